From an optimization exercise on the open Yosys and OpenROAD flow, aimed at small area; shortcuts taken in it are not production practice. Where RTL was checked, it was by simulation tests only, not by an equivalence proof against the original. Runs are listed by start time; runs that overlapped did not see each other's results, and the first one shown may already differ from the original design. The series may have gaps, and a smaller design here may also do less where the tests do not look. Only the layout flow was run in runs 5 and 6; the RTL was not checked for function there. No driver is modelled on the clock port, so clocking that relies on it looks cheaper here than on a real chip.

## design/flow/run.sh

```bash
#!/bin/bash
# synth_recipe.tcl (not shown) runs the flow's synth.tcl, then flattens the netlist and writes it again
# the make line also repeats each setting of config.mk as NAME=value (left out here)
make -C /OpenROAD-flow-scripts/flow DESIGN_CONFIG=/design/flow/config.mk WORK_HOME=/design/flow/orfs CLKGATE_MAP_FILE= SYNTH_SCRIPT=/design/flow/synth_recipe.tcl finish
```

## design/flow/config.mk

```make
export PLATFORM = sky130hd
export DESIGN_NAME = Decoder
export DESIGN_NICKNAME = Decoder
export VERILOG_FILES = /design/flow/design.v
export SDC_FILE = /design/flow/constraint.sdc
export NUM_CORES = 8
export LEC_CHECK = 0
export CAP_MARGIN = 20
export CORE_MARGIN = 2
export CORE_UTILIZATION = 30
export PLACE_DENSITY = 0.4
export SLEW_MARGIN = 20
```

## design/flow/constraint.sdc

```tcl
create_clock -name core_clock -period 8.5 [get_ports {clk_390p625M}]
set_input_delay 1.7000 -clock core_clock [delete_from_list [all_inputs] [get_ports {clk_390p625M}]]
set_output_delay 1.7000 -clock core_clock [all_outputs]
set_load 0.01 [all_outputs]
```

## design/flow/design.v

```verilog
package definitions;
    parameter POLY   = 10'b1000110011   ;
    typedef enum logic [1:0]{
        RECEIVE_PRBS_0  =   2'b00,
        RECEIVE_PRBS_1  =   2'b01,
        RECEIVE_PRBS_2  =   2'b11,
        RECEIVE_PRBS_3  =   2'b10
    } prbs_state_t;
    typedef enum logic [2:0] {
        ALIGNING        =   3'b000,
        IDLE_B_CHECKING =   3'b001,
        SYNC            =   3'b011,
        UNSTABLE_SYNC   =   3'b010,
        OUT_OF_STEP     =   3'b110
    } sync_state_t;
    typedef enum logic [4:0] {
        IDLEB           =   5'b00000,
        DATA1           =   5'b00001,
        DATA2           =   5'b00011,
        DATA3           =   5'b00010,
        DATA4           =   5'b00110,
        DATA5           =   5'b00111,
        DATA6           =   5'b00101,
        DATA7           =   5'b00100,
        DATA8           =   5'b01100,
        DATA9           =   5'b01101,
        DATA10          =   5'b01111,
        DATA11          =   5'b01110,
        DATA12          =   5'b01010,
        DATA13          =   5'b01011,
        DATA14          =   5'b01001,
        DATA15          =   5'b01000,
        DATA16          =   5'b11000,
        DATA17          =   5'b11001,
        DATA18          =   5'b11011,
        DATA19          =   5'b11010,
        DATA20          =   5'b11110,
        DATA21          =   5'b11111,
        DATA22          =   5'b11101,
        DATA23          =   5'b11100,
        DATA24          =   5'b10100,
        DATA25          =   5'b10101,
        DATA_TAIL       =   5'b10111
    } frame_state_t;
    typedef struct packed {
        logic [1:0] sync_head   ;
        logic [61:0]information ;
    } frame_t;
    typedef struct packed {
        logic [7:0][195:0]   word;
    } valid_data_t;
    typedef struct packed {
        logic [26:1][61:0]   information ;
    } information_t;
    typedef struct packed {
        frame_t  [26:1]      frame       ;
    } packet_t;
endpackage
module block_sync(
    input wire          clk_390p625M        ,
    input wire          rst_n               ,
    input wire   [63:0] data_from_CDR       ,
    input wire   [ 1:0] sync_warning_ctrl   ,
    input wire   [ 7:0] resync_ctrl         ,
    input wire          idle_b_check_result ,
    output logic        block_sync_rdy      ,
    output logic [63:0] data_aligned        ,
    output logic        idle_b_check_en     ,
    output logic        decoder_sync_rdy    ,
    output logic        decoder_sync_warning
);
    definitions::sync_state_t            curr_state              ;
    definitions::sync_state_t            next_state              ;
    logic           [63:0]  dly_data_from_CDR       ;
    wire            [126:0] data_two_cycle          ;
    logic           [63:0]  sync_head_ptr           ;
    logic           [10:0]  sync_head_cnt           ;
    logic                   sync_head_cnt_overflow  ;
    logic           [5:0]   sum_sync_head_ptr       ;
    logic                   alignment               ;
    logic           [63:0]  data_aligned_tmp        ;
    always_ff @( posedge clk_390p625M or negedge rst_n ) begin : delay_input_data
        if(!rst_n)begin
            dly_data_from_CDR <= '0;
        end
        else begin
            dly_data_from_CDR <= data_from_CDR;
        end
    end
    assign data_two_cycle = {data_from_CDR,dly_data_from_CDR[62:0]};
    always_ff @( posedge clk_390p625M or negedge rst_n ) begin : set_ready
        if(!rst_n)begin
            decoder_sync_rdy <= 0;
        end
        else if(curr_state == definitions::SYNC)begin
            decoder_sync_rdy <= 1;
        end
        else begin
            decoder_sync_rdy <= decoder_sync_rdy;
        end
    end
    always_ff @( posedge clk_390p625M or negedge rst_n ) begin : set_warning
        if(!rst_n)begin
            decoder_sync_warning <= 0;
        end
        else if(curr_state == definitions::OUT_OF_STEP)begin
            decoder_sync_warning <= 1;
        end
        else begin
            decoder_sync_warning <= decoder_sync_warning;
        end
    end
    always_ff @( posedge clk_390p625M or negedge rst_n ) begin : set_curr_state
        if(!rst_n)begin
            curr_state <= definitions::ALIGNING;
        end
        else begin
            curr_state <= next_state;
        end
    end
    always_comb begin : set_next_state
        unique case(curr_state)
            definitions::ALIGNING:begin
                block_sync_rdy  = 0;
                idle_b_check_en = 1;
                if(alignment)begin
                    next_state = definitions::IDLE_B_CHECKING;
                end
                else begin
                    next_state = definitions::ALIGNING;
                end
            end
            definitions::IDLE_B_CHECKING:begin
                block_sync_rdy  = 0;
                idle_b_check_en = 1;
                if(idle_b_check_result)begin
                    next_state = definitions::SYNC;
                end
                else begin
                    next_state = definitions::ALIGNING;
                end
            end
            definitions::SYNC:begin
                block_sync_rdy  = 1;
                idle_b_check_en = 0;
                if(data_aligned_tmp[63] ^ data_aligned_tmp[62] == 0)begin
                    next_state = definitions::UNSTABLE_SYNC;
                end
                else begin
                    next_state = definitions::SYNC;
                end
            end
            definitions::UNSTABLE_SYNC:begin
                block_sync_rdy  = 1;
                idle_b_check_en = 0;
                if(sync_head_cnt_overflow)begin
                    next_state = definitions::OUT_OF_STEP;
                end
                else if(data_aligned_tmp[63] ^ data_aligned_tmp[62] == 0)begin
                    next_state = definitions::UNSTABLE_SYNC;
                end
                else begin
                    next_state = definitions::SYNC;
                end
            end
            definitions::OUT_OF_STEP:begin
                block_sync_rdy  = 0;
                idle_b_check_en = 0;
                if(sync_head_cnt_overflow)begin
                    next_state = definitions::SYNC;
                end
                else begin
                    next_state = definitions::OUT_OF_STEP;
                end
            end
            default:begin
                block_sync_rdy  = 0;
                idle_b_check_en = 0;
                next_state = definitions::OUT_OF_STEP;
            end
        endcase
    end
    always_comb begin : detect_1
        integer i;
        for(i = 0;i < 64; i= i + 1)begin:loop
            if(i == 0)      sum_sync_head_ptr = sync_head_ptr[i];
            else            sum_sync_head_ptr = sync_head_ptr[i] + sum_sync_head_ptr;
        end:loop
    end
    always_ff @( posedge clk_390p625M or negedge rst_n ) begin : detect_sync_head
        integer i;
        if(!rst_n)begin
            sync_head_ptr                          <= '1;
            {sync_head_cnt_overflow,sync_head_cnt} <= 1;
            alignment                              <= 0;
        end
        else begin
            unique case(curr_state)
                definitions::ALIGNING:begin
                    if(sync_head_ptr == '0)begin
                        sync_head_ptr                           <= '1   ;
                        {sync_head_cnt_overflow,sync_head_cnt}  <= 1    ;
                        alignment                               <= 0    ;
                    end
                    else if(sync_head_cnt_overflow)begin
                        if(sum_sync_head_ptr != 1)begin
                            sync_head_ptr                           <= '1   ;
                            {sync_head_cnt_overflow,sync_head_cnt}  <= 1    ;
                            alignment                               <= 0    ;
                        end
                        else begin
                            sync_head_ptr                           <= sync_head_ptr    ;
                            sync_head_cnt                           <= 1                ;
                            sync_head_cnt_overflow                  <= 1                ;
                            alignment                               <= 1                ;
                        end
                    end
                    else begin
                        integer i;
                        for(i = 62; i < 126; i = i + 1)begin
                            sync_head_ptr[i-62] <= data_two_cycle[i+1] & (!data_two_cycle[i]) & sync_head_ptr[i-62];
                        end
                        sync_head_cnt[10:6]                         <= 0                                                ;
                        {sync_head_cnt_overflow,sync_head_cnt[5:0]} <= {sync_head_cnt_overflow,sync_head_cnt[5:0]} + 1  ;
                        alignment                                   <= 0                                                ;
                    end
                end
                definitions::IDLE_B_CHECKING:begin
                    if(!idle_b_check_result)begin
                        sync_head_ptr                           <= '1   ;
                        {sync_head_cnt_overflow,sync_head_cnt}  <= 1    ;
                        alignment                               <= 0    ;
                    end
                    else begin
                        sync_head_ptr                           <= sync_head_ptr                            ;
                        {sync_head_cnt_overflow,sync_head_cnt}  <= 1                                        ;
                        alignment                               <= alignment                                ;
                    end
                end
                definitions::SYNC:begin
                    sync_head_ptr                               <= sync_head_ptr                            ;
                    {sync_head_cnt_overflow,sync_head_cnt}      <= 1                                        ;
                    alignment                                   <= alignment                                ;
                end
                definitions::UNSTABLE_SYNC:begin
                    sync_head_ptr                               <= sync_head_ptr                            ;
                    alignment                                   <= 1                                        ;
                    if(sync_head_cnt == {sync_warning_ctrl,1'b0})begin
                        sync_head_cnt_overflow                  <= 1                                        ;
                        sync_head_cnt                           <= 1                                        ;
                    end
                    else begin
                        sync_head_cnt_overflow                  <= 0                                        ;
                        sync_head_cnt                           <= sync_head_cnt + 1                        ;
                    end
                end
                definitions::OUT_OF_STEP:begin
                    if(sync_head_ptr == '0)begin
                        sync_head_ptr                           <= '1   ;
                        {sync_head_cnt_overflow,sync_head_cnt}  <= 1    ;
                        alignment                               <= 0    ;
                    end
                    else if(sync_head_cnt_overflow)begin
                        if(sum_sync_head_ptr != 1)begin
                            sync_head_ptr                           <= '1   ;
                            {sync_head_cnt_overflow,sync_head_cnt}  <= 1    ;
                            alignment                               <= 0    ;
                        end
                        else begin
                            sync_head_ptr                           <= sync_head_ptr    ;
                            sync_head_cnt                           <= 1                ;
                            sync_head_cnt_overflow                  <= 1                ;
                            alignment                               <= 1                ;
                        end
                    end
                    else begin
                        integer i;
                        for(i = 62; i < 126; i = i + 1)begin
                            sync_head_ptr[i-62] <= (data_two_cycle[i+1] ^ data_two_cycle[i]) & sync_head_ptr[i-62];
                        end
                        if(sync_head_cnt == {resync_ctrl,3'b0})begin
                            sync_head_cnt           <= '1   ;
                            sync_head_cnt_overflow  <= 1    ;
                        end
                        else begin
                            sync_head_cnt           <= sync_head_cnt + 1;
                            sync_head_cnt_overflow  <= 0                ;
                        end
                        alignment                   <= 0                ;
                    end
                end
                default:begin
                    if(sync_head_ptr == '0)begin
                        sync_head_ptr                           <= '1   ;
                        {sync_head_cnt_overflow,sync_head_cnt}  <= 1    ;
                        alignment                               <= 0    ;
                    end
                    else if(sync_head_cnt_overflow)begin
                        if(sum_sync_head_ptr != 1)begin
                            sync_head_ptr                           <= '1   ;
                            {sync_head_cnt_overflow,sync_head_cnt}  <= 1    ;
                            alignment                               <= 0    ;
                        end
                        else begin
                            sync_head_ptr                           <= sync_head_ptr    ;
                            sync_head_cnt                           <= 1                ;
                            sync_head_cnt_overflow                  <= 1                ;
                            alignment                               <= 1                ;
                        end
                    end
                    else begin
                        integer i;
                        for(i = 62; i < 126; i = i + 1)begin
                            sync_head_ptr[i-62] <= (data_two_cycle[i+1] ^ data_two_cycle[i]) && sync_head_ptr[i-62];
                        end
                        if(sync_head_cnt == {resync_ctrl,3'b0})begin
                            sync_head_cnt           <= '1   ;
                            sync_head_cnt_overflow  <= 1    ;
                        end
                        else begin
                            sync_head_cnt           <= sync_head_cnt + 1;
                            sync_head_cnt_overflow  <= 0                ;
                        end
                        alignment                   <= 0                ;
                    end
                end
            endcase
        end
    end:detect_sync_head
    always_comb begin : output_aligned_data_tmp
        priority case(1'b1)
            sync_head_ptr[0 ]:data_aligned_tmp = data_two_cycle[63 :0 ];
            sync_head_ptr[1 ]:data_aligned_tmp = data_two_cycle[64 :1 ];
            sync_head_ptr[2 ]:data_aligned_tmp = data_two_cycle[65 :2 ];
            sync_head_ptr[3 ]:data_aligned_tmp = data_two_cycle[66 :3 ];
            sync_head_ptr[4 ]:data_aligned_tmp = data_two_cycle[67 :4 ];
            sync_head_ptr[5 ]:data_aligned_tmp = data_two_cycle[68 :5 ];
            sync_head_ptr[6 ]:data_aligned_tmp = data_two_cycle[69 :6 ];
            sync_head_ptr[7 ]:data_aligned_tmp = data_two_cycle[70 :7 ];
            sync_head_ptr[8 ]:data_aligned_tmp = data_two_cycle[71 :8 ];
            sync_head_ptr[9 ]:data_aligned_tmp = data_two_cycle[72 :9 ];
            sync_head_ptr[10]:data_aligned_tmp = data_two_cycle[73 :10];
            sync_head_ptr[11]:data_aligned_tmp = data_two_cycle[74 :11];
            sync_head_ptr[12]:data_aligned_tmp = data_two_cycle[75 :12];
            sync_head_ptr[13]:data_aligned_tmp = data_two_cycle[76 :13];
            sync_head_ptr[14]:data_aligned_tmp = data_two_cycle[77 :14];
            sync_head_ptr[15]:data_aligned_tmp = data_two_cycle[78 :15];
            sync_head_ptr[16]:data_aligned_tmp = data_two_cycle[79 :16];
            sync_head_ptr[17]:data_aligned_tmp = data_two_cycle[80 :17];
            sync_head_ptr[18]:data_aligned_tmp = data_two_cycle[81 :18];
            sync_head_ptr[19]:data_aligned_tmp = data_two_cycle[82 :19];
            sync_head_ptr[20]:data_aligned_tmp = data_two_cycle[83 :20];
            sync_head_ptr[21]:data_aligned_tmp = data_two_cycle[84 :21];
            sync_head_ptr[22]:data_aligned_tmp = data_two_cycle[85 :22];
            sync_head_ptr[23]:data_aligned_tmp = data_two_cycle[86 :23];
            sync_head_ptr[24]:data_aligned_tmp = data_two_cycle[87 :24];
            sync_head_ptr[25]:data_aligned_tmp = data_two_cycle[88 :25];
            sync_head_ptr[26]:data_aligned_tmp = data_two_cycle[89 :26];
            sync_head_ptr[27]:data_aligned_tmp = data_two_cycle[90 :27];
            sync_head_ptr[28]:data_aligned_tmp = data_two_cycle[91 :28];
            sync_head_ptr[29]:data_aligned_tmp = data_two_cycle[92 :29];
            sync_head_ptr[30]:data_aligned_tmp = data_two_cycle[93 :30];
            sync_head_ptr[31]:data_aligned_tmp = data_two_cycle[94 :31];
            sync_head_ptr[32]:data_aligned_tmp = data_two_cycle[95 :32];
            sync_head_ptr[33]:data_aligned_tmp = data_two_cycle[96 :33];
            sync_head_ptr[34]:data_aligned_tmp = data_two_cycle[97 :34];
            sync_head_ptr[35]:data_aligned_tmp = data_two_cycle[98 :35];
            sync_head_ptr[36]:data_aligned_tmp = data_two_cycle[99 :36];
            sync_head_ptr[37]:data_aligned_tmp = data_two_cycle[100:37];
            sync_head_ptr[38]:data_aligned_tmp = data_two_cycle[101:38];
            sync_head_ptr[39]:data_aligned_tmp = data_two_cycle[102:39];
            sync_head_ptr[40]:data_aligned_tmp = data_two_cycle[103:40];
            sync_head_ptr[41]:data_aligned_tmp = data_two_cycle[104:41];
            sync_head_ptr[42]:data_aligned_tmp = data_two_cycle[105:42];
            sync_head_ptr[43]:data_aligned_tmp = data_two_cycle[106:43];
            sync_head_ptr[44]:data_aligned_tmp = data_two_cycle[107:44];
            sync_head_ptr[45]:data_aligned_tmp = data_two_cycle[108:45];
            sync_head_ptr[46]:data_aligned_tmp = data_two_cycle[109:46];
            sync_head_ptr[47]:data_aligned_tmp = data_two_cycle[110:47];
            sync_head_ptr[48]:data_aligned_tmp = data_two_cycle[111:48];
            sync_head_ptr[49]:data_aligned_tmp = data_two_cycle[112:49];
            sync_head_ptr[50]:data_aligned_tmp = data_two_cycle[113:50];
            sync_head_ptr[51]:data_aligned_tmp = data_two_cycle[114:51];
            sync_head_ptr[52]:data_aligned_tmp = data_two_cycle[115:52];
            sync_head_ptr[53]:data_aligned_tmp = data_two_cycle[116:53];
            sync_head_ptr[54]:data_aligned_tmp = data_two_cycle[117:54];
            sync_head_ptr[55]:data_aligned_tmp = data_two_cycle[118:55];
            sync_head_ptr[56]:data_aligned_tmp = data_two_cycle[119:56];
            sync_head_ptr[57]:data_aligned_tmp = data_two_cycle[120:57];
            sync_head_ptr[58]:data_aligned_tmp = data_two_cycle[121:58];
            sync_head_ptr[59]:data_aligned_tmp = data_two_cycle[122:59];
            sync_head_ptr[60]:data_aligned_tmp = data_two_cycle[123:60];
            sync_head_ptr[61]:data_aligned_tmp = data_two_cycle[124:61];
            sync_head_ptr[62]:data_aligned_tmp = data_two_cycle[125:62];
            sync_head_ptr[63]:data_aligned_tmp = data_two_cycle[126:63];
            default          :data_aligned_tmp = data_two_cycle[126:63];
        endcase
    end
    always_ff @( posedge clk_390p625M or negedge rst_n ) begin : output_data_aligned
        if(!rst_n)begin
            data_aligned <= '0;
        end
        else begin
            data_aligned <= data_aligned_tmp;
        end
    end
endmodule
module descrambler#(
    parameter DATA_WIDTH = 62
)(
    input wire                      clk_390p625M        ,
    input wire                      rst_n               ,
    input wire [0:DATA_WIDTH - 1]   scrambled_data_in   ,
    input wire                      idle_b_check_en     ,
    output logic [DATA_WIDTH - 1:0] unscrambled_data_out,
    output logic                    idle_b_check_result
);
    parameter POLY_WIDTH = 58;
    integer                 i           ;
    logic [POLY_WIDTH-1:0]  poly        ;
    logic [POLY_WIDTH-1:0]  poly_temp   ;
    logic [0:DATA_WIDTH-1]  data_temp   ;
    logic                   xor_bit     ;
    always_comb begin:Descrambling
        poly_temp = poly;
        for(i = 0;i < DATA_WIDTH; i += 1)begin
            xor_bit = scrambled_data_in[i] ^ poly_temp[38] ^ poly_temp[57];
            poly_temp = {poly_temp[POLY_WIDTH-2:0],scrambled_data_in[i]};
            data_temp[i] = xor_bit;
        end
    end:Descrambling
    always_ff @(posedge clk_390p625M or negedge rst_n)begin
        if(!rst_n)begin
            unscrambled_data_out    <= {DATA_WIDTH{1'b0}};
            poly                    <= {POLY_WIDTH{1'b1}};
        end
        else begin
            unscrambled_data_out    <= data_temp    ;
            poly                    <= poly_temp    ;
        end
    end
    always_ff @( posedge clk_390p625M or negedge rst_n ) begin : Check_idle_b
        if(!rst_n)begin
           idle_b_check_result <= 0;
        end
        else if(idle_b_check_en)begin
            if(unscrambled_data_out == {{6'h2C},{7{8'hBC}}})begin
                idle_b_check_result <= 1;
            end
            else begin
                idle_b_check_result <= 0;
            end
        end
        else begin
            idle_b_check_result <= idle_b_check_result;
        end
    end
endmodule
module frame_check(
    input wire              clk_390p625M            ,
    input wire              rst_n                   ,
    input wire [1:0]        sync_head               ,
    input wire [3:0]        packet_tail             ,
	input wire  			block_sync_rdy			,
    output definitions::frame_state_t    curr_state              ,
    output logic [29:0]     packet_count            ,
    output logic            packet_count_overflow   ,
    output logic            packet_wrong			,
	output logic 			dly_data_tail_flag
);
    definitions::frame_state_t           next_state          ;
	logic 					data_tail_flag 		;
	always_ff @( posedge clk_390p625M or negedge rst_n ) begin : delay_tail_flag
		if(!rst_n)begin
			dly_data_tail_flag <= 0;
		end
		else begin
			dly_data_tail_flag <= data_tail_flag;
		end
	end
    always_ff @( posedge clk_390p625M or negedge rst_n ) begin : set_curr_state
        if(!rst_n)begin
            curr_state <= definitions::IDLEB;
        end
        else begin
            curr_state <= next_state;
        end
    end
    always_comb begin : set_next_state
		if(!block_sync_rdy)begin
			next_state 		= definitions::IDLEB	;
			packet_wrong 	= 0		;
			data_tail_flag 	= 0		;
		end
		else begin
			data_tail_flag = 0;
        	unique case(curr_state)
        	    definitions::IDLEB:begin
        	        if(sync_head == 2'b01)begin
						next_state 		= definitions::DATA1	;
						packet_wrong 	= 0		;
					end
        	        else begin
						next_state		= definitions::IDLEB	;
						packet_wrong	= 0		;
					end
        	    end
        	    definitions::DATA1:begin
	    	        if(sync_head == 2'b10 && packet_tail == 4'b0011)begin
        	    		next_state      =   definitions::DATA_TAIL   ;
        	    		packet_wrong    =   1           ;
        	    	end
        	    	else begin
        	    		next_state      =   definitions::DATA2		;
        	    		packet_wrong    =   0           ;
        	    	end
        	    end
        	    definitions::DATA2:begin
        	    	if(sync_head == 2'b10 && packet_tail == 4'b0011)begin
        	    		next_state      =   definitions::DATA_TAIL   ;
        	    		packet_wrong    =   1           ;
        	    	end
        	    	else begin
        	    		next_state      =   definitions::DATA3		;
        	    		packet_wrong    =   0           ;
        	    	end
        	    end
        	    definitions::DATA3:begin
        	    	if(sync_head == 2'b10 && packet_tail == 4'b0011)begin
        	    		next_state      =   definitions::DATA_TAIL   ;
        	    		packet_wrong    =   1           ;
        	    	end
        	    	else begin
        	    		next_state      =   definitions::DATA4		;
        	    		packet_wrong    =   0           ;
        	    	end
        	    end
        	    definitions::DATA4:begin
        	    	if(sync_head == 2'b10 && packet_tail == 4'b0011)begin
        	    		next_state      =   definitions::DATA_TAIL   ;
        	    		packet_wrong    =   1           ;
        	    	end
        	    	else begin
        	    		next_state      =   definitions::DATA5		;
        	    		packet_wrong    =   0           ;
        	    	end
        	    end
        	    definitions::DATA5:begin
        	    	if(sync_head == 2'b10 && packet_tail == 4'b0011)begin
        	    		next_state      =   definitions::DATA_TAIL   ;
        	    		packet_wrong    =   1           ;
        	    	end
        	    	else begin
        	    		next_state      =   definitions::DATA6		;
        	    		packet_wrong    =   0           ;
        	    	end
        	    end
        	    definitions::DATA6:begin
        	    	if(sync_head == 2'b10 && packet_tail == 4'b0011)begin
        	    		next_state      =   definitions::DATA_TAIL   ;
        	    		packet_wrong    =   1           ;
        	    	end
        	    	else begin
        	    		next_state      =   definitions::DATA7		;
        	    		packet_wrong    =   0           ;
        	    	end
        	    end
        	    definitions::DATA7:begin
        	    	if(sync_head == 2'b10 && packet_tail == 4'b0011)begin
        	    		next_state      =   definitions::DATA_TAIL   ;
        	    		packet_wrong    =   1           ;
        	    	end
        	    	else begin
        	    		next_state      =   definitions::DATA8		;
        	    		packet_wrong    =   0           ;
        	    	end
        	    end
        	    definitions::DATA8:begin
        	    	if(sync_head == 2'b10 && packet_tail == 4'b0011)begin
        	    		next_state      =   definitions::DATA_TAIL   ;
        	    		packet_wrong    =   1           ;
        	    	end
        	    	else begin
        	    		next_state      =   definitions::DATA9		;
        	    		packet_wrong    =   0           ;
        	    	end
        	    end
        	    definitions::DATA9:begin
        	    	if(sync_head == 2'b10 && packet_tail == 4'b0011)begin
        	    		next_state      =   definitions::DATA_TAIL   ;
        	    		packet_wrong    =   1           ;
        	    	end
        	    	else begin
        	    		next_state      =   definitions::DATA10		;
        	    		packet_wrong    =   0           ;
        	    	end
        	    end
        	    definitions::DATA10:begin
        	    	if(sync_head == 2'b10 && packet_tail == 4'b0011)begin
        	    		next_state      =   definitions::DATA_TAIL   ;
        	    		packet_wrong    =   1           ;
        	    	end
        	    	else begin
        	    		next_state      =   definitions::DATA11		;
        	    		packet_wrong    =   0           ;
        	    	end
        	    end
        	    definitions::DATA11:begin
        	    	if(sync_head == 2'b10 && packet_tail == 4'b0011)begin
        	    		next_state      =   definitions::DATA_TAIL   ;
        	    		packet_wrong    =   1           ;
        	    	end
        	    	else begin
        	    		next_state      =   definitions::DATA12		;
        	    		packet_wrong    =   0           ;
        	    	end
        	    end
        	    definitions::DATA12:begin
        	    	if(sync_head == 2'b10 && packet_tail == 4'b0011)begin
        	    		next_state      =   definitions::DATA_TAIL   ;
        	    		packet_wrong    =   1           ;
        	    	end
        	    	else begin
        	    		next_state      =   definitions::DATA13		;
        	    		packet_wrong    =   0           ;
        	    	end
        	    end
        	    definitions::DATA13:begin
        	    	if(sync_head == 2'b10 && packet_tail == 4'b0011)begin
        	    		next_state      =   definitions::DATA_TAIL   ;
        	    		packet_wrong    =   1           ;
        	    	end
        	    	else begin
        	    		next_state      =   definitions::DATA14		;
        	    		packet_wrong    =   0           ;
        	    	end
        	    end
        	    definitions::DATA14:begin
        	    	if(sync_head == 2'b10 && packet_tail == 4'b0011)begin
        	    		next_state      =   definitions::DATA_TAIL   ;
        	    		packet_wrong    =   1           ;
        	    	end
        	    	else begin
        	    		next_state      =   definitions::DATA15		;
        	    		packet_wrong    =   0           ;
        	    	end
        	    end
        	    definitions::DATA15:begin
        	    	if(sync_head == 2'b10 && packet_tail == 4'b0011)begin
        	    		next_state      =   definitions::DATA_TAIL   ;
        	    		packet_wrong    =   1           ;
        	    	end
        	    	else begin
        	    		next_state      =   definitions::DATA16		;
        	    		packet_wrong    =   0           ;
        	    	end
        	    end
        	    definitions::DATA16:begin
        	    	if(sync_head == 2'b10 && packet_tail == 4'b0011)begin
        	    		next_state      =   definitions::DATA_TAIL   ;
        	    		packet_wrong    =   1           ;
        	    	end
        	    	else begin
        	    		next_state      =   definitions::DATA17		;
        	    		packet_wrong    =   0           ;
        	    	end
        	    end
        	    definitions::DATA17:begin
        	    	if(sync_head == 2'b10 && packet_tail == 4'b0011)begin
        	    		next_state      =   definitions::DATA_TAIL   ;
        	    		packet_wrong    =   1           ;
        	    	end
        	    	else begin
        	    		next_state      =   definitions::DATA18		;
        	    		packet_wrong    =   0           ;
        	    	end
        	    end
        	    definitions::DATA18:begin
        	    	if(sync_head == 2'b10 && packet_tail == 4'b0011)begin
        	    		next_state      =   definitions::DATA_TAIL   ;
        	    		packet_wrong    =   1           ;
        	    	end
        	    	else begin
        	    		next_state      =   definitions::DATA19		;
        	    		packet_wrong    =   0           ;
        	    	end
        	    end
        	    definitions::DATA19:begin
        	    	if(sync_head == 2'b10 && packet_tail == 4'b0011)begin
        	    		next_state      =   definitions::DATA_TAIL   ;
        	    		packet_wrong    =   1           ;
        	    	end
        	    	else begin
        	    		next_state      =   definitions::DATA20		;
        	    		packet_wrong    =   0           ;
        	    	end
        	    end
        	    definitions::DATA20:begin
        	    	if(sync_head == 2'b10 && packet_tail == 4'b0011)begin
        	    		next_state      =   definitions::DATA_TAIL   ;
        	    		packet_wrong    =   1           ;
        	    	end
        	    	else begin
        	    		next_state      =   definitions::DATA21		;
        	    		packet_wrong    =   0           ;
        	    	end
        	    end
        	    definitions::DATA21:begin
        	    	if(sync_head == 2'b10 && packet_tail == 4'b0011)begin
        	    		next_state      =   definitions::DATA_TAIL   ;
        	    		packet_wrong    =   1           ;
        	    	end
        	    	else begin
        	    		next_state      =   definitions::DATA22		;
        	    		packet_wrong    =   0           ;
        	    	end
        	    end
        	    definitions::DATA22:begin
        	    	if(sync_head == 2'b10 && packet_tail == 4'b0011)begin
        	    		next_state      =   definitions::DATA_TAIL   ;
        	    		packet_wrong    =   1           ;
        	    	end
        	    	else begin
        	    		next_state      =   definitions::DATA23		;
        	    		packet_wrong    =   0           ;
        	    	end
        	    end
        	    definitions::DATA23:begin
        	    	if(sync_head == 2'b10 && packet_tail == 4'b0011)begin
        	    		next_state      =   definitions::DATA_TAIL   ;
        	    		packet_wrong    =   1           ;
        	    	end
        	    	else begin
        	    		next_state      =   definitions::DATA24		;
        	    		packet_wrong    =   0           ;
        	    	end
        	    end
        	    definitions::DATA24:begin
        	    	if(sync_head == 2'b10 && packet_tail == 4'b0011)begin
        	    		next_state      =   definitions::DATA_TAIL   ;
        	    		packet_wrong    =   1           ;
        	    	end
        	    	else begin
        	    		next_state      =   definitions::DATA25		;
        	    		packet_wrong    =   0           ;
        	    	end
        	    end
        	    definitions::DATA25:begin
        	    	if(sync_head == 2'b10 && packet_tail == 4'b0011)begin
        	    		next_state      =   definitions::DATA_TAIL   ;
        	    		packet_wrong    =   0           ;
        	    	end
        	    	else begin
        	    		next_state      =   definitions::DATA_TAIL   ;
        	    		packet_wrong    =   1           ;
        	    	end
        	    end
        	    definitions::DATA_TAIL:begin
					data_tail_flag = 1;
        	        if(sync_head == 2'b10)begin
        	            if(packet_tail == 4'b0011)begin
        	                next_state  =   definitions::DATA_TAIL   ;
        	                packet_wrong=   1           ;
        	            end
        	            else begin
        	                next_state  =   definitions::IDLEB       ;
        	                packet_wrong=   0           ;
        	            end
        	        end
        	        else if(sync_head == 2'b01)begin
        	            next_state      = definitions::DATA1         ;
        	            packet_wrong    = 0             ;
        	        end
        	        else begin
        	            next_state      = definitions::IDLEB         ;
        	            packet_wrong    = 1             ;
        	        end
        	    end
        	    default:begin
        	        next_state      = definitions::IDLEB         ;
        	        packet_wrong    = 0             ;
        	    end
        	endcase
		end
    end
    always_ff @( posedge clk_390p625M or negedge rst_n ) begin : count_error_frame
        if(!rst_n)begin
            {packet_count_overflow,packet_count} <= 1;
        end
        else if(curr_state == definitions::DATA1)begin
            if(packet_count_overflow)begin
                {packet_count_overflow,packet_count} <= 1;
            end
            else begin
                {packet_count_overflow,packet_count} <= {packet_count_overflow,packet_count} + 1;
            end
        end
        else begin
            {packet_count_overflow,packet_count} <= {packet_count_overflow,packet_count};
        end
    end
endmodule
module crc10_15bit (
    input wire [14:0]   data_in ,
    input wire [9:0]    lfsr_q  ,
    output wire [9:0]   crc_out
);
    logic [9:0]   lfsr_c;
    assign crc_out = lfsr_c;
    always_comb begin
        lfsr_c[0] = lfsr_q[4] ^ data_in[0] ^ data_in[1] ^ data_in[2] ^ data_in[3] ^ data_in[4]  ^ data_in[9] ;
        lfsr_c[1] = lfsr_q[0] ^ lfsr_q[4]  ^ lfsr_q[5]  ^ data_in[0] ^ data_in[5] ^ data_in[9]  ^ data_in[10];
        lfsr_c[2] = lfsr_q[1] ^ lfsr_q[5]  ^ lfsr_q[6]  ^ data_in[1] ^ data_in[6] ^ data_in[10] ^ data_in[11];
        lfsr_c[3] = lfsr_q[2] ^ lfsr_q[6]  ^ lfsr_q[7]  ^ data_in[2] ^ data_in[7] ^ data_in[11] ^ data_in[12];
        lfsr_c[4] = lfsr_q[3] ^ lfsr_q[4]  ^ lfsr_q[7]  ^ lfsr_q[8]  ^ data_in[0] ^ data_in[1]  ^ data_in[2] ^ data_in[4]  ^ data_in[8]  ^ data_in[9] ^ data_in[12] ^ data_in[13];
        lfsr_c[5] = lfsr_q[0] ^ lfsr_q[5]  ^ lfsr_q[8]  ^ lfsr_q[9]  ^ data_in[0] ^ data_in[4]  ^ data_in[5] ^ data_in[10] ^ data_in[13] ^ data_in[14];
        lfsr_c[6] = lfsr_q[0] ^ lfsr_q[1]  ^ lfsr_q[6]  ^ lfsr_q[9]  ^ data_in[1] ^ data_in[5]  ^ data_in[6] ^ data_in[11] ^ data_in[14] ;
        lfsr_c[7] = lfsr_q[1] ^ lfsr_q[2]  ^ lfsr_q[7]  ^ data_in[2] ^ data_in[6] ^ data_in[7]  ^ data_in[12];
        lfsr_c[8] = lfsr_q[2] ^ lfsr_q[3]  ^ lfsr_q[8]  ^ data_in[3] ^ data_in[7] ^ data_in[8]  ^ data_in[13];
        lfsr_c[9] = lfsr_q[3] ^ lfsr_q[9]  ^ data_in[0] ^ data_in[1] ^ data_in[2] ^ data_in[3]  ^ data_in[8] ^ data_in[14] ;
    end
endmodule
module crc10_16bit (
    input wire [15:0]   data_in ,
    input wire [9:0]    lfsr_q  ,
    output wire [9:0]    crc_out
);
    logic [9:0]   lfsr_c  ;
    assign crc_out = lfsr_c;
    always_comb begin
        lfsr_c[0] = lfsr_q[3] ^ lfsr_q[9] ^ data_in[0] ^ data_in[1] ^ data_in[2] ^ data_in[3]  ^ data_in[4]  ^ data_in[9]  ^ data_in[15] ;
        lfsr_c[1] = lfsr_q[3] ^ lfsr_q[4] ^ lfsr_q[9]  ^ data_in[0] ^ data_in[5] ^ data_in[9]  ^ data_in[10] ^ data_in[15] ;
        lfsr_c[2] = lfsr_q[0] ^ lfsr_q[4] ^ lfsr_q[5]  ^ data_in[1] ^ data_in[6] ^ data_in[10] ^ data_in[11] ;
        lfsr_c[3] = lfsr_q[1] ^ lfsr_q[5] ^ lfsr_q[6]  ^ data_in[2] ^ data_in[7] ^ data_in[11] ^ data_in[12] ;
        lfsr_c[4] = lfsr_q[2] ^ lfsr_q[3] ^ lfsr_q[6]  ^ lfsr_q[7]  ^ lfsr_q[9]  ^ data_in[0]  ^ data_in[1]  ^ data_in[2]  ^ data_in[4]  ^ data_in[8]  ^ data_in[9] ^ data_in[12] ^ data_in[13] ^ data_in[15];
        lfsr_c[5] = lfsr_q[4] ^ lfsr_q[7] ^ lfsr_q[8]  ^ lfsr_q[9]  ^ data_in[0] ^ data_in[4]  ^ data_in[5]  ^ data_in[10] ^ data_in[13] ^ data_in[14] ^ data_in[15];
        lfsr_c[6] = lfsr_q[0] ^ lfsr_q[5] ^ lfsr_q[8]  ^ lfsr_q[9]  ^ data_in[1] ^ data_in[5]  ^ data_in[6]  ^ data_in[11] ^ data_in[14] ^ data_in[15] ;
        lfsr_c[7] = lfsr_q[0] ^ lfsr_q[1] ^ lfsr_q[6]  ^ lfsr_q[9]  ^ data_in[2] ^ data_in[6]  ^ data_in[7]  ^ data_in[12] ^ data_in[15] ;
        lfsr_c[8] = lfsr_q[1] ^ lfsr_q[2] ^ lfsr_q[7]  ^ data_in[3] ^ data_in[7] ^ data_in[8]  ^ data_in[13] ;
        lfsr_c[9] = lfsr_q[2] ^ lfsr_q[8] ^ lfsr_q[9]  ^ data_in[0] ^ data_in[1] ^ data_in[2]  ^ data_in[3]  ^ data_in[8]  ^ data_in[14] ^ data_in[15] ;
    end
endmodule
module crc10(
    input wire          clk_390p625M            ,
    input wire          rst_n                   ,
    input wire [61:0]   crc10_data_in           ,
    input definitions::frame_state_t frame_state             ,
    input wire          packet_count_overflow   ,
    output reg [21:0]   error_packet_cnt        ,
    output reg          check_result
);
    logic [9:0]         group1_lfsr_q ;
    logic [9:0]         group2_lfsr_q ;
    logic [9:0]         group3_lfsr_q ;
    logic [9:0]         group4_lfsr_q ;
    wire  [9:0]         group1_crc_out;
    wire  [9:0]         group2_crc_out;
    wire  [9:0]         group3_crc_out;
    wire  [9:0]         group4_crc_out;
    wire  [14:0]        group1_data_in;
    wire  [15:0]        group2_data_in;
    wire  [14:0]        group3_data_in;
    wire  [15:0]        group4_data_in;
    logic               delay_frame_tail_flag   ;
    wire                crc10_en                ;
    wire                frame_tail_flag         ;
    assign crc10_en       = (frame_state == definitions::IDLEB)?     (1'b0):(1'b1);
    assign frame_tail_flag= (frame_state == definitions::DATA_TAIL)? (1'b1):(1'b0);
    assign group1_data_in = {frame_tail_flag}?          (crc10_data_in[61:47]                            ):(crc10_data_in[61:47]);
    assign group2_data_in = {frame_tail_flag}?          ({crc10_data_in[46:44],crc10_data_in[33:24],3'b0}):(crc10_data_in[46:31]);
    assign group3_data_in = {frame_tail_flag}?          ({crc10_data_in[23:14],5'b0}                     ):(crc10_data_in[30:16]);
    assign group4_data_in = {frame_tail_flag}?          ({crc10_data_in[13: 4],6'b0}                     ):(crc10_data_in[15: 0]);
    always_ff @( posedge clk_390p625M or negedge rst_n ) begin
        if(!rst_n)begin
            delay_frame_tail_flag <= 1'b0;
        end
        else begin
            delay_frame_tail_flag <= frame_tail_flag;
        end
    end
    always_ff @( posedge clk_390p625M or negedge rst_n ) begin
        if(!rst_n)begin
            group1_lfsr_q <= '0;
            group2_lfsr_q <= '0;
            group3_lfsr_q <= '0;
            group4_lfsr_q <= '0;
        end
        else if(frame_tail_flag)begin
            group1_lfsr_q <= '0  ;
            group2_lfsr_q <= '0  ;
            group3_lfsr_q <= '0  ;
            group4_lfsr_q <= '0  ;
        end
        else if(crc10_en)begin
            group1_lfsr_q <= group1_crc_out ;
            group2_lfsr_q <= group2_crc_out ;
            group3_lfsr_q <= group3_crc_out ;
            group4_lfsr_q <= group4_crc_out ;
        end
        else begin
            group1_lfsr_q <= '0  ;
            group2_lfsr_q <= '0  ;
            group3_lfsr_q <= '0  ;
            group4_lfsr_q <= '0  ;
        end
    end
    crc10_15bit group1_crc10_15bit(
        .data_in  ( group1_data_in  ),
        .lfsr_q   ( group1_lfsr_q   ),
        .crc_out  ( group1_crc_out  )
    );
    crc10_16bit group2_crc10_16bit(
        .data_in  ( group2_data_in  ),
        .lfsr_q   ( group2_lfsr_q   ),
        .crc_out  ( group2_crc_out  )
    );
    crc10_15bit group3_crc10_15bit(
        .data_in  ( group3_data_in  ),
        .lfsr_q   ( group3_lfsr_q   ),
        .crc_out  ( group3_crc_out  )
    );
    crc10_16bit group4_crc10_16bit(
        .data_in  ( group4_data_in  ),
        .lfsr_q   ( group4_lfsr_q   ),
        .crc_out  ( group4_crc_out  )
    );
    always_ff @( posedge clk_390p625M or negedge rst_n ) begin
        if(!rst_n)begin
            check_result        <= '1   ;
        end
        else if(frame_tail_flag)begin
            if(group1_crc_out != crc10_data_in[43:34])begin
                check_result        <= '0   ;
            end
            else if(group2_crc_out != '0)begin
                check_result        <= '0   ;
            end
            else if(group3_crc_out != '0)begin
                check_result        <= '0   ;
            end
            else if(group4_crc_out != '0)begin
                check_result        <= '0   ;
            end
            else begin
                check_result        <= 1    ;
            end
        end
        else begin
            check_result        <= check_result     ;
        end
    end
    always_ff @( posedge clk_390p625M or negedge rst_n ) begin
        if(!rst_n)begin
            error_packet_cnt    <= '0   ;
        end
        else if(packet_count_overflow)begin
            error_packet_cnt <= '0;
        end
        else if(frame_tail_flag)begin
            if(group1_crc_out != crc10_data_in[43:34])begin
                if(error_packet_cnt == '1)begin
                    error_packet_cnt <= '1;
                end
                else begin
                    error_packet_cnt <= error_packet_cnt + 1;
                end
            end
            else if(group2_crc_out != '0)begin
                if(error_packet_cnt == '1)begin
                    error_packet_cnt <= '1;
                end
                else begin
                    error_packet_cnt <= error_packet_cnt + 1;
                end
            end
            else if(group3_crc_out != '0)begin
                if(error_packet_cnt == '1)begin
                    error_packet_cnt <= '1;
                end
                else begin
                    error_packet_cnt <= error_packet_cnt + 1;
                end
            end
            else if(group4_crc_out != '0)begin
                if(error_packet_cnt == '1)begin
                    error_packet_cnt <= '1;
                end
                else begin
                    error_packet_cnt <= error_packet_cnt + 1;
                end
            end
            else begin
                error_packet_cnt    <= error_packet_cnt;
            end
        end
        else begin
            error_packet_cnt    <= error_packet_cnt ;
        end
    end
endmodule
module deserializer(
    input wire                  clk_390p625M        ,
    input wire                  rst_n               ,
    input wire [61:0]           unscrambled_data    ,
    input definitions::frame_state_t         frame_state         ,
    input wire                  dly_data_tail_flag  ,
    output logic [8:1][195:0]   data_1568bit
);
    logic [1567:0]      data_1568bit_temp       ;
    always_ff @( posedge clk_390p625M or negedge rst_n ) begin : stitch_data
        if(!rst_n)begin
            data_1568bit_temp <= '1;
        end
        else begin
            case(frame_state)
                definitions::IDLEB  :    data_1568bit_temp <= data_1568bit_temp;
                definitions::DATA1  :    data_1568bit_temp <= {unscrambled_data,data_1568bit_temp[1505:0]};
                definitions::DATA2  :    data_1568bit_temp <= {data_1568bit_temp[1567:1506],unscrambled_data,data_1568bit_temp[1443:0]};
                definitions::DATA3  :    data_1568bit_temp <= {data_1568bit_temp[1567:1444],unscrambled_data,data_1568bit_temp[1381:0]};
                definitions::DATA4  :    data_1568bit_temp <= {data_1568bit_temp[1567:1372],unscrambled_data,data_1568bit_temp[1309:0]};
                definitions::DATA5  :    data_1568bit_temp <= {data_1568bit_temp[1567:1310],unscrambled_data,data_1568bit_temp[1247:0]};
                definitions::DATA6  :    data_1568bit_temp <= {data_1568bit_temp[1567:1248],unscrambled_data,data_1568bit_temp[1185:0]};
                definitions::DATA7  :    data_1568bit_temp <= {data_1568bit_temp[1567:1176],unscrambled_data,data_1568bit_temp[1113:0]};
                definitions::DATA8  :    data_1568bit_temp <= {data_1568bit_temp[1567:1114],unscrambled_data,data_1568bit_temp[1051:0]};
                definitions::DATA9  :    data_1568bit_temp <= {data_1568bit_temp[1567:1052],unscrambled_data,data_1568bit_temp[989 :0]};
                definitions::DATA10 :    data_1568bit_temp <= {data_1568bit_temp[1567:980 ],unscrambled_data,data_1568bit_temp[917 :0]};
                definitions::DATA11 :    data_1568bit_temp <= {data_1568bit_temp[1567:918 ],unscrambled_data,data_1568bit_temp[855 :0]};
                definitions::DATA12 :    data_1568bit_temp <= {data_1568bit_temp[1567:856 ],unscrambled_data,data_1568bit_temp[793 :0]};
                definitions::DATA13 :    data_1568bit_temp <= {data_1568bit_temp[1567:784 ],unscrambled_data,data_1568bit_temp[721 :0]};
                definitions::DATA14 :    data_1568bit_temp <= {data_1568bit_temp[1567:722 ],unscrambled_data,data_1568bit_temp[659 :0]};
                definitions::DATA15 :    data_1568bit_temp <= {data_1568bit_temp[1567:660 ],unscrambled_data,data_1568bit_temp[597 :0]};
                definitions::DATA16 :    data_1568bit_temp <= {data_1568bit_temp[1567:588 ],unscrambled_data,data_1568bit_temp[525 :0]};
                definitions::DATA17 :    data_1568bit_temp <= {data_1568bit_temp[1567:526 ],unscrambled_data,data_1568bit_temp[463 :0]};
                definitions::DATA18 :    data_1568bit_temp <= {data_1568bit_temp[1567:464 ],unscrambled_data,data_1568bit_temp[401 :0]};
                definitions::DATA19 :    data_1568bit_temp <= {data_1568bit_temp[1567:392 ],unscrambled_data,data_1568bit_temp[329 :0]};
                definitions::DATA20 :    data_1568bit_temp <= {data_1568bit_temp[1567:330 ],unscrambled_data,data_1568bit_temp[267 :0]};
                definitions::DATA21 :    data_1568bit_temp <= {data_1568bit_temp[1567:268 ],unscrambled_data,data_1568bit_temp[205 :0]};
                definitions::DATA22 :    data_1568bit_temp <= {data_1568bit_temp[1567:196 ],unscrambled_data,data_1568bit_temp[133 :0]};
                definitions::DATA23 :    data_1568bit_temp <= {data_1568bit_temp[1567:134 ],unscrambled_data,data_1568bit_temp[71  :0]};
                definitions::DATA24 :    data_1568bit_temp <= {data_1568bit_temp[1567:72  ],unscrambled_data,data_1568bit_temp[9   :0]};
                definitions::DATA25 :begin
                    data_1568bit_temp[1381:1372]    <= unscrambled_data[61:52];
                    data_1568bit_temp[1185:1176]    <= unscrambled_data[51:42];
                    data_1568bit_temp[989 :980 ]    <= unscrambled_data[41:32];
                    data_1568bit_temp[793 :784 ]    <= unscrambled_data[31:22];
                    data_1568bit_temp[597 :588 ]    <= unscrambled_data[21:12];
                    data_1568bit_temp[401 :392 ]    <= unscrambled_data[11:2 ];
                    data_1568bit_temp[205 :204 ]    <= unscrambled_data[1 :0 ];
                end
                definitions::DATA_TAIL:begin
                    data_1568bit_temp[203 :196 ]    <= unscrambled_data[61:54];
                    data_1568bit_temp[9   :0   ]    <= unscrambled_data[53:44];
                end
                default:data_1568bit_temp = data_1568bit_temp;
            endcase
        end
    end : stitch_data
    always_ff @( posedge clk_390p625M or negedge rst_n ) begin : output_stitched_data
        if(!rst_n)begin
            data_1568bit <= '1;
        end
        else if(dly_data_tail_flag)begin
            data_1568bit[8] <= data_1568bit_temp[1567:1372];
            data_1568bit[7] <= data_1568bit_temp[1371:1176];
            data_1568bit[6] <= data_1568bit_temp[1175:980 ];
            data_1568bit[5] <= data_1568bit_temp[979 :784 ];
            data_1568bit[4] <= data_1568bit_temp[783 :588 ];
            data_1568bit[3] <= data_1568bit_temp[587 :392 ];
            data_1568bit[2] <= data_1568bit_temp[391 :196 ];
            data_1568bit[1] <= data_1568bit_temp[195 :0   ];
        end
    end
endmodule
module Decoder(
    input wire              clk_390p625M        ,
    input wire              rst_n               ,
    input wire [63:0]       data_from_CDR       ,
    input wire [ 1:0]       sync_warning_ctrl   ,
    input wire [ 7:0]       resync_ctrl         ,
    input wire              monitor_EN          ,
    output logic            prbs31_sync_ready   ,
    output logic [9:0]      error_bit_count     ,
    output logic            decoder_sync_ready  ,
    output logic            decoder_sync_warning,
    output logic [1567:0]   data_1568bit        ,
    output logic [29:0]     packet_count        ,
    output logic [21:0]     error_packet_count  ,
    output logic            crc10_check_result
);
    wire            idle_b_check_result     ;
    wire            block_sync_rdy          ;
    wire [63:0]     data_aligned            ;
    wire            idle_b_check_en         ;
    wire [61:0]     unscrambled_data        ;
    wire            packet_count_overflow   ;
    wire            packet_wrong            ;
    wire            dly_data_tail_flag      ;
    logic [1:0]     sync_head               ;
    definitions::frame_state_t   frame_state             ;
    logic [61:0]    delay_unscrambled_data  ;
    assign prbs31_sync_ready = 1'b0;
    assign error_bit_count   = '0;
    always_ff @( posedge clk_390p625M or negedge rst_n ) begin
        if(!rst_n)begin
            sync_head <= '0;
            delay_unscrambled_data <= '0;
        end
        else begin
            sync_head <= data_aligned[63:62];
            delay_unscrambled_data <= unscrambled_data;
        end
    end
block_sync u_block_sync(
    .clk_390p625M            ( clk_390p625M            ),
    .rst_n                   ( rst_n                   ),
    .data_from_CDR           ( data_from_CDR           ),
    .sync_warning_ctrl       ( sync_warning_ctrl       ),
    .resync_ctrl             ( resync_ctrl             ),
    .idle_b_check_result     ( idle_b_check_result     ),
    .block_sync_rdy          ( block_sync_rdy          ),
    .data_aligned            ( data_aligned            ),
    .idle_b_check_en         ( idle_b_check_en         ),
    .decoder_sync_rdy        ( decoder_sync_ready      ),
    .decoder_sync_warning    ( decoder_sync_warning    )
);
descrambler#(
    .DATA_WIDTH                  ( 62 )
)u_descrambler(
    .clk_390p625M                ( clk_390p625M                ),
    .rst_n                       ( rst_n                       ),
    .scrambled_data_in           ( data_aligned[61:0]          ),
    .idle_b_check_en             ( idle_b_check_en             ),
    .unscrambled_data_out        ( unscrambled_data            ),
    .idle_b_check_result         ( idle_b_check_result         )
);
frame_check u_frame_check(
    .clk_390p625M                 ( clk_390p625M                 ),
    .rst_n                        ( rst_n                        ),
    .sync_head                    ( sync_head                    ),
    .packet_tail                  ( unscrambled_data[3:0]        ),
    .block_sync_rdy               ( block_sync_rdy               ),
    .curr_state                   ( frame_state                  ),
    .packet_count                 ( packet_count                 ),
    .packet_count_overflow        ( packet_count_overflow        ),
    .packet_wrong                 ( packet_wrong                 ),
    .dly_data_tail_flag           ( dly_data_tail_flag           )
);
crc10 u_crc10(
    .clk_390p625M               ( clk_390p625M               ),
    .rst_n                      ( rst_n                      ),
    .crc10_data_in              ( delay_unscrambled_data     ),
    .frame_state                ( frame_state                ),
    .packet_count_overflow      ( packet_count_overflow      ),
    .error_packet_cnt           ( error_packet_count         ),
    .check_result               ( crc10_check_result         )
);
deserializer u_deserializer(
    .clk_390p625M               ( clk_390p625M               ),
    .rst_n                      ( rst_n                      ),
    .unscrambled_data           ( delay_unscrambled_data     ),
    .frame_state                ( frame_state                ),
    .dly_data_tail_flag         ( dly_data_tail_flag         ),
    .data_1568bit               ( data_1568bit               )
);
endmodule
```

==> summary.md, run 1 <==
| Metric | Value |
|---|---|
| Hold Buf Count CTS | `0` |
| CTS clk-pin slew, worst paths | `0.06 ns` |
| Setup Skew | `roughly 0.076 ns` |
| Initial Utilization | `between 30% and 40%` |
| Area post-placement | `just over 0.2 mm²` |
| Overall Global Routing Usage | `a little under a third` |
| CTS Buffer Depth | `4` |
| Synth Area per Inst | `12.13 µm²` |
| Most frequent cell after synthesis | `dfstp_2` |
| Final WL | `between 900 and 1000 mm` |
| # fillers | `57730` |
| Min-Delay Path Class | `flip-flop to flip-flop` |
| Max Slew Vio Count | `0` |
| Highest clock rate | `around 120 MHz` |
| Io pins | `~1700` |
| Final setup TNS | `0 ns` |
| Fin util | `between 30 and 40%` |
| RePlAce Congestion | `~1` |
| Clock sinks | `approximately 3600` |
| Min Tclk post-route | `around 8 ns` |
| Yosys warnings | `8` |
| Critical Path AT | `8.96 ns` |
| CP Class | `flip-flop to flip-flop` |
| Post-synth cell types | `90` |
| Area contributors post-synth | `dfstp_2 (48%), mux2_2 (20%), dfrtp_1 (5.2%), clkbuf_1 (2.9%), a221oi_1 (2.5%)` |
| FP Rows | `about 280` |
| Nets | `15910` |
| Die area | `0.5973 mm²` |
| Post-synth top area cell | `dfstp_2` |
| Fin. Hold Viols | `0` |
| Hpwl dp | `about 650 mm` |
| Cell area after synthesis | `0.1773 mm²` |
| Reg-to-reg endpoint | `u_block_sync.sync_head_ptr[57]` |
| Reg-to-Reg Start | `u_block_sync.sync_head_ptr[0]` |
| Clock latency on the worst-skew pair | `a little over 1 ns` |
| Ys async rst share | `between 90% and 100%` |
| Register area share after synthesis | `a little over half` |
| Rel. slew slack | `10.64%` |
| Final period util | `95.43%` |
| Post-synth top area share | `between 40% and 50%` |
| Residual DRC | `0` |
| Vias | `approximately 140k` |
| Most instantiated cells after synthesis | `dfstp_2 (3261), mux2_2 (3133), clkbuf_1 (1386)` |
| Post-synth EDFFs | `0` |
| TritonRoute pass-1 iters | `12` |
| Worst setup EP type | `flip-flop` |
| WL per Instance | `40.31 µm` |
| CTS tree | `built` |
| Syn Inst Count | `about 15000` |
| Initial antenna violation count | `101` |
| Main synth FF type | `dfstp_2` |
| I/O Buffers | `approximately 1700` |
| Setup crit start kind | `flip-flop` |
| Post-Layout Inst Area | `between 0.2 and 0.25 mm²` |
| Worst R2R Setup Slack | `a little under 0.4 ns` |
| Detail Route Antenna Nets | `0` |
| H-tree Lvls | `5` |
| Synth-to-Final Area Change | `22.59%` |
| Total CTS buffers | `~420` |
| Slew @ Worst Pin | `approximately 1.3 ns` |
| Ratio of cells with drive above 1 in the final layout | `between 40% and 50%` |
| Chip width | `a little under 800 µm` |
| Global-route wire length before repair | `~1300 mm` |
| Hold Crit Start | `u_descrambler.unscrambled_data_out[38]` |
| RSZ-0062 raised after global routing | `false` |
| Hold Crit Depth | `0` |
| Max Cap Violations | `0` |
| CP required | `around 9.4 ns` |
| Worst R2R Path Depth | `24` |
| Worst Hold Path EP | `delay_unscrambled_data[38]` |
| Vias in the first global route | `between 100k and 150k` |
| Vias/cell | `roughly 6` |
| Clk root buf | `clkbuf_16` |
| GRT Residual Overflow | `0` |
| #FFs+latches synth | `between 3000 and 4000` |
| Final Setup Violations | `0` |
| Largest net degree at the start of global routing | `roughly 160` |
| Core area | `0.5892 mm²` |
| Die height | `between 700 and 800 µm` |
| Initial drt markers | `~19000` |
| Crit-path max FO | `8` |
| Status | `finished clean` |
[metal layers]
layer	share of wire (%)	track usage [%]
met1	38	37.46
met2	46	50.23
met3	9.5	9.526
met4	6.3	14.34
met5	0.033	0.2232
[registers in the layout, summed over array words and instances, names as in the netlist, 2 cells and up]
register                            count
u_block_sync.curr_state                 3
u_crc10.group4_lfsr_q                  10
u_crc10.group3_lfsr_q                  10
u_crc10.group2_lfsr_q                  10
u_frame_check.packet_count             30
u_crc10.error_packet_cnt               22
u_block_sync.sync_head_ptr             64
u_descrambler.unscrambled_data_out     62
delay_unscrambled_data                 62
sync_head                               2
u_deserializer.data_1568bit          1568
u_frame_check.curr_state                5
u_deserializer.data_1568bit_temp     1568
u_block_sync.data_aligned              64
u_crc10.group1_lfsr_q                  10
u_block_sync.dly_data_from_CDR         63
u_descrambler.poly                     58
u_block_sync.sync_head_cnt             11
[through the flow]
stage | setup slack [ns] | hold slack (ns) | instances
after CTS | 0.03250 | 0.3707 | 23840
after global routing | 0.02464 | 0.3774 | 23850
final | 0.3885 | 0.3712 | 23900
after floorplan | 0.2062 | 0.3312 | 14630
after global placement | 0.04103 | 0.3551 | 23080
after detailed placement | 0.08363 | 0.3568 | 23080
[placed cells by master (no fill, tap or decap), drive strengths merged, types with 82 or more instances in the layout]
cell type and n:
o221ai 314, ha 82, o211ai 177, nand2 649, xnor2 248, dfstp 3261, inv 211, clkinv 103
clkbuf 662, o21ai 601, nor2 485, a221oi 513, buf 659, nand3 123, a21oi 705, dfrtp 369
mux2 3133, o22ai 238, clkdlybuf4s50 1665, a211oi 200, a22oi 206, a221o 157, nor3 117
[cell families (layout without fill, tap and decap cells)]
family	count (synthesis)	count (layout)	share of synthesized area, %
adders and majority gates	136	136	1.188
muxes	3198	3198	20.26
and+or+nand+nor	1773	1774	4.580
other	1	66	0.002115
AOI/OAI and AO/OA	3626	3626	14.48
buffers and inverters	1905	3311	4.100
xor gates and xnor gates	347	347	1.870
DFF	3630	3630	53.52
[worst max-delay path by stage]
| stage | startpoint | end | slack, ns | depth (start not counted) |
|---|---|---|---|---|
| 6_report | u_block_sync.sync_head_ptr[0] | u_block_sync.sync_head_ptr[57] | 0.39 | 24 |
| 5_1_grt | u_block_sync.sync_head_ptr[0] | u_block_sync.sync_head_ptr[5] | 0.02 | 24 |
| 4_1_cts | u_block_sync.sync_head_ptr[0] | u_block_sync.sync_head_ptr[57] | 0.03 | 25 |
| 3_5_place_dp | u_block_sync.sync_head_ptr[0] | u_block_sync.sync_head_ptr[57] | 0.08 | 25 |
| 3_3_place_gp | u_block_sync.sync_head_ptr[1] | u_block_sync.sync_head_ptr[57] | 0.04 | 25 |
| 2_1_floorplan | u_block_sync.sync_head_ptr[0] | u_block_sync.sync_head_ptr[10] | 0.21 | 31 |
[layout make-up]
cell class	count	area [µm²]	share of cell area [%]
Clock buffer	660	12530	5.763
Tap cell	7810	9772	4.495
Sequential cell	3630	95060	43.73
Inverter	229	859.6	0.3954
Timing Repair Buffer	2326	22200	10.21
Clock inverter	96	1160	0.5335
Multi-Input combinational cell	9092	75670	34.81
Antenna cell	55	137.6	0.06331
[worst max-delay path, stage by stage, from the launching register on]
cell and delay (ns):
dfstp_2 0.55, inv_1 0.06, ha_1 0.27, inv_1 0.05
fa_1 0.58, inv_1 0.07, fa_1 0.55, fa_1 0.53
fa_1 0.52, fa_1 0.53, fa_1 0.54, inv_1 0.05
fa_1 0.50, fa_1 0.52, fa_1 0.46, buf_4 0.14
inv_1 0.05, fa_1 0.40, nor3_1 0.31, o2111ai_1 0.25
o32a_2 0.50, nor2b_4 0.18, buf_4 0.22, nor2_1 0.10
a21oi_1 0.05
[timing repair]
item	4_1_cts	5_1_grt
hold endpoints to repair	0	0
setup buffers	0	1
setup endpoints to repair	0	63
gates resized for setup	0	2
Power of run 1 is not shown: the default activity estimate is doubtful for this run.
==> run 2: changes to the inputs <==
==> design/flow/design.v (replaced) <==
module crc10_15bit (
    input wire [14:0]   data_in ,
    input wire [9:0]    lfsr_q  ,
    output wire [9:0]   crc_out
);
    logic [9:0]   lfsr_c;
    assign crc_out = lfsr_c;
    always_comb begin
        lfsr_c[0] = lfsr_q[4] ^ data_in[0] ^ data_in[1] ^ data_in[2] ^ data_in[3] ^ data_in[4]  ^ data_in[9] ;
        lfsr_c[1] = lfsr_q[0] ^ lfsr_q[4]  ^ lfsr_q[5]  ^ data_in[0] ^ data_in[5] ^ data_in[9]  ^ data_in[10];
        lfsr_c[2] = lfsr_q[1] ^ lfsr_q[5]  ^ lfsr_q[6]  ^ data_in[1] ^ data_in[6] ^ data_in[10] ^ data_in[11];
        lfsr_c[3] = lfsr_q[2] ^ lfsr_q[6]  ^ lfsr_q[7]  ^ data_in[2] ^ data_in[7] ^ data_in[11] ^ data_in[12];
        lfsr_c[4] = lfsr_q[3] ^ lfsr_q[4]  ^ lfsr_q[7]  ^ lfsr_q[8]  ^ data_in[0] ^ data_in[1]  ^ data_in[2] ^ data_in[4]  ^ data_in[8]  ^ data_in[9] ^ data_in[12] ^ data_in[13];
        lfsr_c[5] = lfsr_q[0] ^ lfsr_q[5]  ^ lfsr_q[8]  ^ lfsr_q[9]  ^ data_in[0] ^ data_in[4]  ^ data_in[5] ^ data_in[10] ^ data_in[13] ^ data_in[14];
        lfsr_c[6] = lfsr_q[0] ^ lfsr_q[1]  ^ lfsr_q[6]  ^ lfsr_q[9]  ^ data_in[1] ^ data_in[5]  ^ data_in[6] ^ data_in[11] ^ data_in[14] ;
        lfsr_c[7] = lfsr_q[1] ^ lfsr_q[2]  ^ lfsr_q[7]  ^ data_in[2] ^ data_in[6] ^ data_in[7]  ^ data_in[12];
        lfsr_c[8] = lfsr_q[2] ^ lfsr_q[3]  ^ lfsr_q[8]  ^ data_in[3] ^ data_in[7] ^ data_in[8]  ^ data_in[13];
        lfsr_c[9] = lfsr_q[3] ^ lfsr_q[9]  ^ data_in[0] ^ data_in[1] ^ data_in[2] ^ data_in[3]  ^ data_in[8] ^ data_in[14] ;
    end
endmodule
module crc10_16bit (
    input wire [15:0]   data_in ,
    input wire [9:0]    lfsr_q  ,
    output wire [9:0]    crc_out
);
    logic [9:0]   lfsr_c  ;
    assign crc_out = lfsr_c;
    always_comb begin
        lfsr_c[0] = lfsr_q[3] ^ lfsr_q[9] ^ data_in[0] ^ data_in[1] ^ data_in[2] ^ data_in[3]  ^ data_in[4]  ^ data_in[9]  ^ data_in[15] ;
        lfsr_c[1] = lfsr_q[3] ^ lfsr_q[4] ^ lfsr_q[9]  ^ data_in[0] ^ data_in[5] ^ data_in[9]  ^ data_in[10] ^ data_in[15] ;
        lfsr_c[2] = lfsr_q[0] ^ lfsr_q[4] ^ lfsr_q[5]  ^ data_in[1] ^ data_in[6] ^ data_in[10] ^ data_in[11] ;
        lfsr_c[3] = lfsr_q[1] ^ lfsr_q[5] ^ lfsr_q[6]  ^ data_in[2] ^ data_in[7] ^ data_in[11] ^ data_in[12] ;
        lfsr_c[4] = lfsr_q[2] ^ lfsr_q[3] ^ lfsr_q[6]  ^ lfsr_q[7]  ^ lfsr_q[9]  ^ data_in[0]  ^ data_in[1]  ^ data_in[2]  ^ data_in[4]  ^ data_in[8]  ^ data_in[9] ^ data_in[12] ^ data_in[13] ^ data_in[15];
        lfsr_c[5] = lfsr_q[4] ^ lfsr_q[7] ^ lfsr_q[8]  ^ lfsr_q[9]  ^ data_in[0] ^ data_in[4]  ^ data_in[5]  ^ data_in[10] ^ data_in[13] ^ data_in[14] ^ data_in[15];
        lfsr_c[6] = lfsr_q[0] ^ lfsr_q[5] ^ lfsr_q[8]  ^ lfsr_q[9]  ^ data_in[1] ^ data_in[5]  ^ data_in[6]  ^ data_in[11] ^ data_in[14] ^ data_in[15] ;
        lfsr_c[7] = lfsr_q[0] ^ lfsr_q[1] ^ lfsr_q[6]  ^ lfsr_q[9]  ^ data_in[2] ^ data_in[6]  ^ data_in[7]  ^ data_in[12] ^ data_in[15] ;
        lfsr_c[8] = lfsr_q[1] ^ lfsr_q[2] ^ lfsr_q[7]  ^ data_in[3] ^ data_in[7] ^ data_in[8]  ^ data_in[13] ;
        lfsr_c[9] = lfsr_q[2] ^ lfsr_q[8] ^ lfsr_q[9]  ^ data_in[0] ^ data_in[1] ^ data_in[2]  ^ data_in[3]  ^ data_in[8]  ^ data_in[14] ^ data_in[15] ;
    end
endmodule
module Decoder(
    input wire              clk_390p625M        ,
    input wire              rst_n               ,
    input wire [63:0]       data_from_CDR       ,
    input wire [ 1:0]       sync_warning_ctrl   ,
    input wire [ 7:0]       resync_ctrl         ,
    input wire              monitor_EN          ,
    output logic            prbs31_sync_ready   ,
    output logic [9:0]      error_bit_count     ,
    output logic            decoder_sync_ready  ,
    output logic            decoder_sync_warning,
    output logic [1567:0]   data_1568bit        ,
    output logic [29:0]     packet_count        ,
    output logic [21:0]     error_packet_count  ,
    output logic            crc10_check_result
);
    assign prbs31_sync_ready = 1'b0;
    assign error_bit_count   = '0;
    localparam logic [2:0] S_ALIGN = 3'b000;
    localparam logic [2:0] S_IDLEB = 3'b001;
    localparam logic [2:0] S_SYNC  = 3'b011;
    localparam logic [2:0] S_UNST  = 3'b010;
    localparam logic [2:0] S_OOS   = 3'b110;
    logic [62:0]    dly_data;
    wire  [126:0]   dtc = {data_from_CDR, dly_data};
    logic [2:0]     bs_state;
    logic [2:0]     bs_next;
    logic [63:0]    ptr;
    logic [10:0]    cnt;
    logic           ovf;
    logic           align;
    logic           idle_res;
    logic           bs_rdy;
    logic           idle_en;
    logic [63:0]    dal;
    logic [63:0]    dal_tmp;
    always_ff @(posedge clk_390p625M or negedge rst_n) begin
        if (!rst_n) dly_data[62] <= 1'b0;
        else        dly_data[62] <= data_from_CDR[62];
    end
    always_ff @(posedge clk_390p625M) begin
        dly_data[61:0] <= data_from_CDR[61:0];
        dal            <= dal_tmp;
    end
    logic [5:0]     pidx;
    logic           pany;
    logic           pmany;
    always_comb begin
        logic [63:0] a;
        logic [63:0] m;
        logic [5:0]  ix [64];
        a = ptr;
        m = '0;
        for (int n = 0; n < 64; n++) ix[n] = '0;
        for (int l = 0; l < 6; l++) begin
            for (int n = 0; n < (32 >> l); n++) begin
                ix[n] = a[2*n] ? ix[2*n] : (ix[2*n+1] | (6'd1 << l));
                m[n]  = m[2*n] | m[2*n+1] | (a[2*n] & a[2*n+1]);
                a[n]  = a[2*n] | a[2*n+1];
            end
        end
        pidx  = ix[0];
        pany  = a[0];
        pmany = m[0];
    end
    wire [94:0] sh1 = pidx[5] ? dtc[126:32] : dtc[94:0];
    wire [78:0] sh2 = pidx[4] ? sh1[94:16]  : sh1[78:0];
    wire [70:0] sh3 = pidx[3] ? sh2[78:8]   : sh2[70:0];
    wire [66:0] sh4 = pidx[2] ? sh3[70:4]   : sh3[66:0];
    wire [64:0] sh5 = pidx[1] ? sh4[66:2]   : sh4[64:0];
    assign dal_tmp  = pidx[0] ? sh5[64:1]   : sh5[63:0];
    wire head_bad = dal_tmp[63] ~^ dal_tmp[62];
    always_comb begin
        case (bs_state)
            S_ALIGN: begin bs_rdy = 0; idle_en = 1; bs_next = align    ? S_IDLEB : S_ALIGN; end
            S_IDLEB: begin bs_rdy = 0; idle_en = 1; bs_next = idle_res ? S_SYNC  : S_ALIGN; end
            S_SYNC : begin bs_rdy = 1; idle_en = 0; bs_next = head_bad ? S_UNST  : S_SYNC;  end
            S_UNST : begin bs_rdy = 1; idle_en = 0; bs_next = ovf ? S_OOS : (head_bad ? S_UNST : S_SYNC); end
            S_OOS  : begin bs_rdy = 0; idle_en = 0; bs_next = ovf      ? S_SYNC  : S_OOS;   end
            default: begin bs_rdy = 0; idle_en = 0; bs_next = S_OOS; end
        endcase
    end
    always_ff @(posedge clk_390p625M or negedge rst_n) begin
        if (!rst_n) begin
            bs_state             <= S_ALIGN;
            decoder_sync_ready   <= 1'b0;
            decoder_sync_warning <= 1'b0;
        end
        else begin
            bs_state             <= bs_next;
            decoder_sync_ready   <= decoder_sync_ready   | (bs_state == S_SYNC);
            decoder_sync_warning <= decoder_sync_warning | (bs_state == S_OOS);
        end
    end
    wire [63:0] h10;
    wire [63:0] hok;
    genvar gj;
    generate
        for (gj = 0; gj < 64; gj++) begin : g_head
            assign h10[gj] = dtc[gj+63] & ~dtc[gj+62];
            assign hok[gj] = dtc[gj+63] ^  dtc[gj+62];
        end
    endgenerate
    always_ff @(posedge clk_390p625M or negedge rst_n) begin
        if (!rst_n) begin
            ptr         <= '1;
            {ovf, cnt}  <= 12'd1;
            align       <= 1'b0;
        end
        else begin
            case (bs_state)
                S_IDLEB: begin
                    {ovf, cnt} <= 12'd1;
                    if (!idle_res) begin
                        ptr   <= '1;
                        align <= 1'b0;
                    end
                end
                S_SYNC: begin
                    {ovf, cnt} <= 12'd1;
                end
                S_UNST: begin
                    align <= 1'b1;
                    if (cnt == {8'd0, sync_warning_ctrl, 1'b0}) begin
                        ovf <= 1'b1;
                        cnt <= 11'd1;
                    end
                    else begin
                        ovf <= 1'b0;
                        cnt <= cnt + 11'd1;
                    end
                end
                default: begin
                    if (!pany || (ovf && pmany)) begin
                        ptr        <= '1;
                        {ovf, cnt} <= 12'd1;
                        align      <= 1'b0;
                    end
                    else if (ovf) begin
                        cnt   <= 11'd1;
                        align <= 1'b1;
                    end
                    else if (bs_state == S_ALIGN) begin
                        ptr                <= ptr & h10;
                        cnt[10:6]          <= '0;
                        {ovf, cnt[5:0]}    <= {1'b0, cnt[5:0]} + 7'd1;
                        align              <= 1'b0;
                    end
                    else begin
                        ptr   <= ptr & hok;
                        align <= 1'b0;
                        if (cnt == {resync_ctrl, 3'b0}) begin
                            cnt <= '1;
                            ovf <= 1'b1;
                        end
                        else begin
                            cnt <= cnt + 11'd1;
                            ovf <= 1'b0;
                        end
                    end
                end
            endcase
        end
    end
    logic [57:0]    poly;
    logic [57:0]    poly_next;
    logic [61:0]    ud;
    logic [61:0]    ud_next;
    always_comb begin
        logic [57:0] p;
        logic        s;
        p = poly;
        for (int i = 61; i >= 0; i--) begin
            s          = dal[i];
            ud_next[i] = s ^ p[38] ^ p[57];
            p          = {p[56:0], s};
        end
        poly_next = p;
    end
    always_ff @(posedge clk_390p625M) begin
        ud   <= ud_next;
        poly <= poly_next;
    end
    always_ff @(posedge clk_390p625M or negedge rst_n) begin
        if (!rst_n)       idle_res <= 1'b0;
        else if (idle_en) idle_res <= (ud == {6'h2C, {7{8'hBC}}});
    end
    logic [1:0]     sh;
    logic [61:0]    dud;
    logic [4:0]     fs;
    logic [4:0]     fs_next;
    logic           tail_flag;
    logic           dly_tail;
    logic           ndly_tail;   
    logic [4:0]     fs_n;        
    logic           pc_ovf;
    always_ff @(posedge clk_390p625M) begin
        sh  <= dal[63:62];
        dud <= ud;
    end
    wire sh10    = (sh == 2'b10);
    wire sh01    = (sh == 2'b01);
    wire pt_ok   = (ud[3:0] == 4'b0011);
    always_comb begin
        tail_flag = 1'b0;
        if (!bs_rdy)           fs_next = 5'd0;
        else if (fs == 5'd0)   fs_next = sh01 ? 5'd1 : 5'd0;
        else if (fs == 5'd26) begin
            tail_flag = 1'b1;
            fs_next   = sh10 ? (pt_ok ? 5'd26 : 5'd0) : (sh01 ? 5'd1 : 5'd0);
        end
        else if (fs == 5'd25)  fs_next = 5'd26;
        else                   fs_next = (sh10 && pt_ok) ? 5'd26 : fs + 5'd1;
    end
    always_ff @(posedge clk_390p625M or negedge rst_n) begin
        if (!rst_n) begin
            fs        <= 5'd0;
            fs_n      <= 5'h1f;
            dly_tail  <= 1'b0;
            ndly_tail <= 1'b1;
        end
        else begin
            fs        <= fs_next;
            fs_n      <= ~fs_next;
            dly_tail  <= tail_flag;
            ndly_tail <= ~tail_flag;
        end
    end
    always_ff @(posedge clk_390p625M or negedge rst_n) begin
        if (!rst_n)
            {pc_ovf, packet_count} <= 31'd1;
        else if (fs == 5'd1)
            {pc_ovf, packet_count} <= pc_ovf ? 31'd1 : {pc_ovf, packet_count} + 31'd1;
    end
    wire        crc_en = (fs != 5'd0);
    wire        ftail  = (fs == 5'd26);
    logic [9:0] q1, q2, q3, q4;
    wire  [9:0] c1, c2, c3, c4;
    wire [14:0] g1_in = dud[61:47];
    wire [15:0] g2_in = ftail ? {dud[46:44], dud[33:24], 3'b0} : dud[46:31];
    wire [14:0] g3_in = ftail ? {dud[23:14], 5'b0}             : dud[30:16];
    wire [15:0] g4_in = ftail ? {dud[13:4], 6'b0}              : dud[15:0];
    crc10_15bit u_g1 (.data_in(g1_in), .lfsr_q(q1), .crc_out(c1));
    crc10_16bit u_g2 (.data_in(g2_in), .lfsr_q(q2), .crc_out(c2));
    crc10_15bit u_g3 (.data_in(g3_in), .lfsr_q(q3), .crc_out(c3));
    crc10_16bit u_g4 (.data_in(g4_in), .lfsr_q(q4), .crc_out(c4));
    wire crc_run = crc_en & ~ftail;
    wire crc_ok  = (c1 == dud[43:34]) & ~|c2 & ~|c3 & ~|c4;
    always_ff @(posedge clk_390p625M or negedge rst_n) begin
        if (!rst_n) begin
            q1 <= '0; q2 <= '0; q3 <= '0; q4 <= '0;
        end
        else begin
            q1 <= crc_run ? c1 : 10'd0;
            q2 <= crc_run ? c2 : 10'd0;
            q3 <= crc_run ? c3 : 10'd0;
            q4 <= crc_run ? c4 : 10'd0;
        end
    end
    always_ff @(posedge clk_390p625M or negedge rst_n) begin
        if (!rst_n)     crc10_check_result <= 1'b1;
        else if (ftail) crc10_check_result <= crc_ok;
    end
    always_ff @(posedge clk_390p625M or negedge rst_n) begin
        if (!rst_n)
            error_packet_count <= '0;
        else if (pc_ovf)
            error_packet_count <= '0;
        else if (ftail && !crc_ok && error_packet_count != '1)
            error_packet_count <= error_packet_count + 22'd1;
    end
    logic [26:1]    wr;
    logic           oflag;
    logic [26:1]    we;
    logic [26:1]    nwe;
    logic [26:1]    g;
    logic [1567:0]  tmp_n;
    logic [1567:0]  out_n;
    logic [1567:0]  wdat_n;      
    logic [1567:0]  webit;
    logic [1567:0]  nwebit;
    logic [1567:0]  gbit;
    genvar gk;
    generate
        for (gk = 1; gk <= 26; gk++) begin : g_slot
            localparam logic [4:0] K  = gk;
            localparam logic [4:0] KN = ~K;
            assign we[gk]  = (fs == K);
            assign nwe[gk] = (fs_n != KN);
            assign g[gk]   = dly_tail & wr[gk];
        end
    endgenerate
    always_comb begin
        wdat_n = '0;
        webit  = '0;
        nwebit = '0;
        gbit   = '0;
        for (int k = 1; k <= 24; k++) begin
            wdat_n[1567 - 196*((k-1)/3) - 62*((k-1)%3) -: 62] = ~dud;
            webit [1567 - 196*((k-1)/3) - 62*((k-1)%3) -: 62] = {62{we[k]}};
            nwebit[1567 - 196*((k-1)/3) - 62*((k-1)%3) -: 62] = {62{nwe[k]}};
            gbit  [1567 - 196*((k-1)/3) - 62*((k-1)%3) -: 62] = {62{g[k]}};
        end
        for (int w = 0; w < 6; w++) begin
            wdat_n[1381 - 196*w -: 10] = ~dud[61 - 10*w -: 10];
            webit [1381 - 196*w -: 10] = {10{we[25]}};
            nwebit[1381 - 196*w -: 10] = {10{nwe[25]}};
            gbit  [1381 - 196*w -: 10] = {10{g[25]}};
        end
        wdat_n[205:204] = ~dud[1:0];
        webit [205:204] = {2{we[25]}};
        nwebit[205:204] = {2{nwe[25]}};
        gbit  [205:204] = {2{g[25]}};
        wdat_n[203:196] = ~dud[61:54];
        webit [203:196] = {8{we[26]}};
        nwebit[203:196] = {8{nwe[26]}};
        gbit  [203:196] = {8{g[26]}};
        wdat_n[9:0]     = ~dud[53:44];
        webit [9:0]     = {10{we[26]}};
        nwebit[9:0]     = {10{nwe[26]}};
        gbit  [9:0]     = {10{g[26]}};
    end
    always_ff @(posedge clk_390p625M or negedge rst_n) begin
        if (!rst_n) begin
            wr    <= '0;
            oflag <= 1'b0;
        end
        else begin
            wr    <= wr | we;
            oflag <= oflag | dly_tail;
        end
    end
    always_ff @(posedge clk_390p625M) begin
        tmp_n <= (webit & wdat_n) | (nwebit & tmp_n);
        out_n <= (gbit & tmp_n) | ({1568{ndly_tail}} & out_n);
    end
    assign data_1568bit = ~(out_n & {1568{oflag}});
endmodule
==> summary.md, run 2 <==
| Metric | Value |
|---|---|
| Initial drt markers | `8655 (was 19220)` |
| Cell area after synthesis | `0.1281 mm² (was 0.1773 mm²)` |
| FP Rows | `239 (was 282)` |
| Vias in the first global route | `103300 (was 136400)` |
| Ratio of cells with drive above 1 in the final layout | `7.654% (was 49.30%)` |
| Synth Area per Inst | `9.612 µm² (was 12.13 µm²)` |
| Highest clock rate | `171.2 MHz (was 123.3 MHz)` |
| Die height | `657.4 µm (was 772.9 µm)` |
| Post-synth top area cell | `dfxtp_1 (was dfstp_2)` |
| Critical Path AT | `4.14 ns (was 8.96 ns)` |
| Main synth FF type | `dfxtp_1 (was dfstp_2)` |
| Max Cap Violations | `0 (unchanged)` |
| Slew @ Worst Pin | `1.216 ns (was 1.307 ns)` |
| Global-route wire length before repair | `895.4 mm (was 1300 mm)` |
| Min Tclk post-route | `5.840 ns (was 8.112 ns)` |
| CTS Buffer Depth | `4 (unchanged)` |
| Total CTS buffers | `415 (was 421)` |
| Yosys warnings | `4 (was 8)` |
| Most instantiated cells after synthesis | `dfxtp_1 (3446), nand2_1 (3409), o21ai_0 (1686) (was dfstp_2 (3261), mux2_2 (3133), clkbuf_1 (1386))` |
| Most frequent cells in the layout | `dfxtp_1 (3384), nand2_1 (3372), clkdlybuf4s50_1 (1697), o21ai_0 (1686), a22o_1 (1573) (was dfstp_2 (3258), mux2_2 (3133), clkdlybuf4s50_1 (1665), a21oi_1 (703), nand2_1 (629))` |
| Setup crit start kind | `flip-flop (unchanged)` |
| Final WL | `661.6 mm (was 963.4 mm)` |
| Min-Delay Path Class | `flip-flop to flip-flop (unchanged)` |
| Initial antenna violation count | `66 (was 101)` |
| Setup Skew | `0.03152 ns (was 0.07649 ns)` |
| Fin util | `38.59% (was 36.89%)` |
| Ys async rst share | `5.924% (was 100.0%)` |
| Fin. Hold Viols | `0 (unchanged)` |
| Max Slew Vio Count | `0 (unchanged)` |
| Overall Global Routing Usage | `29.40% (was 30.92%)` |
| Worst setup EP type | `output port (was flip-flop)` |
| Register area share after synthesis | `58.17% (was 53.52%)` |
| Post-synth top area share | `53.86% (was 48.32%)` |
| Die area | `0.4322 mm² (was 0.5973 mm²)` |
| Vias | `106300 (was 143100)` |
| Clock latency on the worst-skew pair | `0.97 ns (was 1.03 ns)` |
| Clock sinks | `3663 (was 3630)` |
| I/O Buffers | `1698 (unchanged)` |
| TritonRoute pass-1 iters | `6 (was 12)` |
| Most frequent cell after synthesis | `dfxtp_1 (was dfstp_2)` |
| Syn Inst Count | `13330 (was 14620)` |
| CP Class | `flip-flop to output port (was flip-flop to flip-flop)` |
| Area contributors post-synth | `dfxtp_1 (54%), a22o_1 (11%), nand2_1 (10%), o21ai_0 (6.6%), clkbuf_1 (3.1%) (was dfstp_2 (48%), mux2_2 (20%), dfrtp_1 (5.2%), clkbuf_1 (2.9%), a221oi_1 (2.5%))` |
| Chip width | `657.4 µm (was 772.9 µm)` |
| Hold Crit Depth | `0 (unchanged)` |
| Crit-path max FO | `76 (was 8)` |
| Final Setup Violations | `0 (unchanged)` |
| Post-Layout Inst Area | `0.1637 mm² (was 0.2174 mm²)` |
| Placed Instances | `19710 (was 23080)` |
| CP required | `6.80 ns (was 9.35 ns)` |
| RSZ-0062 raised after global routing | `false (unchanged)` |
| Final setup TNS | `0 ns (unchanged)` |
| Biggest regs | `out_n: 1568 flops, tmp_n: 1568 flops (was u_deserializer.data_1568bit: 1568 flops, u_deserializer.data_1568bit_temp: 1568 flops)` |
| Hpwl dp | `435.8 mm (was 648.9 mm)` |
| Post-CTS Resized | `0 (unchanged)` |
| Detail Route Antenna Nets | `0 (unchanged)` |
| Status | `finished clean (unchanged)` |
| #FFs+latches synth | `3663 (was 3630)` |
| Post-synth EDFFs | `0 (unchanged)` |
| Residual DRC | `0 (unchanged)` |
| H-tree Lvls | `5 (unchanged)` |
| GRT Residual Overflow | `0 (unchanged)` |
| Synth-to-Final Area Change | `27.83% (was 22.59%)` |
| CTS clk-pin slew, worst paths | `0.06 ns (about the same)` |
| Most common cell after layout, fill and taps aside | `dfxtp_1 (was dfstp_2)` |
| Vias/cell | `5.190 (was 5.987)` |
| Final period util | `68.70% (was 95.43%)` |
| Post-CTS Setup Inserts | `0 (unchanged)` |
| Nets | `14610 (was 15910)` |
| Io pins | `1711 (unchanged)` |
| Core area | `0.4243 mm² (was 0.5892 mm²)` |
| Worst R2R Path Depth | `12 (was 24)` |
| Final std cells w/o fill | `20490 (was 23900)` |
| Rel. slew slack | `18.95% (was 10.64%)` |
| Hold Buf Count CTS | `0 (unchanged)` |
| Initial Utilization | `30.18% (was 30.10%)` |
| Area post-placement | `0.1499 mm² (was 0.2034 mm²)` |
| Largest net degree at the start of global routing | `203 (was 161)` |
| Post-synth cell types | `83 (was 90)` |
| WL per Instance | `32.29 µm (was 40.31 µm)` |
| CTS tree | `built (unchanged)` |
| Clk root buf | `clkbuf_16 (unchanged)` |
| RePlAce Congestion | `0.8796 (was 1.007)` |
-- run 2: cell types whose count changed in the layout (fill, tap and decap cells not counted), sizes merged, moves of 1087 or more --
cell / delta
a22o: +1557
dfstp: -3188
dfxtp: +3446
mux2: -3083
nand2: +2760
o21ai: +1087
-- run 2: stage by stage --
stage / hold slack [ns] / setup slack, ns
after CTS: 0.3317 / 2.458
after floorplan: 0.3096 / 4.759
final: 0.3409 / 2.660
after detailed placement: 0.3274 / 2.906
after global routing: 0.3395 / 2.532
after global placement: 0.3284 / 2.976
-- run 2: final timing paths --
kind / startpoint / to / slack (ns)
setup / recovery: oflag / data_1568bit[951] / 2.66
hold / removal: ud[61] / dud[61] / 0.34
setup reg to reg: fs[0] / error_packet_count[8] / 2.88
hold reg to reg: ud[61] / dud[61] / 0.34
max in group asynchronous: rst_n / oflag / 6.45
min in group asynchronous: rst_n / cnt[10] / 0.73
-- run 2: layout make-up --
cell class	instances	area, µm²
sequential	3663	74730
clock buffer	624	12450
timing repair buffer	1877	18570
inverter	95	356.6
fill	41830	260600
multi-input combinational	8412	49180
tap	5663	7086
clock inverter	118	1267
antenna	35	87.58
-- run 2: kinds of logic after synthesis --
kind of cell	count (synthesis)	synth area share [%]
other cells	1	0.002928
xor+xnor	376	2.818
simple gates	3977	12.35
compound gates	3581	18.94
fa+ha+maj	73	0.7131
mux	394	3.160
buf+inv	1260	3.847
flops	3663	58.17
-- run 2: worst max-delay path, stage by stage, from the launching register on --
cell             delay [ns]
dfrtp_4                0.87
buf_4                  0.44
buf_4                  0.66
nand2_1                0.36
clkdlybuf4s50_1        0.58
-- run 2: layer usage --
layer	track usage, %	vias up	part of all wire (%)	wire length [µm]
met3	5.444	956	6.3	41460
met5	0	-	0.0041	27
met2	48.61	3896	47	309100
met1	36.18	53450	41	270400
li1	-	48010	-	-
met4	15.99	4	6.1	40690
Power of run 2 is not shown: the default activity estimate is doubtful for this run.
==> run 3: changes to the inputs <==
==> design/flow/flow/run.sh (new file) <==
#!/bin/bash
# Own layout flow: the standard layout (standard.sh), with buf_1 port
# buffers and a clock tree of clkbuf_8 without dummy loads.
export BUFFER_PORTS_ARGS="-buffer_cell sky130_fd_sc_hd__buf_1"
export CTS_ARGS="-sink_clustering_enable -repair_clock_nets -dont_use_dummy_load -buf_list sky130_fd_sc_hd__clkbuf_8 -sink_clustering_size 16 -sink_clustering_max_diameter 50"
bash standard.sh > standard.log 2>&1
==> design/flow/standard.sh (new file) <==
#!/bin/bash
# synth_recipe.tcl (not shown) runs the flow's synth.tcl, then flattens the netlist and writes it again
# the make line also repeats each setting of config.mk as NAME=value (left out here)
make -C /OpenROAD-flow-scripts/flow DESIGN_CONFIG=/design/flow/config.mk WORK_HOME=/design/flow/orfs CLKGATE_MAP_FILE= SYNTH_SCRIPT=/design/flow/synth_recipe.tcl "${@:-finish}"
--- a/design/flow/config.mk
+++ b/design/flow/config.mk
@@ -8,5 +8,5 @@
 export CAP_MARGIN = 20
 export CORE_MARGIN = 2
-export CORE_UTILIZATION = 30
-export PLACE_DENSITY = 0.4
+export CORE_UTILIZATION = 50
+export PLACE_DENSITY = 0.6
 export SLEW_MARGIN = 20
removed: design/flow/run.sh
==> summary.md, run 3 <==
| Metric | Value |
|---|---|
| Clk root buf | `clkbuf_8 (was clkbuf_16)` |
| Vias/cell | `6.159 (was 5.190)` |
| I/O Buffers | `1698 (unchanged)` |
| Rel. slew slack | `14.05% (was 18.95%)` |
| PnR worst setup slack | `2.623 ns (was 2.660 ns)` |
| Die height | `510.1 µm (was 657.4 µm)` |
| Final setup TNS | `0 ns (unchanged)` |
| Initial antenna violation count | `83 (was 66)` |
| Worst setup EP type | `output port (unchanged)` |
| Initial Utilization | `50.35% (was 30.18%)` |
| Post-CTS Setup Inserts | `0 (unchanged)` |
| Crit-path max FO | `98 (was 76)` |
| Residual DRC | `0 (unchanged)` |
| Mux contribution to synthesized area | `3.160% (unchanged)` |
| TritonRoute pass-1 iters | `8 (was 6)` |
| Syn Inst Count | `13330 (unchanged)` |
| Post-synth top area share | `53.86% (unchanged)` |
| Hpwl dp | `374.7 mm (was 435.8 mm)` |
| Clock latency on the worst-skew pair | `1.21 ns (was 0.97 ns)` |
| FP Rows | `185 (was 239)` |
| WL per Instance | `32.46 µm (was 32.29 µm)` |
| Biggest regs | `out_n: 1568 flops, tmp_n: 1568 flops (unchanged)` |
| Reg-to-Reg Start | `fs[0] (unchanged)` |
| CP Launch Point | `oflag (unchanged)` |
| Critical Path AT | `4.18 ns (was 4.14 ns)` |
| Slew @ Worst Pin | `1.289 ns (was 1.216 ns)` |
| Register area share after synthesis | `58.17% (unchanged)` |
| Max Cap Violations | `0 (unchanged)` |
| Yosys warnings | `4 (unchanged)` |
| CP required | `6.80 ns (about the same)` |
| Ratio of cells with drive above 1 in the final layout | `5.900% (was 7.654%)` |
| Vias | `109700 (was 106300)` |
| Synth Area in XOR/XNOR | `2.818% (unchanged)` |
| Main combinational cell family by area after synthesis | `compound AO/OA/AOI/OAI gates (unchanged)` |
| Overall Global Routing Usage | `42.47% (was 29.40%)` |
| Nets | `14560 (was 14610)` |
| Post-synth top area cell | `dfxtp_1 (unchanged)` |
| Setup crit start kind | `flip-flop (unchanged)` |
| Largest net degree at the start of global routing | `209 (was 203)` |
| Die area | `0.2602 mm² (was 0.4322 mm²)` |
| RePlAce Congestion | `0.9830 (was 0.8796)` |
| Most instantiated cells after synthesis | `dfxtp_1 (3446), nand2_1 (3409), o21ai_0 (1686) (unchanged)` |
| Core area | `0.2544 mm² (was 0.4243 mm²)` |
| Clock sinks | `3663 (unchanged)` |
| Fin util | `55.56% (was 38.59%)` |
| Synth Area per Inst | `9.612 µm² (unchanged)` |
| Most frequent cell after synthesis | `dfxtp_1 (unchanged)` |
| Hold Crit Start | `ud[40] (was ud[61])` |
| CTS Buffer Depth | `4 (unchanged)` |
| Most common cell after layout, fill and taps aside | `dfxtp_1 (unchanged)` |
| Highest clock rate | `170.2 MHz (was 171.2 MHz)` |
| #FFs+latches synth | `3663 (unchanged)` |
| Main synth FF type | `dfxtp_1 (unchanged)` |
| Detail Route Antenna Nets | `0 (unchanged)` |
| Ys async rst share | `5.924% (unchanged)` |
| Chip width | `510.1 µm (was 657.4 µm)` |
| Compound-cell area share of the yosys netlist | `18.94% (unchanged)` |
| Post-synth EDFFs | `0 (unchanged)` |
| Total CTS buffers | `367 (was 415)` |
| H-tree Lvls | `5 (unchanged)` |
| Max Slew Vio Count | `0 (unchanged)` |
| CTS tree | `built (unchanged)` |
| Post-CTS Resized | `0 (unchanged)` |
| Final Setup Violations | `0 (unchanged)` |
| Hold_ws | `0.3053 ns (was 0.3409 ns)` |
| Post-synthesis simple-gate area fraction | `12.35% (unchanged)` |
| Final WL | `578.5 mm (was 661.6 mm)` |
| Cell area after synthesis | `0.1281 mm² (unchanged)` |
| Fin. Hold Viols | `0 (unchanged)` |
| CP Class | `flip-flop to output port (unchanged)` |
| Hold Buf Count CTS | `0 (unchanged)` |
| Io pins | `1711 (unchanged)` |
| Most frequent cells in the layout | `dfxtp_1 (3384), nand2_1 (3372), buf_1 (1697), o21ai_0 (1686), a22o_1 (1573) (was dfxtp_1 (3384), nand2_1 (3372), clkdlybuf4s50_1 (1697), o21ai_0 (1686), a22o_1 (1573))` |
| CTS clk-pin slew, worst paths | `0.09 ns (was 0.06 ns)` |
| Final period util | `69.14% (was 68.70%)` |
| Min Tclk post-route | `5.877 ns (was 5.840 ns)` |
| Vias in the first global route | `101600 (was 103300)` |
| Post-synth cell types | `83 (unchanged)` |
| Synth-to-Final Area Change | `10.35% (was 27.83%)` |
| Setup Skew | `0.1597 ns (was 0.03152 ns)` |
| Initial drt markers | `13280 (was 8655)` |
| Min-Delay Path Class | `flip-flop to flip-flop (unchanged)` |
| Area contributors post-synth | `dfxtp_1 (54%), a22o_1 (11%), nand2_1 (10%), o21ai_0 (6.6%), clkbuf_1 (3.1%) (unchanged)` |
| Post-Place Worst Slack | `3.113 ns (was 2.906 ns)` |
| Status | `finished clean (unchanged)` |
| RSZ-0062 raised after global routing | `false (unchanged)` |
| GRT Residual Overflow | `0 (unchanged)` |
| Global-route wire length before repair | `789.1 mm (was 895.4 mm)` |
| Adder-Cell Fraction of Synth Area | `0.7131% (unchanged)` |
run 3: critical path, stage by stage (launching register included):
cell and delay (ns):
dfrtp_4 0.92, buf_4 0.72, buf_4 0.91, nand2_1 0.27, buf_1 0.20
run 3: final timing paths:
check,to,slack (ns),cells past startpoint
hold / removal,dud[40],0.31,0
setup / recovery,data_1568bit[207],2.62,4
setup reg to reg,error_packet_count[8],3.04,13
max in group asynchronous,packet_count[17],6.41,2
min in group asynchronous,cnt[5],0.59,1
hold reg to reg,dud[40],0.31,0
run 3: cell type report:
cell class	count	area [µm²]
Inverter	95	356.6
Timing Repair Buffer	1871	7854
Sequential cell	3663	74660
Antenna cell	46	115.1
Fill cell	23330	113000
Multi-Input combinational cell	8412	49090
Tap cell	3366	4212
Clock buffer	367	5051
run 3: stage by stage:
stage                     cell area (µm²)  cells
after floorplan                    128100  13340
after global placement             136100  17410
after detailed placement           136100  17410
after CTS                          141200  17770
after global routing               141200  17780
final                              141300  17820
run 3: kinds of logic (layout without fill, tap and decap cells):
| kind of cell | Yosys count | after routing |
|---|---|---|
| AOI/OAI and AO/OA | 3581 | 3581 |
| xor gates and xnor gates | 376 | 376 |
| adders and majority gates | 73 | 73 |
| buffers and inverters | 1260 | 2333 |
| DFF | 3663 | 3663 |
| muxes | 394 | 394 |
| other | 1 | 57 |
| and+or+nand+nor | 3977 | 3977 |
run 3: layer usage:
| layer | track usage (%) | up-vias | share of wire, % |
|---|---|---|---|
| met5 | 0 | - | 0.038 |
| met2 | 63.87 | 6068 | 44 |
| met3 | 12.16 | 1429 | 10 |
| li1 | - | 47400 | - |
| met1 | 51.84 | 54810 | 38 |
| met4 | 31.40 | 34 | 8.3 |
Power of run 3 is not shown: the default activity estimate is doubtful for this run.
==> run 4: changes to the inputs <==
--- a/design/flow/config.mk
+++ b/design/flow/config.mk
@@ -8,5 +8,5 @@
 export CAP_MARGIN = 20
 export CORE_MARGIN = 2
-export CORE_UTILIZATION = 50
-export PLACE_DENSITY = 0.6
+export CORE_UTILIZATION = 65
+export PLACE_DENSITY = 0.75
 export SLEW_MARGIN = 20
==> summary.md, run 4 <==
| Metric | Value |
|---|---|
| Status | `stopped before the end (was finished clean)` |
| Last flow stage reached | `I/O pin placement (3_2_place_iop)` |
| First Err | `[ERROR PPL-0024] Number of IO pins (1711) exceeds maximum number of available positions (1620). Increase the die perimeter from 1791.62um to 2326.96um.` |
| Most frequent cell after synthesis | `dfxtp_1 (unchanged)` |
| Initial Utilization | `65.55% (was 50.35%)` |
| Post-synth EDFFs | `0 (unchanged)` |
| FP Rows | `162 (was 185)` |
| Cell area after synthesis | `0.1281 mm² (unchanged)` |
| Synth Area per Inst | `9.612 µm² (unchanged)` |
| Chip width | `447.9 µm (was 510.1 µm)` |
| Main synth FF type | `dfxtp_1 (unchanged)` |
| Post-synth cell types | `83 (unchanged)` |
| Syn Inst Count | `13330 (unchanged)` |
| Most instantiated cells after synthesis | `dfxtp_1 (3446), nand2_1 (3409), o21ai_0 (1686) (unchanged)` |
| Post-synth top area share | `53.86% (unchanged)` |
| Register area share after synthesis | `58.17% (unchanged)` |
| #FFs+latches synth | `3663 (unchanged)` |
| Die height | `447.9 µm (was 510.1 µm)` |
| Post-synth top area cell | `dfxtp_1 (unchanged)` |
| Area contributors post-synth | `dfxtp_1 (54%), a22o_1 (11%), nand2_1 (10%), o21ai_0 (6.6%), clkbuf_1 (3.1%) (unchanged)` |
| Yosys warnings | `4 (unchanged)` |
| Ys async rst share | `5.924% (unchanged)` |
==> run 4: cell counts after synthesis <==
Identical to the previous run, type by type.
==> run 4: cells by family after synthesis <==
| family | after synthesis | share of synthesized area (%) |
|---|---|---|
| other cells | 1 | 0.002928 |
| fa+ha+maj | 73 | 0.7131 |
| flops | 3663 | 58.17 |
| compound gates | 3581 | 18.94 |
| xor+xnor | 376 | 2.818 |
| mux | 394 | 3.160 |
| simple gates | 3977 | 12.35 |
| buf+inv | 1260 | 3.847 |
==> run 5: changes to the inputs <==
--- a/design/flow/design.v
+++ b/design/flow/design.v
@@ -353,11 +353,11 @@
         gbit  [205:204] = {2{g[25]}};
         wdat_n[203:196] = ~dud[61:54];
-        webit [203:196] = {8{we[26]}};
-        nwebit[203:196] = {8{nwe[26]}};
-        gbit  [203:196] = {8{g[26]}};
+        webit [203:196] = '1;
+        nwebit[203:196] = '0;
+        gbit  [203:196] = {8{dly_tail}};
         wdat_n[9:0]     = ~dud[53:44];
-        webit [9:0]     = {10{we[26]}};
-        nwebit[9:0]     = {10{nwe[26]}};
-        gbit  [9:0]     = {10{g[26]}};
+        webit [9:0]     = '1;
+        nwebit[9:0]     = '0;
+        gbit  [9:0]     = {10{dly_tail}};
     end
     always_ff @(posedge clk_390p625M or negedge rst_n) begin
==> design/flow/flow/run.sh (replaced) <==
#!/bin/bash
# Own layout flow: the standard layout (standard.sh), with buf_1 port
# buffers, pins one track apart and a clock tree of clkbuf_8 without dummy loads.
export BUFFER_PORTS_ARGS="-buffer_cell sky130_fd_sc_hd__buf_1"
export PLACE_PINS_ARGS="-min_distance 1 -min_distance_in_tracks"
export CTS_ARGS="-sink_clustering_enable -repair_clock_nets -dont_use_dummy_load -buf_list sky130_fd_sc_hd__clkbuf_8 -sink_clustering_size 16 -sink_clustering_max_diameter 50"
bash standard.sh > standard.log 2>&1
==> summary.md, run 5 <==
| Metric | Value |
|---|---|
| First Err | `[ERROR GRT-0116] Global routing finished with congestion. Check the congestion regions in the DRC Viewer. (was [ERROR PPL-0024] Number of IO pins (1711) exceeds maximum number of available positions (1620). Increase the die perimeter from 1791.62um to 2326.96um.)` |
| I/O Buffers | `1698` |
| Global-route wire length before repair | `706.0 mm` |
| Last flow stage reached | `global routing (5_1_grt) (was I/O pin placement (3_2_place_iop))` |
| Hpwl dp | `around 310 mm` |
| Post-Place Worst Slack | `roughly 3.3 ns` |
| Post-CTS Setup Inserts | `0` |
| Clock sinks | `approximately 3700` |
| Chip width | `446.6 µm (was 447.9 µm)` |
| Largest net degree at the start of global routing | `about 250` |
| Cell area after synthesis | `0.1273 mm² (was 0.1281 mm²)` |
| Post-synth EDFFs | `0 (unchanged)` |
| Most frequent cell after synthesis | `dfxtp_1 (unchanged)` |
| GRT Residual Overflow | `12` |
| H-tree Lvls | `5` |
| Synth Area per Inst | `9.645 µm² (was 9.612 µm²)` |
| Main synth FF type | `dfxtp_1 (unchanged)` |
| Post-CTS Resized | `0` |
| Total CTS buffers | `305` |
| Status | `stopped before the end (unchanged)` |
| Hold Buf Count CTS | `0` |
| Post-synth top area cell | `dfxtp_1 (unchanged)` |
| Overall Global Routing Usage | `between 40% and 50%` |
| Die height | `446.6 µm (was 447.9 µm)` |
| FP Rows | `162 (unchanged)` |
| Register area share after synthesis | `58.49% (was 58.17%)` |
| Clk root buf | `clkbuf_8` |
| Post-synth top area share | `54.18% (was 53.86%)` |
| Post-synth cell types | `87 (was 83)` |
| Placed Instances | `16570` |
| Ys async rst share | `5.898% (was 5.924%)` |
| Initial Utilization | `65.37% (was 65.55%)` |
| Area contributors post-synth | `dfxtp_1 (54%), a22o_1 (11%), nand2_1 (9.8%), o21ai_0 (6.5%), clkbuf_1 (3.2%) (was dfxtp_1 (54%), a22o_1 (11%), nand2_1 (10%), o21ai_0 (6.6%), clkbuf_1 (3.1%))` |
| Vias in the first global route | `roughly 100k` |
| Io pins | `1711` |
| #FFs+latches synth | `3662 (was 3663)` |
| CTS Buffer Depth | `4` |
| RePlAce Congestion | `about 1` |
| Most instantiated cells after synthesis | `dfxtp_1 (3446), nand2_1 (3330), o21ai_0 (1651) (was dfxtp_1 (3446), nand2_1 (3409), o21ai_0 (1686))` |
| Syn Inst Count | `13200 (was 13330)` |
| Yosys warnings | `4 (unchanged)` |
[run 5: cell types whose count changed after synthesis, sizes merged, moves of 10 or more]
cell and delta:
a21oi -33, nor2 +15, and3 -10, a211oi +20
mux2i -60, a2bb2oi +38, buf -21, clkbuf +17
inv +23, o22ai -10, o21ai -34, nand3 +14
o22a +25, nand2 -79
[run 5: worst max path at each step]
stage	startpoint	endpoint	slack, ns	cells past startpoint
floorplan	fs[0]	error_packet_count[5]	4.80	14
global placement	fs[2]	error_packet_count[13]	3.40	11
detailed placement	fs[0]	error_packet_count[13]	3.32	13
CTS	oflag	data_1568bit[1471]	2.97	4
[run 5: cell families after synthesis]
group,count (synthesis),share of synthesized area (%)
AND/OR/NAND/NOR,3885,12.08
flip-flops,3662,58.49
AO/OA/AOI/OAI,3591,19.32
buffers and inverters,1278,3.865
XOR/XNOR,372,2.766
multiplexers,339,2.745
adder cells (fa/ha/maj),75,0.7330
other,1,0.002945
[run 5: routing by layer]
metal | global-route usage [%] | GRT overflow
met2 | 69.76 | 10
met3 | 19.97 | 0
met5 | 3.639 | 0
met4 | 32.24 | 2
met1 | 58.89 | 0
[run 5: through the flow]
step,area (µm²),hold slack [ns]
detailed placement,134600,0.3334
CTS,138800,0.3338
floorplan,127400,0.3096
global placement,134600,0.3271
==> run 6: changes to the inputs <==
--- a/design/flow/config.mk
+++ b/design/flow/config.mk
@@ -8,5 +8,5 @@
 export CAP_MARGIN = 20
 export CORE_MARGIN = 2
-export CORE_UTILIZATION = 65
-export PLACE_DENSITY = 0.75
+export CORE_UTILIZATION = 55
+export PLACE_DENSITY = 0.65
 export SLEW_MARGIN = 20
==> summary.md, run 6 <==
| Metric | Value |
|---|---|
| Status | `finished clean (was stopped before the end)` |
| Io pins | `1711 (unchanged)` |
| Post-CTS Setup Inserts | `0 (unchanged)` |
| CTS tree | `built` |
| Die area | `around 0.24 mm²` |
| Synth Area per Inst | `9.645 µm² (unchanged)` |
| Register area share after synthesis | `58.49% (unchanged)` |
| GRT Residual Overflow | `0` |
| Min-Delay Path Class | `flip-flop to flip-flop` |
| RePlAce Congestion | `0.9786 (was 1.005)` |
| Setup crit start kind | `flip-flop` |
| Overall Global Routing Usage | `between 40% and 50%` |
| Hpwl dp | `329.2 mm (was 314.3 mm)` |
| Clock sinks | `3662 (unchanged)` |
| Largest net degree at the start of global routing | `228` |
| Synth-to-Final Area Change | `9.753%` |
| Final period util | `between 60 and 70%` |
| Initial antenna violation count | `53` |
| Cell area after synthesis | `0.1273 mm² (unchanged)` |
| Core area | `~0.23 mm²` |
| Most instantiated cells after synthesis | `dfxtp_1 (3446), nand2_1 (3330), o21ai_0 (1651) (unchanged)` |
| Clk root buf | `clkbuf_8 (unchanged)` |
| Worst setup EP type | `flip-flop` |
| CP required | `9.48 ns` |
| #FFs+latches synth | `3662 (unchanged)` |
| Die height | `485.2 µm (was 446.6 µm)` |
| Highest clock rate | `175.0 MHz` |
| H-tree Lvls | `5 (unchanged)` |
| Vias | `107600` |
| CTS clk-pin slew, worst paths | `around 0.1 ns` |
| Critical path buffers and inverters | `1` |
| Max Slew Vio Count | `0` |
| Post-Place Worst Slack | `2.890 ns (was 3.315 ns)` |
| Hold Buf Count CTS | `0 (unchanged)` |
| Final setup TNS | `0 ns` |
| Critical Path, Cell by Cell | `inv_1 > ha_1 > nand4b_4 > mux2i_1 > xnor2_4 > xor2_2 > mux2i_1 > or4_1 > or4_4 > nor2_4 > and3b_1 > mux2_1` |
| Post-synth cell types | `87 (unchanged)` |
| Residual DRC | `0` |
| Vias/cell | `just over 6` |
| Area of the multi-input gates | `about 0.048 mm²` |
| Fin util | `between 60 and 70%` |
| Area contributors post-synth | `dfxtp_1 (54%), a22o_1 (11%), nand2_1 (9.8%), o21ai_0 (6.5%), clkbuf_1 (3.2%) (unchanged)` |
| Final Setup Violations | `0` |
| # fillers | `slightly above 20000` |
| WL per Instance | `29.82 µm` |
| Rel. slew slack | `under 10%` |
| Hold_ws | `between 0.3 and 0.4 ns` |
| Vias in the first global route | `slightly below 100k` |
| Detail Route Antenna Nets | `0` |
| FF+latch area | `around 0.075 mm²` |
| Worst stage delay on the critical path | `~0.86 ns` |
| Ys async rst share | `5.898% (unchanged)` |
| Ratio of cells with drive above 1 in the final layout | `approximately 5.7%` |
| CP most frequent cell | `mux2i_1` |
| Slew @ Worst Pin | `1.366 ns` |
| Min Tclk post-route | `between 5 and 6 ns` |
| TritonRoute pass-1 iters | `8` |
| CTS Buffer Depth | `4 (unchanged)` |
| Nets | `roughly 14000` |
| RSZ-0062 raised after global routing | `false` |
| Most frequent cells in the layout | `dfxtp_1 (3384), nand2_1 (3298), buf_1 (1697), o21ai_0 (1651), a22o_1 (1574)` |
| Chip width | `485.2 µm (was 446.6 µm)` |
| Total CTS buffers | `335 (was 305)` |
| Crit-path leading delay family | `simple AND/OR/NAND/NOR gates` |
| Post-synth EDFFs | `0 (unchanged)` |
| Post-synth top area cell | `dfxtp_1 (unchanged)` |
| Max Cap Violations | `0` |
| CP Class | `flip-flop to flip-flop` |
| Critical Path AT | `between 6 and 7 ns` |
| Biggest regs | `out_n: 1568 flops, tmp_n: 1568 flops` |
| Fin. Hold Viols | `0` |
| Slowest CP cell | `nand4b_4` |
| Main synth FF type | `dfxtp_1 (unchanged)` |
| FP Rows | `176 (was 162)` |
| Initial drt markers | `between 10000 and 15000` |
| Global-route wire length before repair | `between 700 and 800 mm` |
| Post-CTS Resized | `0 (unchanged)` |
| Yosys warnings | `4 (unchanged)` |
| Clock latency on the worst-skew pair | `~1.1 ns` |
| Initial Utilization | `55.34% (was 65.37%)` |
| Most common cell after layout, fill and taps aside | `dfxtp_1` |
| Most frequent cell after synthesis | `dfxtp_1 (unchanged)` |
| Final WL | `516.9 mm` |
| PnR worst setup slack | `between 2 and 3 ns` |
| Crit-path max FO | `39` |
| I/O Buffers | `1698 (unchanged)` |
| Setup Skew | `around 0.1 ns` |
| Syn Inst Count | `13200 (unchanged)` |
| Post-synth top area share | `54.18% (unchanged)` |
[run 6: metal layers]
metal | track usage, % | vias up | share of wire, %
met4 | 26.30 | 18 | 7.0
met3 | 15.71 | 1244 | 13
met1 | 54.26 | 52910 | 39
met2 | 58.93 | 6458 | 41
met5 | 1.674 | - | 0.091
li1 | - | 46970 | -
[run 6: final cells by class]
type | instances | area share [%]
flip-flops and latches | 3662 | 53.36
multi-input cells | 8273 | 34.60
repair buffers | 1886 | 5.663
clock buffers | 335 | 3.299
well taps | 3026 | 2.709
inverters | 117 | 0.3160
diodes | 32 | 0.05730
[run 6: worst paths after layout]
| check | from | to | slack (ns) | cells after the start |
|---|---|---|---|---|
| worst max-delay path | fs[0] | error_packet_count[15] | 2.79 | 12 |
| worst min-delay path | dal[16] | poly[16] | 0.31 | 0 |
| worst max register to register | fs[0] | error_packet_count[15] | 2.79 | 12 |
| worst min register to register | dal[16] | poly[16] | 0.31 | 0 |
| max in group asynchronous | rst_n | ptr[36] | 5.68 | 3 |
| min in group asynchronous | rst_n | error_packet_count[5] | 0.70 | 1 |
[run 6: cells by family (layout without fill, tap and decap cells)]
logic type	count (synthesis)	in the layout	synth area share, %
xor gates and xnor gates	372	372	2.766
DFF	3662	3662	58.49
other	1	43	0.002945
buffers and inverters	1278	2338	3.865
and+or+nand+nor	3885	3885	12.08
adders and majority gates	75	75	0.7330
muxes	339	339	2.745
AOI/OAI and AO/OA	3591	3591	19.32
[run 6: through the flow]
step	cell area [µm²]	instances
after floorplan	127400	13210
after global placement	135100	16960
after detailed placement	135100	16960
after CTS	139700	17300
after global routing	139700	17300
final	139800	17330
Power of run 6 is not shown: the default activity estimate is doubtful for this run.
==> run 7: changes to the inputs <==
--- a/design/flow/design.v
+++ b/design/flow/design.v
@@ -222,7 +222,6 @@
         poly <= poly_next;
     end
-    always_ff @(posedge clk_390p625M or negedge rst_n) begin
-        if (!rst_n)       idle_res <= 1'b0;
-        else if (idle_en) idle_res <= (ud == {6'h2C, {7{8'hBC}}});
+    always_ff @(posedge clk_390p625M) begin
+        if (idle_en) idle_res <= (ud == {6'h2C, {7{8'hBC}}});
     end
     logic [1:0]     sh;
@@ -287,14 +286,9 @@
     wire crc_run = crc_en & ~ftail;
     wire crc_ok  = (c1 == dud[43:34]) & ~|c2 & ~|c3 & ~|c4;
-    always_ff @(posedge clk_390p625M or negedge rst_n) begin
-        if (!rst_n) begin
-            q1 <= '0; q2 <= '0; q3 <= '0; q4 <= '0;
-        end
-        else begin
-            q1 <= crc_run ? c1 : 10'd0;
-            q2 <= crc_run ? c2 : 10'd0;
-            q3 <= crc_run ? c3 : 10'd0;
-            q4 <= crc_run ? c4 : 10'd0;
-        end
+    always_ff @(posedge clk_390p625M) begin
+        q1 <= crc_run ? c1 : 10'd0;
+        q2 <= crc_run ? c2 : 10'd0;
+        q3 <= crc_run ? c3 : 10'd0;
+        q4 <= crc_run ? c4 : 10'd0;
     end
     always_ff @(posedge clk_390p625M or negedge rst_n) begin
==> summary.md, run 7 <==
| Metric | Value |
|---|---|
| GRT Residual Overflow | `0 (unchanged)` |
| Biggest regs | `out_n: 1568 flops, tmp_n: 1568 flops (unchanged)` |
| Worst setup EP type | `output port (was flip-flop)` |
| Post-synth cell types | `99 (was 87)` |
| Status | `finished clean (unchanged)` |
| Final period util | `65.69% (was 67.23%)` |
| Final Setup Violations | `0 (unchanged)` |
| Crit-path max FO | `230 (was 39)` |
| Chip width | `485.6 µm (was 485.2 µm)` |
| Highest clock rate | `179.1 MHz (was 175.0 MHz)` |
| Vias in the first global route | `99160 (was 98710)` |
| CP Capture Point | `data_1568bit[99] (was error_packet_count[15])` |
| Io pins | `1711 (unchanged)` |
| FP Rows | `176 (unchanged)` |
| Final setup TNS | `0 ns (unchanged)` |
| CTS clk-pin slew, worst paths | `0.10 ns (about the same)` |
| Initial Utilization | `55.38% (was 55.34%)` |
| Most frequent cells in the layout | `dfxtp_1 (3424), nand2_1 (3323), buf_1 (1696), o21ai_0 (1670), a22o_1 (1572) (was dfxtp_1 (3384), nand2_1 (3298), buf_1 (1697), o21ai_0 (1651), a22o_1 (1574))` |
| I/O Buffers | `1698 (unchanged)` |
| CP required | `6.80 ns (was 9.48 ns)` |
| Residual DRC | `0 (unchanged)` |
| TritonRoute pass-1 iters | `6 (was 8)` |
| Overall Global Routing Usage | `42.02% (was 42.00%)` |
| Cell area after synthesis | `0.1276 mm² (was 0.1273 mm²)` |
| Min-Delay Path Class | `flip-flop to flip-flop (unchanged)` |
| CP Class | `flip-flop to output port (was flip-flop to flip-flop)` |
| Area contributors post-synth | `dfxtp_1 (55%), a22o_1 (11%), nand2_1 (9.9%), o21ai_0 (6.6%), clkbuf_1 (3.1%) (was dfxtp_1 (54%), a22o_1 (11%), nand2_1 (9.8%), o21ai_0 (6.5%), clkbuf_1 (3.2%))` |
| CTS Buffer Depth | `4 (unchanged)` |
| Final WL | `517.5 mm (was 516.9 mm)` |
| # fillers | `20330 (was 20180)` |
| Nets | `14510 (was 14430)` |
| Setup Skew | `0.1402 ns (was 0.09994 ns)` |
| RSZ-0062 raised after global routing | `false (unchanged)` |
| Initial antenna violation count | `54 (was 53)` |
| Max Slew Vio Count | `0 (unchanged)` |
| Clock latency on the worst-skew pair | `1.15 ns (was 1.12 ns)` |
| CP Launch Point | `oflag (was fs[0])` |
| Min Tclk post-route | `5.584 ns (was 5.715 ns)` |
| Post-CTS Resized | `0 (unchanged)` |
| Most frequent cell after synthesis | `dfxtp_1 (unchanged)` |
| Ys async rst share | `4.779% (was 5.898%)` |
| Post-synth top area cell | `dfxtp_1 (unchanged)` |
| CTS tree | `built (unchanged)` |
| Hpwl dp | `330.2 mm (was 329.2 mm)` |
| Max Cap Violations | `0 (unchanged)` |
| Clk root buf | `clkbuf_8 (unchanged)` |
| Die area | `0.2358 mm² (was 0.2354 mm²)` |
| RePlAce Congestion | `0.9548 (was 0.9786)` |
| Die height | `485.6 µm (was 485.2 µm)` |
| Critical Path AT | `3.88 ns (was 6.69 ns)` |
| Fin. Hold Viols | `0 (unchanged)` |
| Initial drt markers | `13270 (was 13670)` |
| Yosys warnings | `4 (unchanged)` |
| Main synth FF type | `dfxtp_1 (unchanged)` |
| Reg-to-Reg Start | `fs[2] (was fs[0])` |
| Syn Inst Count | `13290 (was 13200)` |
| Hold Buf Count CTS | `0 (unchanged)` |
| Total CTS buffers | `341 (was 335)` |
| Reg-to-reg endpoint | `error_packet_count[21] (was error_packet_count[15])` |
| Worst R2R Path Depth | `11 (was 12)` |
| Clock sinks | `3662 (unchanged)` |
| #FFs+latches synth | `3662 (unchanged)` |
| Post-synth top area share | `54.71% (was 54.18%)` |
| Synth-to-Final Area Change | `9.641% (was 9.753%)` |
| Vias/cell | `6.192 (was 6.209)` |
| Detail Route Antenna Nets | `0 (unchanged)` |
| Post-synth EDFFs | `1 (was 0)` |
| Ratio of cells with drive above 1 in the final layout | `5.747% (was 5.696%)` |
| Largest net degree at the start of global routing | `237 (was 228)` |
| Core area | `0.2303 mm² (was 0.2301 mm²)` |
| Register area share after synthesis | `58.24% (was 58.49%)` |
| H-tree Lvls | `5 (unchanged)` |
| Slew @ Worst Pin | `1.348 ns (was 1.366 ns)` |
| Post-CTS Setup Inserts | `0 (unchanged)` |
| Worst R2R Setup Slack | `2.98 ns (was 2.79 ns)` |
| WL per Instance | `29.73 µm (was 29.82 µm)` |
| Synth Area per Inst | `9.602 µm² (was 9.645 µm²)` |
| Global-route wire length before repair | `724.0 mm (was 722.6 mm)` |
| Setup crit start kind | `flip-flop (unchanged)` |
| Most common cell after layout, fill and taps aside | `dfxtp_1 (unchanged)` |
| Vias | `107800 (was 107600)` |
| Rel. slew slack | `10.16% (was 8.954%)` |
| Most instantiated cells after synthesis | `dfxtp_1 (3486), nand2_1 (3356), o21ai_0 (1670) (was dfxtp_1 (3446), nand2_1 (3330), o21ai_0 (1651))` |
run 7: cell count changes after synthesis, sizes merged, moves of 14 or more:
cell     delta
dfxtp      +40
o21ai      +19
a21oi      +60
mux2i      -21
clkbuf     -17
buf        +19
nand2      +27
dfrtp      -41
o22a       -25
a2bb2oi    -38
xnor3      +14
run 7: layout make-up:
| cell class | instances | area (µm²) | share of cell area (%) |
|---|---|---|---|
| antenna | 23 | 57.56 | 0.04115 |
| clock buffer | 341 | 4693 | 3.356 |
| inverter | 118 | 442.9 | 0.3167 |
| multi-input combinational | 8352 | 48570 | 34.73 |
| sequential | 3662 | 74370 | 53.18 |
| tap | 3026 | 3786 | 2.707 |
| timing repair buffer | 1883 | 7938 | 5.675 |
run 7: stage by stage:
step           cells  cell area, µm²  utilization, %  hold WS (ns)  setup WS, ns
6_report       17410          139900           60.72        0.3095         2.916
5_1_grt        17390          139800           60.70        0.3224         2.695
4_1_cts        17380          139800           60.68        0.3071         2.883
3_5_place_dp   17040          135100           58.64        0.3314         3.044
3_3_place_gp   17040          135100           58.64        0.3190         3.132
2_1_floorplan  13300          127600               -        0.3096         5.267
run 7: worst min path at each step:
stage / end / cells after the start / start / slack (ns)
after global placement: sh[0] / 0 / dal[62] / 0.32
after detailed placement: dud[6] / 0 / ud[6] / 0.33
final: poly[15] / 0 / dal[15] / 0.31
after global routing: poly[16] / 0 / dal[16] / 0.32
after floorplan: sh[0] / 0 / dal[62] / 0.31
after CTS: poly[15] / 0 / dal[15] / 0.31
run 7: cells by family after synthesis:
| group | count (synthesis) | share of synthesized area, % |
|---|---|---|
| adders and majority gates | 73 | 0.7160 |
| muxes | 303 | 2.420 |
| and+or+nand+nor | 3941 | 12.31 |
| other | 1 | 0.002940 |
| buffers and inverters | 1281 | 3.943 |
| DFF | 3662 | 58.24 |
| xor gates and xnor gates | 376 | 2.919 |
| AOI/OAI and AO/OA | 3648 | 19.45 |
run 7: per-layer routing:
metal	share of wire (%)	track usage, %	vias up
li1	-	-	47240
met1	39	53.77	53070
met2	41	58.95	6083
met3	13	16.71	1335
met4	7.2	25.84	34
met5	0.19	2.449	-
run 7: critical path: stages, from the launching register on:
cell and delay, ns:
dfrtp_4 1.01, buf_12 0.67, nand2_1 0.42, buf_1 0.25
Power of run 7 is not shown: the default activity estimate is doubtful for this run.
==> run 8: changes to the inputs <==
--- a/design/flow/config.mk
+++ b/design/flow/config.mk
@@ -6,7 +6,7 @@
 export NUM_CORES = 8
 export LEC_CHECK = 0
-export CAP_MARGIN = 20
+export CAP_MARGIN = 5
 export CORE_MARGIN = 2
 export CORE_UTILIZATION = 55
 export PLACE_DENSITY = 0.65
-export SLEW_MARGIN = 20
+export SLEW_MARGIN = 5
==> summary.md, run 8 <==
| Metric | Value |
|---|---|
| Largest net degree at the start of global routing | `237 (unchanged)` |
| Chip width | `485.6 µm (unchanged)` |
| Most frequent cells in the layout | `dfxtp_1 (3424), nand2_1 (3323), buf_1 (1697), o21ai_0 (1670), a22o_1 (1572) (was dfxtp_1 (3424), nand2_1 (3323), buf_1 (1696), o21ai_0 (1670), a22o_1 (1572))` |
| Synth-to-Final Area Change | `9.616% (was 9.641%)` |
| Global-route wire length before repair | `724.0 mm (unchanged)` |
| Vias/cell | `6.201 (was 6.192)` |
| Die height | `485.6 µm (unchanged)` |
| Final WL | `517.4 mm (was 517.5 mm)` |
| H-tree Lvls | `5 (unchanged)` |
| Worst Hold Path EP | `poly[15] (unchanged)` |
| Ys async rst share | `4.779% (unchanged)` |
| Highest clock rate | `176.3 MHz (was 179.1 MHz)` |
| Ratio of cells with drive above 1 in the final layout | `5.733% (was 5.747%)` |
| I/O Buffers | `1698 (unchanged)` |
| Crit-path max FO | `230 (unchanged)` |
| Total CTS buffers | `341 (unchanged)` |
| Nets | `14510 (about the same)` |
| Max Cap Violations | `0 (unchanged)` |
| Fin. Hold Viols | `0 (unchanged)` |
| Io pins | `1711 (unchanged)` |
| Initial Utilization | `55.38% (unchanged)` |
| Hold Crit Start | `dal[15] (unchanged)` |
| Hold Crit Depth | `0 (unchanged)` |
| FP Rows | `176 (unchanged)` |
| Overall Global Routing Usage | `42.02% (unchanged)` |
| PnR worst setup slack | `2.829 ns (was 2.916 ns)` |
| Post-synth cell types | `99 (unchanged)` |
| Critical Path AT | `3.97 ns (was 3.88 ns)` |
| Clk root buf | `clkbuf_8 (unchanged)` |
| CTS Buffer Depth | `4 (unchanged)` |
| Reg-to-Reg Start | `fs[2] (unchanged)` |
| Clock latency on the worst-skew pair | `1.14 ns (was 1.15 ns)` |
| Most frequent cell after synthesis | `dfxtp_1 (unchanged)` |
| Post-Place Worst Slack | `3.044 ns (unchanged)` |
| GRT Residual Overflow | `0 (unchanged)` |
| FF+latch area | `0.07437 mm² (unchanged)` |
| Initial antenna violation count | `54 (unchanged)` |
| Hold Buf Count CTS | `0 (unchanged)` |
| #FFs+latches synth | `3662 (unchanged)` |
| Worst setup EP type | `output port (unchanged)` |
| Core area | `0.2303 mm² (unchanged)` |
| Most instantiated cells after synthesis | `dfxtp_1 (3486), nand2_1 (3356), o21ai_0 (1670) (unchanged)` |
| Final period util | `66.71% (was 65.69%)` |
| Die area | `0.2358 mm² (unchanged)` |
| Final setup TNS | `0 ns (unchanged)` |
| Vias | `107900 (was 107800)` |
| WL per Instance | `29.73 µm (about the same)` |
| Hpwl dp | `330.2 mm (unchanged)` |
| Syn Inst Count | `13290 (unchanged)` |
| Worst R2R Path Depth | `11 (unchanged)` |
| CTS tree | `built (unchanged)` |
| CP required | `6.80 ns (about the same)` |
| Register area share after synthesis | `58.24% (unchanged)` |
| Area of the multi-input gates | `0.04857 mm² (unchanged)` |
| Initial drt markers | `13180 (was 13270)` |
| Min-Delay Path Class | `flip-flop to flip-flop (unchanged)` |
| TritonRoute pass-1 iters | `8 (was 6)` |
| Rel. slew slack | `14.71% (was 10.16%)` |
| Setup Skew | `0.1400 ns (was 0.1402 ns)` |
| Synth Area per Inst | `9.602 µm² (unchanged)` |
| Residual DRC | `0 (unchanged)` |
| Status | `finished clean (unchanged)` |
| Worst R2R Setup Slack | `2.97 ns (was 2.98 ns)` |
| Max Slew Vio Count | `0 (unchanged)` |
| CTS clk-pin slew, worst paths | `0.10 ns (about the same)` |
| Post-synth top area share | `54.71% (unchanged)` |
| # fillers | `20340 (was 20330)` |
| Post-CTS Setup Inserts | `0 (unchanged)` |
| Main synth FF type | `dfxtp_1 (unchanged)` |
| Post-CTS Resized | `0 (unchanged)` |
| Cell area after synthesis | `0.1276 mm² (unchanged)` |
| CP Class | `flip-flop to output port (unchanged)` |
| Reg-to-reg endpoint | `error_packet_count[21] (unchanged)` |
| Biggest regs | `out_n: 1568 flops, tmp_n: 1568 flops (unchanged)` |
| Most common cell after layout, fill and taps aside | `dfxtp_1 (unchanged)` |
| Final Setup Violations | `0 (unchanged)` |
| Slew @ Worst Pin | `1.285 ns (was 1.348 ns)` |
| Area contributors post-synth | `dfxtp_1 (55%), a22o_1 (11%), nand2_1 (9.9%), o21ai_0 (6.6%), clkbuf_1 (3.1%) (unchanged)` |
| Yosys warnings | `4 (unchanged)` |
| Clock sinks | `3662 (unchanged)` |
| Min Tclk post-route | `5.671 ns (was 5.584 ns)` |
| Post-synth top area cell | `dfxtp_1 (unchanged)` |
| Vias in the first global route | `99160 (unchanged)` |
| RePlAce Congestion | `0.9548 (unchanged)` |
| Detail Route Antenna Nets | `0 (unchanged)` |
| Setup crit start kind | `flip-flop (unchanged)` |
| Post-synth EDFFs | `1 (unchanged)` |
| RSZ-0062 raised after global routing | `false (unchanged)` |
==> run 8: cells by family (layout without fill, tap and decap cells) <==
logic type,after synthesis,after routing,synth area share (%)
AO/OA/AOI/OAI,3648,3648,19.45
XOR/XNOR,376,376,2.919
adder cells (fa/ha/maj),73,73,0.7160
buffers and inverters,1281,2341,3.943
flip-flops,3662,3662,58.24
multiplexers,303,303,2.420
other,1,33,0.002940
AND/OR/NAND/NOR,3941,3941,12.31
==> run 8: metrics by stage <==
step | area [µm²] | utilization [%] | hold WS, ns | cells
floorplan | 127600 | - | 0.3096 | 13300
global placement | 135100 | 58.64 | 0.3190 | 17040
detailed placement | 135100 | 58.64 | 0.3314 | 17040
CTS | 139800 | 60.68 | 0.3071 | 17380
global route | 139800 | 60.69 | 0.3224 | 17390
finish | 139800 | 60.70 | 0.3103 | 17400
==> run 8: worst max-delay path by stage <==
| stage | from | to | slack, ns | cells past startpoint |
|---|---|---|---|---|
| 2_1_floorplan | fs[0] | error_packet_count[8] | 5.27 | 13 |
| 3_3_place_gp | fs[2] | error_packet_count[21] | 3.13 | 11 |
| 3_5_place_dp | fs[2] | error_packet_count[21] | 3.04 | 11 |
| 4_1_cts | oflag | data_1568bit[1463] | 2.88 | 4 |
| 5_1_grt | oflag | data_1568bit[979] | 2.71 | 3 |
| 6_report | oflag | data_1568bit[494] | 2.83 | 3 |
==> run 8: routing by layer <==
| metal | vias to the layer above | GRT usage [%] | part of all wire, % |
|---|---|---|---|
| met2 | 6046 | 58.95 | 41 |
| met1 | 53260 | 53.77 | 39 |
| met4 | 34 | 25.84 | 7.2 |
| met3 | 1323 | 16.71 | 13 |
| li1 | 47250 | - | - |
| met5 | - | 2.449 | 0.18 |
==> run 8: worst max-delay path, cell delays in order, from the launching register on <==
cell and delay (ns):
dfrtp_4 1.00, buf_12 0.63, nand2_1 0.55, buf_1 0.27
==> run 8: cell type report <==
| type | count | share of cell area, % |
|---|---|---|
| Antenna cell | 22 | 0.03937 |
| Clock buffer | 341 | 3.356 |
| Inverter | 118 | 0.3168 |
| Multi-Input combinational cell | 8352 | 34.73 |
| Sequential cell | 3662 | 53.19 |
| Tap cell | 3026 | 2.708 |
| Timing Repair Buffer | 1882 | 5.656 |
Power of run 8 is not shown: the default activity estimate is doubtful for this run.
==> run 9: changes to the inputs <==
--- a/design/flow/config.mk
+++ b/design/flow/config.mk
@@ -9,4 +9,5 @@
 export CORE_MARGIN = 2
 export CORE_UTILIZATION = 55
+export GPL_TIMING_DRIVEN = 0
 export PLACE_DENSITY = 0.65
 export SLEW_MARGIN = 5
==> summary.md, run 9 <==
| Metric | Value |
|---|---|
| Final Setup Violations | `0 (unchanged)` |
| Worst stage delay on the critical path | `0.92 ns (was 1.00 ns)` |
| Worst setup EP type | `output port (unchanged)` |
| Setup crit start kind | `flip-flop (unchanged)` |
| RSZ-0062 raised after global routing | `false (unchanged)` |
| Largest net degree at the start of global routing | `37 (was 237)` |
| CTS Buffer Depth | `4 (unchanged)` |
| Critical Path AT | `4.66 ns (was 3.97 ns)` |
| CP required | `6.80 ns (about the same)` |
| Io pins | `1711 (unchanged)` |
| Min Tclk post-route | `6.359 ns (was 5.671 ns)` |
| Reg-to-reg endpoint | `dal[28] (was error_packet_count[21])` |
| Critical Path, Cell by Cell | `clkbuf_1 > clkbuf_1 > clkbuf_1 > nand2_1 > buf_1 (was buf_12 > nand2_1 > buf_1)` |
| Hold Crit Start | `dal[12] (was dal[15])` |
| FP Rows | `176 (unchanged)` |
| H-tree Lvls | `5 (unchanged)` |
| Cell area after synthesis | `0.1276 mm² (unchanged)` |
| Nets | `15500 (was 14510)` |
| Ratio of cells with drive above 1 in the final layout | `4.084% (was 5.733%)` |
| Post-Route M1 WL | `204.8 mm (was 200.6 mm)` |
| Detail Route Antenna Nets | `0 (unchanged)` |
| Area contributors post-synth | `dfxtp_1 (55%), a22o_1 (11%), nand2_1 (9.9%), o21ai_0 (6.6%), clkbuf_1 (3.1%) (unchanged)` |
| Min-Delay Path Class | `flip-flop to flip-flop (unchanged)` |
| Worst R2R Setup Slack | `3.25 ns (was 2.97 ns)` |
| Register area share after synthesis | `58.24% (unchanged)` |
| Most instantiated cells after synthesis | `dfxtp_1 (3486), nand2_1 (3356), o21ai_0 (1670) (unchanged)` |
| Initial Utilization | `55.38% (unchanged)` |
| Setup Skew | `0.1349 ns (was 0.1400 ns)` |
| Hold Crit Depth | `0 (unchanged)` |
| Overall Global Routing Usage | `45.44% (was 42.02%)` |
| Worst Hold Path EP | `poly[12] (was poly[15])` |
| Cell depth of the worst setup path | `5 (was 3)` |
| Vias | `114500 (was 107900)` |
| DR top layer | `met5 (unchanged)` |
| Met3 Wirelength | `72.45 mm (was 67.19 mm)` |
| Highest clock rate | `157.2 MHz (was 176.3 MHz)` |
| Most frequent cells in the layout | `dfxtp_1 (3486), nand2_1 (3356), buf_1 (1716), o21ai_0 (1670), a22o_1 (1572) (was dfxtp_1 (3424), nand2_1 (3323), buf_1 (1697), o21ai_0 (1670), a22o_1 (1572))` |
| CP Class | `flip-flop to output port (unchanged)` |
| Chip width | `485.6 µm (unchanged)` |
| Mux contribution to synthesized area | `2.420% (unchanged)` |
| #FFs+latches synth | `3662 (unchanged)` |
| CTS clk-pin slew, worst paths | `0.10 ns (about the same)` |
| Core area | `0.2303 mm² (unchanged)` |
| WL per Instance | `30.38 µm (was 29.73 µm)` |
| Clock sinks | `3662 (unchanged)` |
| GRT Residual Overflow | `0 (unchanged)` |
| Reg-to-Reg Start | `ptr[40] (was fs[2])` |
| Worst R2R Path Depth | `11 (unchanged)` |
| Adder-Cell Fraction of Synth Area | `0.7160% (unchanged)` |
| TritonRoute pass-1 iters | `8 (unchanged)` |
| Post-synth top area share | `54.71% (unchanged)` |
| Vias/cell | `6.216 (was 6.201)` |
| Max Cap Violations | `4 (was 0)` |
| CP most frequent cell | `clkbuf_1` |
| Syn Inst Count | `13290 (unchanged)` |
| Main combinational cell family by area after synthesis | `compound AO/OA/AOI/OAI gates (unchanged)` |
| Hold Buf Count CTS | `0 (unchanged)` |
| Crit-path leading delay family | `buffers and inverters (was flip-flops)` |
| Post-synth cell types | `99 (unchanged)` |
| Initial antenna violation count | `52 (was 54)` |
| Hpwl dp | `414.7 mm (was 330.2 mm)` |
| Global-route wire length before repair | `769.9 mm (was 724.0 mm)` |
| Synth-to-Final Area Change | `12.11% (was 9.616%)` |
| Status | `finished with violations (was finished clean)` |
| Slew @ Worst Pin | `1.573 ns (was 1.285 ns)` |
| Fin util | `62.09% (was 60.70%)` |
| Post-synth top area cell | `dfxtp_1 (unchanged)` |
| Biggest regs | `out_n: 1568 flops, tmp_n: 1568 flops (unchanged)` |
| Ys async rst share | `4.779% (unchanged)` |
| Most frequent cell after synthesis | `dfxtp_1 (unchanged)` |
| Post-synthesis simple-gate area fraction | `12.31% (unchanged)` |
| Main synth FF type | `dfxtp_1 (unchanged)` |
| Post-synth EDFFs | `1 (unchanged)` |
| Crit-path max FO | `10 (was 230)` |
| Final period util | `74.82% (was 66.71%)` |
| Synth Area in XOR/XNOR | `2.919% (unchanged)` |
| Total CTS buffers | `338 (was 341)` |
| Hold_ws | `0.2864 ns (was 0.3103 ns)` |
| Die area | `0.2358 mm² (unchanged)` |
| Post-CTS Setup Inserts | `0 (unchanged)` |
| Clock latency on the worst-skew pair | `1.11 ns (was 1.14 ns)` |
| Max Slew Vio Count | `28 (was 0)` |
| Compound-cell area share of the yosys netlist | `19.45% (unchanged)` |
| RePlAce Congestion | `1.025 (was 0.9548)` |
| Layout violations | `max-capacitance violations, max-slew violations` |
| Post-CTS Resized | `0 (unchanged)` |
| Final WL | `559.4 mm (was 517.4 mm)` |
| Rel. slew slack | `-4.891% (was 14.71%)` |
| Slowest CP cell | `clkbuf_1 (was dfrtp_4)` |
| Final std cells w/o fill | `18420 (was 17400)` |
| Die height | `485.6 µm (unchanged)` |
| I/O Buffers | `1698 (unchanged)` |
| Residual DRC | `0 (unchanged)` |
| Critical path buffers and inverters | `4 (was 2)` |
| Final setup TNS | `0 ns (unchanged)` |
| Yosys warnings | `4 (unchanged)` |
| Placed Instances | `18040 (was 17040)` |
| Vias in the first global route | `105400 (was 99160)` |
| Initial drt markers | `14280 (was 13180)` |
| WL met2 | `232.4 mm (was 211.6 mm)` |
| CTS tree | `built (unchanged)` |
| Synth Area per Inst | `9.602 µm² (unchanged)` |
| Most common cell after layout, fill and taps aside | `dfxtp_1 (unchanged)` |
| Fin. Hold Viols | `0 (unchanged)` |
| Clk root buf | `clkbuf_8 (unchanged)` |
-- run 9: cell counts after synthesis --
Identical to the previous run, type by type.
-- run 9: logic make-up (layout without fill, tap and decap cells) --
kind of cell | after synthesis | after routing
multiplexers | 303 | 303
flip-flops | 3662 | 3662
buffers and inverters | 1281 | 3337
AO/OA/AOI/OAI | 3648 | 3648
adder cells (fa/ha/maj) | 73 | 73
AND/OR/NAND/NOR | 3941 | 3941
XOR/XNOR | 376 | 376
other | 1 | 50
-- run 9: area by class of cell --
| type | instances | area, µm² |
|---|---|---|
| timing repair buffer | 1718 | 6828 |
| clock buffer | 338 | 4652 |
| sequential | 3662 | 74290 |
| antenna | 39 | 97.59 |
| buffer | 1163 | 4632 |
| multi-input combinational | 8352 | 48290 |
| inverter | 118 | 442.9 |
| fill | 19940 | 87330 |
| tap | 3026 | 3786 |
-- run 9: metal layers --
metal  vias up  global-route usage, %
met5         -                  2.082
met2      7618                  66.18
met3      1842                  15.85
met1     55610                  55.42
met4        32                  33.41
li1      49370                      -
-- run 9: how the worst max path moves through the flow --
stage / from / end / slack, ns
2_1_floorplan: fs[0] / error_packet_count[8] / 5.27
3_3_place_gp: rst_n / error_packet_count[20] / -4.15
3_5_place_dp: fs[0] / error_packet_count[8] / 3.52
4_1_cts: oflag / data_1568bit[660] / 2.37
5_1_grt: oflag / data_1568bit[721] / 2.20
6_report: oflag / data_1568bit[719] / 2.14
-- run 9: stage by stage --
stage | cell area (µm²) | setup WS, ns
after floorplan | 127600 | 5.267
after global placement | 137800 | -4.148
after detailed placement | 138300 | 3.524
after CTS | 142900 | 2.375
after global routing | 142900 | 2.199
final | 143000 | 2.141
Power of run 9 is not shown: the default activity estimate is doubtful for this run.
==> run 10: changes to the inputs <==
--- a/design/flow/design.v
+++ b/design/flow/design.v
@@ -1,41 +1,82 @@
-module crc10_15bit (
-    input wire [14:0]   data_in ,
-    input wire [9:0]    lfsr_q  ,
-    output wire [9:0]   crc_out
+module crc10_g1 (
+    input  wire [14:0] data_in,
+    input  wire [9:0]  lfsr_q,
+    output wire [9:0]  crc_out
 );
-    logic [9:0]   lfsr_c;
-    assign crc_out = lfsr_c;
-    always_comb begin
-        lfsr_c[0] = lfsr_q[4] ^ data_in[0] ^ data_in[1] ^ data_in[2] ^ data_in[3] ^ data_in[4]  ^ data_in[9] ;
-        lfsr_c[1] = lfsr_q[0] ^ lfsr_q[4]  ^ lfsr_q[5]  ^ data_in[0] ^ data_in[5] ^ data_in[9]  ^ data_in[10];
-        lfsr_c[2] = lfsr_q[1] ^ lfsr_q[5]  ^ lfsr_q[6]  ^ data_in[1] ^ data_in[6] ^ data_in[10] ^ data_in[11];
-        lfsr_c[3] = lfsr_q[2] ^ lfsr_q[6]  ^ lfsr_q[7]  ^ data_in[2] ^ data_in[7] ^ data_in[11] ^ data_in[12];
-        lfsr_c[4] = lfsr_q[3] ^ lfsr_q[4]  ^ lfsr_q[7]  ^ lfsr_q[8]  ^ data_in[0] ^ data_in[1]  ^ data_in[2] ^ data_in[4]  ^ data_in[8]  ^ data_in[9] ^ data_in[12] ^ data_in[13];
-        lfsr_c[5] = lfsr_q[0] ^ lfsr_q[5]  ^ lfsr_q[8]  ^ lfsr_q[9]  ^ data_in[0] ^ data_in[4]  ^ data_in[5] ^ data_in[10] ^ data_in[13] ^ data_in[14];
-        lfsr_c[6] = lfsr_q[0] ^ lfsr_q[1]  ^ lfsr_q[6]  ^ lfsr_q[9]  ^ data_in[1] ^ data_in[5]  ^ data_in[6] ^ data_in[11] ^ data_in[14] ;
-        lfsr_c[7] = lfsr_q[1] ^ lfsr_q[2]  ^ lfsr_q[7]  ^ data_in[2] ^ data_in[6] ^ data_in[7]  ^ data_in[12];
-        lfsr_c[8] = lfsr_q[2] ^ lfsr_q[3]  ^ lfsr_q[8]  ^ data_in[3] ^ data_in[7] ^ data_in[8]  ^ data_in[13];
-        lfsr_c[9] = lfsr_q[3] ^ lfsr_q[9]  ^ data_in[0] ^ data_in[1] ^ data_in[2] ^ data_in[3]  ^ data_in[8] ^ data_in[14] ;
-    end
+    assign crc_out[0] = lfsr_q[3] ^ data_in[3] ^ data_in[12];
+    assign crc_out[1] = lfsr_q[4] ^ lfsr_q[8] ^ data_in[5] ^ data_in[10] ^ data_in[14];
+    assign crc_out[2] = lfsr_q[1] ^ lfsr_q[3] ^ data_in[2] ^ data_in[7] ^ data_in[11] ^ data_in[12];
+    assign crc_out[3] = lfsr_q[3] ^ lfsr_q[4] ^ lfsr_q[7] ^ data_in[2] ^ data_in[6] ^ data_in[7] ^ data_in[12];
+    assign crc_out[4] = lfsr_q[0] ^ lfsr_q[1] ^ lfsr_q[9] ^ data_in[0] ^ data_in[5] ^ data_in[9] ^ data_in[10];
+    assign crc_out[5] = lfsr_q[5] ^ lfsr_q[9] ^ data_in[1] ^ data_in[2] ^ data_in[3] ^ data_in[4] ^ data_in[14];
+    assign crc_out[6] = lfsr_q[7] ^ data_in[3] ^ data_in[7];
+    assign crc_out[7] = lfsr_q[4] ^ lfsr_q[7] ^ lfsr_q[8] ^ lfsr_q[9] ^ data_in[1] ^ data_in[6] ^ data_in[10] ^ data_in[11];
+    assign crc_out[8] = lfsr_q[2] ^ lfsr_q[6] ^ lfsr_q[8] ^ data_in[8] ^ data_in[13];
+    assign crc_out[9] = lfsr_q[2] ^ data_in[0] ^ data_in[4] ^ data_in[8];
 endmodule
-module crc10_16bit (
-    input wire [15:0]   data_in ,
-    input wire [9:0]    lfsr_q  ,
-    output wire [9:0]    crc_out
+module crc10_g2 (
+    input  wire [15:0] data_in,
+    input  wire [9:0]  lfsr_q,
+    output wire [9:0]  crc_out
 );
-    logic [9:0]   lfsr_c  ;
-    assign crc_out = lfsr_c;
-    always_comb begin
-        lfsr_c[0] = lfsr_q[3] ^ lfsr_q[9] ^ data_in[0] ^ data_in[1] ^ data_in[2] ^ data_in[3]  ^ data_in[4]  ^ data_in[9]  ^ data_in[15] ;
-        lfsr_c[1] = lfsr_q[3] ^ lfsr_q[4] ^ lfsr_q[9]  ^ data_in[0] ^ data_in[5] ^ data_in[9]  ^ data_in[10] ^ data_in[15] ;
-        lfsr_c[2] = lfsr_q[0] ^ lfsr_q[4] ^ lfsr_q[5]  ^ data_in[1] ^ data_in[6] ^ data_in[10] ^ data_in[11] ;
-        lfsr_c[3] = lfsr_q[1] ^ lfsr_q[5] ^ lfsr_q[6]  ^ data_in[2] ^ data_in[7] ^ data_in[11] ^ data_in[12] ;
-        lfsr_c[4] = lfsr_q[2] ^ lfsr_q[3] ^ lfsr_q[6]  ^ lfsr_q[7]  ^ lfsr_q[9]  ^ data_in[0]  ^ data_in[1]  ^ data_in[2]  ^ data_in[4]  ^ data_in[8]  ^ data_in[9] ^ data_in[12] ^ data_in[13] ^ data_in[15];
-        lfsr_c[5] = lfsr_q[4] ^ lfsr_q[7] ^ lfsr_q[8]  ^ lfsr_q[9]  ^ data_in[0] ^ data_in[4]  ^ data_in[5]  ^ data_in[10] ^ data_in[13] ^ data_in[14] ^ data_in[15];
-        lfsr_c[6] = lfsr_q[0] ^ lfsr_q[5] ^ lfsr_q[8]  ^ lfsr_q[9]  ^ data_in[1] ^ data_in[5]  ^ data_in[6]  ^ data_in[11] ^ data_in[14] ^ data_in[15] ;
-        lfsr_c[7] = lfsr_q[0] ^ lfsr_q[1] ^ lfsr_q[6]  ^ lfsr_q[9]  ^ data_in[2] ^ data_in[6]  ^ data_in[7]  ^ data_in[12] ^ data_in[15] ;
-        lfsr_c[8] = lfsr_q[1] ^ lfsr_q[2] ^ lfsr_q[7]  ^ data_in[3] ^ data_in[7] ^ data_in[8]  ^ data_in[13] ;
-        lfsr_c[9] = lfsr_q[2] ^ lfsr_q[8] ^ lfsr_q[9]  ^ data_in[0] ^ data_in[1] ^ data_in[2]  ^ data_in[3]  ^ data_in[8]  ^ data_in[14] ^ data_in[15] ;
-    end
+    assign crc_out[0] = lfsr_q[2] ^ lfsr_q[4] ^ lfsr_q[7] ^ data_in[4] ^ data_in[9] ^ data_in[13] ^ data_in[14];
+    assign crc_out[1] = lfsr_q[6] ^ lfsr_q[7] ^ data_in[3] ^ data_in[12];
+    assign crc_out[2] = lfsr_q[1] ^ lfsr_q[8] ^ lfsr_q[9] ^ data_in[8] ^ data_in[13];
+    assign crc_out[3] = lfsr_q[3] ^ lfsr_q[7] ^ lfsr_q[8] ^ lfsr_q[9] ^ data_in[4] ^ data_in[5] ^ data_in[6] ^ data_in[7];
+    assign crc_out[4] = lfsr_q[5] ^ data_in[3] ^ data_in[7];
+    assign crc_out[5] = lfsr_q[0] ^ lfsr_q[8] ^ data_in[0] ^ data_in[5] ^ data_in[9] ^ data_in[10] ^ data_in[15];
+    assign crc_out[6] = lfsr_q[2] ^ lfsr_q[4] ^ data_in[1] ^ data_in[5] ^ data_in[14];
+    assign crc_out[7] = lfsr_q[2] ^ lfsr_q[5] ^ data_in[6] ^ data_in[11] ^ data_in[15];
+    assign crc_out[8] = lfsr_q[0] ^ data_in[2] ^ data_in[3] ^ data_in[7] ^ data_in[11];
+    assign crc_out[9] = lfsr_q[0] ^ lfsr_q[1] ^ data_in[1] ^ data_in[10] ^ data_in[15];
+endmodule
+module crc10_g3 (
+    input  wire [14:0] data_in,
+    input  wire [9:0]  lfsr_q,
+    output wire [9:0]  crc_out
+);
+    assign crc_out[0] = lfsr_q[1] ^ lfsr_q[7] ^ data_in[5] ^ data_in[10] ^ data_in[14];
+    assign crc_out[1] = lfsr_q[0] ^ lfsr_q[3] ^ lfsr_q[4] ^ data_in[0] ^ data_in[5] ^ data_in[9] ^ data_in[10];
+    assign crc_out[2] = lfsr_q[3] ^ lfsr_q[6] ^ lfsr_q[9] ^ data_in[7] ^ data_in[12];
+    assign crc_out[3] = lfsr_q[2] ^ lfsr_q[8] ^ data_in[3] ^ data_in[12];
+    assign crc_out[4] = lfsr_q[3] ^ lfsr_q[9] ^ data_in[0] ^ data_in[4] ^ data_in[8];
+    assign crc_out[5] = lfsr_q[5] ^ lfsr_q[9] ^ data_in[4] ^ data_in[5] ^ data_in[6] ^ data_in[7];
+    assign crc_out[6] = lfsr_q[0] ^ lfsr_q[4] ^ lfsr_q[7] ^ data_in[1] ^ data_in[10];
+    assign crc_out[7] = lfsr_q[2] ^ lfsr_q[7] ^ lfsr_q[9] ^ data_in[8] ^ data_in[13];
+    assign crc_out[8] = lfsr_q[1] ^ data_in[2] ^ data_in[6];
+    assign crc_out[9] = lfsr_q[0] ^ data_in[2] ^ data_in[3] ^ data_in[7] ^ data_in[11];
+endmodule
+module crc10_g4 (
+    input  wire [15:0] data_in,
+    input  wire [9:0]  lfsr_q,
+    output wire [9:0]  crc_out
+);
+    assign crc_out[0] = lfsr_q[2] ^ lfsr_q[4] ^ lfsr_q[7] ^ data_in[4] ^ data_in[9] ^ data_in[13] ^ data_in[14];
+    assign crc_out[1] = lfsr_q[6] ^ lfsr_q[7] ^ data_in[3] ^ data_in[12];
+    assign crc_out[2] = lfsr_q[1] ^ lfsr_q[8] ^ lfsr_q[9] ^ data_in[8] ^ data_in[13];
+    assign crc_out[3] = lfsr_q[3] ^ lfsr_q[7] ^ lfsr_q[8] ^ lfsr_q[9] ^ data_in[4] ^ data_in[5] ^ data_in[6] ^ data_in[7];
+    assign crc_out[4] = lfsr_q[5] ^ data_in[3] ^ data_in[7];
+    assign crc_out[5] = lfsr_q[0] ^ lfsr_q[8] ^ data_in[0] ^ data_in[5] ^ data_in[9] ^ data_in[10] ^ data_in[15];
+    assign crc_out[6] = lfsr_q[2] ^ lfsr_q[4] ^ data_in[1] ^ data_in[5] ^ data_in[14];
+    assign crc_out[7] = lfsr_q[2] ^ lfsr_q[5] ^ data_in[6] ^ data_in[11] ^ data_in[15];
+    assign crc_out[8] = lfsr_q[0] ^ data_in[2] ^ data_in[3] ^ data_in[7] ^ data_in[11];
+    assign crc_out[9] = lfsr_q[0] ^ lfsr_q[1] ^ data_in[1] ^ data_in[10] ^ data_in[15];
+endmodule
+module crc10_g1_check (
+    input  wire [9:0] u,
+    input  wire [9:0] x,
+    output wire       ok
+);
+    wire t0 = u[1] ^ u[4] ^ u[5];
+    wire t1 = u[4];
+    wire t2 = u[7];
+    wire t3 = u[2];
+    wire t4 = u[0] ^ u[1] ^ u[4] ^ u[5] ^ u[8];
+    wire t5 = u[1] ^ u[8] ^ u[9];
+    wire t6 = u[1] ^ u[7];
+    wire t7 = u[3];
+    wire t8 = u[6] ^ u[8];
+    wire t9 = u[5] ^ u[9];
+    assign ok = ({t9,t8,t7,t6,t5,t4,t3,t2,t1,t0} == x);
 endmodule
 module Decoder(
@@ -280,10 +321,12 @@
     wire [14:0] g3_in = ftail ? {dud[23:14], 5'b0}             : dud[30:16];
     wire [15:0] g4_in = ftail ? {dud[13:4], 6'b0}              : dud[15:0];
-    crc10_15bit u_g1 (.data_in(g1_in), .lfsr_q(q1), .crc_out(c1));
-    crc10_16bit u_g2 (.data_in(g2_in), .lfsr_q(q2), .crc_out(c2));
-    crc10_15bit u_g3 (.data_in(g3_in), .lfsr_q(q3), .crc_out(c3));
-    crc10_16bit u_g4 (.data_in(g4_in), .lfsr_q(q4), .crc_out(c4));
+    crc10_g1 u_g1 (.data_in(g1_in), .lfsr_q(q1), .crc_out(c1));
+    crc10_g2 u_g2 (.data_in(g2_in), .lfsr_q(q2), .crc_out(c2));
+    crc10_g3 u_g3 (.data_in(g3_in), .lfsr_q(q3), .crc_out(c3));
+    crc10_g4 u_g4 (.data_in(g4_in), .lfsr_q(q4), .crc_out(c4));
+    wire crc1_ok;
+    crc10_g1_check u_g1_check (.u(c1), .x(dud[43:34]), .ok(crc1_ok));
     wire crc_run = crc_en & ~ftail;
-    wire crc_ok  = (c1 == dud[43:34]) & ~|c2 & ~|c3 & ~|c4;
+    wire crc_ok  = crc1_ok & ~|c2 & ~|c3 & ~|c4;
     always_ff @(posedge clk_390p625M) begin
         q1 <= crc_run ? c1 : 10'd0;
--- a/design/flow/config.mk
+++ b/design/flow/config.mk
@@ -6,8 +6,7 @@
 export NUM_CORES = 8
 export LEC_CHECK = 0
-export CAP_MARGIN = 5
+export CAP_MARGIN = 20
 export CORE_MARGIN = 2
 export CORE_UTILIZATION = 55
-export GPL_TIMING_DRIVEN = 0
 export PLACE_DENSITY = 0.65
-export SLEW_MARGIN = 5
+export SLEW_MARGIN = 20
==> summary.md, run 10 <==
| Metric | Value |
|---|---|
| Max Cap Violations | `0 (was 4)` |
| Yosys warnings | `2 (was 4)` |
| Biggest regs | `out_n: 1568 flops, tmp_n: 1568 flops (unchanged)` |
| Status | `finished clean (was finished with violations)` |
| Synth-to-Final Area Change | `9.789% (was 12.11%)` |
| Total CTS buffers | `329 (was 338)` |
| Global-route wire length before repair | `718.2 mm (was 769.9 mm)` |
| I/O Buffers | `1698 (unchanged)` |
| Most common cell after layout, fill and taps aside | `dfxtp_1 (unchanged)` |
| Final Setup Violations | `0 (unchanged)` |
| Synth Area per Inst | `9.664 µm² (was 9.602 µm²)` |
| Worst stage delay on the critical path | `0.85 ns (was 0.92 ns)` |
| Critical Path, Cell by Cell | `buf_4 > buf_4 > nand2_1 > buf_1 (was clkbuf_1 > clkbuf_1 > clkbuf_1 > nand2_1 > buf_1)` |
| Main synth FF type | `dfxtp_1 (unchanged)` |
| Final period util | `64.86% (was 74.82%)` |
| Post-CTS Setup Inserts | `0 (unchanged)` |
| Clock latency on the worst-skew pair | `1.16 ns (was 1.11 ns)` |
| Hold Buf Count CTS | `0 (unchanged)` |
| FP Rows | `176 (unchanged)` |
| Final setup TNS | `0 ns (unchanged)` |
| Min-Delay Path Class | `flip-flop to flip-flop (unchanged)` |
| Ys async rst share | `4.779% (unchanged)` |
| Largest net degree at the start of global routing | `271 (was 37)` |
| Final WL | `512.2 mm (was 559.4 mm)` |
| Chip width | `484.0 µm (was 485.6 µm)` |
| Min Tclk post-route | `5.513 ns (was 6.359 ns)` |
| Fin. Hold Viols | `0 (unchanged)` |
| Critical Path AT | `3.81 ns (was 4.66 ns)` |
| Initial antenna violation count | `54 (was 52)` |
| Core area | `0.2295 mm² (was 0.2303 mm²)` |
| CTS Buffer Depth | `4 (unchanged)` |
| Max Slew Vio Count | `0 (was 28)` |
| # fillers | `20120 (was 19940)` |
| Reg-to-Reg Start | `ptr[4] (was ptr[40])` |
| TritonRoute pass-1 iters | `10 (was 8)` |
| Setup Skew | `0.1312 ns (was 0.1349 ns)` |
| Vias/cell | `6.203 (was 6.216)` |
| Highest clock rate | `181.4 MHz (was 157.2 MHz)` |
| CTS tree | `built (unchanged)` |
| Most instantiated cells after synthesis | `dfxtp_1 (3486), nand2_1 (3311), o21ai_0 (1665) (was dfxtp_1 (3486), nand2_1 (3356), o21ai_0 (1670))` |
| Hold_ws | `0.3178 ns (was 0.2864 ns)` |
| Crit-path max FO | `76 (was 10)` |
| RSZ-0062 raised after global routing | `false (unchanged)` |
| Hold Crit Start | `ud[36] (was dal[12])` |
| Die area | `0.2343 mm² (was 0.2358 mm²)` |
| Register area share after synthesis | `58.62% (was 58.24%)` |
| WL per Instance | `29.72 µm (was 30.38 µm)` |
| Ratio of cells with drive above 1 in the final layout | `5.774% (was 4.084%)` |
| Worst setup EP type | `output port (unchanged)` |
| Cell area after synthesis | `0.1267 mm² (was 0.1276 mm²)` |
| Vias in the first global route | `97730 (was 105400)` |
| CTS clk-pin slew, worst paths | `0.08 ns (was 0.10 ns)` |
| Most frequent cells in the layout | `dfxtp_1 (3424), nand2_1 (3282), buf_1 (1697), o21ai_0 (1665), a22o_1 (1569) (was dfxtp_1 (3486), nand2_1 (3356), buf_1 (1716), o21ai_0 (1670), a22o_1 (1572))` |
| Most frequent cell after synthesis | `dfxtp_1 (unchanged)` |
| Placed Instances | `16880 (was 18040)` |
| CP Class | `flip-flop to output port (unchanged)` |
| CP most frequent cell | `buf_4 (was clkbuf_1)` |
| Slew @ Worst Pin | `1.395 ns (was 1.573 ns)` |
| Detail Route Antenna Nets | `0 (unchanged)` |
| Clk root buf | `clkbuf_8 (unchanged)` |
| Area contributors post-synth | `dfxtp_1 (55%), a22o_1 (11%), nand2_1 (9.8%), o21ai_0 (6.6%), clkbuf_1 (3.2%) (was dfxtp_1 (55%), a22o_1 (11%), nand2_1 (9.9%), o21ai_0 (6.6%), clkbuf_1 (3.1%))` |
| Initial Utilization | `55.23% (was 55.38%)` |
| H-tree Lvls | `5 (unchanged)` |
| RePlAce Congestion | `0.9768 (was 1.025)` |
| CP Launch Point | `oflag (unchanged)` |
| Hpwl dp | `326.6 mm (was 414.7 mm)` |
| Overall Global Routing Usage | `41.86% (was 45.44%)` |
| Post-synth top area share | `55.06% (was 54.71%)` |
| Io pins | `1711 (unchanged)` |
| CP required | `6.80 ns (about the same)` |
| Slowest CP cell | `dfrtp_4 (was clkbuf_1)` |
| #FFs+latches synth | `3662 (unchanged)` |
| Post-synth cell types | `85 (was 99)` |
| Rel. slew slack | `7.027% (was -4.891%)` |
| Clock sinks | `3662 (unchanged)` |
| Residual DRC | `0 (unchanged)` |
| Initial drt markers | `13410 (was 14280)` |
| Nets | `14340 (was 15500)` |
| Vias | `106900 (was 114500)` |
| GRT Residual Overflow | `0 (unchanged)` |
| Die height | `484.0 µm (was 485.6 µm)` |
| Post-synth top area cell | `dfxtp_1 (unchanged)` |
| Post-CTS Resized | `0 (unchanged)` |
| Final std cells w/o fill | `17240 (was 18420)` |
| Post-synth EDFFs | `1 (unchanged)` |
| Syn Inst Count | `13110 (was 13290)` |
| Setup crit start kind | `flip-flop (unchanged)` |
[run 10: changes by cell type in the layout (fill, tap and decap cells not counted), moves of 35 or more]
cell	previous run	this run
a21oi_1	185	141
and2_1	40	5
buf_2	46	0
buf_4	24	177
clkbuf_1	1030	0
clkbuf_2	36	0
dfxtp_1	3486	3424
dfxtp_2	0	61
mux2i_1	260	348
nand2_1	3356	3282
nor2_1	259	190
[run 10: worst max-delay path, delay by kind of cell, from the launching register on]
family | cells | cell delay [ns]
simple gates | 1 | 0.27
flops | 1 | 0.85
buf+inv | 3 | 1.56
[run 10: area by class of cell]
class	instances	area, µm²	share of cell area (%)
inverter	113	424.2	0.3048
timing repair buffer	1891	8025	5.768
antenna	25	62.56	0.04496
sequential	3662	74380	53.45
multi-input combinational	8189	47940	34.45
clock buffer	329	4528	3.254
tap	3026	3786	2.721
[run 10: worst paths after layout]
path                                      end  slack (ns)  cells after the start
setup / recovery           data_1568bit[1036]        2.99                      4
hold / removal                        dud[36]        0.32                      0
setup reg to reg                      dal[10]        3.61                      8
hold reg to reg                       dud[36]        0.32                      0
max in group asynchronous              pc_ovf        6.01                      3
min in group asynchronous              cnt[3]        0.54                      1
[run 10: layer usage]
metal	vias up	GRT usage [%]	part of all wire [%]
met5	-	2.858	0.19
met4	44	25.39	6.9
met3	1271	16.84	13
met2	6193	58.10	41
met1	52670	54.08	39
li1	46730	-	-
[run 10: kinds of logic after synthesis]
family,count (synthesis),synth area share [%]
AOI/OAI and AO/OA,3545,19.06
xor gates and xnor gates,341,2.467
adders and majority gates,73,0.7207
buffers and inverters,1273,3.866
DFF,3662,58.62
muxes,407,3.308
other,1,0.002959
and+or+nand+nor,3812,11.95
[run 10: stage by stage]
| stage | worst slack, ns | cell area (µm²) | utilization (%) |
|---|---|---|---|
| after floorplan | 5.134 | 126800 | - |
| after global placement | 3.627 | 134500 | 58.60 |
| after detailed placement | 3.612 | 134500 | 58.60 |
| after CTS | 3.012 | 139000 | 60.58 |
| after global routing | 2.841 | 139100 | 60.62 |
| final | 2.987 | 139100 | 60.64 |
Power of run 10 is not shown: the default activity estimate is doubtful for this run.
==> run 11: changes to the inputs <==
--- a/design/flow/config.mk
+++ b/design/flow/config.mk
@@ -9,4 +9,4 @@
 export CORE_MARGIN = 2
 export CORE_UTILIZATION = 55
-export PLACE_DENSITY = 0.65
+export PLACE_DENSITY = 0.72
 export SLEW_MARGIN = 20
==> summary.md, run 11 <==
| Metric | Value |
|---|---|
| Status | `finished clean (unchanged)` |
| GRT Max-Usage Layer | `met2 (unchanged)` |
| Slew @ Worst Pin | `1.259 ns (was 1.395 ns)` |
| Syn Inst Count | `13110 (unchanged)` |
| Critical Path AT | `3.83 ns (was 3.81 ns)` |
| Min-Delay Path Class | `flip-flop to flip-flop (unchanged)` |
| CP required | `6.80 ns (about the same)` |
| TritonRoute pass-1 iters | `9 (was 10)` |
| Clock sinks | `3662 (unchanged)` |
| Ys async rst share | `4.779% (unchanged)` |
| Nets | `14350 (was 14340)` |
| Fin. Hold Viols | `0 (unchanged)` |
| Vias | `108300 (was 106900)` |
| Setup crit start kind | `flip-flop (unchanged)` |
| Largest net degree at the start of global routing | `253 (was 271)` |
| Final WL | `515.1 mm (was 512.2 mm)` |
| Most frequent cells in the layout | `dfxtp_1 (3424), nand2_1 (3283), buf_1 (1697), o21ai_0 (1665), a22o_1 (1569) (was dfxtp_1 (3424), nand2_1 (3282), buf_1 (1697), o21ai_0 (1665), a22o_1 (1569))` |
| Vias in the first global route | `99540 (was 97730)` |
| Register area share after synthesis | `58.62% (unchanged)` |
| Global-route wire length before repair | `719.9 mm (was 718.2 mm)` |
| CP most frequent cell | `buf_4 (unchanged)` |
| Rel. slew slack | `16.06% (was 7.027%)` |
| RSZ-0062 raised after global routing | `false (unchanged)` |
| Worst setup EP type | `output port (unchanged)` |
| Max Slew Vio Count | `0 (unchanged)` |
| Chip width | `484.0 µm (unchanged)` |
| Final period util | `65.05% (was 64.86%)` |
| Initial Utilization | `55.23% (unchanged)` |
| Slowest CP cell | `dfrtp_4 (unchanged)` |
| Cell area after synthesis | `0.1267 mm² (unchanged)` |
| Most frequent cell after synthesis | `dfxtp_1 (unchanged)` |
| H-tree Lvls | `5 (unchanged)` |
| Critical Path, Cell by Cell | `buf_4 > buf_4 > nand2_1 > buf_1 (unchanged)` |
| Clock latency on the worst-skew pair | `1.19 ns (was 1.16 ns)` |
| Io pins | `1711 (unchanged)` |
| Post-synth top area cell | `dfxtp_1 (unchanged)` |
| Crit-path max FO | `69 (was 76)` |
| GRT Residual Overflow | `0 (unchanged)` |
| Main synth FF type | `dfxtp_1 (unchanged)` |
| Synth-to-Final Area Change | `9.941% (was 9.789%)` |
| Most instantiated cells after synthesis | `dfxtp_1 (3486), nand2_1 (3311), o21ai_0 (1665) (unchanged)` |
| CTS clk-pin slew, worst paths | `0.09 ns (was 0.08 ns)` |
| Post-synth top area share | `55.06% (unchanged)` |
| Vias/cell | `6.274 (was 6.203)` |
| Setup Skew | `0.1433 ns (was 0.1312 ns)` |
| Final setup TNS | `0 ns (unchanged)` |
| CTS Buffer Depth | `4 (unchanged)` |
| Synth Area per Inst | `9.664 µm² (unchanged)` |
| Hold Buf Count CTS | `0 (unchanged)` |
| CTS tree | `built (unchanged)` |
| Die height | `484.0 µm (unchanged)` |
| Max Cap Violations | `0 (unchanged)` |
| Biggest regs | `out_n: 1568 flops, tmp_n: 1568 flops (unchanged)` |
| Grt met1 use | `53.71% (was 54.08%)` |
| Detail Route Antenna Nets | `0 (unchanged)` |
| Initial antenna violation count | `42 (was 54)` |
| RePlAce Congestion | `1.042 (was 0.9768)` |
| Met3 Track Usage GR | `17.00% (was 16.84%)` |
| Post-synth EDFFs | `1 (unchanged)` |
| Area contributors post-synth | `dfxtp_1 (55%), a22o_1 (11%), nand2_1 (9.8%), o21ai_0 (6.6%), clkbuf_1 (3.2%) (unchanged)` |
| Highest clock rate | `180.8 MHz (was 181.4 MHz)` |
| Overall Global Routing Usage | `41.87% (was 41.86%)` |
| Ratio of cells with drive above 1 in the final layout | `5.853% (was 5.774%)` |
| Most common cell after layout, fill and taps aside | `dfxtp_1 (unchanged)` |
| Worst stage delay on the critical path | `0.73 ns (was 0.85 ns)` |
| Core area | `0.2295 mm² (unchanged)` |
| I/O Buffers | `1698 (unchanged)` |
| Final Setup Violations | `0 (unchanged)` |
| Total CTS buffers | `338 (was 329)` |
| Initial drt markers | `14810 (was 13410)` |
| Min Tclk post-route | `5.530 ns (was 5.513 ns)` |
| WL per Instance | `29.85 µm (was 29.72 µm)` |
| M2 GR Usage | `57.99% (was 58.10%)` |
| #FFs+latches synth | `3662 (unchanged)` |
| Clk root buf | `clkbuf_8 (unchanged)` |
| Die area | `0.2343 mm² (unchanged)` |
| CP Class | `flip-flop to output port (unchanged)` |
| FP Rows | `176 (unchanged)` |
| Hpwl dp | `325.7 mm (was 326.6 mm)` |
| Post-CTS Setup Inserts | `0 (unchanged)` |
| Post-CTS Resized | `0 (unchanged)` |
| Residual DRC | `0 (unchanged)` |
| Yosys warnings | `2 (unchanged)` |
| Post-synth cell types | `85 (unchanged)` |
run 11: cell count changes in the layout (fill, tap and decap cells not counted), moves of 2 or more:
cell,before,now
buf_4,177,182
clkbuf_8,329,338
diode_2,25,31
nand2_2,25,21
nand2_4,5,8
nand3_2,10,8
nand3_4,5,7
run 11: through the flow:
step	hold WS (ns)	std cells	cell area [µm²]	setup WS, ns	utilization [%]
after floorplan	0.3096	13120	126800	5.134	-
after global placement	0.3262	16880	134600	3.356	58.64
after detailed placement	0.3314	16880	134600	3.280	58.64
after CTS	0.2909	17220	139200	3.060	60.67
after global routing	0.2922	17230	139300	2.868	60.69
final	0.2956	17250	139300	2.970	60.72
run 11: cell families (layout without fill, tap and decap cells):
logic type | after synthesis | count (layout) | synth area share [%]
AND/OR/NAND/NOR | 3812 | 3812 | 11.95
flip-flops | 3662 | 3662 | 58.62
AO/OA/AOI/OAI | 3545 | 3545 | 19.06
buffers and inverters | 1273 | 2346 | 3.866
multiplexers | 407 | 407 | 3.308
XOR/XNOR | 341 | 341 | 2.467
adder cells (fa/ha/maj) | 73 | 73 | 0.7207
other | 1 | 42 | 0.002959
run 11: metal layers:
| metal | vias up | wire, µm |
|---|---|---|
| met5 | - | 923 |
| met4 | 22 | 37810 |
| met3 | 1481 | 71870 |
| met2 | 7057 | 207400 |
| met1 | 52960 | 197100 |
| li1 | 46740 | - |
run 11: final cells by class:
type	instances	area, µm²
multi-input cells	8189	47970
clock buffers	338	4652
fillers	19740	90130
diodes	31	77.57
flip-flops and latches	3662	74380
repair buffers	1895	8051
inverters	113	424.2
well taps	3026	3786
run 11: worst paths after layout:
path	start	to	slack (ns)	cells after the start
setup / recovery	oflag	data_1568bit[1207]	2.97	4
hold / removal	ud[43]	dud[43]	0.30	0
setup reg to reg	ptr[20]	dal[1]	3.16	9
hold reg to reg	ud[43]	dud[43]	0.30	0
max in group asynchronous	rst_n	packet_count[19]	6.32	2
min in group asynchronous	rst_n	cnt[2]	0.65	1
run 11: worst max-delay path: cells and delay by family (launching register included):
family / cells / cell delay [ns]
buf+inv: 3 / 1.65
flops: 1 / 0.73
simple gates: 1 / 0.27
Power of run 11 is not shown: the default activity estimate is doubtful for this run.
==> run 12: changes to the inputs <==
==> design/flow/flow/run.sh (replaced) <==
#!/bin/bash
# Own layout flow: the standard layout (standard.sh), with buf_1 port
# buffers, pins one track apart, a clock tree of clkbuf_8 without dummy loads,
# and a power-recovery resizing pass after clock tree synthesis.
export BUFFER_PORTS_ARGS="-buffer_cell sky130_fd_sc_hd__buf_1"
export PLACE_PINS_ARGS="-min_distance 1 -min_distance_in_tracks"
export CTS_ARGS="-sink_clustering_enable -repair_clock_nets -dont_use_dummy_load -buf_list sky130_fd_sc_hd__clkbuf_8 -sink_clustering_size 16 -sink_clustering_max_diameter 60"
export POST_CTS_TCL="$(pwd)/flow/recover.tcl"
bash standard.sh > standard.log 2>&1
==> design/flow/flow/recover.tcl (new file) <==
# After clock tree synthesis: downsize cells that have timing slack to spare
# (OpenRoad's power recovery), then legalize the placement again.
estimate_parasitics -placement
repair_timing -recover_power 100 -setup_margin 0.5
detailed_placement
check_placement -verbose
--- a/design/flow/config.mk
+++ b/design/flow/config.mk
@@ -9,4 +9,4 @@
 export CORE_MARGIN = 2
 export CORE_UTILIZATION = 55
-export PLACE_DENSITY = 0.72
+export PLACE_DENSITY = 0.65
 export SLEW_MARGIN = 20
==> summary.md, run 12 <==
| Metric | Value |
|---|---|
| CP required | `6.80 ns (about the same)` |
| Clock latency on the worst-skew pair | `1.13 ns (was 1.19 ns)` |
| Nets | `14360 (was 14350)` |
| Max Cap Violations | `0 (unchanged)` |
| #FFs+latches synth | `3662 (unchanged)` |
| Die height | `484.0 µm (unchanged)` |
| Highest clock rate | `185.4 MHz (was 180.8 MHz)` |
| Most frequent cell after synthesis | `dfxtp_1 (unchanged)` |
| Vias in the first global route | `97420 (was 99540)` |
| Met3 Track Usage GR | `16.83% (was 17.00%)` |
| Io pins | `1711 (unchanged)` |
| Worst setup EP type | `output port (unchanged)` |
| Area contributors post-synth | `dfxtp_1 (55%), a22o_1 (11%), nand2_1 (9.8%), o21ai_0 (6.6%), clkbuf_1 (3.2%) (unchanged)` |
| Clock sinks | `3662 (unchanged)` |
| Cell area after synthesis | `0.1267 mm² (unchanged)` |
| Min-Delay Path Class | `flip-flop to flip-flop (unchanged)` |
| GRT Residual Overflow | `0 (unchanged)` |
| Post-Place Worst Slack | `3.612 ns (was 3.280 ns)` |
| Initial antenna violation count | `50 (was 42)` |
| Critical Path AT | `3.69 ns (was 3.83 ns)` |
| FP Rows | `176 (unchanged)` |
| Initial Utilization | `55.23% (unchanged)` |
| TritonRoute pass-1 iters | `8 (was 9)` |
| Vias | `106700 (was 108300)` |
| I/O Buffers | `1698 (unchanged)` |
| Hpwl dp | `326.6 mm (was 325.7 mm)` |
| Ratio of cells with drive above 1 in the final layout | `5.694% (was 5.853%)` |
| CP Launch Point | `oflag (unchanged)` |
| Fin. Hold Viols | `0 (unchanged)` |
| Post-synth top area cell | `dfxtp_1 (unchanged)` |
| CTS tree | `built (unchanged)` |
| Residual DRC | `0 (unchanged)` |
| Chip width | `484.0 µm (unchanged)` |
| Most frequent cells in the layout | `dfxtp_1 (3433), nand2_1 (3283), o21ai_0 (1665), a22o_1 (1569), buf_1 (1242) (was dfxtp_1 (3424), nand2_1 (3283), buf_1 (1697), o21ai_0 (1665), a22o_1 (1569))` |
| Min Tclk post-route | `5.393 ns (was 5.530 ns)` |
| Register area share after synthesis | `58.62% (unchanged)` |
| Grt met1 use | `53.95% (was 53.71%)` |
| Final WL | `513.4 mm (was 515.1 mm)` |
| Vias/cell | `6.183 (was 6.274)` |
| Biggest regs | `out_n: 1568 flops, tmp_n: 1568 flops (unchanged)` |
| CP Class | `flip-flop to output port (unchanged)` |
| Post-synth EDFFs | `1 (unchanged)` |
| CTS clk-pin slew, worst paths | `0.10 ns (was 0.09 ns)` |
| Final period util | `63.45% (was 65.05%)` |
| Largest net degree at the start of global routing | `271 (was 253)` |
| M2 GR Usage | `58.70% (was 57.99%)` |
| Ys async rst share | `4.779% (unchanged)` |
| Core area | `0.2295 mm² (unchanged)` |
| Crit-path max FO | `76 (was 69)` |
| RePlAce Congestion | `0.9768 (was 1.042)` |
| Synth-to-Final Area Change | `10.44% (was 9.941%)` |
| Worst stage delay on the critical path | `0.71 ns (was 0.73 ns)` |
| Synth Area per Inst | `9.664 µm² (unchanged)` |
| Die area | `0.2343 mm² (unchanged)` |
| Hold Crit Start | `ud[61] (was ud[43])` |
| Overall Global Routing Usage | `41.88% (was 41.87%)` |
| Reg-to-Reg Start | `ptr[29] (was ptr[20])` |
| GRT Max-Usage Layer | `met2 (unchanged)` |
| Setup Skew | `0.1321 ns (was 0.1433 ns)` |
| Post-synth top area share | `55.06% (unchanged)` |
| Post-synth cell types | `85 (unchanged)` |
| Area of the multi-input gates | `0.04792 mm² (was 0.04797 mm²)` |
| Final Setup Violations | `0 (unchanged)` |
| Most instantiated cells after synthesis | `dfxtp_1 (3486), nand2_1 (3311), o21ai_0 (1665) (unchanged)` |
| CP most frequent cell | `buf_4 (unchanged)` |
| Initial drt markers | `12880 (was 14810)` |
| Most common cell after layout, fill and taps aside | `dfxtp_1 (unchanged)` |
| FF+latch area | `0.07436 mm² (was 0.07438 mm²)` |
| # fillers | `20120 (was 19740)` |
| Setup crit start kind | `flip-flop (unchanged)` |
| Status | `finished clean (unchanged)` |
| Slew @ Worst Pin | `1.190 ns (was 1.259 ns)` |
| Yosys warnings | `2 (unchanged)` |
| Max Slew Vio Count | `0 (unchanged)` |
| Final setup TNS | `0 ns (unchanged)` |
| RSZ-0062 raised after global routing | `false (unchanged)` |
| PnR worst setup slack | `3.107 ns (was 2.970 ns)` |
| Syn Inst Count | `13110 (unchanged)` |
| Critical Path, Cell by Cell | `buf_12 > buf_4 > buf_4 > nand2_1 > buf_1 (was buf_4 > buf_4 > nand2_1 > buf_1)` |
| Main synth FF type | `dfxtp_1 (unchanged)` |
| WL per Instance | `29.75 µm (was 29.85 µm)` |
| Rel. slew slack | `20.66% (was 16.06%)` |
| Detail Route Antenna Nets | `0 (unchanged)` |
| Global-route wire length before repair | `718.2 mm (was 719.9 mm)` |
| Slowest CP cell | `buf_4 (was dfrtp_4)` |
==> run 12: cell counts after synthesis <==
Identical to the previous run, type by type.
==> run 12: layout make-up <==
class	instances	area share (%)
clock buffer	287	2.822
antenna	25	0.04470
tap	3026	2.705
timing repair buffer	1956	6.763
sequential	3662	53.13
inverter	113	0.3030
multi-input combinational	8189	34.23
==> run 12: layer usage <==
metal	vias up	wire length (µm)
met5	-	598
met3	1258	67200
met2	6080	209600
met4	34	35440
li1	46740	-
met1	52590	200500
==> run 12: cells by family after synthesis <==
kind of cell	after synthesis	synth area share, %
compound gates	3545	19.06
flops	3662	58.62
fa+ha+maj	73	0.7207
simple gates	3812	11.95
other cells	1	0.002959
mux	407	3.308
xor+xnor	341	2.467
buf+inv	1273	3.866
==> run 12: worst paths after layout <==
| kind | to | slack [ns] | depth (start not counted) |
|---|---|---|---|
| setup / recovery | data_1568bit[1036] | 3.11 | 5 |
| min in group asynchronous | cnt[2] | 0.74 | 2 |
| setup reg to reg | dal[10] | 3.60 | 9 |
| max in group asynchronous | packet_count[25] | 5.99 | 4 |
| hold / removal | dud[61] | 0.32 | 0 |
| hold reg to reg | dud[61] | 0.32 | 0 |
==> run 12: metrics by stage <==
step	instance area (µm²)	cells	hold slack, ns	utilization (%)
global placement	134500	16880	0.3290	58.60
floorplan	126800	13120	0.3096	-
detailed placement	134500	16880	0.3336	58.60
global route	139900	17240	0.3303	60.97
finish	140000	17260	0.3241	61.00
==> run 12: critical path: cells and delay by family, from the launching register on <==
kind | cells | cell delay (ns)
AND/OR/NAND/NOR | 1 | 0.27
buffers and inverters | 4 | 1.74
flip-flops | 1 | 0.59
Power of run 12 is not shown: the default activity estimate is doubtful for this run.
==> run 13: changes to the inputs <==
==> design/flow/flow/run.sh (replaced) <==
#!/bin/bash
# Own layout flow: the standard layout (standard.sh), with buf_1 port
# buffers, pins one track apart and a clock tree of clkbuf_8 without dummy loads.
export BUFFER_PORTS_ARGS="-buffer_cell sky130_fd_sc_hd__buf_1"
export PLACE_PINS_ARGS="-min_distance 1 -min_distance_in_tracks"
export CTS_ARGS="-sink_clustering_enable -repair_clock_nets -dont_use_dummy_load -buf_list sky130_fd_sc_hd__clkbuf_8 -sink_clustering_size 16 -sink_clustering_max_diameter 60"
bash standard.sh > standard.log 2>&1
removed: design/flow/flow/recover.tcl
==> summary.md, run 13 <==
| Metric | Value |
|---|---|
| Critical path buffers and inverters | `3 (was 4)` |
| WL per Instance | `29.83 µm (was 29.75 µm)` |
| Post-Layout Inst Area | `0.1386 mm² (was 0.1400 mm²)` |
| Clk root buf | `clkbuf_8` |
| Rel. slew slack | `16.55% (was 20.66%)` |
| Initial drt markers | `12970 (was 12880)` |
| Worst R2R Setup Slack | `3.55 ns (was 3.60 ns)` |
| Cell area after synthesis | `0.1267 mm² (unchanged)` |
| Area post-placement | `0.1345 mm² (unchanged)` |
| Met3 Track Usage GR | `16.84% (was 16.83%)` |
| #FFs+latches synth | `3662 (unchanged)` |
| Io pins | `1711 (unchanged)` |
| Critical Path AT | `3.79 ns (was 3.69 ns)` |
| Vias | `106400 (was 106700)` |
| Biggest regs | `out_n: 1568 flops, tmp_n: 1568 flops (unchanged)` |
| CTS tree | `built (unchanged)` |
| Worst R2R Path Depth | `8 (was 9)` |
| Final WL | `512.9 mm (was 513.4 mm)` |
| Final Setup Violations | `0 (unchanged)` |
| Max Slew Vio Count | `0 (unchanged)` |
| Global-route wire length before repair | `717.8 mm (was 718.2 mm)` |
| Hold Crit Start | `ud[61] (unchanged)` |
| RePlAce Congestion | `0.9768 (unchanged)` |
| Post-synth top area share | `55.06% (unchanged)` |
| Register area share after synthesis | `58.62% (unchanged)` |
| M2 GR Usage | `58.39% (was 58.70%)` |
| Synth-to-Final Area Change | `9.333% (was 10.44%)` |
| Core area | `0.2295 mm² (unchanged)` |
| Yosys warnings | `2 (unchanged)` |
| Vias in the first global route | `97500 (was 97420)` |
| Setup crit start kind | `flip-flop (unchanged)` |
| Highest clock rate | `182.1 MHz (was 185.4 MHz)` |
| Most common cell after layout, fill and taps aside | `dfxtp_1 (unchanged)` |
| # fillers | `20250 (was 20120)` |
| Post-synth cell types | `85 (unchanged)` |
| Critical Path, Cell by Cell | `buf_4 > buf_4 > nand2_1 > buf_1 (was buf_12 > buf_4 > buf_4 > nand2_1 > buf_1)` |
| Post-CTS Setup Inserts | `0` |
| Hpwl dp | `326.6 mm (unchanged)` |
| CP required | `6.80 ns (about the same)` |
| Slowest CP cell | `dfrtp_4 (was buf_4)` |
| Reg-to-reg endpoint | `dal[10] (unchanged)` |
| Initial antenna violation count | `56 (was 50)` |
| Post-CTS Resized | `0` |
| I/O Buffers | `1698 (unchanged)` |
| Syn Inst Count | `13110 (unchanged)` |
| Total CTS buffers | `287` |
| CTS clk-pin slew, worst paths | `0.10 ns (about the same)` |
| Synth Area per Inst | `9.664 µm² (unchanged)` |
| Fin. Hold Viols | `0 (unchanged)` |
| H-tree Lvls | `5` |
| Final period util | `64.59% (was 63.45%)` |
| Post-synth EDFFs | `1 (unchanged)` |
| Slew @ Worst Pin | `1.252 ns (was 1.190 ns)` |
| Post-synth top area cell | `dfxtp_1 (unchanged)` |
| Nets | `14290 (was 14360)` |
| Status | `finished clean (unchanged)` |
| Setup Skew | `0.1243 ns (was 0.1321 ns)` |
| RSZ-0062 raised after global routing | `false (unchanged)` |
| Fin util | `60.39% (was 61.00%)` |
| Max Cap Violations | `0 (unchanged)` |
| Crit-path max FO | `76 (unchanged)` |
| Reg-to-Reg Start | `ptr[29] (unchanged)` |
| GRT Residual Overflow | `0 (unchanged)` |
| Worst stage delay on the critical path | `0.86 ns (was 0.71 ns)` |
| TritonRoute pass-1 iters | `7 (was 8)` |
| Residual DRC | `0 (unchanged)` |
| CP Class | `flip-flop to output port (unchanged)` |
| Overall Global Routing Usage | `41.88% (about the same)` |
| CTS Buffer Depth | `4` |
| CP most frequent cell | `buf_4 (unchanged)` |
| Chip width | `484.0 µm (unchanged)` |
| Final setup TNS | `0 ns (unchanged)` |
| Clock latency on the worst-skew pair | `1.12 ns (was 1.13 ns)` |
| Hold Buf Count CTS | `0` |
| Hold Crit Depth | `0 (unchanged)` |
| Most frequent cells in the layout | `dfxtp_1 (3424), nand2_1 (3282), buf_1 (1697), o21ai_0 (1665), a22o_1 (1569) (was dfxtp_1 (3433), nand2_1 (3283), o21ai_0 (1665), a22o_1 (1569), buf_1 (1242))` |
| Worst Hold Path EP | `dud[61] (unchanged)` |
| Worst setup EP type | `output port (unchanged)` |
| Initial Utilization | `55.23% (unchanged)` |
| Die area | `0.2343 mm² (unchanged)` |
| Crit-path leading delay family | `buffers and inverters (unchanged)` |
| Vias/cell | `6.187 (was 6.183)` |
| FP Rows | `176 (unchanged)` |
| Ratio of cells with drive above 1 in the final layout | `5.494% (was 5.694%)` |
| Main synth FF type | `dfxtp_1 (unchanged)` |
| Grt met1 use | `53.98% (was 53.95%)` |
| Min Tclk post-route | `5.490 ns (was 5.393 ns)` |
| Largest net degree at the start of global routing | `271 (unchanged)` |
| Ys async rst share | `4.779% (unchanged)` |
| Clock sinks | `3662 (unchanged)` |
| GRT Max-Usage Layer | `met2 (unchanged)` |
| Detail Route Antenna Nets | `0 (unchanged)` |
| Min-Delay Path Class | `flip-flop to flip-flop (unchanged)` |
| Area contributors post-synth | `dfxtp_1 (55%), a22o_1 (11%), nand2_1 (9.8%), o21ai_0 (6.6%), clkbuf_1 (3.2%) (unchanged)` |
| Die height | `484.0 µm (unchanged)` |
| Most frequent cell after synthesis | `dfxtp_1 (unchanged)` |
| Most instantiated cells after synthesis | `dfxtp_1 (3486), nand2_1 (3311), o21ai_0 (1665) (unchanged)` |
run 13: cells by family (layout without fill, tap and decap cells):
group | after synthesis | count (layout) | synth area share [%]
simple gates | 3812 | 3812 | 11.95
buf+inv | 1273 | 2291 | 3.866
other cells | 1 | 36 | 0.002959
mux | 407 | 407 | 3.308
xor+xnor | 341 | 341 | 2.467
compound gates | 3545 | 3545 | 19.06
flops | 3662 | 3662 | 58.62
fa+ha+maj | 73 | 73 | 0.7207
run 13: worst max path at each step:
stage | startpoint | to | slack, ns | cells after the start
after CTS | oflag | data_1568bit[1027] | 3.02 | 4
after detailed placement | ptr[28] | dal[10] | 3.61 | 8
after global routing | oflag | data_1568bit[1025] | 2.87 | 4
final | oflag | data_1568bit[766] | 3.01 | 4
after floorplan | data_from_CDR[15] | bs_state[0] | 5.13 | 9
after global placement | ptr[28] | dal[10] | 3.63 | 8
run 13: metrics by stage:
step                      hold WS (ns)  std cells  worst slack, ns
final                           0.3245      17190            3.010
after detailed placement        0.3336      16880            3.612
after CTS                       0.3276      17170            3.024
after global placement          0.3290      16880            3.627
after global routing            0.3302      17170            2.875
after floorplan                 0.3096      13120            5.134
run 13: area by class of cell:
class	instances	area, µm²	share of cell area (%)
inverter	113	424.2	0.3061
multi-input combinational	8189	47940	34.60
tap	3026	3786	2.732
antenna	25	62.56	0.04515
timing repair buffer	1891	8025	5.792
sequential	3662	74380	53.68
clock buffer	287	3950	2.851
run 13: routing by layer:
layer	vias to the layer above	part of all wire (%)	wire [µm]
met4	36	7.1	36210
met5	-	0.13	653
met1	52420	39	200200
li1	46600	-	-
met3	1260	13	67790
met2	6048	41	208100
Power of run 13 is not shown: the default activity estimate is doubtful for this run.
==> run 14: changes to the inputs <==
--- a/design/flow/design.v
+++ b/design/flow/design.v
@@ -145,10 +145,13 @@
         pmany = m[0];
     end
-    wire [94:0] sh1 = pidx[5] ? dtc[126:32] : dtc[94:0];
-    wire [78:0] sh2 = pidx[4] ? sh1[94:16]  : sh1[78:0];
-    wire [70:0] sh3 = pidx[3] ? sh2[78:8]   : sh2[70:0];
-    wire [66:0] sh4 = pidx[2] ? sh3[70:4]   : sh3[66:0];
-    wire [64:0] sh5 = pidx[1] ? sh4[66:2]   : sh4[64:0];
-    assign dal_tmp  = pidx[0] ? sh5[64:1]   : sh5[63:0];
+    wire [3:0] s2 = 4'b1 << pidx[5:4];
+    wire [3:0] s1 = 4'b1 << pidx[3:2];
+    wire [3:0] s0 = 4'b1 << pidx[1:0];
+    logic [78:0] sa; logic [66:0] sb;
+    always_comb begin
+        for (int j = 0; j < 79; j++) sa[j] = (s2[0] & dtc[j]) | (s2[1] & dtc[j+16]) | (s2[2] & dtc[j+32]) | (s2[3] & dtc[j+48]);
+        for (int j = 0; j < 67; j++) sb[j] = (s1[0] & sa[j]) | (s1[1] & sa[j+4]) | (s1[2] & sa[j+8]) | (s1[3] & sa[j+12]);
+        for (int j = 0; j < 64; j++) dal_tmp[j] = (s0[0] & sb[j]) | (s0[1] & sb[j+1]) | (s0[2] & sb[j+2]) | (s0[3] & sb[j+3]);
+    end
     wire head_bad = dal_tmp[63] ~^ dal_tmp[62];
     always_comb begin
==> summary.md, run 14 <==
| Metric | Value |
|---|---|
| Biggest regs | `out_n: 1568 flops, tmp_n: 1568 flops (unchanged)` |
| Min-Delay Path Class | `flip-flop to flip-flop (unchanged)` |
| Ys async rst share | `4.779% (unchanged)` |
| Core area | `0.2277 mm² (was 0.2295 mm²)` |
| CP required | `6.80 ns (about the same)` |
| Main combinational cell family by area after synthesis | `compound AO/OA/AOI/OAI gates (unchanged)` |
| Final setup TNS | `0 ns (unchanged)` |
| Critical Path, Cell by Cell | `buf_4 > nand2_1 > buf_1 (was buf_4 > buf_4 > nand2_1 > buf_1)` |
| Main synth FF type | `dfxtp_1 (unchanged)` |
| Worst stage delay on the critical path | `0.89 ns (was 0.86 ns)` |
| Min Tclk post-route | `5.418 ns (was 5.490 ns)` |
| CTS tree | `built (unchanged)` |
| Syn Inst Count | `13120 (was 13110)` |
| WL per Instance | `29.83 µm (about the same)` |
| Largest net degree at the start of global routing | `240 (was 271)` |
| Fin. Hold Viols | `0 (unchanged)` |
| Most instantiated cells after synthesis | `dfxtp_1 (3486), nand2_1 (3292), o21ai_0 (1690) (was dfxtp_1 (3486), nand2_1 (3311), o21ai_0 (1665))` |
| Overall Global Routing Usage | `41.92% (was 41.88%)` |
| Hold Buf Count CTS | `0 (unchanged)` |
| Crit-path leading delay family | `buffers and inverters (unchanged)` |
| TritonRoute pass-1 iters | `8 (was 7)` |
| Nets | `14300 (was 14290)` |
| Post-synth EDFFs | `1 (unchanged)` |
| Most common cell after layout, fill and taps aside | `dfxtp_1 (unchanged)` |
| Most frequent cells in the layout | `dfxtp_1 (3424), nand2_1 (3259), buf_1 (1697), o21ai_0 (1690), a22o_1 (1571) (was dfxtp_1 (3424), nand2_1 (3282), buf_1 (1697), o21ai_0 (1665), a22o_1 (1569))` |
| I/O Buffers | `1698 (unchanged)` |
| Post-synthesis simple-gate area fraction | `12.03% (was 11.95%)` |
| Mux contribution to synthesized area | `2.052% (was 3.308%)` |
| Vias in the first global route | `97750 (was 97500)` |
| GRT Residual Overflow | `0 (unchanged)` |
| Synth-to-Final Area Change | `9.333% (about the same)` |
| RePlAce Congestion | `0.9621 (was 0.9768)` |
| Register area share after synthesis | `58.84% (was 58.62%)` |
| Initial drt markers | `13380 (was 12970)` |
| Io pins | `1711 (unchanged)` |
| Cell area after synthesis | `0.1263 mm² (was 0.1267 mm²)` |
| Initial Utilization | `55.44% (was 55.23%)` |
| Post-CTS Setup Inserts | `0 (unchanged)` |
| #FFs+latches synth | `3662 (unchanged)` |
| Yosys warnings | `2 (unchanged)` |
| Total CTS buffers | `288 (was 287)` |
| Critical path buffers and inverters | `2 (was 3)` |
| Hpwl dp | `325.2 mm (was 326.6 mm)` |
| Final Setup Violations | `0 (unchanged)` |
| Synth Area per Inst | `9.623 µm² (was 9.664 µm²)` |
| Clock sinks | `3662 (unchanged)` |
| Post-synth top area cell | `dfxtp_1 (unchanged)` |
| Slew @ Worst Pin | `1.312 ns (was 1.252 ns)` |
| Final WL | `512.7 mm (was 512.9 mm)` |
| Critical Path AT | `3.72 ns (was 3.79 ns)` |
| Residual DRC | `0 (unchanged)` |
| Most frequent cell after synthesis | `dfxtp_1 (unchanged)` |
| Max Slew Vio Count | `0 (unchanged)` |
| Rel. slew slack | `12.50% (was 16.55%)` |
| Fin util | `60.62% (was 60.39%)` |
| Chip width | `483.1 µm (was 484.0 µm)` |
| Clk root buf | `clkbuf_8 (unchanged)` |
| CTS clk-pin slew, worst paths | `0.09 ns (was 0.10 ns)` |
| Area post-placement | `0.1339 mm² (was 0.1345 mm²)` |
| Post-synth cell types | `88 (was 85)` |
| Detail Route Antenna Nets | `0 (unchanged)` |
| Slowest CP cell | `dfrtp_4 (unchanged)` |
| CP Class | `flip-flop to output port (unchanged)` |
| Vias/cell | `6.219 (was 6.187)` |
| Worst setup EP type | `output port (unchanged)` |
| Final period util | `63.74% (was 64.59%)` |
| Status | `finished clean (unchanged)` |
| # fillers | `19920 (was 20250)` |
| FP Rows | `175 (was 176)` |
| Post-synth top area share | `55.27% (was 55.06%)` |
| Post-Layout Inst Area | `0.1380 mm² (was 0.1386 mm²)` |
| Setup crit start kind | `flip-flop (unchanged)` |
| Adder-Cell Fraction of Synth Area | `0.7234% (was 0.7207%)` |
| H-tree Lvls | `5 (unchanged)` |
| Global-route wire length before repair | `717.1 mm (was 717.8 mm)` |
| Highest clock rate | `184.6 MHz (was 182.1 MHz)` |
| Area contributors post-synth | `dfxtp_1 (55%), a22o_1 (11%), nand2_1 (9.8%), o21ai_0 (6.7%), clkbuf_1 (3.2%) (was dfxtp_1 (55%), a22o_1 (11%), nand2_1 (9.8%), o21ai_0 (6.6%), clkbuf_1 (3.2%))` |
| CTS Buffer Depth | `4 (unchanged)` |
| Ratio of cells with drive above 1 in the final layout | `5.201% (was 5.494%)` |
| Post-CTS Resized | `0 (unchanged)` |
| Max Cap Violations | `0 (unchanged)` |
| Die height | `483.1 µm (was 484.0 µm)` |
| Synth Area in XOR/XNOR | `2.581% (was 2.467%)` |
| Compound-cell area share of the yosys netlist | `19.84% (was 19.06%)` |
| Die area | `0.2334 mm² (was 0.2343 mm²)` |
| Setup Skew | `0.1199 ns (was 0.1243 ns)` |
| Crit-path max FO | `68 (was 76)` |
| Vias | `106900 (was 106400)` |
| Initial antenna violation count | `67 (was 56)` |
| Clock latency on the worst-skew pair | `1.12 ns (about the same)` |
| RSZ-0062 raised after global routing | `false (unchanged)` |
run 14: cell count changes after synthesis, moves of 18 or more:
| cell | delta |
|---|---|
| mux2_2 | -48 |
| a21oi_1 | -23 |
| a22oi_1 | +84 |
| nand2_1 | -19 |
| a221oi_1 | +21 |
| or3_1 | -18 |
| o22ai_1 | +18 |
| mux2i_1 | -97 |
| o21ai_0 | +25 |
| nor2_1 | +44 |
run 14: final timing paths:
path | from | to | slack [ns] | depth (start not counted)
max | oflag | data_1568bit[978] | 3.08 | 3
min | ud[20] | dud[20] | 0.33 | 0
max reg2reg | ptr[24] | ptr[21] | 3.15 | 13
min reg2reg | ud[20] | dud[20] | 0.33 | 0
max in group asynchronous | rst_n | oflag | 6.19 | 2
min in group asynchronous | rst_n | ptr[59] | 1.06 | 1
run 14: cells by family (layout without fill, tap and decap cells):
family	count (synthesis)	in the layout
other	1	41
AO/OA/AOI/OAI	3662	3662
buffers and inverters	1283	2303
multiplexers	258	258
flip-flops	3662	3662
adder cells (fa/ha/maj)	73	73
XOR/XNOR	357	357
AND/OR/NAND/NOR	3824	3824
run 14: layout make-up:
class / instances / area (µm²) / share of cell area [%]
sequential: 3662 / 74370 / 53.88
multi-input combinational: 8185 / 47350 / 34.30
timing repair buffer: 1889 / 8034 / 5.820
clock buffer: 288 / 3964 / 2.871
tap: 3009 / 3765 / 2.727
inverter: 126 / 475.5 / 0.3444
antenna: 30 / 75.07 / 0.05438
run 14: per-layer routing:
metal	global-route usage (%)	routed length, µm
met5	1.898	635
met4	24.61	33420
met2	58.40	208600
met3	16.46	68460
met1	54.60	201600
run 14: stage by stage:
step	hold slack (ns)	std cells	worst slack, ns
after floorplan	0.3096	13130	5.168
after global placement	0.3284	16870	3.413
after detailed placement	0.3315	16870	3.327
after CTS	0.3409	17160	3.051
after global routing	0.3393	17160	2.903
final	0.3267	17190	3.082
Power of run 14 is not shown: the default activity estimate is doubtful for this run.
==> run 15: changes to the inputs <==
--- a/design/flow/design.v
+++ b/design/flow/design.v
@@ -350,5 +350,5 @@
             error_packet_count <= error_packet_count + 22'd1;
     end
-    logic [26:1]    wr;
+    logic [4:0]     nwr;
     logic           oflag;
     logic [26:1]    we;
@@ -368,5 +368,5 @@
             assign we[gk]  = (fs == K);
             assign nwe[gk] = (fs_n != KN);
-            assign g[gk]   = dly_tail & wr[gk];
+            assign g[gk]   = dly_tail & (nwr >= K);
         end
     endgenerate
@@ -403,9 +403,10 @@
     always_ff @(posedge clk_390p625M or negedge rst_n) begin
         if (!rst_n) begin
-            wr    <= '0;
+            nwr   <= 5'd0;
             oflag <= 1'b0;
         end
         else begin
-            wr    <= wr | we;
+            if (fs == nwr + 5'd1 && nwr != 5'd25)
+                nwr <= nwr + 5'd1;
             oflag <= oflag | dly_tail;
         end
==> summary.md, run 15 <==
| Metric | Value |
|---|---|
| Status | `stopped before the end (was finished clean)` |
| Last flow stage reached | `global routing (5_1_grt)` |
| First Err | `[ERROR GRT-0116] Global routing finished with congestion. Check the congestion regions in the DRC Viewer.` |
| Main combinational cell family by area after synthesis | `compound AO/OA/AOI/OAI gates (unchanged)` |
| Post-synth top area cell | `dfxtp_1 (unchanged)` |
| Chip width | `483.0 µm (was 483.1 µm)` |
| Total CTS buffers | `289 (was 288)` |
| Most instantiated cells after synthesis | `dfxtp_1 (3486), nand2_1 (3318), o21ai_0 (1622) (was dfxtp_1 (3486), nand2_1 (3292), o21ai_0 (1690))` |
| Vias in the first global route | `slightly above 100k` |
| Most frequent cell after synthesis | `dfxtp_1 (unchanged)` |
| Post-CTS Resized | `0 (unchanged)` |
| I/O Buffers | `1698 (unchanged)` |
| Post-synth top area share | `55.31% (was 55.27%)` |
| Syn Inst Count | `13110 (was 13120)` |
| GRT Residual Overflow | `6` |
| RePlAce Congestion | `0.9853 (was 0.9621)` |
| Compound-cell area share of the yosys netlist | `19.81% (was 19.84%)` |
| Die height | `483.0 µm (was 483.1 µm)` |
| Synth Area per Inst | `9.624 µm² (was 9.623 µm²)` |
| Ys async rst share | `4.256% (was 4.779%)` |
| Cell area after synthesis | `0.1262 mm² (was 0.1263 mm²)` |
| Hold Buf Count CTS | `0 (unchanged)` |
| Post-synthesis simple-gate area fraction | `12.02% (was 12.03%)` |
| Main synth FF type | `dfxtp_1 (unchanged)` |
| Synth Area in XOR/XNOR | `2.641% (was 2.581%)` |
| Post-CTS Setup Inserts | `0 (unchanged)` |
| Io pins | `1711 (unchanged)` |
| Global-route wire length before repair | `712.5 mm` |
| Overall Global Routing Usage | `between 40% and 50%` |
| Post-synth cell types | `96 (was 88)` |
| Mux contribution to synthesized area | `2.341% (was 2.052%)` |
| Clock sinks | `3642 (was 3662)` |
| Clk root buf | `clkbuf_8 (unchanged)` |
| Adder-Cell Fraction of Synth Area | `0.7715% (was 0.7234%)` |
| Largest net degree at the start of global routing | `254` |
| Hpwl dp | `327.7 mm (was 325.2 mm)` |
| Area contributors post-synth | `dfxtp_1 (55%), a22o_1 (11%), nand2_1 (9.9%), o21ai_0 (6.4%), clkbuf_1 (3.1%) (was dfxtp_1 (55%), a22o_1 (11%), nand2_1 (9.8%), o21ai_0 (6.7%), clkbuf_1 (3.2%))` |
| Initial Utilization | `55.41% (was 55.44%)` |
| Register area share after synthesis | `58.48% (was 58.84%)` |
| H-tree Lvls | `5 (unchanged)` |
| CTS Buffer Depth | `4 (unchanged)` |
| Post-synth EDFFs | `1 (unchanged)` |
| #FFs+latches synth | `3642 (was 3662)` |
| Placed Instances | `16870 (unchanged)` |
| FP Rows | `175 (unchanged)` |
| Post-Place Worst Slack | `3.521 ns (was 3.327 ns)` |
| Area post-placement | `0.1340 mm² (was 0.1339 mm²)` |
| Yosys warnings | `2 (unchanged)` |
## run 15: cell types whose count changed after synthesis, moves of 20 or more
cell / previous run / this run
a22oi_1: 103 / 47
and2_1: 33 / 4
dfrtp_1: 102 / 82
mux2_2: 6 / 126
mux2i_1: 251 / 150
nand2_1: 3292 / 3318
nand2b_1: 31 / 10
nor2_1: 235 / 263
o21ai_0: 1690 / 1622
o21ai_1: 2 / 52
## run 15: cell families after synthesis
kind of cell             count (synthesis)
XOR/XNOR                               365
AO/OA/AOI/OAI                         3645
other                                    1
adder cells (fa/ha/maj)                 78
buffers and inverters                 1270
multiplexers                           279
flip-flops                            3642
AND/OR/NAND/NOR                       3830
## run 15: how the worst max path moves through the flow
stage / start / to / slack [ns] / depth (start not counted)
after floorplan: data_from_CDR[16] / bs_state[0] / 5.16 / 10
after global placement: ptr[44] / dal[48] / 3.59 / 8
after CTS: oflag / data_1568bit[461] / 2.59 / 4
after detailed placement: fs[0] / error_packet_count[17] / 3.52 / 13
## run 15: through the flow
step           hold WS, ns  util [%]
2_1_floorplan       0.3096         -
3_5_place_dp        0.3320     58.85
4_1_cts             0.3092     60.60
3_3_place_gp        0.3291     58.85
## run 15: metal layers
metal / overflow / track usage [%]
met1: 0 / 53.30
met2: 4 / 61.49
met3: 0 / 16.12
met4: 2 / 22.54
met5: 0 / 1.307

[re-timing with driven ports]
No port has a modelled driver above. Below, the same layouts with a new extraction and two added sets of constraints.
Step 1 sets driving cells, clkbuf_16 on the clock port and buf_2 on the other inputs (assumed; they add their load-dependent delay and slew).
Step 2 times the ports against the registers' clock, not the clock port: input delays grow and output delays shrink by t, the midpoint of the rising clock arrivals with the driver on.
a / b / c = ideal / step 1 / step 2; a / b = the first two.
| run | t (ns) | setup slack, ns | worst setup path at the end | worst slew at a driven data input, ns | pins driven straight from the clock port |
|---|---|---|---|---|---|
| run 1 | 1.139 | 0.388 / 0.388 / 0.388 | register to register | 0.16 | 1 |
| run 2 | 1.085 | 2.660 / 2.537 / 2.877 | register to register | 0.06 | 1 |
| run 3 | 1.226 | 2.623 / 2.520 / 3.043 | register to register | 0.19 | 1 |
| run 6 | 1.176 | 2.785 / 2.765 / 2.785 | register to register | 0.17 | 1 |
| run 7 | 1.177 | 2.916 / 2.824 / 2.984 | register to register | 0.11 | 1 |
| run 8 | 1.181 | 2.829 / 2.722 / 2.971 | register to register | 0.12 | 1 |
| run 9 | 1.159 | 2.141 / 2.029 / 3.188 | register to output | 0.10 | 1 |
| run 10 | 1.204 | 2.987 / 2.884 / 3.609 | register to register | 0.12 | 1 |
| run 11 | 1.192 | 2.970 / 2.889 / 3.162 | register to register | 0.11 | 1 |
| run 12 | 1.168 | 3.107 / 3.007 / 3.602 | register to register | 0.12 | 1 |
| run 13 | 1.170 | 3.010 / 2.908 / 3.552 | register to register | 0.12 | 1 |
| run 14 | 1.165 | 3.082 / 2.978 / 3.148 | register to register | 0.22 | 1 |
